Context: an optimization exercise on an open-source flow, tuned for small area, a short achievable clock period and few clock cycles per item. The choices shown serve that exercise and are no tape-out recipe. At most, simulation tests tie the RTL to the original design; equivalence was not proved. Order is by start time. A run may have started before the one above it ended, and the first run may already hold edits. Not every run is shown, and edits may drop behaviour that the tests do not exercise. Only the layout flow was run in runs 5 to 7, 10, 12, 13, 15 and 16; the RTL was not checked for function there. Power and IR drop assume default switching activity.

===== flow/run.sh =====
#!/bin/bash
# synth_recipe.tcl (not shown) runs the flow's synth.tcl, then flattens the netlist and writes it again
# the make line also repeats each setting of config.mk as NAME=value (left out here)
make -C /OpenROAD-flow-scripts/flow DESIGN_CONFIG=/design/flow/config.mk WORK_HOME=/design/flow/orfs CLKGATE_MAP_FILE= SYNTH_SCRIPT=/design/flow/synth_recipe.tcl finish

===== flow/config.mk =====
export PLATFORM = sky130hd
export DESIGN_NAME = SET
export DESIGN_NICKNAME = SET
export VERILOG_FILES = /design/flow/design.v
export SDC_FILE = /design/flow/constraint.sdc
export NUM_CORES = 4
export LEC_CHECK = 0
export CAP_MARGIN = 20
export CORE_MARGIN = 2
export CORE_UTILIZATION = 40
export SLEW_MARGIN = 20

===== flow/constraint.sdc =====
create_clock -name core_clock -period 8.0 [get_ports {clk}]
set_input_delay 1.6000 -clock core_clock [delete_from_list [all_inputs] [get_ports {clk}]]
set_output_delay 1.6000 -clock core_clock [all_outputs]
set_load 0.01 [all_outputs]

===== flow/design.v =====
module SET (rst,clk,en,central,radius,mode,busy,valid,candidate);
    input   rst;
    input   clk;
    input   en;
    input   [23:0]central;
    input   [11:0]radius;
    input   [1:0]mode;
    output    busy;
    output    valid;
    output   [7:0]candidate;
    reg valid_d1;
    wire read_done;
    reg en_d1;
    wire cal_done;
    reg [8:0]ANS;
    wire [8:0]site;
    reg [2:0]circle;
    wire[3:0] ax,ay,bx,by,cx,cy,ar,br,cr;
    reg [1:0]counter_pic;
    reg [3:0]counter_x;
    reg [3:0]counter_y;
    reg [2:0]next_state;
    reg [2:0]cur_state;
    parameter IDLE=4'd0,READ=4'd1,CALCULATE=4'd2,ADDPIC=4'd3,CALANS=4'd4,ADDSITE=4'd5,OUTPUT=4'd6;
always @(posedge clk or posedge rst) begin
    if(rst)
        cur_state<=IDLE;
    else
        cur_state<=next_state;
end
always @(posedge clk) begin
    en_d1<=en;
end
assign read_done=((~en)&&(en_d1));
always @(*) begin
    case (cur_state)
        IDLE:begin
                next_state=READ;
        end
        READ:begin
            if(read_done) 
                next_state=CALCULATE;
            else
                next_state=READ;
        end
        CALCULATE:begin
            next_state=ADDPIC;
        end
        ADDPIC:begin
            if(counter_pic==2)
                next_state=CALANS;
            else
                next_state=CALCULATE;
        end
        CALANS:begin
            next_state=ADDSITE;
        end
        ADDSITE:begin
            if(cal_done)
                next_state=OUTPUT;
            else
                next_state=CALCULATE;
        end
        OUTPUT:begin
                next_state=READ;
        end
        default: next_state=IDLE;
    endcase
end
assign ax=central[23:20];
assign ay=central[19:16];
assign bx=central[15:12];
assign by=central[11:8];
assign cx=central[7:4];
assign cy=central[3:0];
assign ar=radius[11:8];
assign br=radius[7:4];
assign cr=radius[3:0];
assign busy=(~((cur_state==IDLE)||(cur_state==READ)));
assign valid=(cur_state==OUTPUT);
assign candidate=(cur_state==OUTPUT)?ANS:8'd0;
assign cal_done=((counter_y==8)&&(counter_x==8));
always @(posedge clk) begin     
    case (cur_state)
        READ:ANS=0;
        CALANS:begin
            case(mode)
                0:begin
                    ANS=ANS+circle[0];
                end
                1:begin
                    ANS=ANS+(circle[0]&circle[1]);
                end
                2:begin
                    ANS=ANS+(circle[0]^circle[1]);
                end
                3:begin
                    ANS=ANS+((circle[0]&circle[1])+(circle[0]&circle[2])+(circle[2]&circle[1])-3*(circle[2]&(circle[0]&circle[1])));
                end
            endcase
        end
    endcase
end
always @(posedge clk or posedge rst) begin
    if(rst)
        counter_pic<=0;
    else if (cur_state==ADDPIC)begin
        if(counter_pic==2)
            counter_pic<=0;
        else    
            counter_pic<=counter_pic+1;
        end
end
assign site=counter_x+counter_y*8;
 always @(posedge clk) begin
     if(cur_state==CALCULATE)begin
         case(counter_pic)
         0:circle[0]=dot_compare(counter_x,counter_y,ar,ax,ay);
		 1:circle[1]=dot_compare(counter_x,counter_y,br,bx,by);
		 2:circle[2]=dot_compare(counter_x,counter_y,cr,cx,cy);
         default:circle=circle;
        endcase
     end
     else begin
         circle=circle;
     end
 end
always @(posedge clk) begin
    if (cur_state==READ) counter_x<=1;
        else if((counter_x==8)&&(cur_state==ADDSITE))
                    counter_x<=1;
                else if(cur_state==ADDSITE)
                    counter_x<=counter_x+1;
end
always @(posedge clk) begin
    if(cur_state==READ)
        counter_y<=1;
    else if((counter_x==8)&&(cur_state==ADDSITE))
        counter_y<=counter_y+1;
end
function dot_compare;
    input [3:0] X,Y,radius ;
    input [3:0] central_x,central_y;
    reg  [4:0] XD,YD;
    reg  [9:0] squ_x,squ_y;
    reg [9:0] squ_r;
    begin
        XD=(central_x>X)?(central_x-X):(X-central_x);
        YD=(central_y>Y)?(central_y-Y):(Y-central_y);
        squ_x=XD*XD;
        squ_y=YD*YD;
        squ_r=radius*radius;
        dot_compare=(squ_r>=(squ_x+squ_y));
    end
endfunction
endmodule

==> load_flow_metrics.sql, run 1 <==
INSERT INTO impl_metrics (metric_group, metric, value, unit) VALUES
('layout', 'drive_above_1_share', '16.4', '%'),
('die', 'design.portCount', '51', ''),
('sta', 'finalCriticalPeriod', '7.72', 'ns'),
('die', 'start_util', '40.6', '%'),
('synth', 'yosys_warnings', '1', ''),
('clock_network', 'cts.clk_slew.worst_paths', '0.07', 'ns'),
('sta', 'setup_tns_final', '0', 'ns'),
('clock_network', 'clock_latency', '0.26', 'ns'),
('critical_path', 'crit_slowest_cell', 'sky130_fd_sc_hd__clkdlybuf4s50_1', ''),
('die', 'placeableCoreArea', '20100', 'um2'),
('synth', 'ys_dominant_reg_cell', 'sky130_fd_sc_hd__edfxtp_1', ''),
('place', 'final_weighted_congestion_of_routability_driven_global_placement', '0.838', ''),
('die', 'die_h', '147', 'um'),
('min_path', 'type_of_the_tightest_min_delay_check', 'flop to flop', ''),
('clock_network', 'ctsLongestPathBuffers', '2', ''),
('layout', 'layout.cells.most_common', 'sky130_fd_sc_hd__inv_1', ''),
('clock_network', 'cts_tree', 'yes', ''),
('power_and_ir_drop', 'power.leakage', '5.29', 'nW'),
('routing', 'drt-vias-per-instance', '4.83', ''),
('critical_path', 'cp_max_fo', '3', ''),
('synth', 'syn_area', '8170', 'um2'),
('sta', 'report.final.slew_viol_count', '0', ''),
('layout', 'final_instance_count_without_filler_cells', '1387', ''),
('layout', 'design.final.nets', '1413', ''),
('clock_network', 'root_buffer', 'sky130_fd_sc_hd__clkbuf_16', ''),
('critical_path', 'setup.worst_path.start_class', 'input port', ''),
('global_route', 'grt_start_max_net_pins', '17', ''),
('routing', 'post_drt_wl_per_cell', '12.7', 'um'),
('critical_path', 'path_class', 'input port to flop', ''),
('critical_path', 'critPathTopFamily', 'adder cells', ''),
('status', 'status', 'no timing/DRC/antenna violations', ''),
('layout', 'diodes', '0', ''),
('global_route', 'antenna_violations_before_repair', '0', ''),
('synth', 'ys_seq_elements', '25', ''),
('power_and_ir_drop', 'power.density', '225', 'nW/um2'),
('synth', 'async_flop_share', '20.0', '%'),
('power_and_ir_drop', 'power.ir.vdd_worst', '0.000162', 'V'),
('place', 'estimated_wirelength_of_the_detail_placed_design', '15.2', 'mm'),
('die', 'dieWidth', '147', 'um'),
('routing', 'dr_total_vias', '6695', ''),
('critical_path', 'cpMostUsedCell', 'sky130_fd_sc_hd__inv_1', ''),
('critical_path', 'crit_buf_inv', '7', ''),
('synth', 'syn-num-nets', '1258', ''),
('synth', 'yosysSeqAreaShare', '7.78', '%'),
('synth', 'postSynthAreaPerCell', '8.48', 'um2'),
('critical_path', 'critPathArrivalTime', '7.73', 'ns'),
('sta', 'layout_setup_ws', '0.281', 'ns'),
('die', 'fp.dieArea', '21600', 'um2'),
('routing', 'drc', '0', ''),
('die', 'rows', '52', ''),
('clock_network', 'htree_levels', '1', ''),
('power_and_ir_drop', 'total_power', '2.29', 'mW'),
('sta', 'worst_slew_margin_rel', '45.1', '%'),
('sta', 'skew', '0.00428', 'ns'),
('sta', 'max_freq', '130', 'MHz'),
('critical_path', 'crit_path_end_kind', 'flop', ''),
('routing', 'postRouteWirelength', '17.7', 'mm'),
('sta', 'worst_pin_slew', '0.822', 'ns'),
('layout', 'syn2layout_area_growth', '24.8', '%'),
('clock_network', 'cts_inserted_buffers', '3', ''),
('place', 'dp_slack', '-0.720', 'ns'),
('global_route', 'grt_overflow_total', '0', ''),
('synth', 'synth-edff-count', '11', ''),
('layout', 'final_cell_mix', 'sky130_fd_sc_hd__inv_1, sky130_fd_sc_hd__ha_1, sky130_fd_sc_hd__buf_4, sky130_fd_sc_hd__nor2_1, sky130_fd_sc_hd__fa_1', ''),
('global_route', 'number_of_global_route_vias_before_repair', '6628', ''),
('routing', 'ant_nets', '0', ''),
('synth', 'syn_inst', '963', ''),
('place', 'portBuffers', '50', ''),
('sta', 'final.period_utilization', '96.5', '%'),
('global_route', 'globalRouteTotalUtil', '16.5', '%'),
('routing', 'drtIter0Drc', '215', ''),
('critical_path', 'crit_required', '8.01', 'ns'),
('flow_run', 'max_cap_violations', '0', ''),
('synth', 'netlist-cell-type-count', '61', ''),
('clock_network', 'cts_num_sinks', '25', ''),
('critical_path', 'cpPeakStageDelay', '0.53', 'ns'),
('global_route', 'grt_first_pass_wirelength', '30.0', 'mm'),
('clock_network', 'cts_hold_buffers', '0', ''),
('sta', 'number_of_hold_slack_violations_in_the_final_timing_report', '0', ''),
('place', 'dpl.cell_count', '1375', ''),
('routing', 'drt_first_pass_iters', '5', ''),
('sta', 'setup_viol_count_final', '0', '');
tightest hold or removal path, cell delays in order, from the launching register on:
cell,delay [ns]
sky130_fd_sc_hd__dfrtp_1,0.40
sky130_fd_sc_hd__nand2_1,0.06
sky130_fd_sc_hd__o21ai_0,0.07
final timing paths:
| check | start | to | slack [ns] | cells past startpoint |
|---|---|---|---|---|
| max | central[7] | circle[2] | 0.28 | 28 |
| min | counter_pic[1] | counter_pic[1] | 0.57 | 2 |
| max reg2reg | counter_y[1] | circle[2] | 0.74 | 26 |
| min reg2reg | counter_pic[1] | counter_pic[1] | 0.57 | 2 |
| max in group asynchronous | rst | cur_state[2] | 6.20 | 2 |
| min in group asynchronous | rst | counter_pic[0] | 1.59 | 2 |
power by group:
group / switching (mW) / internal, mW
logic: 1.00 / 1.03
clock network: 0.0479 / 0.0680
registers: 0.0000345 / 0.141
final cells by class:
| cell class | count | area [um2] |
|---|---|---|
| fillers | 1905 | 9910 |
| well taps | 270 | 338 |
| flip-flops and latches | 25 | 636 |
| clock buffers | 3 | 75.1 |
| inverters | 188 | 706 |
| clock inverters | 1 | 7.51 |
| multi-input cells | 743 | 7100 |
| repair buffers | 157 | 1330 |
timing repair:
| action | in CTS | in global routing |
|---|---|---|
| gates resized for setup | 7 | 72 |
| setup buffers | 0 | 8 |
| setup endpoints to repair | 2 | 3 |
| pin swaps | 1 | 36 |
layer usage:
layer / part of all wire (%) / routed length (um) / track usage [%] / vias to the layer above
li1: - / - / - / 3472
met1: 50 / 8820 / 23.8 / 3133
met2: 46 / 8140 / 27.9 / 76
met3: 2.6 / 467 / 1.40 / 14
met4: 1.3 / 227 / 1.97 / 0
met5: 0 / 0 / 0 / -
Yosys cell counts, drive strengths merged, types with 12 or more instances:
cell	instances	area, um2
and2	23	144
nor2b	27	169
a21oi	46	234
xor2	18	158
nor2	97	364
nor3	20	105
nand2b	13	88.8
mux2i	21	210
a21o	14	105
nand2	33	124
xnor2	37	324
o21ai	40	200
ha	175	2190
a211oi	12	90.1
inv	188	706
fa	79	1580
cells by family (layout without fill, tap and decap cells):
group | after synthesis | count (layout) | synth area share, %
adder cells (fa/ha/maj) | 254 | 254 | 46.2
AND/OR/NAND/NOR | 254 | 254 | 15.4
buffers and inverters | 195 | 349 | 9.08
AO/OA/AOI/OAI | 152 | 152 | 11.7
XOR/XNOR | 58 | 58 | 6.72
multiplexers | 25 | 25 | 3.12
flip-flops | 25 | 25 | 7.78
flip-flops by register name (all words and copies together) (netlist names):
name         count
counter_x        4
en_d1            1
counter_y        4
ANS              8
counter_pic      2
cur_state        3
circle           3
metrics by stage:
step / hold WS, ns / cell area [um2] / util (%)
after detailed placement: 0.546 / 9710 / 48.3
after floorplan: 0.506 / 8170 / -
after global placement: 0.537 / 9710 / 48.3
final: 0.566 / 10200 / 50.7
after CTS: 0.563 / 9820 / 48.9
after global routing: 0.605 / 10200 / 50.7
Testbench counts, summed over its fixed seeds: cycles 131,840, items 256.
==> run 2: changes to the inputs <==
==> flow/design.v (replaced) <==
module SET (rst,clk,en,central,radius,mode,busy,valid,candidate);
    input   rst;
    input   clk;
    input   en;
    input   [23:0]central;
    input   [11:0]radius;
    input   [1:0]mode;
    output    busy;
    output    valid;
    output   [7:0]candidate;
    reg  [2:0] ph;
    reg        first;      
    reg        valid_r;
    reg [15:0] hit;        
    reg  [5:0] acc;        
    always @(posedge clk or posedge rst) begin
        if (rst) begin
            ph      <= 3'd0;
            valid_r <= 1'b0;
        end else begin
            if (en)
                ph <= 3'd1;
            else if (ph == 3'd4)
                ph <= 3'd0;
            else if (ph != 3'd0)
                ph <= ph + 3'd1;
            valid_r <= (ph == 3'd3);
        end
    end
    assign busy  = (ph != 3'd0);
    assign valid = valid_r;
    wire [11:0] pa = {central[23:16], radius[11:8]};
    wire [11:0] pb = (mode == 2'd0) ? pa : {central[15:8], radius[7:4]};
    wire [11:0] pc = (mode == 2'd3) ? {central[7:0], radius[3:0]} :
                     (mode == 2'd2) ? {4'd4, 4'd4, 4'd15} : {4'd15, 4'd15, 4'd0};
    function [79:0] prof;
        input [3:0] r;
        begin
            case (r)
                4'd0: prof = 80'h84210842108421084200;
                4'd1: prof = 80'h84210842108421084001;
                4'd2: prof = 80'h84210842108421080022;
                4'd3: prof = 80'h84210842108421000843;
                4'd4: prof = 80'h84210842108420010c64;
                4'd5: prof = 80'h84210842108400321085;
                4'd6: prof = 80'h842108421080064294a6;
                4'd7: prof = 80'h842108421000c85318c7;
                4'd8: prof = 80'h8421084200194c639ce8;
                4'd9: prof = 80'h8421084004298e842109;
                4'd10: prof = 80'h84210800863a1094a52a;
                4'd11: prof = 80'h84210010c74252a5294b;
                4'd12: prof = 80'h84200218e84a94b5ad6c;
                4'd13: prof = 80'h840053212a52d8c6318d;
                4'd14: prof = 80'h800a74254b631ad6b5ae;
                4'd15: prof = 80'h014e952d8c6b5ce739cf;
            endcase
        end
    endfunction
    function [3:0] absdiff;
        input [3:0] p, q;
        begin
            absdiff = (p > q) ? (p - q) : (q - p);
        end
    endfunction
    function [7:0] rowmask;
        input [11:0] p;
        input [79:0] pr;
        input [3:0] y;
        reg [4:0] w;
        reg [5:0] lo, hi;
        integer x;
        begin
            w  = pr[5 * absdiff(p[7:4], y) +: 5];
            lo = {2'b00, p[11:8]} - {2'b00, w[3:0]};    
            hi = {2'b00, p[11:8]} + {2'b00, w[3:0]};
            for (x = 1; x <= 8; x = x + 1)
                rowmask[x-1] = ~w[4] & (lo[5] | (lo[4:0] <= x)) & (hi >= x);
        end
    endfunction
    wire [79:0] pra = prof(pa[3:0]);
    wire [79:0] prb = prof(pb[3:0]);
    wire [79:0] prc = prof(pc[3:0]);
    wire [3:0]  y1  = {ph[1:0], 1'b1};
    wire [3:0]  y2  = {ph[1:0], 1'b0} + 4'd2;
    wire [7:0]  a1 = rowmask(pa, pra, y1), b1 = rowmask(pb, prb, y1), c1 = rowmask(pc, prc, y1);
    wire [7:0]  a2 = rowmask(pa, pra, y2), b2 = rowmask(pb, prb, y2), c2 = rowmask(pc, prc, y2);
    wire [15:0] two = {(a2 & b2 & ~c2) | (a2 & ~b2 & c2) | (~a2 & b2 & c2),
                       (a1 & b1 & ~c1) | (a1 & ~b1 & c1) | (~a1 & b1 & c1)};
    always @(posedge clk) begin
        hit   <= two;
        first <= (ph == 3'd0);
    end
    reg [4:0] n;
    integer i;
    always @(*) begin
        n = 5'd0;
        for (i = 0; i < 16; i = i + 1)
            n = n + hit[i];
    end
    wire [6:0] sum = {1'b0, n} + {1'b0, (first ? 6'd0 : acc)};
    always @(posedge clk)
        acc <= sum[5:0];
    assign candidate = {1'b0, sum};
endmodule
==> run 2 against run 1 <==
  * Register-to-register slack better by 0.27 ns
  * Clock skew is 0.0068 ns higher
  * Critical path depth is 3 lower
  * Non-clock buffer count is 66 lower
  * Cell count is 40% higher
  * Critical endpoint is now hit[7]
  * Setup slack better by 0.27 ns
  * Flip-flop and latch count is 2 higher
  * Still clean
  * Core utilization is 6.6 points lower
  * Clock-buffer cell count stayed put
  * Sequential share of layout area is 1.5 points lower
  * Global-route usage is 8.2 points higher
  * Fmax is 3.6% higher
==> load_flow_metrics.sql, run 2 <==
INSERT INTO impl_metrics (metric_group, metric, value, unit) VALUES
('global_route', 'global_route.usage.met1', '36.0', '%'),
('routing', 'drtIter0Drc', '1312', ''),
('sta', 'final.period_utilization', '93.1', '%'),
('clock_network', 'cts_hold_buffers', '0', ''),
('synth', 'top_cell_type_by_total_area_after_synthesis', 'sky130_fd_sc_hd__ha_1', ''),
('status', 'status', 'no timing/DRC/antenna violations', ''),
('sta', 'finalCriticalPeriod', '7.45', 'ns'),
('critical_path', 'crit_slowest_cell', 'sky130_fd_sc_hd__clkdlybuf4s50_1', ''),
('critical_path', 'crit_required', '8.16', 'ns'),
('critical_path', 'cpPeakStageDelay', '0.64', 'ns'),
('critical_path', 'critPathTopFamily', 'compound AO/OA/AOI/OAI gates', ''),
('synth', 'netlist-cell-type-count', '99', ''),
('synth', 'ys_seq_elements', '27', ''),
('die', 'fp.dieArea', '28800', 'um2'),
('global_route', 'grt_overflow_total', '0', ''),
('synth', 'synthDominantCellAreaShare', '13.8', '%'),
('layout', 'final_instance_count_without_filler_cells', '1945', ''),
('sta', 'number_of_hold_slack_violations_in_the_final_timing_report', '0', ''),
('min_path', 'type_of_the_tightest_min_delay_check', 'flop to flop', ''),
('clock_network', 'root_buffer', 'sky130_fd_sc_hd__clkbuf_16', ''),
('synth', 'syn_inst', '1612', ''),
('global_route', 'grt_start_max_net_pins', '47', ''),
('layout', 'design.final.nets', '1804', ''),
('critical_path', 'crit_buf_inv', '1', ''),
('global_route', 'number_of_global_route_vias_before_repair', '10900', ''),
('critical_path', 'cp_max_fo', '20', ''),
('layout', 'layout.cells.most_common', 'sky130_fd_sc_hd__nand2_1', ''),
('sta', 'setup_viol_count_final', '0', ''),
('sta', 'grt_setup_unrepaired', 'false', ''),
('global_route', 'globalRouteTotalUtil', '24.7', '%'),
('flow_run', 'max_cap_violations', '0', ''),
('critical_path', 'cp.depth', '25', ''),
('synth', 'synth-edff-count', '0', ''),
('synth', 'synthMostInstantiatedCell', 'sky130_fd_sc_hd__nand2_1', ''),
('die', 'rows', '60', ''),
('sta', 'report.final.slew_viol_count', '0', ''),
('routing', 'drt_first_pass_iters', '7', ''),
('sta', 'worst_pin_slew', '1.11', 'ns'),
('synth', 'yosysSeqAreaShare', '5.10', '%'),
('layout', 'drive_above_1_share', '6.73', '%'),
('routing', 'drc', '0', ''),
('clock_network', 'cts.repair_timing.setup_buffer_count', '0', ''),
('critical_path', 'worst-r2r-cell-count', '22', ''),
('synth', 'syn-num-nets', '1811', ''),
('routing', 'dr_total_vias', '11900', ''),
('global_route', 'grt_use_met3', '2.01', '%'),
('synth', 'async_flop_share', '14.8', '%'),
('clock_network', 'htree_levels', '1', ''),
('synth', 'yosys_warnings', '1', ''),
('routing', 'postRouteWirelength', '36.1', 'mm'),
('clock_network', 'cts_num_sinks', '27', ''),
('layout', 'diodes', '0', ''),
('critical_path', 'path_class', 'input port to flop', ''),
('layout', 'syn2layout_area_growth', '8.18', '%'),
('critical_path', 'cpMostUsedCell', 'sky130_fd_sc_hd__nor2_1', ''),
('critical_path', 'setup.worst_path.start_class', 'input port', ''),
('critical_path', 'critPathArrivalTime', '7.61', 'ns'),
('routing', 'post_drt_wl_per_cell', '18.6', 'um'),
('sta', 'max_freq', '134', 'MHz'),
('layout', 'final_cell_mix', 'sky130_fd_sc_hd__nand2_1, sky130_fd_sc_hd__nor2_1, sky130_fd_sc_hd__o21ai_0, sky130_fd_sc_hd__a21oi_1, sky130_fd_sc_hd__ha_1', ''),
('min_path', 'hold_depth', '3', ''),
('synth', 'postSynthAreaPerCell', '6.81', 'um2'),
('die', 'dieWidth', '170', 'um'),
('clock_network', 'post_cts_resized', '0', ''),
('clock_network', 'cts.clk_slew.worst_paths', '0.07', 'ns'),
('routing', 'drt-vias-per-instance', '6.14', ''),
('place', 'estimated_wirelength_of_the_detail_placed_design', '28.0', 'mm'),
('synth', 'syn_area', '11000', 'um2'),
('sta', 'worst_slew_margin_rel', '25.5', '%'),
('die', 'start_util', '40.8', '%'),
('layout', 'layout.filler_cells', '2782', ''),
('synth', 'yosys-top-cells-count', 'sky130_fd_sc_hd__nand2_1, sky130_fd_sc_hd__nor2_1, sky130_fd_sc_hd__o21ai_0', ''),
('synth', 'ys_dominant_reg_cell', 'sky130_fd_sc_hd__dfxtp_1', ''),
('clock_network', 'cts_tree', 'yes', ''),
('global_route', 'groute.layer.met2.usage', '40.2', '%'),
('sta', 'skew', '0.0111', 'ns'),
('place', 'dpl.cell_count', '1941', ''),
('routing', 'ant_nets', '0', ''),
('global_route', 'antenna_violations_before_repair', '0', ''),
('layout', 'largest_reg_flops', '16', ''),
('die', 'design.portCount', '51', ''),
('critical_path', 'crit_path_end_kind', 'flop', ''),
('die', 'placeableCoreArea', '27000', 'um2'),
('global_route', 'top_usage_layer', 'met2', ''),
('place', 'portBuffers', '49', ''),
('global_route', 'grt_first_pass_wirelength', '58.6', 'mm'),
('clock_network', 'clock_latency', '0.27', 'ns'),
('sta', 'setup_tns_final', '0', 'ns'),
('die', 'die_h', '170', 'um'),
('synth', 'synth_top_cells_by_area', 'sky130_fd_sc_hd__ha_1, sky130_fd_sc_hd__fa_1, sky130_fd_sc_hd__nand2_1', ''),
('clock_network', 'cts_inserted_buffers', '3', ''),
('place', 'final_weighted_congestion_of_routability_driven_global_placement', '0.965', ''),
('clock_network', 'ctsLongestPathBuffers', '2', '');
run 2: changes by cell type after synthesis, moves of 42 or more:
cell	change
sky130_fd_sc_hd__ha_1	-54
sky130_fd_sc_hd__a21oi_1	+80
sky130_fd_sc_hd__inv_1	-103
sky130_fd_sc_hd__fa_1	-42
sky130_fd_sc_hd__nor2_1	+59
sky130_fd_sc_hd__nand2_1	+164
sky130_fd_sc_hd__clkbuf_1	+75
sky130_fd_sc_hd__o21ai_0	+102
run 2: cells by family after synthesis:
family | synth area share (%)
compound gates | 32.2
buf+inv | 6.78
flops | 5.10
fa+ha+maj | 21.0
xor+xnor | 4.15
mux | 6.36
simple gates | 24.4
other cells | 0.0341
run 2: path summary, 6_finish.rpt:
kind | from | to | slack (ns)
min in group asynchronous | rst | ph[1] | 1.55
worst max-delay path | mode[1] | hit[7] | 0.55
worst max register to register | ph[0] | hit[14] | 1.01
worst min register to register | ph[2] | ph[1] | 0.57
worst min-delay path | ph[2] | ph[1] | 0.57
max in group asynchronous | rst | ph[0] | 6.30
run 2: through the flow:
| step | util (%) | worst slack, ns | hold slack [ns] | area (um2) |
|---|---|---|---|---|
| after global routing | 44.1 | 0.0913 | 0.605 | 11900 |
| final | 44.1 | 0.549 | 0.575 | 11900 |
| after floorplan | - | 0.911 | 0.517 | 11000 |
| after CTS | 44.1 | 0.566 | 0.577 | 11900 |
| after detailed placement | 43.8 | 0.299 | 0.576 | 11800 |
| after global placement | 43.8 | 0.429 | 0.554 | 11800 |
run 2: layout make-up:
class / instances / area, um2 / area share [%]
sequential: 27 / 561 / 4.72
inverter: 85 / 319 / 2.69
multi-input combinational: 1397 / 9690 / 81.5
clock inverter: 1 / 6.26 / 0.0527
timing repair buffer: 91 / 806 / 6.78
tap: 341 / 427 / 3.59
clock buffer: 3 / 75.1 / 0.632
run 2: routing by layer:
metal	share of wire, %	wire [um]	vias to the layer above
met4	1.9	671	0
met1	46	16800	5547
met2	45	16200	513
li1	-	-	5814
met5	0	0	-
met3	6.7	2420	64
run 2: worst min-delay path, stage by stage (launching register included):
cell and delay [ns]:
sky130_fd_sc_hd__dfrtp_1 0.33, sky130_fd_sc_hd__inv_1 0.06, sky130_fd_sc_hd__nand3_1 0.08, sky130_fd_sc_hd__a21oi_1 0.06
Testbench counts for the RTL of run 2, summed over its fixed seeds: cycles 1,280, items 256.
Power of run 2 is not shown: default switching activity piles up to over one toggle a cycle in this logic, so the estimate is an artifact.
==> run 3: changes to the inputs <==
--- a/flow/config.mk
+++ b/flow/config.mk
@@ -7,2 +7,3 @@
 export LEC_CHECK = 0
+export ABC_CLOCK_PERIOD_IN_PS = 4000
 export CAP_MARGIN = 20
@@ -10,2 +11,3 @@
 export CORE_UTILIZATION = 40
+export SETUP_SLACK_MARGIN = 4
 export SLEW_MARGIN = 20
==> run 3 against run 2 <==
  * Still clean
  * Synthesized cell count did not move
  * Critical path depth grew 2
  * Synthesized area unchanged
  * Flip-flop and latch count unchanged
  * Non-clock buffer count rose by 221
  * Setup slack improved by 1.5 ns
  * Hold slack worse by 0.0016 ns
  * Sequential share of layout area down 1.2 points
  * Largest cell class unchanged
  * Highest routed layer unchanged
==> load_flow_metrics.sql, run 3 <==
INSERT INTO impl_metrics (metric_group, metric, value, unit) VALUES
('sta', 'worst_slew_margin_rel', '46.1', '%'),
('synth', 'async_flop_share', '14.8', '%'),
('place', 'portBuffers', '49', ''),
('synth', 'yosysSeqAreaShare', '5.10', '%'),
('clock_network', 'cts_num_sinks', '27', ''),
('critical_path', 'crit_required', '8.19', 'ns'),
('die', 'start_util', '40.8', '%'),
('die', 'die_h', '170', 'um'),
('critical_path', 'cp_max_fo', '6', ''),
('synth', 'ys_dominant_reg_cell', 'sky130_fd_sc_hd__dfxtp_1', ''),
('layout', 'layout.filler_cells', '2382', ''),
('layout', 'syn2layout_area_growth', '45.8', '%'),
('global_route', 'antenna_violations_before_repair', '1', ''),
('global_route', 'globalRouteTotalUtil', '27.8', '%'),
('critical_path', 'reg2reg_to', 'hit[10]', ''),
('clock_network', 'clock_latency', '0.28', 'ns'),
('layout', 'final_cell_mix', 'sky130_fd_sc_hd__buf_4, sky130_fd_sc_hd__nand2_1, sky130_fd_sc_hd__nor2_1, sky130_fd_sc_hd__a21oi_1, sky130_fd_sc_hd__o21ai_0', ''),
('min_path', 'holdCritStartpoint', 'ph[2]', ''),
('routing', 'drt-vias-per-instance', '6.28', ''),
('layout', 'design.final.nets', '2030', ''),
('routing', 'drtIter0Drc', '1756', ''),
('die', 'design.portCount', '51', ''),
('clock_network', 'cts_hold_buffers', '0', ''),
('critical_path', 'worst-r2r-cell-count', '24', ''),
('die', 'fp.dieArea', '28800', 'um2'),
('global_route', 'grt_start_max_net_pins', '47', ''),
('place', 'final_weighted_congestion_of_routability_driven_global_placement', '0.946', ''),
('layout', 'multi_input_area', '11700', 'um2'),
('min_path', 'min_to', 'ph[1]', ''),
('layout', 'largest_reg_flops', '16', ''),
('place', 'estimated_wirelength_of_the_detail_placed_design', '28.3', 'mm'),
('routing', 'drt_first_pass_iters', '6', ''),
('sta', 'layout_setup_ws', '2.02', 'ns'),
('routing', 'ant_nets', '0', ''),
('synth', 'postSynthAreaPerCell', '6.81', 'um2'),
('critical_path', 'reg2reg_from', 'ph[1]', ''),
('critical_path', 'crit_path_end_kind', 'flop', ''),
('sta', 'final.period_utilization', '74.8', '%'),
('clock_network', 'cts.clk_slew.worst_paths', '0.09', 'ns'),
('sta', 'report.final.slew_viol_count', '0', ''),
('routing', 'postRouteWirelength', '43.9', 'mm'),
('critical_path', 'rrSetupSlack', '2.18', 'ns'),
('synth', 'synth_compound_area_share', '32.2', '%'),
('routing', 'dr_total_vias', '13600', ''),
('clock_network', 'htree_levels', '1', ''),
('sta', 'grt_setup_unrepaired', 'true', ''),
('die', 'dieWidth', '170', 'um'),
('synth', 'synth-edff-count', '0', ''),
('routing', 'drc', '0', ''),
('layout', 'layout.cells.most_common', 'sky130_fd_sc_hd__buf_4', ''),
('routing', 'post_drt_wl_per_cell', '20.2', 'um'),
('synth', 'top_cell_type_by_total_area_after_synthesis', 'sky130_fd_sc_hd__ha_1', ''),
('synth', 'syn-num-nets', '1811', ''),
('global_route', 'grt_overflow_total', '0', ''),
('synth', 'netlist-cell-type-count', '99', ''),
('synth', 'synth_top_cells_by_area', 'sky130_fd_sc_hd__ha_1, sky130_fd_sc_hd__fa_1, sky130_fd_sc_hd__nand2_1', ''),
('synth', 'syn_area', '11000', 'um2'),
('clock_network', 'cts_inserted_buffers', '3', ''),
('flow_run', 'max_cap_violations', '0', ''),
('clock_network', 'root_buffer', 'sky130_fd_sc_hd__clkbuf_16', ''),
('clock_network', 'ctsLongestPathBuffers', '2', ''),
('sta', 'skew', '0.0119', 'ns'),
('status', 'status', 'no timing/DRC/antenna violations', ''),
('synth', 'synthSimpleGateAreaFrac', '24.4', '%'),
('synth', 'synth_xor_area_share', '4.15', '%'),
('synth', 'synthMostInstantiatedCell', 'sky130_fd_sc_hd__nand2_1', ''),
('sta', 'number_of_hold_slack_violations_in_the_final_timing_report', '0', ''),
('die', 'placeableCoreArea', '27000', 'um2'),
('clock_network', 'cts_tree', 'yes', ''),
('synth', 'yosys-top-cells-count', 'sky130_fd_sc_hd__nand2_1, sky130_fd_sc_hd__nor2_1, sky130_fd_sc_hd__o21ai_0', ''),
('sta', 'setup_tns_final', '0', 'ns'),
('sta', 'finalCriticalPeriod', '5.98', 'ns'),
('critical_path', 'path_class', 'input port to flop', ''),
('min_path', 'type_of_the_tightest_min_delay_check', 'flop to flop', ''),
('synth', 'synth.mux.area_fraction', '6.36', '%'),
('synth', 'combinational_family_with_the_most_area_after_synthesis', 'compound AO/OA/AOI/OAI gates', ''),
('layout', 'final_util', '59.4', '%'),
('layout', 'final_instance_count_without_filler_cells', '2171', ''),
('place', 'dpl.cell_count', '1937', ''),
('layout', 'diodes', '0', ''),
('synth', 'synthDominantCellAreaShare', '13.8', '%'),
('sta', 'max_freq', '167', 'MHz'),
('synth', 'ys_seq_elements', '27', ''),
('synth', 'syn_inst', '1612', ''),
('die', 'rows', '60', ''),
('min_path', 'hold_depth', '3', ''),
('synth', 'synth-adder-area-share', '21.0', '%'),
('global_route', 'number_of_global_route_vias_before_repair', '12400', ''),
('sta', 'setup_viol_count_final', '0', ''),
('place', 'dp_slack', '0.416', 'ns'),
('layout', 'ff_latch_area', '562', 'um2'),
('sta', 'worst_pin_slew', '0.793', 'ns'),
('critical_path', 'setup.worst_path.start_class', 'input port', ''),
('global_route', 'grt_first_pass_wirelength', '65.6', 'mm'),
('synth', 'yosys_warnings', '1', ''),
('layout', 'drive_above_1_share', '36.8', '%'),
('critical_path', 'critPathArrivalTime', '6.17', 'ns');
[run 3: cell count changes in the layout (fill, tap and decap cells not counted), sizes merged, moves of 2 or more]
cell and change:
buf +230, clkinvlp +10, inv -10, clkdlybuf4s15 +3, dlygate4sd2 +6, mux2 +2, clkdlybuf4s50 -25, clkbuf +6
[run 3: critical path: stages]
cell and delay (ns):
sky130_fd_sc_hd__buf_16 0.12, sky130_fd_sc_hd__buf_12 0.11, sky130_fd_sc_hd__nand2_8 0.04, sky130_fd_sc_hd__or2_4 0.26
sky130_fd_sc_hd__inv_4 0.06, sky130_fd_sc_hd__ha_4 0.20, sky130_fd_sc_hd__and2b_1 0.19, sky130_fd_sc_hd__o21ai_2 0.19
sky130_fd_sc_hd__a22o_4 0.19, sky130_fd_sc_hd__mux2i_4 0.31, sky130_fd_sc_hd__buf_12 0.15, sky130_fd_sc_hd__buf_16 0.11
sky130_fd_sc_hd__o211ai_1 0.11, sky130_fd_sc_hd__a31oi_2 0.20, sky130_fd_sc_hd__nor2_1 0.07, sky130_fd_sc_hd__a21oi_2 0.19
sky130_fd_sc_hd__ha_2 0.24, sky130_fd_sc_hd__inv_2 0.04, sky130_fd_sc_hd__fa_2 0.36, sky130_fd_sc_hd__nor3_2 0.20
sky130_fd_sc_hd__a21oi_2 0.07, sky130_fd_sc_hd__nor4_4 0.39, sky130_fd_sc_hd__buf_4 0.19, sky130_fd_sc_hd__or2_4 0.13
sky130_fd_sc_hd__nor3_2 0.05, sky130_fd_sc_hd__xor2_1 0.20, sky130_fd_sc_hd__mux2i_1 0.20
[run 3: cell families after synthesis]
| kind of cell | after synthesis |
|---|---|
| simple gates | 579 |
| compound gates | 540 |
| buf+inv | 188 |
| fa+ha+maj | 163 |
| mux | 62 |
| xor+xnor | 52 |
| flops | 27 |
| other cells | 1 |
[run 3: layer usage]
metal	up-vias	track usage (%)	wire length, um
met5	-	0	0
met4	0	6.91	1410
met1	6453	38.1	18600
li1	6289	-	-
met3	139	2.92	3590
met2	752	46.7	20300
[run 3: worst max path at each step]
stage / start / to / depth (start not counted)
after global placement: central[18] / hit[10] / 23
final: mode[0] / hit[14] / 27
after CTS: mode[1] / hit[5] / 24
after floorplan: mode[0] / hit[7] / 28
after global routing: mode[0] / hit[12] / 27
after detailed placement: central[18] / hit[10] / 23
[run 3: through the flow]
stage	instance area (um2)	hold slack [ns]
floorplan	11700	0.517
global placement	12200	0.541
detailed placement	12200	0.556
CTS	14500	0.568
global route	16000	0.589
finish	16000	0.573
[run 3: layout make-up]
| cell class | instances | area share [%] |
|---|---|---|
| clock buffers | 3 | 0.469 |
| clock inverters | 1 | 0.0391 |
| inverters | 85 | 2.38 |
| multi-input cells | 1402 | 73.4 |
| flip-flops and latches | 27 | 3.51 |
| well taps | 341 | 2.66 |
| repair buffers | 312 | 17.6 |
[run 3: repair_timing]
item / 4_1_cts / 5_1_grt
endpoints found under the setup margin: 23 / 23
pin swaps: 142 / 137
gates resized for setup: 339 / 177
cloned: 6 / 5
setup buffers: 127 / 92
hold endpoints to repair: 0 / 0
Power of run 3 is left out for the same reason.
==> run 4: changes to the inputs <==
--- a/flow/config.mk
+++ b/flow/config.mk
@@ -7,3 +7,3 @@
 export LEC_CHECK = 0
-export ABC_CLOCK_PERIOD_IN_PS = 4000
+export ABC_CLOCK_PERIOD_IN_PS = 6000
 export CAP_MARGIN = 20
@@ -11,3 +11,3 @@
 export CORE_UTILIZATION = 40
-export SETUP_SLACK_MARGIN = 4
+export SETUP_SLACK_MARGIN = 2
 export SLEW_MARGIN = 20
==> run 4 against run 3 <==
  * First-iteration DRC count down 6.6%
  * Clock-buffer cell count unchanged
  * Die area unchanged
  * Routed wire length down 7.1%
  * Synthesized cell count unchanged
  * Sequential share of layout area up 0.34 points
  * Non-clock buffer count down 81
  * Register-to-register slack better by 0.31 ns
  * Cell area down 8.5%
  * Largest cell class unchanged
  * Synthesized area unchanged
  * Flip-flop and latch count unchanged
  * Highest routed layer unchanged
  * Critical path type unchanged
  * Cell count down 3.8%
==> load_flow_metrics.sql, run 4 <==
INSERT INTO impl_metrics (metric_group, metric, value, unit) VALUES
('critical_path', 'path_class', 'input port to flop', ''),
('synth', 'synth_top_cells_by_area', 'sky130_fd_sc_hd__ha_1, sky130_fd_sc_hd__fa_1, sky130_fd_sc_hd__nand2_1', ''),
('synth', 'synthDominantCellAreaShare', '13.8', '%'),
('layout', 'diodes', '0', ''),
('synth', 'yosys-top-cells-count', 'sky130_fd_sc_hd__nand2_1, sky130_fd_sc_hd__nor2_1, sky130_fd_sc_hd__o21ai_0', ''),
('clock_network', 'cts_num_sinks', '27', ''),
('place', 'estimated_wirelength_of_the_detail_placed_design', '28.4', 'mm'),
('min_path', 'holdCritStartpoint', 'ph[2]', ''),
('routing', 'drtIter0Drc', '1640', ''),
('global_route', 'globalRouteTotalUtil', '26.5', '%'),
('layout', 'drive_above_1_share', '28.1', '%'),
('routing', 'drc', '0', ''),
('routing', 'postRouteWirelength', '40.8', 'mm'),
('die', 'dieWidth', '170', 'um'),
('sta', 'final.period_utilization', '74.4', '%'),
('sta', 'number_of_hold_slack_violations_in_the_final_timing_report', '0', ''),
('critical_path', 'cp_max_fo', '10', ''),
('synth', 'synth-edff-count', '0', ''),
('global_route', 'grt_start_max_net_pins', '44', ''),
('sta', 'setup_tns_final', '0', 'ns'),
('die', 'start_util', '40.8', '%'),
('sta', 'worst_pin_slew', '0.863', 'ns'),
('critical_path', 'critPathArrivalTime', '6.12', 'ns'),
('synth', 'synthSimpleGateAreaFrac', '24.4', '%'),
('die', 'fp.dieArea', '28800', 'um2'),
('layout', 'largest_reg_flops', '16', ''),
('flow_run', 'max_cap_violations', '0', ''),
('synth', 'syn_inst', '1612', ''),
('sta', 'skew', '0.00803', 'ns'),
('routing', 'drt_first_pass_iters', '6', ''),
('sta', 'setup_viol_count_final', '0', ''),
('global_route', 'antenna_violations_before_repair', '0', ''),
('place', 'final_weighted_congestion_of_routability_driven_global_placement', '0.959', ''),
('critical_path', 'crit_path_end_kind', 'flop', ''),
('critical_path', 'reg2reg_from', 'ph[0]', ''),
('routing', 'dr_total_vias', '13000', ''),
('synth', 'async_flop_share', '14.8', '%'),
('sta', 'hold_slack', '0.563', 'ns'),
('synth', 'yosysSeqAreaShare', '5.10', '%'),
('min_path', 'hold_depth', '3', ''),
('synth', 'synthMostInstantiatedCell', 'sky130_fd_sc_hd__nand2_1', ''),
('sta', 'grt_setup_unrepaired', 'true', ''),
('global_route', 'groute.layer.met2.usage', '42.2', '%'),
('sta', 'max_freq', '168', 'MHz'),
('global_route', 'grt_use_met3', '4.06', '%'),
('critical_path', 'setup.worst_path.start_class', 'input port', ''),
('global_route', 'global_route.usage.met1', '37.6', '%'),
('global_route', 'grt_first_pass_wirelength', '62.1', 'mm'),
('synth', 'synth.mux.area_fraction', '6.36', '%'),
('sta', 'report.final.slew_viol_count', '0', ''),
('die', 'design.portCount', '51', ''),
('die', 'placeableCoreArea', '27000', 'um2'),
('synth', 'synth_xor_area_share', '4.15', '%'),
('synth', 'combinational_family_with_the_most_area_after_synthesis', 'compound AO/OA/AOI/OAI gates', ''),
('synth', 'yosys_warnings', '1', ''),
('min_path', 'type_of_the_tightest_min_delay_check', 'flop to flop', ''),
('place', 'portBuffers', '49', ''),
('die', 'rows', '60', ''),
('clock_network', 'root_buffer', 'sky130_fd_sc_hd__clkbuf_16', ''),
('routing', 'drt-vias-per-instance', '6.20', ''),
('routing', 'ant_nets', '0', ''),
('critical_path', 'rrSetupSlack', '2.49', 'ns'),
('place', 'placement_stage_cell_area', '12200', 'um2'),
('critical_path', 'reg2reg_to', 'hit[14]', ''),
('synth', 'syn_area', '11000', 'um2'),
('synth', 'syn-num-nets', '1811', ''),
('clock_network', 'cts.clk_slew.worst_paths', '0.08', 'ns'),
('routing', 'post_drt_wl_per_cell', '19.6', 'um'),
('die', 'die_h', '170', 'um'),
('clock_network', 'cts_inserted_buffers', '3', ''),
('synth', 'ys_dominant_reg_cell', 'sky130_fd_sc_hd__dfxtp_1', ''),
('synth', 'synth-adder-area-share', '21.0', '%'),
('clock_network', 'clock_latency', '0.28', 'ns'),
('global_route', 'top_usage_layer', 'met2', ''),
('layout', 'stdcell_area', '14600', 'um2'),
('layout', 'layout.cells.most_common', 'sky130_fd_sc_hd__nand2_1', ''),
('synth', 'netlist-cell-type-count', '99', ''),
('clock_network', 'cts_tree', 'yes', ''),
('status', 'status', 'no timing/DRC/antenna violations', ''),
('min_path', 'min_to', 'ph[1]', ''),
('layout', 'final_cell_mix', 'sky130_fd_sc_hd__nand2_1, sky130_fd_sc_hd__buf_4, sky130_fd_sc_hd__nor2_1, sky130_fd_sc_hd__a21oi_1, sky130_fd_sc_hd__o21ai_0', ''),
('global_route', 'grt_overflow_total', '0', ''),
('sta', 'worst_slew_margin_rel', '42.1', '%'),
('critical_path', 'worst-r2r-cell-count', '21', ''),
('clock_network', 'cts_hold_buffers', '0', ''),
('critical_path', 'worstSetupStartpoint', 'mode[1]', ''),
('synth', 'top_cell_type_by_total_area_after_synthesis', 'sky130_fd_sc_hd__ha_1', ''),
('layout', 'syn2layout_area_growth', '33.4', '%'),
('synth', 'synth_compound_area_share', '32.2', '%'),
('clock_network', 'htree_levels', '1', ''),
('clock_network', 'ctsLongestPathBuffers', '2', ''),
('global_route', 'number_of_global_route_vias_before_repair', '11500', ''),
('synth', 'postSynthAreaPerCell', '6.81', 'um2'),
('sta', 'finalCriticalPeriod', '5.95', 'ns'),
('critical_path', 'crit_required', '8.17', 'ns'),
('layout', 'design.final.nets', '1947', ''),
('synth', 'ys_seq_elements', '27', '');
-- run 4: final cells by class --
| class | instances | area, um2 |
|---|---|---|
| flip-flops and latches | 27 | 563 |
| multi-input cells | 1400 | 11100 |
| inverters | 85 | 367 |
| fillers | 2508 | 12300 |
| repair buffers | 231 | 2160 |
| clock inverters | 1 | 6.26 |
| clock buffers | 3 | 75.1 |
| well taps | 341 | 427 |
-- run 4: cells by family after synthesis --
| family | after synthesis |
|---|---|
| AOI/OAI and AO/OA | 540 |
| xor gates and xnor gates | 52 |
| adders and majority gates | 163 |
| buffers and inverters | 188 |
| DFF | 27 |
| muxes | 62 |
| other | 1 |
| and+or+nand+nor | 579 |
-- run 4: per-stage QoR --
step | util, % | worst slack (ns) | std cells
final | 54.3 | 2.05 | 2088
after detailed placement | 45.2 | 0.475 | 1939
after floorplan | - | 1.80 | 1612
after global routing | 54.3 | 1.89 | 2088
after CTS | 49.4 | 1.91 | 2008
after global placement | 45.2 | 0.496 | 1939
-- run 4: worst max-delay path by stage --
stage / end / slack, ns / cells past startpoint
6_report: hit[13] / 2.05 / 23
5_1_grt: hit[8] / 1.89 / 26
4_1_cts: hit[14] / 1.91 / 21
3_5_place_dp: hit[12] / 0.47 / 23
3_3_place_gp: hit[8] / 0.50 / 25
2_1_floorplan: hit[7] / 1.80 / 28
-- run 4: timing repair --
| item | 4_1_cts | 5_1_grt |
|---|---|---|
| endpoints found under the hold margin | 0 | 0 |
| pin swaps | 28 | 103 |
| gates resized for setup | 141 | 184 |
| setup endpoints to repair | 19 | 21 |
| setup buffers | 59 | 74 |
| cloned | 6 | 6 |
-- run 4: per-layer routing --
layer,part of all wire (%),wire [um]
met1,44,17900
met2,44,18000
met3,9.2,3750
met4,2.8,1130
met5,0,0
-- run 4: worst max-delay path, cell delays in order --
cell	delay (ns)
sky130_fd_sc_hd__buf_12	0.11
sky130_fd_sc_hd__buf_12	0.14
sky130_fd_sc_hd__or3b_4	0.43
sky130_fd_sc_hd__nand2_8	0.11
sky130_fd_sc_hd__clkinv_8	0.06
sky130_fd_sc_hd__buf_12	0.14
sky130_fd_sc_hd__ha_2	0.18
sky130_fd_sc_hd__a32o_2	0.31
sky130_fd_sc_hd__mux2_4	0.35
sky130_fd_sc_hd__buf_4	0.16
sky130_fd_sc_hd__buf_4	0.16
sky130_fd_sc_hd__a211oi_2	0.23
sky130_fd_sc_hd__a21oi_1	0.10
sky130_fd_sc_hd__a21oi_1	0.20
sky130_fd_sc_hd__o21ai_2	0.13
sky130_fd_sc_hd__ha_4	0.20
sky130_fd_sc_hd__fa_2	0.48
sky130_fd_sc_hd__or2_2	0.32
sky130_fd_sc_hd__o21a_1	0.17
sky130_fd_sc_hd__o22ai_1	0.17
sky130_fd_sc_hd__nor2b_1	0.10
sky130_fd_sc_hd__xnor2_1	0.16
sky130_fd_sc_hd__o21ai_1	0.09
Power of run 4 is left out for the same reason.
==> run 5: changes to the inputs <==
==> flow/design.v (replaced) <==
module SET (rst,clk,en,central,radius,mode,busy,valid,candidate);
    input   rst;
    input   clk;
    input   en;
    input   [23:0]central;
    input   [11:0]radius;
    input   [1:0]mode;
    output    busy;
    output    valid;
    output   [7:0]candidate;
    reg  [3:0] ph;
    reg        valid_r;
    always @(posedge clk or posedge rst) begin
        if (rst) begin
            ph      <= 4'd0;
            valid_r <= 1'b0;
        end else begin
            if (en)
                ph <= 4'd1;
            else if (ph == 4'd9)
                ph <= 4'd0;
            else if (ph != 4'd0)
                ph <= ph + 4'd1;
            valid_r <= (ph == 4'd8);
        end
    end
    assign busy  = (ph != 4'd0);
    assign valid = valid_r;
    wire [3:0] ax = central[23:20], ay = central[19:16], ar = radius[11:8];
    wire [3:0] bx = central[15:12], by = central[11:8],  br = radius[7:4];
    wire [3:0] cx = central[7:4],   cy = central[3:0],   cr = radius[3:0];
    function [79:0] prof;
        input [3:0] r;
        begin
            case (r)
                4'd0: prof = 80'h84210842108421084200;
                4'd1: prof = 80'h84210842108421084001;
                4'd2: prof = 80'h84210842108421080022;
                4'd3: prof = 80'h84210842108421000843;
                4'd4: prof = 80'h84210842108420010c64;
                4'd5: prof = 80'h84210842108400321085;
                4'd6: prof = 80'h842108421080064294a6;
                4'd7: prof = 80'h842108421000c85318c7;
                4'd8: prof = 80'h8421084200194c639ce8;
                4'd9: prof = 80'h8421084004298e842109;
                4'd10: prof = 80'h84210800863a1094a52a;
                4'd11: prof = 80'h84210010c74252a5294b;
                4'd12: prof = 80'h84200218e84a94b5ad6c;
                4'd13: prof = 80'h840053212a52d8c6318d;
                4'd14: prof = 80'h800a74254b631ad6b5ae;
                4'd15: prof = 80'h014e952d8c6b5ce739cf;
            endcase
        end
    endfunction
    function [3:0] absdiff;
        input [3:0] p, q;
        begin
            absdiff = (p > q) ? (p - q) : (q - p);
        end
    endfunction
    function [7:0] rowmask;
        input [3:0] x0;
        input [4:0] w;
        reg [5:0] lo, hi;
        integer x;
        begin
            lo = {2'b00, x0} - {2'b00, w[3:0]};    
            hi = {2'b00, x0} + {2'b00, w[3:0]};
            for (x = 1; x <= 8; x = x + 1)
                rowmask[x-1] = ~w[4] & (lo[5] | (lo[4:0] <= x)) & (hi >= x);
        end
    endfunction
    function [7:0] pick;
        input [1:0] m;
        input [7:0] a, b, c;
        begin
            case (m)
                2'd0: pick = a;
                2'd1: pick = a & b;
                2'd2: pick = a ^ b;
                default: pick = (a & b & ~c) | (a & ~b & c) | (~a & b & c);
            endcase
        end
    endfunction
    function [3:0] ones;
        input [7:0] v;
        integer i;
        begin
            ones = 0;
            for (i = 0; i < 8; i = i + 1)
                ones = ones + v[i];
        end
    endfunction
    wire [79:0] pra = prof(ar);
    wire [79:0] prb = prof(br);
    wire [79:0] prc = prof(cr);
    wire [3:0] y0 = ph * 1 + 1;
    reg  [4:0] wa0, wb0, wc0;
    always @(posedge clk) begin
        wa0 <= pra[5 * absdiff(ay, y0) +: 5];
        wb0 <= prb[5 * absdiff(by, y0) +: 5];
        wc0 <= prc[5 * absdiff(cy, y0) +: 5];
    end
    wire [7:0] sel = {pick(mode, rowmask(ax, wa0), rowmask(bx, wb0), rowmask(cx, wc0))};
    reg  [3:0] n;
    reg        first1, first2;
    always @(posedge clk) begin
        n      <= ones(sel);
        first1 <= (ph == 4'd0);
        first2 <= first1;
    end
    reg  [5:0] acc;
    wire [6:0] sum = n + (first2 ? 6'd0 : acc);
    always @(posedge clk)
        acc <= sum[5:0];
    assign candidate = {1'b0, sum};
endmodule
--- a/flow/config.mk
+++ b/flow/config.mk
@@ -7,3 +7,2 @@
 export LEC_CHECK = 0
-export ABC_CLOCK_PERIOD_IN_PS = 6000
 export CAP_MARGIN = 20
@@ -11,3 +10,2 @@
 export CORE_UTILIZATION = 40
-export SETUP_SLACK_MARGIN = 2
 export SLEW_MARGIN = 20
==> run 5 against run 4 <==
  * Still clean on timing, DRC and antenna
  * Critical path depth down 2
  * Sequential share of layout area up 4.8 points
  * Die area down 36%
  * Cell count down 44%
  * Core utilization down 9.3 points
  * Via count down 48%
  * Non-clock buffer count down 173
==> load_flow_metrics.sql, run 5 <==
INSERT INTO impl_metrics (metric_group, metric, value, unit) VALUES
('global_route', 'globalRouteTotalUtil', '18.6', '%'),
('sta', 'finalCriticalPeriod', '6.87', 'ns'),
('routing', 'drc', '0', ''),
('synth', 'synthMostInstantiatedCell', 'sky130_fd_sc_hd__ha_1', ''),
('flow_run', 'max_cap_violations', '0', ''),
('sta', 'worst_slew_margin_rel', '37.6', '%'),
('place', 'portBuffers', '49', ''),
('layout', 'largest_reg_flops', '6', ''),
('global_route', 'grt_first_pass_wirelength', '28.9', 'mm'),
('critical_path', 'critPathArrivalTime', '7.04', 'ns'),
('critical_path', 'setup.worst_path.start_class', 'input port', ''),
('layout', 'stdcell_area', '7730', 'um2'),
('global_route', 'number_of_global_route_vias_before_repair', '6100', ''),
('sta', 'skew', '0.00471', 'ns'),
('synth', 'top_cell_type_by_total_area_after_synthesis', 'sky130_fd_sc_hd__ha_1', ''),
('global_route', 'grt_start_max_net_pins', '53', ''),
('layout', 'design.final.nets', '1110', ''),
('clock_network', 'clock_latency', '0.27', 'ns'),
('sta', 'number_of_hold_slack_violations_in_the_final_timing_report', '0', ''),
('layout', 'final_cell_mix', 'sky130_fd_sc_hd__ha_1, sky130_fd_sc_hd__inv_1, sky130_fd_sc_hd__nand2_1, sky130_fd_sc_hd__nor2_1, sky130_fd_sc_hd__a21oi_1', ''),
('sta', 'setup_tns_final', '0', 'ns'),
('layout', 'diodes', '0', ''),
('critical_path', 'crit_slowest_cell', 'sky130_fd_sc_hd__fa_1', ''),
('place', 'final_weighted_congestion_of_routability_driven_global_placement', '0.818', ''),
('status', 'status', 'no timing/DRC/antenna violations', ''),
('layout', 'final_util', '45.0', '%'),
('clock_network', 'cts_num_sinks', '32', ''),
('global_route', 'antenna_violations_before_repair', '0', ''),
('global_route', 'grt_overflow_total', '0', ''),
('die', 'die_h', '136', 'um'),
('clock_network', 'post_cts_resized', '0', ''),
('routing', 'ant_nets', '0', ''),
('critical_path', 'setup.worst_path.end', 'n[2]', ''),
('critical_path', 'reg2reg_to', 'n[2]', ''),
('routing', 'dr_total_vias', '6689', ''),
('synth', 'syn_inst', '931', ''),
('clock_network', 'ctsLongestPathBuffers', '2', ''),
('sta', 'worst_pin_slew', '0.933', 'ns'),
('critical_path', 'worst-r2r-cell-count', '19', ''),
('min_path', 'type_of_the_tightest_min_delay_check', 'flop to flop', ''),
('critical_path', 'worstPathCellList', 'clkdlybuf4s50_1 > inv_1 > ha_1 > inv_1 > fa_1 > xnor2_1 > nand2b_1 > a21oi_1 > o221a_2 > ha_1 > nor2_1 > mux2_2 > mux4_2 > fa_1 > fa_1 > fa_1 > inv_1 > ha_1 > inv_1 > fa_1 > xnor2_1', ''),
('critical_path', 'cpPeakStageDelay', '0.52', 'ns'),
('die', 'dieWidth', '136', 'um'),
('clock_network', 'htree_levels', '2', ''),
('place', 'placement_stage_cell_area', '7580', 'um2'),
('critical_path', 'cp_max_fo', '6', ''),
('synth', 'syn-num-nets', '1098', ''),
('synth', 'ys_seq_elements', '32', ''),
('layout', 'drive_above_1_share', '4.66', '%'),
('synth', 'syn_area', '6970', 'um2'),
('layout', 'layout.filler_cells', '1757', ''),
('routing', 'drt-vias-per-instance', '5.72', ''),
('place', 'estimated_wirelength_of_the_detail_placed_design', '13.1', 'mm'),
('clock_network', 'cts_inserted_buffers', '5', ''),
('place', 'dp_slack', '0.855', 'ns'),
('clock_network', 'cts_tree', 'yes', ''),
('sta', 'layout_setup_ws', '1.13', 'ns'),
('critical_path', 'cpMostUsedCell', 'sky130_fd_sc_hd__fa_1', ''),
('clock_network', 'cts.repair_timing.setup_buffer_count', '0', ''),
('synth', 'postSynthAreaPerCell', '7.49', 'um2'),
('die', 'fp.dieArea', '18500', 'um2'),
('sta', 'max_freq', '146', 'MHz'),
('layout', 'syn2layout_area_growth', '10.9', '%'),
('sta', 'final.period_utilization', '85.9', '%'),
('critical_path', 'crit_path_end_kind', 'flop', ''),
('critical_path', 'crit_required', '8.16', 'ns'),
('synth', 'synth-edff-count', '0', ''),
('layout', 'layout.cells.most_common', 'sky130_fd_sc_hd__ha_1', ''),
('die', 'start_util', '40.6', '%'),
('synth', 'synth_top_cells_by_area', 'sky130_fd_sc_hd__ha_1, sky130_fd_sc_hd__dfxtp_1, sky130_fd_sc_hd__fa_1', ''),
('routing', 'drtIter0Drc', '506', ''),
('clock_network', 'root_buffer', 'sky130_fd_sc_hd__clkbuf_16', ''),
('synth', 'ys_dominant_reg_cell', 'sky130_fd_sc_hd__dfxtp_1', ''),
('sta', 'setup_viol_count_final', '0', ''),
('critical_path', 'worstSetupStartpoint', 'central[12]', ''),
('synth', 'yosys_warnings', '1', ''),
('die', 'rows', '48', ''),
('synth', 'netlist-cell-type-count', '80', ''),
('die', 'design.portCount', '51', ''),
('critical_path', 'rrSetupSlack', '2.59', 'ns'),
('sta', 'report.final.slew_viol_count', '0', ''),
('routing', 'drt_first_pass_iters', '5', ''),
('synth', 'yosys-top-cells-count', 'sky130_fd_sc_hd__ha_1, sky130_fd_sc_hd__inv_1, sky130_fd_sc_hd__nand2_1', ''),
('clock_network', 'cts_hold_buffers', '0', ''),
('sta', 'grt_setup_unrepaired', 'false', ''),
('synth', 'yosysSeqAreaShare', '9.54', '%'),
('critical_path', 'path_class', 'input port to flop', ''),
('synth', 'synthDominantCellAreaShare', '19.6', '%'),
('clock_network', 'cts.clk_slew.worst_paths', '0.05', 'ns'),
('routing', 'post_drt_wl_per_cell', '14.8', 'um'),
('die', 'placeableCoreArea', '17200', 'um2'),
('critical_path', 'reg2reg_from', 'wb0[0]', ''),
('routing', 'postRouteWirelength', '17.3', 'mm'),
('synth', 'async_flop_share', '15.6', '%');
==> run 5: critical path: cells and delay by family <==
family | cells | cell delay (ns)
AOI/OAI and AO/OA | 2 | 0.66
xor gates and xnor gates | 2 | 0.53
adders and majority gates | 8 | 2.71
buffers and inverters | 5 | 0.66
muxes | 2 | 0.74
and+or+nand+nor | 2 | 0.14
==> run 5: worst min-delay path by stage <==
stage,from,to,depth (start not counted)
floorplan,first1,first2,0
global placement,first1,first2,0
detailed placement,first1,first2,0
CTS,first1,first2,0
global route,first1,first2,0
finish,first1,first2,0
==> run 5: logic make-up after synthesis <==
group / count (synthesis) / synth area share, %
buf+inv: 136 / 8.02
mux: 40 / 6.69
simple gates: 289 / 20.3
compound gates: 283 / 27.9
other cells: 1 / 0.0538
xor+xnor: 21 / 2.64
fa+ha+maj: 129 / 24.9
flops: 32 / 9.54
==> run 5: layout make-up <==
type / instances / area, um2 / area share (%)
clock inverters: 1 / 7.51 / 0.0971
multi-input cells: 763 / 5760 / 74.6
well taps: 225 / 282 / 3.64
inverters: 83 / 312 / 4.03
clock buffers: 7 / 143 / 1.84
repair buffers: 58 / 558 / 7.22
flip-flops and latches: 32 / 666 / 8.61
==> run 5: stage by stage <==
step	hold WS [ns]	instances
after detailed placement	0.322	1161
after floorplan	0.310	931
after global routing	0.340	1169
after global placement	0.313	1161
after CTS	0.334	1169
final	0.331	1169
==> run 5: layer usage <==
metal	vias up	GRT usage [%]	wire length, um
li1	3406	-	-
met1	3115	26.2	8380
met3	17	1.53	563
met2	151	31.3	8140
met5	-	0	0
met4	0	3.47	215
Power of run 5 is not shown: the default activity estimate is doubtful for this run.
==> run 6: changes to the inputs <==
--- a/flow/design.v
+++ b/flow/design.v
@@ -10,3 +10,3 @@
     output   [7:0]candidate;
-    reg  [3:0] ph;
+    reg  [2:0] ph;
     reg        valid_r;
@@ -14,3 +14,3 @@
         if (rst) begin
-            ph      <= 4'd0;
+            ph      <= 3'd0;
             valid_r <= 1'b0;
@@ -18,11 +18,11 @@
             if (en)
-                ph <= 4'd1;
-            else if (ph == 4'd9)
-                ph <= 4'd0;
-            else if (ph != 4'd0)
-                ph <= ph + 4'd1;
-            valid_r <= (ph == 4'd8);
+                ph <= 3'd1;
+            else if (ph == 3'd4)
+                ph <= 3'd0;
+            else if (ph != 3'd0)
+                ph <= ph + 3'd1;
+            valid_r <= (ph == 3'd3);
         end
     end
-    assign busy  = (ph != 4'd0);
+    assign busy  = (ph != 3'd0);
     assign valid = valid_r;
@@ -84,11 +84,2 @@
     endfunction
-    function [3:0] ones;
-        input [7:0] v;
-        integer i;
-        begin
-            ones = 0;
-            for (i = 0; i < 8; i = i + 1)
-                ones = ones + v[i];
-        end
-    endfunction
     wire [79:0] pra = prof(ar);
@@ -96,19 +87,52 @@
     wire [79:0] prc = prof(cr);
-    wire [3:0] y0 = ph * 1 + 1;
-    reg  [4:0] wa0, wb0, wc0;
+    wire [3:0] y0 = ph * 2 + 1;
+    wire [4:0] wa0 = pra[5 * absdiff(ay, y0) +: 5];
+    wire [4:0] wb0 = prb[5 * absdiff(by, y0) +: 5];
+    wire [4:0] wc0 = prc[5 * absdiff(cy, y0) +: 5];
+    wire [3:0] y1 = ph * 2 + 2;
+    wire [4:0] wa1 = pra[5 * absdiff(ay, y1) +: 5];
+    wire [4:0] wb1 = prb[5 * absdiff(by, y1) +: 5];
+    wire [4:0] wc1 = prc[5 * absdiff(cy, y1) +: 5];
+    reg  [15:0] hit;
+    reg        first;
     always @(posedge clk) begin
-        wa0 <= pra[5 * absdiff(ay, y0) +: 5];
-        wb0 <= prb[5 * absdiff(by, y0) +: 5];
-        wc0 <= prc[5 * absdiff(cy, y0) +: 5];
-    end
-    wire [7:0] sel = {pick(mode, rowmask(ax, wa0), rowmask(bx, wb0), rowmask(cx, wc0))};
-    reg  [3:0] n;
-    reg        first1, first2;
-    always @(posedge clk) begin
-        n      <= ones(sel);
-        first1 <= (ph == 4'd0);
-        first2 <= first1;
+        hit   <= {pick(mode, rowmask(ax, wa1), rowmask(bx, wb1), rowmask(cx, wc1)),
+                  pick(mode, rowmask(ax, wa0), rowmask(bx, wb0), rowmask(cx, wc0))};
+        first <= (ph == 3'd0);
     end
     reg  [5:0] acc;
-    wire [6:0] sum = n + (first2 ? 6'd0 : acc);
+    wire [5:0] accg = first ? 6'd0 : acc;
+    wire s1 = hit[0] ^ hit[1] ^ hit[2];
+    wire k1 = (hit[0] & hit[1]) | (hit[0] & hit[2]) | (hit[1] & hit[2]);
+    wire s2 = hit[3] ^ hit[4] ^ hit[5];
+    wire k2 = (hit[3] & hit[4]) | (hit[3] & hit[5]) | (hit[4] & hit[5]);
+    wire s3 = hit[6] ^ hit[7] ^ hit[8];
+    wire k3 = (hit[6] & hit[7]) | (hit[6] & hit[8]) | (hit[7] & hit[8]);
+    wire s4 = hit[9] ^ hit[10] ^ hit[11];
+    wire k4 = (hit[9] & hit[10]) | (hit[9] & hit[11]) | (hit[10] & hit[11]);
+    wire s5 = hit[12] ^ hit[13] ^ hit[14];
+    wire k5 = (hit[12] & hit[13]) | (hit[12] & hit[14]) | (hit[13] & hit[14]);
+    wire s6 = hit[15] ^ accg[0];
+    wire k6 = hit[15] & accg[0];
+    wire s7 = s1 ^ s2 ^ s3;
+    wire k7 = (s1 & s2) | (s1 & s3) | (s2 & s3);
+    wire s8 = s4 ^ s5 ^ s6;
+    wire k8 = (s4 & s5) | (s4 & s6) | (s5 & s6);
+    wire s9 = k1 ^ k2 ^ k3;
+    wire k9 = (k1 & k2) | (k1 & k3) | (k2 & k3);
+    wire s10 = k4 ^ k5 ^ k6;
+    wire k10 = (k4 & k5) | (k4 & k6) | (k5 & k6);
+    wire s11 = k7 ^ k8 ^ s9;
+    wire k11 = (k7 & k8) | (k7 & s9) | (k8 & s9);
+    wire s12 = s10 ^ accg[1];
+    wire k12 = s10 & accg[1];
+    wire s13 = k9 ^ k10 ^ accg[2];
+    wire k13 = (k9 & k10) | (k9 & accg[2]) | (k10 & accg[2]);
+    wire s14 = k11 ^ k12 ^ s13;
+    wire k14 = (k11 & k12) | (k11 & s13) | (k12 & s13);
+    wire s15 = k14 ^ k13 ^ accg[3];
+    wire k15 = (k14 & k13) | (k14 & accg[3]) | (k13 & accg[3]);
+    wire [6:0] ta = {1'b0, accg[5], k15, s15, s14, s11, s7};
+    wire [6:0] tb = {1'b0, 1'b0, accg[4], 1'b0, 1'b0, s12, s8};
+    wire [6:0] sum = ta + tb;
     always @(posedge clk)
--- a/flow/config.mk
+++ b/flow/config.mk
@@ -10,2 +10,3 @@
 export CORE_UTILIZATION = 40
+export SETUP_SLACK_MARGIN = 2
 export SLEW_MARGIN = 20
==> run 6 against run 5 <==
  * Setup slack better by 0.66 ns
  * Cell count is 89% higher
  * Flip-flop and latch count is 5 lower
  * Fmax is 11% higher
  * Non-clock buffer count is 166 higher
  * Via count is 99% higher
  * Largest cell class unchanged
  * Cell area is 100% higher
  * Critical path type unchanged
  * Clock skew is 0.0043 ns higher
  * Clock-buffer cell count is 4 lower
  * Die area is 66% higher
  * Still clean on timing, DRC and antenna
  * Sequential share of layout area is 5.0 points lower
  * Global-route usage is 5.3 points higher
==> load_flow_metrics.sql, run 6 <==
INSERT INTO impl_metrics (metric_group, metric, value, unit) VALUES
('global_route', 'grt_first_pass_wirelength', '62.1', 'mm'),
('routing', 'dr_total_vias', '13300', ''),
('critical_path', 'setup.worst_path.start_class', 'input port', ''),
('routing', 'drt-vias-per-instance', '6.03', ''),
('sta', 'worst_slew_margin_rel', '24.6', '%'),
('global_route', 'number_of_global_route_vias_before_repair', '12300', ''),
('clock_network', 'cts.clk_slew.worst_paths', '0.07', 'ns'),
('sta', 'report.final.slew_viol_count', '0', ''),
('global_route', 'grt_overflow_total', '0', ''),
('synth', 'syn_inst', '1691', ''),
('synth', 'synth-edff-count', '0', ''),
('place', 'final_weighted_congestion_of_routability_driven_global_placement', '0.929', ''),
('sta', 'layout_setup_ws', '1.79', 'ns'),
('synth', 'synth_top_cells_by_area', 'sky130_fd_sc_hd__ha_1, sky130_fd_sc_hd__fa_1, sky130_fd_sc_hd__a21oi_1', ''),
('clock_network', 'cts_num_sinks', '27', ''),
('routing', 'post_drt_wl_per_cell', '18.1', 'um'),
('sta', 'grt_setup_unrepaired', 'true', ''),
('routing', 'ant_nets', '0', ''),
('synth', 'ys_dominant_reg_cell', 'sky130_fd_sc_hd__dfxtp_1', ''),
('synth', 'synthDominantCellAreaShare', '16.4', '%'),
('status', 'status', 'no timing/DRC/antenna violations', ''),
('sta', 'setup_tns_final', '0', 'ns'),
('sta', 'max_freq', '161', 'MHz'),
('critical_path', 'cp_max_fo', '4', ''),
('layout', 'largest_reg_flops', '16', ''),
('critical_path', 'crit_path_end_kind', 'flop', ''),
('layout', 'design.final.nets', '2062', ''),
('critical_path', 'crit_required', '8.15', 'ns'),
('synth', 'top_cell_type_by_total_area_after_synthesis', 'sky130_fd_sc_hd__ha_1', ''),
('routing', 'drtIter0Drc', '1433', ''),
('clock_network', 'cts_tree', 'yes', ''),
('layout', 'final_cell_mix', 'sky130_fd_sc_hd__nor2_1, sky130_fd_sc_hd__buf_4, sky130_fd_sc_hd__nand2_1, sky130_fd_sc_hd__a21oi_1, sky130_fd_sc_hd__inv_1', ''),
('die', 'design.portCount', '51', ''),
('layout', 'drive_above_1_share', '28.5', '%'),
('critical_path', 'path_class', 'input port to flop', ''),
('routing', 'drt_first_pass_iters', '6', ''),
('die', 'rows', '62', ''),
('sta', 'finalCriticalPeriod', '6.21', 'ns'),
('synth', 'yosys_warnings', '1', ''),
('die', 'start_util', '40.8', '%'),
('global_route', 'antenna_violations_before_repair', '0', ''),
('layout', 'diodes', '0', ''),
('die', 'die_h', '176', 'um'),
('synth', 'syn_area', '11800', 'um2'),
('clock_network', 'htree_levels', '1', ''),
('sta', 'hold_slack', '0.530', 'ns'),
('clock_network', 'clock_latency', '0.28', 'ns'),
('layout', 'layout.cells.most_common', 'sky130_fd_sc_hd__nor2_1', ''),
('sta', 'number_of_hold_slack_violations_in_the_final_timing_report', '0', ''),
('die', 'placeableCoreArea', '28900', 'um2'),
('synth', 'ys_seq_elements', '27', ''),
('critical_path', 'critPathArrivalTime', '6.36', 'ns'),
('sta', 'skew', '0.00897', 'ns'),
('routing', 'postRouteWirelength', '40.1', 'mm'),
('place', 'portBuffers', '49', ''),
('place', 'placement_stage_cell_area', '12800', 'um2'),
('synth', 'synthMostInstantiatedCell', 'sky130_fd_sc_hd__nor2_1', ''),
('clock_network', 'cts_inserted_buffers', '3', ''),
('synth', 'yosys-top-cells-count', 'sky130_fd_sc_hd__nor2_1, sky130_fd_sc_hd__nand2_1, sky130_fd_sc_hd__ha_1', ''),
('place', 'dp_slack', '0.419', 'ns'),
('synth', 'syn-num-nets', '1927', ''),
('global_route', 'grt_start_max_net_pins', '53', ''),
('clock_network', 'root_buffer', 'sky130_fd_sc_hd__clkbuf_16', ''),
('sta', 'worst_pin_slew', '1.10', 'ns'),
('synth', 'yosysSeqAreaShare', '4.76', '%'),
('place', 'estimated_wirelength_of_the_detail_placed_design', '27.9', 'mm'),
('min_path', 'type_of_the_tightest_min_delay_check', 'flop to flop', ''),
('synth', 'postSynthAreaPerCell', '6.96', 'um2'),
('synth', 'async_flop_share', '14.8', '%'),
('synth', 'netlist-cell-type-count', '93', ''),
('clock_network', 'ctsLongestPathBuffers', '2', ''),
('flow_run', 'max_cap_violations', '0', ''),
('layout', 'syn2layout_area_growth', '32.2', '%'),
('sta', 'setup_viol_count_final', '0', ''),
('global_route', 'globalRouteTotalUtil', '23.9', '%'),
('die', 'fp.dieArea', '30800', 'um2'),
('routing', 'drc', '0', ''),
('layout', 'stdcell_area', '15500', 'um2'),
('die', 'dieWidth', '176', 'um'),
('sta', 'final.period_utilization', '77.6', '%');
[run 6: cell count changes in the layout (fill, tap and decap cells not counted), moves of 19 or more]
cell	delta
sky130_fd_sc_hd__a21oi_1	+67
sky130_fd_sc_hd__a31oi_1	+19
sky130_fd_sc_hd__buf_4	+140
sky130_fd_sc_hd__buf_6	+19
sky130_fd_sc_hd__ha_2	+25
sky130_fd_sc_hd__ha_4	+29
sky130_fd_sc_hd__inv_1	+31
sky130_fd_sc_hd__nand2_1	+71
sky130_fd_sc_hd__nor2_1	+84
sky130_fd_sc_hd__nor2_2	+19
sky130_fd_sc_hd__o21ai_0	+34
sky130_fd_sc_hd__o21ai_1	+36
[run 6: final cells by class]
class / count / area, um2
multi-input combinational: 1431 / 11900
sequential: 27 / 562
clock inverter: 1 / 6.26
tap: 384 / 480
clock buffer: 3 / 75.1
timing repair buffer: 224 / 1980
inverter: 139 / 572
fill: 2722 / 13300
[run 6: worst max-delay path, cell delays in order]
cell and delay, ns:
sky130_fd_sc_hd__buf_12 0.09, sky130_fd_sc_hd__inv_6 0.03, sky130_fd_sc_hd__buf_6 0.11, sky130_fd_sc_hd__fa_2 0.49
sky130_fd_sc_hd__nand3b_1 0.15, sky130_fd_sc_hd__o311ai_4 0.13, sky130_fd_sc_hd__buf_4 0.16, sky130_fd_sc_hd__a211o_4 0.35
sky130_fd_sc_hd__buf_4 0.15, sky130_fd_sc_hd__nand2_2 0.09, sky130_fd_sc_hd__o22ai_2 0.08, sky130_fd_sc_hd__o211ai_1 0.22
sky130_fd_sc_hd__o31a_1 0.24, sky130_fd_sc_hd__buf_6 0.13, sky130_fd_sc_hd__inv_1 0.06, sky130_fd_sc_hd__fa_2 0.38
sky130_fd_sc_hd__buf_4 0.14, sky130_fd_sc_hd__a21oi_1 0.25, sky130_fd_sc_hd__nor4_4 0.11, sky130_fd_sc_hd__buf_4 0.16
sky130_fd_sc_hd__nor3_4 0.28, sky130_fd_sc_hd__inv_1 0.08, sky130_fd_sc_hd__ha_2 0.18, sky130_fd_sc_hd__or4_1 0.52
sky130_fd_sc_hd__o21ai_1 0.10, sky130_fd_sc_hd__o21ai_1 0.07
[run 6: kinds of logic (layout without fill, tap and decap cells)]
family / count (synthesis) / count (layout) / share of synthesized area (%)
adders and majority gates: 203 / 203 / 24.1
and+or+nand+nor: 557 / 557 / 22.1
muxes: 73 / 73 / 7.85
other: 1 / 1 / 0.0319
buffers and inverters: 235 / 367 / 7.78
AOI/OAI and AO/OA: 554 / 556 / 30.3
DFF: 27 / 27 / 4.76
xor gates and xnor gates: 41 / 41 / 3.12
[run 6: timing repair]
| item | CTS | global route |
|---|---|---|
| cloned | 1 | 4 |
| setup buffers | 69 | 70 |
| resized for setup | 229 | 219 |
| pin swaps | 66 | 108 |
| endpoints found under the setup margin | 16 | 16 |
| hold buffers | 0 | 0 |
[run 6: worst paths after layout]
kind	startpoint	end	slack [ns]	cells after the start
max	central[17]	hit[5]	1.79	26
min	acc[5]	acc[5]	0.53	2
max reg2reg	ph[0]	hit[14]	1.96	24
min reg2reg	acc[5]	acc[5]	0.53	2
max in group asynchronous	rst	ph[0]	6.34	2
min in group asynchronous	rst	valid_r	1.49	2
[run 6: layer usage]
metal | global-route usage [%] | wire length [um]
met2 | 39.7 | 18800
met1 | 32.2 | 17300
met3 | 2.92 | 2540
met5 | 0 | 0
met4 | 8.06 | 1420
[run 6: per-stage QoR]
step	util [%]	instances
floorplan	-	1691
global placement	44.3	2061
detailed placement	44.3	2061
CTS	49.0	2135
global route	53.9	2209
finish	53.9	2209
Power of run 6 is not shown: default switching activity piles up to over one toggle a cycle in this logic, so the estimate is an artifact.
==> run 7: changes to the inputs <==
--- a/flow/design.v
+++ b/flow/design.v
@@ -10,3 +10,3 @@
     output   [7:0]candidate;
-    reg  [2:0] ph;
+    reg  [1:0] ph;
     reg        valid_r;
@@ -14,3 +14,3 @@
         if (rst) begin
-            ph      <= 3'd0;
+            ph      <= 2'd0;
             valid_r <= 1'b0;
@@ -18,11 +18,11 @@
             if (en)
-                ph <= 3'd1;
-            else if (ph == 3'd4)
-                ph <= 3'd0;
-            else if (ph != 3'd0)
-                ph <= ph + 3'd1;
-            valid_r <= (ph == 3'd3);
+                ph <= 2'd1;
+            else if (ph == 2'd2)
+                ph <= 2'd0;
+            else if (ph != 2'd0)
+                ph <= ph + 2'd1;
+            valid_r <= (ph == 2'd1);
         end
     end
-    assign busy  = (ph != 3'd0);
+    assign busy  = (ph != 2'd0);
     assign valid = valid_r;
@@ -87,3 +87,3 @@
     wire [79:0] prc = prof(cr);
-    wire [3:0] y0 = ph * 2 + 1;
+    wire [3:0] y0 = ph * 4 + 1;
     wire [4:0] wa0 = pra[5 * absdiff(ay, y0) +: 5];
@@ -91,3 +91,3 @@
     wire [4:0] wc0 = prc[5 * absdiff(cy, y0) +: 5];
-    wire [3:0] y1 = ph * 2 + 2;
+    wire [3:0] y1 = ph * 4 + 2;
     wire [4:0] wa1 = pra[5 * absdiff(ay, y1) +: 5];
@@ -95,8 +95,18 @@
     wire [4:0] wc1 = prc[5 * absdiff(cy, y1) +: 5];
-    reg  [15:0] hit;
+    wire [3:0] y2 = ph * 4 + 3;
+    wire [4:0] wa2 = pra[5 * absdiff(ay, y2) +: 5];
+    wire [4:0] wb2 = prb[5 * absdiff(by, y2) +: 5];
+    wire [4:0] wc2 = prc[5 * absdiff(cy, y2) +: 5];
+    wire [3:0] y3 = ph * 4 + 4;
+    wire [4:0] wa3 = pra[5 * absdiff(ay, y3) +: 5];
+    wire [4:0] wb3 = prb[5 * absdiff(by, y3) +: 5];
+    wire [4:0] wc3 = prc[5 * absdiff(cy, y3) +: 5];
+    reg  [31:0] hit;
     reg        first;
     always @(posedge clk) begin
-        hit   <= {pick(mode, rowmask(ax, wa1), rowmask(bx, wb1), rowmask(cx, wc1)),
+        hit   <= {pick(mode, rowmask(ax, wa3), rowmask(bx, wb3), rowmask(cx, wc3)),
+                  pick(mode, rowmask(ax, wa2), rowmask(bx, wb2), rowmask(cx, wc2)),
+                  pick(mode, rowmask(ax, wa1), rowmask(bx, wb1), rowmask(cx, wc1)),
                   pick(mode, rowmask(ax, wa0), rowmask(bx, wb0), rowmask(cx, wc0))};
-        first <= (ph == 3'd0);
+        first <= (ph == 2'd0);
     end
@@ -114,24 +124,58 @@
     wire k5 = (hit[12] & hit[13]) | (hit[12] & hit[14]) | (hit[13] & hit[14]);
-    wire s6 = hit[15] ^ accg[0];
-    wire k6 = hit[15] & accg[0];
-    wire s7 = s1 ^ s2 ^ s3;
-    wire k7 = (s1 & s2) | (s1 & s3) | (s2 & s3);
-    wire s8 = s4 ^ s5 ^ s6;
-    wire k8 = (s4 & s5) | (s4 & s6) | (s5 & s6);
-    wire s9 = k1 ^ k2 ^ k3;
-    wire k9 = (k1 & k2) | (k1 & k3) | (k2 & k3);
-    wire s10 = k4 ^ k5 ^ k6;
-    wire k10 = (k4 & k5) | (k4 & k6) | (k5 & k6);
-    wire s11 = k7 ^ k8 ^ s9;
-    wire k11 = (k7 & k8) | (k7 & s9) | (k8 & s9);
-    wire s12 = s10 ^ accg[1];
-    wire k12 = s10 & accg[1];
-    wire s13 = k9 ^ k10 ^ accg[2];
-    wire k13 = (k9 & k10) | (k9 & accg[2]) | (k10 & accg[2]);
-    wire s14 = k11 ^ k12 ^ s13;
-    wire k14 = (k11 & k12) | (k11 & s13) | (k12 & s13);
-    wire s15 = k14 ^ k13 ^ accg[3];
-    wire k15 = (k14 & k13) | (k14 & accg[3]) | (k13 & accg[3]);
-    wire [6:0] ta = {1'b0, accg[5], k15, s15, s14, s11, s7};
-    wire [6:0] tb = {1'b0, 1'b0, accg[4], 1'b0, 1'b0, s12, s8};
+    wire s6 = hit[15] ^ hit[16] ^ hit[17];
+    wire k6 = (hit[15] & hit[16]) | (hit[15] & hit[17]) | (hit[16] & hit[17]);
+    wire s7 = hit[18] ^ hit[19] ^ hit[20];
+    wire k7 = (hit[18] & hit[19]) | (hit[18] & hit[20]) | (hit[19] & hit[20]);
+    wire s8 = hit[21] ^ hit[22] ^ hit[23];
+    wire k8 = (hit[21] & hit[22]) | (hit[21] & hit[23]) | (hit[22] & hit[23]);
+    wire s9 = hit[24] ^ hit[25] ^ hit[26];
+    wire k9 = (hit[24] & hit[25]) | (hit[24] & hit[26]) | (hit[25] & hit[26]);
+    wire s10 = hit[27] ^ hit[28] ^ hit[29];
+    wire k10 = (hit[27] & hit[28]) | (hit[27] & hit[29]) | (hit[28] & hit[29]);
+    wire s11 = hit[30] ^ hit[31] ^ accg[0];
+    wire k11 = (hit[30] & hit[31]) | (hit[30] & accg[0]) | (hit[31] & accg[0]);
+    wire s12 = s1 ^ s2 ^ s3;
+    wire k12 = (s1 & s2) | (s1 & s3) | (s2 & s3);
+    wire s13 = s4 ^ s5 ^ s6;
+    wire k13 = (s4 & s5) | (s4 & s6) | (s5 & s6);
+    wire s14 = s7 ^ s8 ^ s9;
+    wire k14 = (s7 & s8) | (s7 & s9) | (s8 & s9);
+    wire s15 = s10 ^ s11;
+    wire k15 = s10 & s11;
+    wire s16 = k1 ^ k2 ^ k3;
+    wire k16 = (k1 & k2) | (k1 & k3) | (k2 & k3);
+    wire s17 = k4 ^ k5 ^ k6;
+    wire k17 = (k4 & k5) | (k4 & k6) | (k5 & k6);
+    wire s18 = k7 ^ k8 ^ k9;
+    wire k18 = (k7 & k8) | (k7 & k9) | (k8 & k9);
+    wire s19 = k10 ^ k11 ^ accg[1];
+    wire k19 = (k10 & k11) | (k10 & accg[1]) | (k11 & accg[1]);
+    wire s20 = s12 ^ s13 ^ s14;
+    wire k20 = (s12 & s13) | (s12 & s14) | (s13 & s14);
+    wire s21 = k12 ^ k13 ^ k14;
+    wire k21 = (k12 & k13) | (k12 & k14) | (k13 & k14);
+    wire s22 = k15 ^ s16 ^ s17;
+    wire k22 = (k15 & s16) | (k15 & s17) | (s16 & s17);
+    wire s23 = s18 ^ s19;
+    wire k23 = s18 & s19;
+    wire s24 = k16 ^ k17 ^ k18;
+    wire k24 = (k16 & k17) | (k16 & k18) | (k17 & k18);
+    wire s25 = k19 ^ accg[2];
+    wire k25 = k19 & accg[2];
+    wire s26 = k20 ^ s21 ^ s22;
+    wire k26 = (k20 & s21) | (k20 & s22) | (s21 & s22);
+    wire s27 = k21 ^ k22 ^ k23;
+    wire k27 = (k21 & k22) | (k21 & k23) | (k22 & k23);
+    wire s28 = s24 ^ s25;
+    wire k28 = s24 & s25;
+    wire s29 = k24 ^ k25 ^ accg[3];
+    wire k29 = (k24 & k25) | (k24 & accg[3]) | (k25 & accg[3]);
+    wire s30 = k26 ^ s27 ^ s28;
+    wire k30 = (k26 & s27) | (k26 & s28) | (s27 & s28);
+    wire s31 = k27 ^ k28 ^ s29;
+    wire k31 = (k27 & k28) | (k27 & s29) | (k28 & s29);
+    wire s32 = k31 ^ k29 ^ accg[4];
+    wire k32 = (k31 & k29) | (k31 & accg[4]) | (k29 & accg[4]);
+    wire [6:0] ta = {1'b0, k32, s32, k30, s30, s26, s20};
+    wire [6:0] tb = {1'b0, accg[5], 1'b0, s31, 1'b0, s23, s15};
     wire [6:0] sum = ta + tb;
==> run 7 against run 6 <==
  * Core utilization about the same
  * Synthesized cell count is 59% higher
  * Critical endpoint is now hit[0]
  * Flip-flop and latch count increased by 15
  * Global-route usage is 2.5 points higher
  * Synthesized area rose by 60%
  * Clock-buffer cell count grew 2
  * Register-to-register slack better by 0.43 ns
==> load_flow_metrics.sql, run 7 <==
INSERT INTO impl_metrics (metric_group, metric, value, unit) VALUES
('status', 'status', 'no timing/DRC/antenna violations', ''),
('synth', 'netlist-cell-type-count', '110', ''),
('die', 'start_util', '40.4', '%'),
('synth', 'async_flop_share', '7.14', '%'),
('clock_network', 'cts_num_sinks', '42', ''),
('sta', 'finalCriticalPeriod', '6.13', 'ns'),
('clock_network', 'cts_tree', 'yes', ''),
('synth', 'yosysSeqAreaShare', '4.54', '%'),
('routing', 'post_drt_wl_per_cell', '20.3', 'um'),
('synth', 'syn-num-nets', '3051', ''),
('critical_path', 'cp_max_fo', '7', ''),
('synth', 'synth_top_cells_by_area', 'sky130_fd_sc_hd__ha_1, sky130_fd_sc_hd__fa_1, sky130_fd_sc_hd__a21oi_1', ''),
('clock_network', 'cts.clk_slew.worst_paths', '0.08', 'ns'),
('critical_path', 'crit_slowest_cell', 'sky130_fd_sc_hd__or4_4', ''),
('sta', 'final.period_utilization', '76.7', '%'),
('synth', 'ys_seq_elements', '42', ''),
('critical_path', 'cpPeakStageDelay', '0.50', 'ns'),
('sta', 'worst_slew_margin_rel', '32.5', '%'),
('critical_path', 'crit_path_end_kind', 'flop', ''),
('clock_network', 'htree_levels', '2', ''),
('global_route', 'grt_start_max_net_pins', '68', ''),
('layout', 'syn2layout_area_growth', '33.3', '%'),
('sta', 'skew', '0.00864', 'ns'),
('sta', 'setup_viol_count_final', '0', ''),
('sta', 'report.final.slew_viol_count', '0', ''),
('sta', 'worst_pin_slew', '1.01', 'ns'),
('die', 'dieWidth', '221', 'um'),
('die', 'rows', '79', ''),
('clock_network', 'root_buffer', 'sky130_fd_sc_hd__clkbuf_16', ''),
('critical_path', 'setup.worst_path.start_class', 'input port', ''),
('min_path', 'holdCritStartpoint', 'ph[1]', ''),
('routing', 'ant_nets', '0', ''),
('layout', 'layout.filler_cells', '4270', ''),
('routing', 'drt-vias-per-instance', '6.14', ''),
('die', 'design.portCount', '51', ''),
('layout', 'drive_above_1_share', '31.3', '%'),
('synth', 'yosys_warnings', '1', ''),
('layout', 'ff_latch_area', '856', 'um2'),
('layout', 'largest_reg_flops', '32', ''),
('routing', 'postRouteWirelength', '71.2', 'mm'),
('die', 'placeableCoreArea', '46600', 'um2'),
('die', 'fp.dieArea', '48800', 'um2'),
('min_path', 'type_of_the_tightest_min_delay_check', 'flop to flop', ''),
('sta', 'layout_setup_ws', '1.87', 'ns'),
('clock_network', 'cts_inserted_buffers', '5', ''),
('place', 'final_weighted_congestion_of_routability_driven_global_placement', '0.948', ''),
('routing', 'drtIter0Drc', '2453', ''),
('layout', 'design.final.nets', '3256', ''),
('routing', 'dr_total_vias', '21500', ''),
('global_route', 'globalRouteTotalUtil', '26.4', '%'),
('synth', 'synth-edff-count', '0', ''),
('critical_path', 'crit_required', '8.15', 'ns'),
('critical_path', 'critPathArrivalTime', '6.29', 'ns'),
('synth', 'synthDominantCellAreaShare', '16.7', '%'),
('synth', 'syn_area', '18800', 'um2'),
('layout', 'layout.cells.most_common', 'sky130_fd_sc_hd__buf_4', ''),
('flow_run', 'max_cap_violations', '0', ''),
('global_route', 'number_of_global_route_vias_before_repair', '19600', ''),
('layout', 'final_cell_mix', 'sky130_fd_sc_hd__buf_4, sky130_fd_sc_hd__nand2_1, sky130_fd_sc_hd__nor2_1, sky130_fd_sc_hd__inv_1, sky130_fd_sc_hd__a21oi_1', ''),
('place', 'portBuffers', '49', ''),
('synth', 'yosys-top-cells-count', 'sky130_fd_sc_hd__nor2_1, sky130_fd_sc_hd__nand2_1, sky130_fd_sc_hd__ha_1', ''),
('synth', 'top_cell_type_by_total_area_after_synthesis', 'sky130_fd_sc_hd__ha_1', ''),
('place', 'dp_slack', '0.242', 'ns'),
('layout', 'diodes', '0', ''),
('critical_path', 'reg2reg_from', 'ph[0]', ''),
('global_route', 'grt_first_pass_wirelength', '107', 'mm'),
('die', 'die_h', '221', 'um'),
('critical_path', 'worstSetupStartpoint', 'central[10]', ''),
('synth', 'postSynthAreaPerCell', '6.99', 'um2'),
('synth', 'synthMostInstantiatedCell', 'sky130_fd_sc_hd__nor2_1', ''),
('clock_network', 'ctsLongestPathBuffers', '2', ''),
('sta', 'max_freq', '163', 'MHz'),
('layout', 'multi_input_area', '19200', 'um2'),
('clock_network', 'clock_latency', '0.32', 'ns'),
('sta', 'grt_setup_unrepaired', 'true', ''),
('routing', 'drc', '0', ''),
('global_route', 'grt_overflow_total', '0', ''),
('synth', 'ys_dominant_reg_cell', 'sky130_fd_sc_hd__dfxtp_1', ''),
('critical_path', 'path_class', 'input port to flop', ''),
('routing', 'drt_first_pass_iters', '6', ''),
('sta', 'setup_tns_final', '0', 'ns'),
('global_route', 'antenna_violations_before_repair', '0', ''),
('synth', 'syn_inst', '2695', ''),
('sta', 'number_of_hold_slack_violations_in_the_final_timing_report', '0', ''),
('place', 'estimated_wirelength_of_the_detail_placed_design', '51.0', 'mm');
==> run 7: changes by cell type after synthesis, sizes merged, moves of 23 or more <==
cell	change
inv	+106
fa	+23
o211ai	+31
ha	+97
a21oi	+85
mux2i	+59
o21ai	+78
a211oi	+28
nand2	+95
xnor2	+28
buf	+26
nor2	+101
clkbuf	+30
o22ai	+23
==> run 7: worst paths after layout <==
path / slack (ns) / depth (start not counted) / end
worst max register to register: 2.39 / 26 / hit[0]
max in group asynchronous: 6.41 / 2 / ph[1]
min in group asynchronous: 1.46 / 2 / ph[0]
worst min register to register: 0.72 / 3 / ph[1]
worst min-delay path: 0.72 / 3 / ph[1]
worst max-delay path: 1.87 / 25 / hit[0]
==> run 7: final cells by class <==
cell class                 count  area share (%)
sequential                    42            3.41
timing repair buffer         348            12.3
tap                          607            3.03
multi-input combinational   2259            76.5
clock inverter                 3           0.194
clock buffer                   5           0.498
inverter                     244            4.02
==> run 7: cell families (layout without fill, tap and decap cells) <==
logic type	count (synthesis)	in the layout	share of synthesized area (%)
fa+ha+maj	341	341	24.9
simple gates	820	820	20.1
mux	141	142	8.52
compound gates	887	888	30.4
other cells	1	1	0.0199
xor+xnor	67	67	3.16
flops	42	42	4.54
buf+inv	396	600	8.32
==> run 7: per-stage QoR <==
| step | hold WS (ns) | cell area [um2] | instances | utilization, % |
|---|---|---|---|---|
| finish | 0.720 | 25100 | 3508 | 53.9 |
| global placement | 0.733 | 20200 | 3270 | 43.5 |
| global route | 0.767 | 25100 | 3508 | 53.9 |
| CTS | 0.770 | 22400 | 3377 | 48.2 |
| floorplan | 0.695 | 19200 | 2695 | - |
| detailed placement | 0.739 | 20200 | 3270 | 43.5 |
==> run 7: critical path: cells and delay by family <==
kind | cells | cell delay, ns
simple gates | 6 | 1.26
fa+ha+maj | 5 | 1.34
compound gates | 7 | 1.07
mux | 2 | 0.46
buf+inv | 5 | 0.56
==> run 7: what timing repair did <==
| item | CTS | global route |
|---|---|---|
| hold buffers | 0 | 0 |
| cloned | 3 | 5 |
| endpoints found under the hold margin | 0 | 0 |
| buffers inserted | 96 | 126 |
| resized for setup | 321 | 430 |
| setup endpoints to repair | 36 | 36 |
| pin swaps | 79 | 191 |
==> run 7: layer usage <==
metal	up-vias	global-route usage [%]	share of wire (%)
met1	10300	34.8	42
li1	10000	-	-
met2	1019	45.2	48
met3	165	1.85	6.4
met4	0	9.48	3.6
met5	-	0	0
Power of run 7 is not shown: the default activity estimate is doubtful for this run.
==> run 8: changes to the inputs <==
==> flow/design.v: back to that of run 2 <==
--- a/flow/config.mk
+++ b/flow/config.mk
@@ -10,3 +10,3 @@
 export CORE_UTILIZATION = 40
-export SETUP_SLACK_MARGIN = 2
+export SETUP_SLACK_MARGIN = 1
 export SLEW_MARGIN = 20
==> run 8 against run 7 <==
  * Die area is 41% lower
  * Global-route usage is 2.0 points lower
  * Cell area is 52% lower
  * Fmax is 11% lower
  * Core utilization is 8.9 points lower
  * Flip-flop and latch count is 15 lower
  * Routed wire length is 49% lower
  * Cell count is 44% lower
  * Register-to-register slack worse by 0.44 ns
  * Critical path type unchanged
==> load_flow_metrics.sql, run 8 <==
INSERT INTO impl_metrics (metric_group, metric, value, unit) VALUES
('status', 'status', 'no timing/DRC/antenna violations', ''),
('synth', 'ys_dominant_reg_cell', 'sky130_fd_sc_hd__dfxtp_1', ''),
('critical_path', 'setup.worst_path.start_class', 'input port', ''),
('layout', 'syn2layout_area_growth', '10.4', '%'),
('global_route', 'number_of_global_route_vias_before_repair', '10900', ''),
('global_route', 'grt_overflow_total', '0', ''),
('synth', 'syn_inst', '1612', ''),
('layout', 'multi_input_area', '9840', 'um2'),
('synth', 'syn_area', '11000', 'um2'),
('routing', 'drt-vias-per-instance', '6.14', ''),
('clock_network', 'cts_tree', 'yes', ''),
('layout', 'design.final.nets', '1814', ''),
('place', 'portBuffers', '49', ''),
('sta', 'finalCriticalPeriod', '6.85', 'ns'),
('clock_network', 'clock_latency', '0.27', 'ns'),
('clock_network', 'cts.clk_slew.worst_paths', '0.08', 'ns'),
('critical_path', 'cpMostUsedCell', 'sky130_fd_sc_hd__o21ai_0', ''),
('layout', 'diodes', '0', ''),
('synth', 'synth-edff-count', '0', ''),
('sta', 'number_of_hold_slack_violations_in_the_final_timing_report', '0', ''),
('routing', 'drtIter0Drc', '1255', ''),
('sta', 'max_freq', '146', 'MHz'),
('clock_network', 'htree_levels', '1', ''),
('layout', 'largest_reg_flops', '16', ''),
('die', 'placeableCoreArea', '27000', 'um2'),
('global_route', 'grt_start_max_net_pins', '47', ''),
('synth', 'synthMostInstantiatedCell', 'sky130_fd_sc_hd__nand2_1', ''),
('layout', 'ff_latch_area', '561', 'um2'),
('sta', 'worst_slew_margin_rel', '31.4', '%'),
('die', 'dieWidth', '170', 'um'),
('critical_path', 'path_class', 'input port to flop', ''),
('flow_run', 'max_cap_violations', '0', ''),
('critical_path', 'critPathArrivalTime', '7.03', 'ns'),
('sta', 'setup_tns_final', '0', 'ns'),
('synth', 'synthDominantCellAreaShare', '13.8', '%'),
('routing', 'postRouteWirelength', '36.1', 'mm'),
('synth', 'syn-num-nets', '1811', ''),
('clock_network', 'root_buffer', 'sky130_fd_sc_hd__clkbuf_16', ''),
('synth', 'ys_seq_elements', '27', ''),
('layout', 'drive_above_1_share', '8.86', '%'),
('critical_path', 'crit_slowest_cell', 'sky130_fd_sc_hd__clkdlybuf4s50_1', ''),
('critical_path', 'cp_max_fo', '10', ''),
('clock_network', 'cts_inserted_buffers', '3', ''),
('routing', 'dr_total_vias', '12000', ''),
('layout', 'layout.filler_cells', '2755', ''),
('global_route', 'globalRouteTotalUtil', '24.4', '%'),
('synth', 'netlist-cell-type-count', '99', ''),
('synth', 'top_cell_type_by_total_area_after_synthesis', 'sky130_fd_sc_hd__ha_1', ''),
('routing', 'drc', '0', ''),
('die', 'rows', '60', ''),
('routing', 'ant_nets', '0', ''),
('global_route', 'antenna_violations_before_repair', '0', ''),
('synth', 'yosys-top-cells-count', 'sky130_fd_sc_hd__nand2_1, sky130_fd_sc_hd__nor2_1, sky130_fd_sc_hd__o21ai_0', ''),
('place', 'final_weighted_congestion_of_routability_driven_global_placement', '1.01', ''),
('synth', 'yosysSeqAreaShare', '5.10', '%'),
('critical_path', 'crit_path_end_kind', 'flop', ''),
('sta', 'setup_viol_count_final', '0', ''),
('sta', 'final.period_utilization', '85.7', '%'),
('sta', 'report.final.slew_viol_count', '0', ''),
('die', 'die_h', '170', 'um'),
('min_path', 'type_of_the_tightest_min_delay_check', 'flop to flop', ''),
('sta', 'worst_pin_slew', '1.02', 'ns'),
('synth', 'synth_top_cells_by_area', 'sky130_fd_sc_hd__ha_1, sky130_fd_sc_hd__fa_1, sky130_fd_sc_hd__nand2_1', ''),
('routing', 'post_drt_wl_per_cell', '18.5', 'um'),
('die', 'start_util', '40.8', '%'),
('layout', 'layout.cells.most_common', 'sky130_fd_sc_hd__nand2_1', ''),
('clock_network', 'cts_num_sinks', '27', ''),
('die', 'design.portCount', '51', ''),
('sta', 'skew', '0.00946', 'ns'),
('routing', 'drt_first_pass_iters', '5', ''),
('die', 'fp.dieArea', '28800', 'um2'),
('critical_path', 'cpPeakStageDelay', '0.56', 'ns'),
('place', 'estimated_wirelength_of_the_detail_placed_design', '27.6', 'mm'),
('sta', 'grt_setup_unrepaired', 'true', ''),
('layout', 'final_cell_mix', 'sky130_fd_sc_hd__nand2_1, sky130_fd_sc_hd__nor2_1, sky130_fd_sc_hd__o21ai_0, sky130_fd_sc_hd__a21oi_1, sky130_fd_sc_hd__ha_1', ''),
('global_route', 'grt_first_pass_wirelength', '57.9', 'mm'),
('synth', 'async_flop_share', '14.8', '%'),
('synth', 'yosys_warnings', '1', ''),
('critical_path', 'worstPathCellList', 'clkdlybuf4s50_1 > or3b_1 > nand2_2 > inv_1 > fa_1 > nor2b_1 > o21ai_0 > nand2_2 > buf_4 > mux2_2 > or3_1 > a21oi_1 > o21ai_0 > o211ai_1 > o21ai_0 > a21o_1 > ha_1 > nor2_1 > or2_2 > o21ai_0 > o22ai_1 > nor2_1 > xnor2_1 > o31ai_1', ''),
('synth', 'postSynthAreaPerCell', '6.81', 'um2'),
('clock_network', 'ctsLongestPathBuffers', '2', ''),
('critical_path', 'crit_required', '8.18', 'ns');
run 8: logic make-up (layout without fill, tap and decap cells):
logic type                 Yosys count  after routing  share of synthesized area [%]
and+or+nand+nor                    579            579                           24.4
AOI/OAI and AO/OA                  540            540                           32.2
buffers and inverters              188            189                           6.78
adders and majority gates          163            163                           21.0
muxes                               62             63                           6.36
xor gates and xnor gates            52             52                           4.15
DFF                                 27             27                           5.10
other                                1              1                         0.0341
run 8: through the flow:
stage	setup slack (ns)	cells	hold slack, ns	cell area (um2)	util [%]
after detailed placement	0.313	1938	0.580	11800	43.7
final	1.15	1955	0.583	12100	45.0
after global routing	0.962	1955	0.609	12100	45.0
after floorplan	1.06	1612	0.517	11000	-
after CTS	1.02	1945	0.585	11900	44.3
after global placement	0.383	1938	0.555	11800	43.7
run 8: routing by layer:
| metal | global-route usage (%) | up-vias | part of all wire [%] | routed length [um] |
|---|---|---|---|---|
| li1 | - | 5839 | - | - |
| met1 | 34.4 | 5539 | 46 | 16500 |
| met2 | 40.2 | 548 | 45 | 16200 |
| met3 | 1.80 | 80 | 6.9 | 2490 |
| met4 | 6.32 | 0 | 2.6 | 952 |
| met5 | 0 | - | 0 | 0 |
run 8: final cells by class:
type | instances | share of cell area (%)
sequential | 27 | 4.62
tap | 341 | 3.52
multi-input combinational | 1398 | 81.2
timing repair buffer | 100 | 7.38
clock inverter | 1 | 0.0516
inverter | 85 | 2.63
clock buffer | 3 | 0.619
run 8: repair_timing:
item,4_1_cts,5_1_grt
hold buffers,0,0
buffers inserted,3,7
pin swaps,1,3
endpoints found under the setup margin,16,16
resized for setup,18,34
gates cloned,0,2
run 8: critical path, delay by kind of cell:
kind                     cells  cell delay, ns
AND/OR/NAND/NOR              8            1.72
AO/OA/AOI/OAI                9            1.52
adder cells (fa/ha/maj)      2            0.82
buffers and inverters        3            0.81
multiplexers                 1            0.44
XOR/XNOR                     1            0.10
run 8: worst paths after layout:
kind                             start      end  slack [ns]  cells past startpoint
min in group asynchronous          rst  valid_r        1.56                      2
hold / removal                   ph[2]    ph[1]        0.58                      3
max in group asynchronous          rst    ph[1]        6.30                      2
setup / recovery           central[16]   hit[5]        1.15                     24
hold reg to reg                  ph[2]    ph[1]        0.58                      3
setup reg to reg                 ph[0]  hit[14]        1.95                     24
Testbench counts for the RTL of run 8, summed over its fixed seeds: cycles 1,280, items 256.
Power of run 8 is left out: the tool's default activity adds up to more than one toggle a clock period on the data nets, which glitch-free logic cannot reach.
==> run 9: changes to the inputs <==
--- a/flow/config.mk
+++ b/flow/config.mk
@@ -9,4 +9,5 @@
 export CORE_MARGIN = 2
-export CORE_UTILIZATION = 40
-export SETUP_SLACK_MARGIN = 1
+export CORE_UTILIZATION = 65
+export PLACE_DENSITY = 0.75
+export SETUP_SLACK_MARGIN = 2
 export SLEW_MARGIN = 20
==> run 9 against run 8 <==
  * Fmax is 3.6% higher
  * Flip-flop and latch count stayed put
  * Register-to-register slack worse by 0.14 ns
==> load_flow_metrics.sql, run 9 <==
INSERT INTO impl_metrics (metric_group, metric, value, unit) VALUES
('status', 'status', 'no timing/DRC/antenna violations', ''),
('die', 'design.portCount', '51', ''),
('routing', 'drtIter0Drc', '2748', ''),
('layout', 'drive_above_1_share', '29.3', '%'),
('layout', 'final_util', '87.8', '%'),
('synth', 'yosys_warnings', '1', ''),
('synth', 'synth-adder-area-share', '21.0', '%'),
('synth', 'synthMostInstantiatedCell', 'sky130_fd_sc_hd__nand2_1', ''),
('layout', 'design.final.nets', '1953', ''),
('synth', 'ys_seq_elements', '27', ''),
('die', 'placeableCoreArea', '16500', 'um2'),
('layout', 'syn2layout_area_growth', '32.1', '%'),
('sta', 'worst_pin_slew', '1.12', 'ns'),
('sta', 'setup_viol_count_final', '0', ''),
('routing', 'post_drt_wl_per_cell', '22.8', 'um'),
('synth', 'syn_inst', '1612', ''),
('flow_run', 'max_cap_violations', '0', ''),
('min_path', 'type_of_the_tightest_min_delay_check', 'flop to flop', ''),
('synth', 'top_cell_type_by_total_area_after_synthesis', 'sky130_fd_sc_hd__ha_1', ''),
('synth', 'synth_xor_area_share', '4.15', '%'),
('critical_path', 'crit_required', '8.18', 'ns'),
('global_route', 'globalRouteTotalUtil', '41.7', '%'),
('critical_path', 'crit_path_end_kind', 'flop', ''),
('routing', 'drt-vias-per-instance', '7.29', ''),
('clock_network', 'cts.clk_slew.worst_paths', '0.08', 'ns'),
('sta', 'max_freq', '151', 'MHz'),
('synth', 'yosysSeqAreaShare', '5.10', '%'),
('critical_path', 'critPathArrivalTime', '6.79', 'ns'),
('clock_network', 'htree_levels', '1', ''),
('sta', 'finalCriticalPeriod', '6.61', 'ns'),
('routing', 'ant_nets', '0', ''),
('clock_network', 'cts_inserted_buffers', '3', ''),
('place', 'portBuffers', '49', ''),
('synth', 'synthDominantCellAreaShare', '13.8', '%'),
('sta', 'grt_setup_unrepaired', 'true', ''),
('sta', 'setup_tns_final', '0', 'ns'),
('place', 'final_weighted_congestion_of_routability_driven_global_placement', '1.04', ''),
('synth', 'postSynthAreaPerCell', '6.81', 'um2'),
('sta', 'final.period_utilization', '82.7', '%'),
('layout', 'layout.cells.most_common', 'sky130_fd_sc_hd__nand2_1', ''),
('clock_network', 'cts_tree', 'yes', ''),
('routing', 'postRouteWirelength', '45.0', 'mm'),
('sta', 'report.final.slew_viol_count', '0', ''),
('synth', 'netlist-cell-type-count', '99', ''),
('routing', 'drt_first_pass_iters', '14', ''),
('clock_network', 'clock_latency', '0.28', 'ns'),
('sta', 'number_of_hold_slack_violations_in_the_final_timing_report', '0', ''),
('synth', 'synth_compound_area_share', '32.2', '%'),
('critical_path', 'cp_max_fo', '7', ''),
('synth', 'async_flop_share', '14.8', '%'),
('synth', 'synth-edff-count', '0', ''),
('clock_network', 'cts_num_sinks', '27', ''),
('synth', 'ys_dominant_reg_cell', 'sky130_fd_sc_hd__dfxtp_1', ''),
('die', 'die_h', '134', 'um'),
('synth', 'syn-num-nets', '1811', ''),
('clock_network', 'ctsLongestPathBuffers', '2', ''),
('global_route', 'grt_start_max_net_pins', '42', ''),
('global_route', 'number_of_global_route_vias_before_repair', '12100', ''),
('place', 'estimated_wirelength_of_the_detail_placed_design', '26.9', 'mm'),
('routing', 'dr_total_vias', '14400', ''),
('die', 'rows', '47', ''),
('global_route', 'grt_overflow_total', '0', ''),
('die', 'fp.dieArea', '18000', 'um2'),
('sta', 'skew', '0.00950', 'ns'),
('synth', 'synth_top_cells_by_area', 'sky130_fd_sc_hd__ha_1, sky130_fd_sc_hd__fa_1, sky130_fd_sc_hd__nand2_1', ''),
('global_route', 'antenna_violations_before_repair', '3', ''),
('synth', 'yosys-top-cells-count', 'sky130_fd_sc_hd__nand2_1, sky130_fd_sc_hd__nor2_1, sky130_fd_sc_hd__o21ai_0', ''),
('layout', 'largest_reg_flops', '16', ''),
('critical_path', 'setup.worst_path.start_class', 'input port', ''),
('layout', 'final_cell_mix', 'sky130_fd_sc_hd__nand2_1, sky130_fd_sc_hd__buf_4, sky130_fd_sc_hd__nor2_1, sky130_fd_sc_hd__a21oi_1, sky130_fd_sc_hd__o21ai_0', ''),
('synth', 'synthSimpleGateAreaFrac', '24.4', '%'),
('synth', 'synth.mux.area_fraction', '6.36', '%'),
('synth', 'combinational_family_with_the_most_area_after_synthesis', 'compound AO/OA/AOI/OAI gates', ''),
('clock_network', 'root_buffer', 'sky130_fd_sc_hd__clkbuf_16', ''),
('sta', 'worst_slew_margin_rel', '25.2', '%'),
('global_route', 'grt_first_pass_wirelength', '61.6', 'mm'),
('synth', 'syn_area', '11000', 'um2'),
('die', 'dieWidth', '134', 'um'),
('routing', 'drc', '0', ''),
('critical_path', 'path_class', 'input port to flop', ''),
('die', 'start_util', '66.5', '%');
run 9: changes by cell type in the layout (fill, tap and decap cells not counted), moves of 22 or more:
cell | before | now
sky130_fd_sc_hd__inv_1 | 83 | 61
sky130_fd_sc_hd__buf_4 | 43 | 159
sky130_fd_sc_hd__o21ai_0 | 129 | 96
sky130_fd_sc_hd__ha_1 | 119 | 81
sky130_fd_sc_hd__ha_4 | 0 | 23
run 9: cell type report:
| class | count | area [um2] |
|---|---|---|
| inverters | 85 | 379 |
| clock inverters | 1 | 6.26 |
| flip-flops and latches | 27 | 562 |
| clock buffers | 3 | 75.1 |
| repair buffers | 236 | 2100 |
| diodes | 1 | 2.50 |
| repair inverters | 1 | 7.51 |
| multi-input cells | 1400 | 11100 |
| well taps | 220 | 275 |
| fillers | 846 | 2020 |
run 9: final timing paths:
path / from / slack (ns) / cells after the start / endpoint
min reg2reg: hit[4] / 0.60 / 1 / acc[0]
min in group asynchronous: rst / 1.51 / 2 / valid_r
max reg2reg: ph[0] / 1.81 / 22 / hit[11]
max in group asynchronous: rst / 6.33 / 2 / ph[0]
min: hit[4] / 0.60 / 1 / acc[0]
max: mode[1] / 1.39 / 24 / hit[11]
run 9: per-stage QoR:
step / instances / instance area (um2) / setup slack (ns) / hold WS [ns]
3_3_place_gp: 1813 / 12000 / 0.580 / 0.536
5_1_grt: 1973 / 14500 / 1.28 / 0.630
4_1_cts: 1867 / 12900 / 1.96 / 0.557
2_1_floorplan: 1612 / 11600 / 1.80 / 0.517
3_5_place_dp: 1813 / 12000 / 0.461 / 0.546
6_report: 1974 / 14500 / 1.39 / 0.603
run 9: routing by layer:
| layer | part of all wire (%) | vias to the layer above | track usage [%] | routed length [um] |
|---|---|---|---|---|
| li1 | - | 6128 | - | - |
| met2 | 43 | 1356 | 68.4 | 19500 |
| met4 | 7.1 | 2 | 11.2 | 3220 |
| met5 | 0.080 | - | 0 | 36 |
| met3 | 14 | 448 | 7.94 | 6090 |
| met1 | 36 | 6453 | 56.1 | 16200 |
run 9: logic make-up after synthesis:
| kind of cell | after synthesis |
|---|---|
| fa+ha+maj | 163 |
| simple gates | 579 |
| mux | 62 |
| buf+inv | 188 |
| flops | 27 |
| compound gates | 540 |
| other cells | 1 |
| xor+xnor | 52 |
run 9: critical path: stages:
cell	delay, ns
sky130_fd_sc_hd__buf_12	0.12
sky130_fd_sc_hd__or2_4	0.27
sky130_fd_sc_hd__buf_8	0.13
sky130_fd_sc_hd__o21ai_4	0.20
sky130_fd_sc_hd__ha_4	0.27
sky130_fd_sc_hd__inv_8	0.08
sky130_fd_sc_hd__ha_4	0.12
sky130_fd_sc_hd__a32o_2	0.27
sky130_fd_sc_hd__mux2i_4	0.42
sky130_fd_sc_hd__buf_4	0.23
sky130_fd_sc_hd__nor2_1	0.06
sky130_fd_sc_hd__a211oi_1	0.82
sky130_fd_sc_hd__o31ai_1	0.25
sky130_fd_sc_hd__a21o_1	0.24
sky130_fd_sc_hd__ha_4	0.28
sky130_fd_sc_hd__inv_6	0.10
sky130_fd_sc_hd__a21oi_2	0.08
sky130_fd_sc_hd__mux2_4	0.28
sky130_fd_sc_hd__a22oi_2	0.24
sky130_fd_sc_hd__nand2_1	0.08
sky130_fd_sc_hd__o21ai_1	0.19
sky130_fd_sc_hd__nand3_4	0.13
sky130_fd_sc_hd__xor2_1	0.16
sky130_fd_sc_hd__a21o_1	0.17
run 9: what timing repair did:
action | 4_1_cts | 5_1_grt
setup endpoints to repair | 19 | 19
pin swaps | 21 | 119
hold buffers | 0 | 0
buffers inserted | 46 | 104
cloned | 4 | 2
gates resized for setup | 133 | 210
Power of run 9 is left out for the same reason.
==> run 10: changes to the inputs <==
--- a/flow/design.v
+++ b/flow/design.v
@@ -61,3 +61,260 @@
         begin
-            absdiff = (p > q) ? (p - q) : (q - p);
+            case ({p, q})
+                8'd0: absdiff = 4'd0;
+                8'd1: absdiff = 4'd1;
+                8'd2: absdiff = 4'd2;
+                8'd3: absdiff = 4'd3;
+                8'd4: absdiff = 4'd4;
+                8'd5: absdiff = 4'd5;
+                8'd6: absdiff = 4'd6;
+                8'd7: absdiff = 4'd7;
+                8'd8: absdiff = 4'd8;
+                8'd9: absdiff = 4'd9;
+                8'd10: absdiff = 4'd10;
+                8'd11: absdiff = 4'd11;
+                8'd12: absdiff = 4'd12;
+                8'd13: absdiff = 4'd13;
+                8'd14: absdiff = 4'd14;
+                8'd15: absdiff = 4'd15;
+                8'd16: absdiff = 4'd1;
+                8'd17: absdiff = 4'd0;
+                8'd18: absdiff = 4'd1;
+                8'd19: absdiff = 4'd2;
+                8'd20: absdiff = 4'd3;
+                8'd21: absdiff = 4'd4;
+                8'd22: absdiff = 4'd5;
+                8'd23: absdiff = 4'd6;
+                8'd24: absdiff = 4'd7;
+                8'd25: absdiff = 4'd8;
+                8'd26: absdiff = 4'd9;
+                8'd27: absdiff = 4'd10;
+                8'd28: absdiff = 4'd11;
+                8'd29: absdiff = 4'd12;
+                8'd30: absdiff = 4'd13;
+                8'd31: absdiff = 4'd14;
+                8'd32: absdiff = 4'd2;
+                8'd33: absdiff = 4'd1;
+                8'd34: absdiff = 4'd0;
+                8'd35: absdiff = 4'd1;
+                8'd36: absdiff = 4'd2;
+                8'd37: absdiff = 4'd3;
+                8'd38: absdiff = 4'd4;
+                8'd39: absdiff = 4'd5;
+                8'd40: absdiff = 4'd6;
+                8'd41: absdiff = 4'd7;
+                8'd42: absdiff = 4'd8;
+                8'd43: absdiff = 4'd9;
+                8'd44: absdiff = 4'd10;
+                8'd45: absdiff = 4'd11;
+                8'd46: absdiff = 4'd12;
+                8'd47: absdiff = 4'd13;
+                8'd48: absdiff = 4'd3;
+                8'd49: absdiff = 4'd2;
+                8'd50: absdiff = 4'd1;
+                8'd51: absdiff = 4'd0;
+                8'd52: absdiff = 4'd1;
+                8'd53: absdiff = 4'd2;
+                8'd54: absdiff = 4'd3;
+                8'd55: absdiff = 4'd4;
+                8'd56: absdiff = 4'd5;
+                8'd57: absdiff = 4'd6;
+                8'd58: absdiff = 4'd7;
+                8'd59: absdiff = 4'd8;
+                8'd60: absdiff = 4'd9;
+                8'd61: absdiff = 4'd10;
+                8'd62: absdiff = 4'd11;
+                8'd63: absdiff = 4'd12;
+                8'd64: absdiff = 4'd4;
+                8'd65: absdiff = 4'd3;
+                8'd66: absdiff = 4'd2;
+                8'd67: absdiff = 4'd1;
+                8'd68: absdiff = 4'd0;
+                8'd69: absdiff = 4'd1;
+                8'd70: absdiff = 4'd2;
+                8'd71: absdiff = 4'd3;
+                8'd72: absdiff = 4'd4;
+                8'd73: absdiff = 4'd5;
+                8'd74: absdiff = 4'd6;
+                8'd75: absdiff = 4'd7;
+                8'd76: absdiff = 4'd8;
+                8'd77: absdiff = 4'd9;
+                8'd78: absdiff = 4'd10;
+                8'd79: absdiff = 4'd11;
+                8'd80: absdiff = 4'd5;
+                8'd81: absdiff = 4'd4;
+                8'd82: absdiff = 4'd3;
+                8'd83: absdiff = 4'd2;
+                8'd84: absdiff = 4'd1;
+                8'd85: absdiff = 4'd0;
+                8'd86: absdiff = 4'd1;
+                8'd87: absdiff = 4'd2;
+                8'd88: absdiff = 4'd3;
+                8'd89: absdiff = 4'd4;
+                8'd90: absdiff = 4'd5;
+                8'd91: absdiff = 4'd6;
+                8'd92: absdiff = 4'd7;
+                8'd93: absdiff = 4'd8;
+                8'd94: absdiff = 4'd9;
+                8'd95: absdiff = 4'd10;
+                8'd96: absdiff = 4'd6;
+                8'd97: absdiff = 4'd5;
+                8'd98: absdiff = 4'd4;
+                8'd99: absdiff = 4'd3;
+                8'd100: absdiff = 4'd2;
+                8'd101: absdiff = 4'd1;
+                8'd102: absdiff = 4'd0;
+                8'd103: absdiff = 4'd1;
+                8'd104: absdiff = 4'd2;
+                8'd105: absdiff = 4'd3;
+                8'd106: absdiff = 4'd4;
+                8'd107: absdiff = 4'd5;
+                8'd108: absdiff = 4'd6;
+                8'd109: absdiff = 4'd7;
+                8'd110: absdiff = 4'd8;
+                8'd111: absdiff = 4'd9;
+                8'd112: absdiff = 4'd7;
+                8'd113: absdiff = 4'd6;
+                8'd114: absdiff = 4'd5;
+                8'd115: absdiff = 4'd4;
+                8'd116: absdiff = 4'd3;
+                8'd117: absdiff = 4'd2;
+                8'd118: absdiff = 4'd1;
+                8'd119: absdiff = 4'd0;
+                8'd120: absdiff = 4'd1;
+                8'd121: absdiff = 4'd2;
+                8'd122: absdiff = 4'd3;
+                8'd123: absdiff = 4'd4;
+                8'd124: absdiff = 4'd5;
+                8'd125: absdiff = 4'd6;
+                8'd126: absdiff = 4'd7;
+                8'd127: absdiff = 4'd8;
+                8'd128: absdiff = 4'd8;
+                8'd129: absdiff = 4'd7;
+                8'd130: absdiff = 4'd6;
+                8'd131: absdiff = 4'd5;
+                8'd132: absdiff = 4'd4;
+                8'd133: absdiff = 4'd3;
+                8'd134: absdiff = 4'd2;
+                8'd135: absdiff = 4'd1;
+                8'd136: absdiff = 4'd0;
+                8'd137: absdiff = 4'd1;
+                8'd138: absdiff = 4'd2;
+                8'd139: absdiff = 4'd3;
+                8'd140: absdiff = 4'd4;
+                8'd141: absdiff = 4'd5;
+                8'd142: absdiff = 4'd6;
+                8'd143: absdiff = 4'd7;
+                8'd144: absdiff = 4'd9;
+                8'd145: absdiff = 4'd8;
+                8'd146: absdiff = 4'd7;
+                8'd147: absdiff = 4'd6;
+                8'd148: absdiff = 4'd5;
+                8'd149: absdiff = 4'd4;
+                8'd150: absdiff = 4'd3;
+                8'd151: absdiff = 4'd2;
+                8'd152: absdiff = 4'd1;
+                8'd153: absdiff = 4'd0;
+                8'd154: absdiff = 4'd1;
+                8'd155: absdiff = 4'd2;
+                8'd156: absdiff = 4'd3;
+                8'd157: absdiff = 4'd4;
+                8'd158: absdiff = 4'd5;
+                8'd159: absdiff = 4'd6;
+                8'd160: absdiff = 4'd10;
+                8'd161: absdiff = 4'd9;
+                8'd162: absdiff = 4'd8;
+                8'd163: absdiff = 4'd7;
+                8'd164: absdiff = 4'd6;
+                8'd165: absdiff = 4'd5;
+                8'd166: absdiff = 4'd4;
+                8'd167: absdiff = 4'd3;
+                8'd168: absdiff = 4'd2;
+                8'd169: absdiff = 4'd1;
+                8'd170: absdiff = 4'd0;
+                8'd171: absdiff = 4'd1;
+                8'd172: absdiff = 4'd2;
+                8'd173: absdiff = 4'd3;
+                8'd174: absdiff = 4'd4;
+                8'd175: absdiff = 4'd5;
+                8'd176: absdiff = 4'd11;
+                8'd177: absdiff = 4'd10;
+                8'd178: absdiff = 4'd9;
+                8'd179: absdiff = 4'd8;
+                8'd180: absdiff = 4'd7;
+                8'd181: absdiff = 4'd6;
+                8'd182: absdiff = 4'd5;
+                8'd183: absdiff = 4'd4;
+                8'd184: absdiff = 4'd3;
+                8'd185: absdiff = 4'd2;
+                8'd186: absdiff = 4'd1;
+                8'd187: absdiff = 4'd0;
+                8'd188: absdiff = 4'd1;
+                8'd189: absdiff = 4'd2;
+                8'd190: absdiff = 4'd3;
+                8'd191: absdiff = 4'd4;
+                8'd192: absdiff = 4'd12;
+                8'd193: absdiff = 4'd11;
+                8'd194: absdiff = 4'd10;
+                8'd195: absdiff = 4'd9;
+                8'd196: absdiff = 4'd8;
+                8'd197: absdiff = 4'd7;
+                8'd198: absdiff = 4'd6;
+                8'd199: absdiff = 4'd5;
+                8'd200: absdiff = 4'd4;
+                8'd201: absdiff = 4'd3;
+                8'd202: absdiff = 4'd2;
+                8'd203: absdiff = 4'd1;
+                8'd204: absdiff = 4'd0;
+                8'd205: absdiff = 4'd1;
+                8'd206: absdiff = 4'd2;
+                8'd207: absdiff = 4'd3;
+                8'd208: absdiff = 4'd13;
+                8'd209: absdiff = 4'd12;
+                8'd210: absdiff = 4'd11;
+                8'd211: absdiff = 4'd10;
+                8'd212: absdiff = 4'd9;
+                8'd213: absdiff = 4'd8;
+                8'd214: absdiff = 4'd7;
+                8'd215: absdiff = 4'd6;
+                8'd216: absdiff = 4'd5;
+                8'd217: absdiff = 4'd4;
+                8'd218: absdiff = 4'd3;
+                8'd219: absdiff = 4'd2;
+                8'd220: absdiff = 4'd1;
+                8'd221: absdiff = 4'd0;
+                8'd222: absdiff = 4'd1;
+                8'd223: absdiff = 4'd2;
+                8'd224: absdiff = 4'd14;
+                8'd225: absdiff = 4'd13;
+                8'd226: absdiff = 4'd12;
+                8'd227: absdiff = 4'd11;
+                8'd228: absdiff = 4'd10;
+                8'd229: absdiff = 4'd9;
+                8'd230: absdiff = 4'd8;
+                8'd231: absdiff = 4'd7;
+                8'd232: absdiff = 4'd6;
+                8'd233: absdiff = 4'd5;
+                8'd234: absdiff = 4'd4;
+                8'd235: absdiff = 4'd3;
+                8'd236: absdiff = 4'd2;
+                8'd237: absdiff = 4'd1;
+                8'd238: absdiff = 4'd0;
+                8'd239: absdiff = 4'd1;
+                8'd240: absdiff = 4'd15;
+                8'd241: absdiff = 4'd14;
+                8'd242: absdiff = 4'd13;
+                8'd243: absdiff = 4'd12;
+                8'd244: absdiff = 4'd11;
+                8'd245: absdiff = 4'd10;
+                8'd246: absdiff = 4'd9;
+                8'd247: absdiff = 4'd8;
+                8'd248: absdiff = 4'd7;
+                8'd249: absdiff = 4'd6;
+                8'd250: absdiff = 4'd5;
+                8'd251: absdiff = 4'd4;
+                8'd252: absdiff = 4'd3;
+                8'd253: absdiff = 4'd2;
+                8'd254: absdiff = 4'd1;
+                8'd255: absdiff = 4'd0;
+            endcase
         end
--- a/flow/config.mk
+++ b/flow/config.mk
@@ -9,5 +9,4 @@
 export CORE_MARGIN = 2
-export CORE_UTILIZATION = 65
-export PLACE_DENSITY = 0.75
-export SETUP_SLACK_MARGIN = 2
+export CORE_UTILIZATION = 40
+export SETUP_SLACK_MARGIN = 1
 export SLEW_MARGIN = 20
==> run 10 against run 9 <==
  * Still clean
  * Sequential share of layout area rose by 0.75 points
  * Cell count rose by 1.7%
  * Setup slack got worse by 0.058 ns
  * Synthesized area rose by 2.2%
  * Critical path type unchanged
==> load_flow_metrics.sql, run 10 <==
INSERT INTO impl_metrics (metric_group, metric, value, unit) VALUES
('layout', 'largest_reg_flops', '16', ''),
('layout', 'diodes', '0', ''),
('power_and_ir_drop', 'power.density', '366', 'nW/um2'),
('status', 'status', 'no timing/DRC/antenna violations', ''),
('layout', 'layout.cells.most_common', 'sky130_fd_sc_hd__nand2_1', ''),
('die', 'placeableCoreArea', '27700', 'um2'),
('power_and_ir_drop', 'total_power', '4.43', 'mW'),
('critical_path', 'cp_max_fo', '31', ''),
('synth', 'synth-edff-count', '0', ''),
('critical_path', 'setup.worst_path.start_class', 'input port', ''),
('critical_path', 'reg2reg_to', 'hit[4]', ''),
('sta', 'final.period_utilization', '83.4', '%'),
('routing', 'drtIter0Drc', '1484', ''),
('synth', 'ys_dominant_reg_cell', 'sky130_fd_sc_hd__dfxtp_1', ''),
('synth', 'syn-num-nets', '1817', ''),
('die', 'dieWidth', '172', 'um'),
('clock_network', 'root_buffer', 'sky130_fd_sc_hd__clkbuf_16', ''),
('synth', 'synth-adder-area-share', '16.0', '%'),
('layout', 'design.final.nets', '1795', ''),
('critical_path', 'crit_required', '8.17', 'ns'),
('critical_path', 'rrSetupSlack', '1.90', 'ns'),
('die', 'design.portCount', '51', ''),
('clock_network', 'clock_latency', '0.28', 'ns'),
('synth', 'yosys_warnings', '1', ''),
('critical_path', 'critPathTopFamily', 'simple AND/OR/NAND/NOR gates', ''),
('synth', 'yosysSeqAreaShare', '4.99', '%'),
('flow_run', 'max_cap_violations', '0', ''),
('layout', 'final_cell_mix', 'sky130_fd_sc_hd__nand2_1, sky130_fd_sc_hd__nor2_1, sky130_fd_sc_hd__a21oi_1, sky130_fd_sc_hd__o21ai_0, sky130_fd_sc_hd__ha_1', ''),
('critical_path', 'cpPeakStageDelay', '0.47', 'ns'),
('synth', 'synth_xor_area_share', '4.29', '%'),
('place', 'final_weighted_congestion_of_routability_driven_global_placement', '0.943', ''),
('synth', 'async_flop_share', '14.8', '%'),
('clock_network', 'cts.clk_slew.worst_paths', '0.08', 'ns'),
('sta', 'worst_slew_margin_rel', '38.3', '%'),
('sta', 'layout_setup_ws', '1.33', 'ns'),
('die', 'start_util', '40.5', '%'),
('clock_network', 'ctsLongestPathBuffers', '2', ''),
('critical_path', 'worstSetupStartpoint', 'central[17]', ''),
('synth', 'top_cell_type_by_total_area_after_synthesis', 'sky130_fd_sc_hd__ha_1', ''),
('global_route', 'number_of_global_route_vias_before_repair', '11300', ''),
('clock_network', 'cts_tree', 'yes', ''),
('routing', 'post_drt_wl_per_cell', '18.8', 'um'),
('sta', 'setup_viol_count_final', '0', ''),
('sta', 'hold_slack', '0.508', 'ns'),
('critical_path', 'crit_slowest_cell', 'sky130_fd_sc_hd__clkdlybuf4s50_1', ''),
('die', 'die_h', '172', 'um'),
('synth', 'synthMostInstantiatedCell', 'sky130_fd_sc_hd__nand2_1', ''),
('sta', 'skew', '0.00831', 'ns'),
('clock_network', 'htree_levels', '1', ''),
('synth', 'syn_inst', '1652', ''),
('place', 'portBuffers', '49', ''),
('place', 'estimated_wirelength_of_the_detail_placed_design', '28.4', 'mm'),
('synth', 'netlist-cell-type-count', '99', ''),
('place', 'dp_slack', '0.751', 'ns'),
('routing', 'drt-vias-per-instance', '6.21', ''),
('power_and_ir_drop', 'power.ir.vdd_worst', '0.000198', 'V'),
('critical_path', 'reg2reg_from', 'ph[1]', ''),
('synth', 'synth_top_cells_by_area', 'sky130_fd_sc_hd__ha_1, sky130_fd_sc_hd__nand2_1, sky130_fd_sc_hd__a21oi_1', ''),
('layout', 'final_util', '43.7', '%'),
('sta', 'number_of_hold_slack_violations_in_the_final_timing_report', '0', ''),
('critical_path', 'setup.worst_path.end', 'hit[9]', ''),
('critical_path', 'worst-r2r-cell-count', '22', ''),
('power_and_ir_drop', 'power.leakage', '4.93', 'nW'),
('sta', 'grt_setup_unrepaired', 'true', ''),
('global_route', 'grt_first_pass_wirelength', '60.6', 'mm'),
('global_route', 'grt_overflow_total', '0', ''),
('critical_path', 'worstPathCellList', 'clkdlybuf4s50_1 > buf_4 > or3b_1 > nand3_1 > and3_1 > o31a_1 > nor2_4 > buf_4 > o21ai_0 > mux2i_1 > nand2_1 > o2111ai_1 > a31oi_1 > ha_1 > inv_1 > fa_1 > nand2_1 > mux2_2 > or3_1 > nor2_1 > a22oi_1 > o21ai_1 > xor2_1 > mux2_2', ''),
('sta', 'setup_tns_final', '0', 'ns'),
('sta', 'finalCriticalPeriod', '6.67', 'ns'),
('synth', 'synth.mux.area_fraction', '10.3', '%'),
('die', 'fp.dieArea', '29400', 'um2'),
('die', 'rows', '61', ''),
('layout', 'syn2layout_area_growth', '7.96', '%'),
('critical_path', 'crit_buf_inv', '4', ''),
('layout', 'drive_above_1_share', '8.53', '%'),
('synth', 'synthSimpleGateAreaFrac', '23.1', '%'),
('routing', 'postRouteWirelength', '37.6', 'mm'),
('critical_path', 'crit_path_end_kind', 'flop', ''),
('clock_network', 'cts_inserted_buffers', '3', ''),
('global_route', 'antenna_violations_before_repair', '0', ''),
('synth', 'synthDominantCellAreaShare', '11.1', '%'),
('routing', 'ant_nets', '0', ''),
('sta', 'report.final.slew_viol_count', '0', ''),
('critical_path', 'cp.depth', '24', ''),
('synth', 'synth_compound_area_share', '33.7', '%'),
('critical_path', 'critPathArrivalTime', '6.84', 'ns'),
('synth', 'syn_area', '11200', 'um2'),
('synth', 'postSynthAreaPerCell', '6.80', 'um2'),
('critical_path', 'path_class', 'input port to flop', ''),
('global_route', 'grt_start_max_net_pins', '58', ''),
('clock_network', 'cts_hold_buffers', '0', ''),
('clock_network', 'cts_num_sinks', '27', ''),
('routing', 'drt_first_pass_iters', '7', ''),
('sta', 'worst_pin_slew', '0.925', 'ns'),
('min_path', 'type_of_the_tightest_min_delay_check', 'flop to flop', ''),
('sta', 'max_freq', '150', 'MHz'),
('routing', 'dr_total_vias', '12500', ''),
('synth', 'yosys-top-cells-count', 'sky130_fd_sc_hd__nand2_1, sky130_fd_sc_hd__nor2_1, sky130_fd_sc_hd__a21oi_1', ''),
('synth', 'ys_seq_elements', '27', ''),
('global_route', 'globalRouteTotalUtil', '25.3', '%'),
('synth', 'combinational_family_with_the_most_area_after_synthesis', 'compound AO/OA/AOI/OAI gates', ''),
('routing', 'drc', '0', '');
-- run 10: cell count changes after synthesis, moves of 8 or more --
| cell | previous run | this run |
|---|---|---|
| sky130_fd_sc_hd__o21ai_0 | 138 | 121 |
| sky130_fd_sc_hd__a31oi_1 | 27 | 39 |
| sky130_fd_sc_hd__a21o_1 | 27 | 13 |
| sky130_fd_sc_hd__ha_1 | 121 | 100 |
| sky130_fd_sc_hd__mux2i_1 | 38 | 56 |
| sky130_fd_sc_hd__fa_1 | 37 | 24 |
| sky130_fd_sc_hd__o21ai_1 | 5 | 15 |
| sky130_fd_sc_hd__nand2_1 | 197 | 187 |
| sky130_fd_sc_hd__buf_2 | 8 | 17 |
| sky130_fd_sc_hd__mux2_2 | 18 | 28 |
| sky130_fd_sc_hd__a21oi_1 | 125 | 140 |
| sky130_fd_sc_hd__clkbuf_1 | 79 | 87 |
| sky130_fd_sc_hd__o31ai_1 | 8 | 19 |
-- run 10: repair_timing --
item | in CTS | in global routing
setup buffers | 0 | 7
endpoints found under the setup margin | 0 | 16
gates resized for setup | 0 | 12
-- run 10: layer usage --
layer | vias up | routed length, um | global-route usage (%)
met1 | 5869 | 17400 | 36.7
met3 | 50 | 2810 | 2.62
met4 | 0 | 574 | 4.57
met2 | 538 | 16900 | 40.6
met5 | - | 0 | 0
li1 | 6009 | - | -
-- run 10: cell families after synthesis --
| family | Yosys count |
|---|---|
| AOI/OAI and AO/OA | 575 |
| and+or+nand+nor | 561 |
| buffers and inverters | 205 |
| adders and majority gates | 130 |
| muxes | 98 |
| xor gates and xnor gates | 55 |
| DFF | 27 |
| other | 1 |
-- run 10: area by class of cell --
| cell class | count | area, um2 |
|---|---|---|
| inverters | 80 | 304 |
| clock inverters | 1 | 6.26 |
| fillers | 2860 | 15600 |
| flip-flops and latches | 27 | 561 |
| repair buffers | 98 | 850 |
| clock buffers | 3 | 75.1 |
| multi-input cells | 1420 | 9850 |
| well taps | 378 | 473 |
-- run 10: through the flow --
step	std cells	instance area [um2]
after floorplan	1652	11200
after global placement	1996	12000
after detailed placement	1996	12000
after CTS	2000	12000
after global routing	2007	12100
final	2007	12100
-- run 10: worst min-delay path by stage --
stage | startpoint | end | slack, ns | depth (start not counted)
2_1_floorplan | ph[2] | valid_r | 0.45 | 1
3_3_place_gp | ph[2] | valid_r | 0.48 | 1
3_5_place_dp | ph[2] | valid_r | 0.49 | 1
4_1_cts | ph[2] | valid_r | 0.50 | 1
5_1_grt | ph[2] | valid_r | 0.54 | 1
6_report | ph[2] | valid_r | 0.51 | 1
-- run 10: power by group --
part	internal, mW	switching (mW)	leakage, nW
Sequential	0.212	0.0445	0.242
Combinational	1.71	2.35	4.64
Clock	0.0686	0.0569	0.0414
Total	1.99	2.45	4.93
-- run 10: worst reg2reg max path, delay by kind of cell (launching register included) --
| family | cells | cell delay, ns |
|---|---|---|
| flip-flops | 1 | 0.79 |
| AND/OR/NAND/NOR | 4 | 0.56 |
| buffers and inverters | 5 | 1.12 |
| XOR/XNOR | 1 | 0.12 |
| adder cells (fa/ha/maj) | 3 | 1.05 |
| AO/OA/AOI/OAI | 9 | 2.36 |
==> run 11: changes to the inputs <==
==> flow/design.v: back to that of run 2 <==
==> flow/flow/run.sh (new file) <==
#!/bin/bash
# The standard layout, with the port buffers made of plain buffers
# (sky130_fd_sc_hd__buf_4) instead of the default cell.
set -euo pipefail
export BUFFER_PORTS_ARGS="-buffer_cell sky130_fd_sc_hd__buf_4"
bash standard.sh > standard.log 2>&1
==> flow/standard.sh (new file) <==
#!/bin/bash
# synth_recipe.tcl (not shown) runs the flow's synth.tcl, then flattens the netlist and writes it again
# the make line also repeats each setting of config.mk as NAME=value (left out here)
make -C /OpenROAD-flow-scripts/flow DESIGN_CONFIG=/design/flow/config.mk WORK_HOME=/design/flow/orfs CLKGATE_MAP_FILE= SYNTH_SCRIPT=/design/flow/synth_recipe.tcl "${@:-finish}"
removed: flow/run.sh
==> run 11 against run 10 <==
  * Cell count down 3.8%
  * Global-route usage fell by 0.95 points
  * Register-to-register slack worse by 0.19 ns
  * Cell area shrank 2.5%
  * Clock-buffer cell count did not move
  * Setup slack improved by 0.014 ns
  * Non-clock buffer count decreased by 22
  * Sequential share of layout area rose by 0.12 points
  * Flip-flop and latch count unchanged
  * Synthesized cell count is 2.4% lower
  * Largest cell class unchanged
==> load_flow_metrics.sql, run 11 <==
INSERT INTO impl_metrics (metric_group, metric, value, unit) VALUES
('status', 'status', 'no timing/DRC/antenna violations', ''),
('die', 'start_util', '40.8', '%'),
('synth', 'ys_seq_elements', '27', ''),
('critical_path', 'reg2reg_to', 'hit[14]', ''),
('critical_path', 'crit_slowest_cell', 'sky130_fd_sc_hd__or2_2', ''),
('global_route', 'grt_first_pass_wirelength', '58.1', 'mm'),
('place', 'dp_slack', '0.538', 'ns'),
('sta', 'report.final.slew_viol_count', '0', ''),
('critical_path', 'crit_required', '8.16', 'ns'),
('die', 'dieWidth', '170', 'um'),
('global_route', 'antenna_violations_before_repair', '0', ''),
('synth', 'syn_inst', '1612', ''),
('clock_network', 'cts_num_sinks', '27', ''),
('synth', 'postSynthAreaPerCell', '6.81', 'um2'),
('place', 'placement_stage_cell_area', '11500', 'um2'),
('layout', 'diodes', '0', ''),
('sta', 'layout_setup_ws', '1.34', 'ns'),
('layout', 'largest_reg_flops', '16', ''),
('clock_network', 'htree_levels', '1', ''),
('global_route', 'number_of_global_route_vias_before_repair', '11000', ''),
('critical_path', 'cpPeakStageDelay', '0.42', 'ns'),
('clock_network', 'cts_inserted_buffers', '3', ''),
('routing', 'drtIter0Drc', '1251', ''),
('sta', 'setup_viol_count_final', '0', ''),
('global_route', 'globalRouteTotalUtil', '24.3', '%'),
('critical_path', 'cp_max_fo', '38', ''),
('synth', 'synth-edff-count', '0', ''),
('clock_network', 'ctsLongestPathBuffers', '2', ''),
('synth', 'synthDominantCellAreaShare', '13.8', '%'),
('synth', 'yosys_warnings', '1', ''),
('synth', 'synthMostInstantiatedCell', 'sky130_fd_sc_hd__nand2_1', ''),
('die', 'fp.dieArea', '28800', 'um2'),
('synth', 'netlist-cell-type-count', '99', ''),
('layout', 'layout.cells.most_common', 'sky130_fd_sc_hd__nand2_1', ''),
('clock_network', 'clock_latency', '0.27', 'ns'),
('routing', 'drc', '0', ''),
('sta', 'setup_tns_final', '0', 'ns'),
('clock_network', 'cts_tree', 'yes', ''),
('routing', 'ant_nets', '0', ''),
('routing', 'drt-vias-per-instance', '6.15', ''),
('synth', 'yosysSeqAreaShare', '5.10', '%'),
('critical_path', 'critPathArrivalTime', '6.81', 'ns'),
('clock_network', 'cts.clk_slew.worst_paths', '0.07', 'ns'),
('layout', 'final_cell_mix', 'sky130_fd_sc_hd__nand2_1, sky130_fd_sc_hd__nor2_1, sky130_fd_sc_hd__o21ai_0, sky130_fd_sc_hd__a21oi_1, sky130_fd_sc_hd__ha_1', ''),
('routing', 'postRouteWirelength', '35.7', 'mm'),
('critical_path', 'setup.worst_path.start_class', 'input port', ''),
('synth', 'async_flop_share', '14.8', '%'),
('synth', 'syn_area', '11000', 'um2'),
('routing', 'post_drt_wl_per_cell', '18.5', 'um'),
('sta', 'worst_pin_slew', '1.05', 'ns'),
('synth', 'synth_top_cells_by_area', 'sky130_fd_sc_hd__ha_1, sky130_fd_sc_hd__fa_1, sky130_fd_sc_hd__nand2_1', ''),
('flow_run', 'max_cap_violations', '0', ''),
('layout', 'syn2layout_area_growth', '7.55', '%'),
('routing', 'drt_first_pass_iters', '5', ''),
('layout', 'stdcell_area', '11800', 'um2'),
('sta', 'final.period_utilization', '83.2', '%'),
('global_route', 'grt_overflow_total', '0', ''),
('critical_path', 'worst-r2r-cell-count', '23', ''),
('synth', 'syn-num-nets', '1811', ''),
('critical_path', 'cpMostUsedCell', 'sky130_fd_sc_hd__o21ai_0', ''),
('synth', 'yosys-top-cells-count', 'sky130_fd_sc_hd__nand2_1, sky130_fd_sc_hd__nor2_1, sky130_fd_sc_hd__o21ai_0', ''),
('min_path', 'hold_depth', '3', ''),
('layout', 'design.final.nets', '1790', ''),
('min_path', 'type_of_the_tightest_min_delay_check', 'flop to flop', ''),
('synth', 'top_cell_type_by_total_area_after_synthesis', 'sky130_fd_sc_hd__ha_1', ''),
('place', 'final_weighted_congestion_of_routability_driven_global_placement', '0.955', ''),
('clock_network', 'root_buffer', 'sky130_fd_sc_hd__clkbuf_16', ''),
('synth', 'ys_dominant_reg_cell', 'sky130_fd_sc_hd__dfxtp_1', ''),
('routing', 'dr_total_vias', '11900', ''),
('layout', 'drive_above_1_share', '9.94', '%'),
('critical_path', 'rrSetupSlack', '1.71', 'ns'),
('min_path', 'holdCritStartpoint', 'ph[2]', ''),
('die', 'rows', '60', ''),
('global_route', 'grt_start_max_net_pins', '49', ''),
('layout', 'final_util', '43.8', '%'),
('critical_path', 'crit_path_end_kind', 'flop', ''),
('die', 'design.portCount', '51', ''),
('sta', 'number_of_hold_slack_violations_in_the_final_timing_report', '0', ''),
('sta', 'max_freq', '150', 'MHz'),
('critical_path', 'path_class', 'input port to flop', ''),
('sta', 'worst_slew_margin_rel', '30.2', '%'),
('place', 'portBuffers', '49', ''),
('sta', 'finalCriticalPeriod', '6.66', 'ns'),
('place', 'estimated_wirelength_of_the_detail_placed_design', '26.7', 'mm'),
('sta', 'skew', '0.00130', 'ns'),
('die', 'placeableCoreArea', '27000', 'um2'),
('clock_network', 'cts_hold_buffers', '0', ''),
('sta', 'grt_setup_unrepaired', 'false', ''),
('min_path', 'min_to', 'ph[1]', ''),
('die', 'die_h', '170', 'um'),
('critical_path', 'reg2reg_from', 'ph[1]', '');
-- run 11: metrics by stage --
stage	hold slack [ns]	instances
floorplan	0.517	1612
global placement	0.540	1924
detailed placement	0.546	1924
CTS	0.555	1929
global route	0.585	1931
finish	0.552	1931
-- run 11: worst max-delay path: cells and delay by family --
kind,cells,cell delay [ns]
xor+xnor,1,0.14
compound gates,9,1.51
simple gates,8,1.68
mux,2,0.27
buf+inv,3,0.61
fa+ha+maj,3,1.00
-- run 11: cells by family (layout without fill, tap and decap cells) --
logic type / after synthesis / after routing / synth area share (%)
other cells: 1 / 1 / 0.0341
buf+inv: 188 / 165 / 6.78
mux: 62 / 63 / 6.36
xor+xnor: 52 / 52 / 4.15
simple gates: 579 / 579 / 24.4
compound gates: 540 / 540 / 32.2
fa+ha+maj: 163 / 163 / 21.0
flops: 27 / 27 / 5.10
-- run 11: layout make-up --
class                      instances  area (um2)
clock inverter                     1        6.26
clock buffer                       3        75.1
tap                              341         427
sequential                        27         561
fill                            2783       15100
timing repair buffer              76         606
inverter                          85         319
multi-input combinational       1398        9820
-- run 11: routing by layer --
metal  global-route usage (%)  routed length [um]
met2                     39.1               16000
met3                     1.91                2380
met1                     35.6               16600
met4                     4.98                 729
met5                        0                   0
-- run 11: repair_timing --
action                                  4_1_cts  5_1_grt
resized for setup                             9       26
cloned                                        1        0
buffers inserted                              0        2
endpoints found under the setup margin       15       16
-- run 11: worst max path at each step --
stage	startpoint	to	cells past startpoint
final	mode[1]	hit[2]	26
after detailed placement	mode[1]	hit[4]	23
after global placement	mode[0]	hit[10]	22
after global routing	mode[1]	hit[2]	26
after CTS	mode[1]	hit[8]	24
after floorplan	mode[1]	hit[8]	26
Testbench counts for the RTL of run 11, summed over its fixed seeds: cycles 1,280, items 256.
Power of run 11 is left out: the tool's default activity adds up to more than one toggle a clock period on the data nets, which glitch-free logic cannot reach.
==> run 12: changes to the inputs <==
==> flow/design.v: back to that of run 10 <==
==> run 12 against run 11 <==
  * Still clean
  * Flip-flop and latch count stayed put
  * Sequential share of layout area down 0.074 points
  * Clock skew increased by 0.0030 ns
  * Core utilization decreased by 0.52 points
  * Synthesized area increased by 2.2%
  * Clock-buffer cell count unchanged
  * Critical path depth down 3
  * First-iteration DRC count rose by 21%
  * Hold slack got worse by 0.030 ns
  * Routed wire length rose by 6.6%
  * Synthesized cell count increased by 2.5%
  * Setup slack worse by 0.013 ns
  * Critical endpoint is now hit[9]
  * Largest cell class unchanged
==> load_flow_metrics.sql, run 12 <==
INSERT INTO impl_metrics (metric_group, metric, value, unit) VALUES
('layout', 'largest_reg_flops', '16', ''),
('clock_network', 'cts_num_sinks', '27', ''),
('synth', 'synth_compound_area_share', '33.7', '%'),
('sta', 'report.final.slew_viol_count', '0', ''),
('clock_network', 'ctsLongestPathBuffers', '2', ''),
('synth', 'synthMostInstantiatedCell', 'sky130_fd_sc_hd__nand2_1', ''),
('synth', 'combinational_family_with_the_most_area_after_synthesis', 'compound AO/OA/AOI/OAI gates', ''),
('layout', 'design.final.nets', '1790', ''),
('clock_network', 'cts_inserted_buffers', '3', ''),
('routing', 'drc', '0', ''),
('synth', 'yosysSeqAreaShare', '4.99', '%'),
('critical_path', 'crit_required', '8.16', 'ns'),
('routing', 'ant_nets', '0', ''),
('synth', 'synth_top_cells_by_area', 'sky130_fd_sc_hd__ha_1, sky130_fd_sc_hd__nand2_1, sky130_fd_sc_hd__a21oi_1', ''),
('synth', 'synth-adder-area-share', '16.0', '%'),
('global_route', 'number_of_global_route_vias_before_repair', '11300', ''),
('die', 'dieWidth', '172', 'um'),
('synth', 'ys_seq_elements', '27', ''),
('power_and_ir_drop', 'power_frac_clock', '2.8', '%'),
('sta', 'number_of_hold_slack_violations_in_the_final_timing_report', '0', ''),
('clock_network', 'root_buffer', 'sky130_fd_sc_hd__clkbuf_16', ''),
('sta', 'final.period_utilization', '83.4', '%'),
('place', 'dp_slack', '0.937', 'ns'),
('power_and_ir_drop', 'power.switching', '2.47', 'mW'),
('global_route', 'globalRouteTotalUtil', '25.5', '%'),
('layout', 'layout.cells.most_common', 'sky130_fd_sc_hd__nand2_1', ''),
('routing', 'post_drt_wl_per_cell', '19.0', 'um'),
('sta', 'setup_tns_final', '0', 'ns'),
('critical_path', 'path_class', 'input port to flop', ''),
('clock_network', 'cts.clk_slew.worst_paths', '0.08', 'ns'),
('sta', 'setup_viol_count_final', '0', ''),
('critical_path', 'cp_max_fo', '28', ''),
('sta', 'worst_pin_slew', '0.860', 'ns'),
('layout', 'diodes', '0', ''),
('routing', 'postRouteWirelength', '38.1', 'mm'),
('sta', 'worst_slew_margin_rel', '41.5', '%'),
('global_route', 'antenna_violations_before_repair', '0', ''),
('synth', 'yosys_warnings', '1', ''),
('place', 'portBuffers', '49', ''),
('layout', 'multi_input_area', '9880', 'um2'),
('synth', 'postSynthAreaPerCell', '6.80', 'um2'),
('synth', 'syn-num-nets', '1817', ''),
('place', 'dpl.cell_count', '1995', ''),
('routing', 'dr_total_vias', '12500', ''),
('synth', 'syn_inst', '1652', ''),
('global_route', 'grt_overflow_total', '0', ''),
('routing', 'drt-vias-per-instance', '6.23', ''),
('power_and_ir_drop', 'pwr-share-comb', '91.6', '%'),
('place', 'estimated_wirelength_of_the_detail_placed_design', '29.0', 'mm'),
('layout', 'layout.filler_cells', '2904', ''),
('die', 'rows', '61', ''),
('place', 'final_weighted_congestion_of_routability_driven_global_placement', '0.995', ''),
('die', 'start_util', '40.5', '%'),
('layout', 'drive_above_1_share', '11.1', '%'),
('min_path', 'type_of_the_tightest_min_delay_check', 'flop to flop', ''),
('layout', 'final_instance_count_without_filler_cells', '2002', ''),
('synth', 'synthDominantCellAreaShare', '11.1', '%'),
('power_and_ir_drop', 'swShare', '56.3', '%'),
('global_route', 'grt_first_pass_wirelength', '61.2', 'mm'),
('routing', 'wl_met2', '17.0', 'mm'),
('layout', 'final_cell_mix', 'sky130_fd_sc_hd__nand2_1, sky130_fd_sc_hd__nor2_1, sky130_fd_sc_hd__a21oi_1, sky130_fd_sc_hd__o21ai_0, sky130_fd_sc_hd__ha_1', ''),
('synth', 'yosys-top-cells-count', 'sky130_fd_sc_hd__nand2_1, sky130_fd_sc_hd__nor2_1, sky130_fd_sc_hd__a21oi_1', ''),
('die', 'design.portCount', '51', ''),
('synth', 'netlist-cell-type-count', '99', ''),
('clock_network', 'cts_hold_buffers', '0', ''),
('sta', 'max_freq', '150', 'MHz'),
('sta', 'skew', '0.00427', 'ns'),
('power_and_ir_drop', 'power.leakage', '4.94', 'nW'),
('clock_network', 'clock_latency', '0.27', 'ns'),
('clock_network', 'cts_tree', 'yes', ''),
('routing', 'wl_met3', '3.24', 'mm'),
('synth', 'ys_dominant_reg_cell', 'sky130_fd_sc_hd__dfxtp_1', ''),
('synth', 'synth.mux.area_fraction', '10.3', '%'),
('sta', 'layout_setup_ws', '1.33', 'ns'),
('sta', 'grt_setup_unrepaired', 'true', ''),
('synth', 'async_flop_share', '14.8', '%'),
('global_route', 'grt_start_max_net_pins', '59', ''),
('die', 'die_h', '172', 'um'),
('power_and_ir_drop', 'pwr-share-seq', '5.6', '%'),
('power_and_ir_drop', 'power.ir.vdd_worst', '0.000198', 'V'),
('flow_run', 'max_cap_violations', '0', ''),
('synth', 'synthSimpleGateAreaFrac', '23.1', '%'),
('synth', 'synth-edff-count', '0', ''),
('clock_network', 'htree_levels', '1', ''),
('power_and_ir_drop', 'power.density', '366', 'nW/um2'),
('critical_path', 'critPathArrivalTime', '6.84', 'ns'),
('die', 'placeableCoreArea', '27700', 'um2'),
('routing', 'drt_first_pass_iters', '6', ''),
('synth', 'top_cell_type_by_total_area_after_synthesis', 'sky130_fd_sc_hd__ha_1', ''),
('routing', 'top_layer_used', 'met4', ''),
('critical_path', 'crit_path_end_kind', 'flop', ''),
('status', 'status', 'no timing/DRC/antenna violations', ''),
('sta', 'finalCriticalPeriod', '6.67', 'ns'),
('synth', 'syn_area', '11200', 'um2'),
('layout', 'ff_latch_area', '561', 'um2'),
('sta', 'hold_slack', '0.522', 'ns'),
('synth', 'synth_xor_area_share', '4.29', '%'),
('die', 'fp.dieArea', '29400', 'um2'),
('routing', 'wire_length_the_detailed_router_placed_on_met1', '17.2', 'mm'),
('layout', 'syn2layout_area_growth', '6.88', '%'),
('power_and_ir_drop', 'power_report.internal_total', '1.92', 'mW'),
('critical_path', 'setup.worst_path.start_class', 'input port', ''),
('routing', 'drtIter0Drc', '1511', '');
==> run 12: cell count changes in the layout (fill, tap and decap cells not counted), sizes merged, moves of 7 or more <==
cell / before / now
fa: 37 / 24
o31ai: 9 / 19
mux4: 3 / 10
a31oi: 27 / 39
buf: 76 / 93
nand2: 198 / 188
a21o: 27 / 13
mux2i: 41 / 58
ha: 121 / 100
a21oi: 126 / 141
mux2: 19 / 30
o21ai: 143 / 136
inv: 86 / 79
nor3b: 1 / 8
==> run 12: area by class of cell <==
cell class | count | share of cell area [%]
Tap cell | 378 | 3.94
Inverter | 80 | 2.50
Timing Repair Buffer | 93 | 5.85
Clock buffer | 3 | 0.626
Multi-Input combinational cell | 1420 | 82.4
Sequential cell | 27 | 4.67
Clock inverter | 1 | 0.0521
==> run 12: power by group through the flow <==
stage / registers [mW] / clock network (mW) / logic, mW
floorplan: 0.239 / 0 / 2.92
global placement: 0.251 / 0 / 3.91
detailed placement: 0.252 / 0 / 3.96
CTS: 0.248 / 0.127 / 3.97
global route: 0.255 / 0.133 / 4.49
finish: 0.247 / 0.123 / 4.02
==> run 12: path summary, 6_finish.rpt <==
path,slack [ns],end,startpoint,cells past startpoint
worst max-delay path,1.33,hit[9],mode[0],23
worst min-delay path,0.52,valid_r,ph[2],1
worst max register to register,1.86,hit[15],ph[0],23
worst min register to register,0.52,valid_r,ph[2],1
max in group asynchronous,6.60,ph[1],rst,2
min in group asynchronous,1.23,ph[0],rst,2
==> run 12: critical path, stage by stage <==
cell	delay, ns
sky130_fd_sc_hd__buf_4	0.21
sky130_fd_sc_hd__buf_4	0.25
sky130_fd_sc_hd__nor3b_1	0.37
sky130_fd_sc_hd__o21ai_1	0.27
sky130_fd_sc_hd__and3_1	0.30
sky130_fd_sc_hd__o31a_1	0.41
sky130_fd_sc_hd__nor2_4	0.38
sky130_fd_sc_hd__mux2i_1	0.24
sky130_fd_sc_hd__mux2i_1	0.09
sky130_fd_sc_hd__mux2_2	0.28
sky130_fd_sc_hd__o22ai_1	0.12
sky130_fd_sc_hd__a31oi_1	0.11
sky130_fd_sc_hd__ha_1	0.25
sky130_fd_sc_hd__inv_1	0.07
sky130_fd_sc_hd__fa_1	0.24
sky130_fd_sc_hd__nand2_1	0.06
sky130_fd_sc_hd__mux2_2	0.25
sky130_fd_sc_hd__or3_1	0.41
sky130_fd_sc_hd__nor2_1	0.26
sky130_fd_sc_hd__a22oi_1	0.14
sky130_fd_sc_hd__o21ai_1	0.14
sky130_fd_sc_hd__xor2_1	0.09
sky130_fd_sc_hd__mux2_2	0.26
==> run 12: per-layer routing <==
layer,vias up,track usage (%)
li1,5996,-
met3,62,4.16
met4,0,4.83
met5,-,0
met2,603,40.2
met1,5811,36.6
==> run 12: stage by stage <==
stage	cell area [um2]	power [mW]	utilization, %
final	12000	4.39	43.3
after global routing	12000	4.88	43.3
after global placement	11800	4.16	42.7
after floorplan	11200	3.16	-
after CTS	11900	4.35	43.0
after detailed placement	11800	4.21	42.7
==> run 12: cells by family (layout without fill, tap and decap cells) <==
logic type | Yosys count | in the layout
xor+xnor | 55 | 55
simple gates | 561 | 561
flops | 27 | 27
mux | 98 | 98
compound gates | 575 | 575
fa+ha+maj | 130 | 130
buf+inv | 205 | 177
other cells | 1 | 1
==> run 12: what timing repair did <==
action | CTS | global route
resized for setup | 0 | 14
buffers inserted | 0 | 3
endpoints found under the setup margin | 0 | 14
==> run 13: changes to the inputs <==
==> flow/design.v (replaced) <==
module SET (rst,clk,en,central,radius,mode,busy,valid,candidate);
    input   rst;
    input   clk;
    input   en;
    input   [23:0]central;
    input   [11:0]radius;
    input   [1:0]mode;
    output    busy;
    output    valid;
    output   [7:0]candidate;
    reg  [2:0] ph;
    reg        valid_r;
    always @(posedge clk or posedge rst) begin
        if (rst) begin
            ph      <= 3'd0;
            valid_r <= 1'b0;
        end else begin
            if (en)
                ph <= 3'd1;
            else if (ph == 3'd5)
                ph <= 3'd0;
            else if (ph != 3'd0)
                ph <= ph + 3'd1;
            valid_r <= (ph == 3'd4);
        end
    end
    assign busy  = (ph != 3'd0);
    assign valid = valid_r;
    wire [3:0] ax = central[23:20], ay = central[19:16], ar = radius[11:8];
    wire [3:0] bx = central[15:12], by = central[11:8],  br = radius[7:4];
    wire [3:0] cx = central[7:4],   cy = central[3:0],   cr = radius[3:0];
    function [79:0] prof;
        input [3:0] r;
        begin
            case (r)
                4'd0: prof = 80'h84210842108421084200;
                4'd1: prof = 80'h84210842108421084001;
                4'd2: prof = 80'h84210842108421080022;
                4'd3: prof = 80'h84210842108421000843;
                4'd4: prof = 80'h84210842108420010c64;
                4'd5: prof = 80'h84210842108400321085;
                4'd6: prof = 80'h842108421080064294a6;
                4'd7: prof = 80'h842108421000c85318c7;
                4'd8: prof = 80'h8421084200194c639ce8;
                4'd9: prof = 80'h8421084004298e842109;
                4'd10: prof = 80'h84210800863a1094a52a;
                4'd11: prof = 80'h84210010c74252a5294b;
                4'd12: prof = 80'h84200218e84a94b5ad6c;
                4'd13: prof = 80'h840053212a52d8c6318d;
                4'd14: prof = 80'h800a74254b631ad6b5ae;
                4'd15: prof = 80'h014e952d8c6b5ce739cf;
            endcase
        end
    endfunction
    function [3:0] absdiff;
        input [3:0] p, q;
        begin
            absdiff = (p > q) ? (p - q) : (q - p);
        end
    endfunction
    function [7:0] rowmask;
        input [3:0] x0;
        input [4:0] w;
        reg [5:0] lo, hi;
        integer x;
        begin
            lo = {2'b00, x0} - {2'b00, w[3:0]};    
            hi = {2'b00, x0} + {2'b00, w[3:0]};
            for (x = 1; x <= 8; x = x + 1)
                rowmask[x-1] = ~w[4] & (lo[5] | (lo[4:0] <= x)) & (hi >= x);
        end
    endfunction
    function [7:0] pick;
        input [1:0] m;
        input [7:0] a, b, c;
        begin
            case (m)
                2'd0: pick = a;
                2'd1: pick = a & b;
                2'd2: pick = a ^ b;
                default: pick = (a & b & ~c) | (a & ~b & c) | (~a & b & c);
            endcase
        end
    endfunction
    function [4:0] ones;
        input [15:0] v;
        integer i;
        begin
            ones = 0;
            for (i = 0; i < 16; i = i + 1)
                ones = ones + v[i];
        end
    endfunction
    wire [79:0] pra = prof(ar);
    wire [79:0] prb = prof(br);
    wire [79:0] prc = prof(cr);
    wire [3:0] y0 = ph * 2 + 1;
    reg  [4:0] wa0, wb0, wc0;
    wire [3:0] y1 = ph * 2 + 2;
    reg  [4:0] wa1, wb1, wc1;
    always @(posedge clk) begin
        wa0 <= pra[5 * absdiff(ay, y0) +: 5];
        wb0 <= prb[5 * absdiff(by, y0) +: 5];
        wc0 <= prc[5 * absdiff(cy, y0) +: 5];
        wa1 <= pra[5 * absdiff(ay, y1) +: 5];
        wb1 <= prb[5 * absdiff(by, y1) +: 5];
        wc1 <= prc[5 * absdiff(cy, y1) +: 5];
    end
    wire [15:0] sel = {pick(mode, rowmask(ax, wa1), rowmask(bx, wb1), rowmask(cx, wc1)), pick(mode, rowmask(ax, wa0), rowmask(bx, wb0), rowmask(cx, wc0))};
    reg  [4:0] n;
    reg        first1, first2;
    always @(posedge clk) begin
        n      <= ones(sel);
        first1 <= (ph == 3'd0);
        first2 <= first1;
    end
    reg  [5:0] acc;
    wire [6:0] sum = n + (first2 ? 6'd0 : acc);
    always @(posedge clk)
        acc <= sum[5:0];
    assign candidate = {1'b0, sum};
endmodule
--- a/flow/config.mk
+++ b/flow/config.mk
@@ -10,3 +10,3 @@
 export CORE_UTILIZATION = 40
-export SETUP_SLACK_MARGIN = 1
+export SETUP_SLACK_MARGIN = 3
 export SLEW_MARGIN = 20
==> run 13 against run 12 <==
  * Critical endpoint is now n[3]
  * Flip-flop and latch count is 20 higher
  * Highest routed layer unchanged
  * Sequential share of layout area is 2.2 points higher
  * Non-clock buffer count is 1 lower
  * Clock-buffer cell count is 4 higher
  * Clock skew is 0.0011 ns higher
  * Die area is 11% higher
  * Via count is 1.5% higher
  * First-iteration DRC count is 15% lower
  * Global-route usage is 4.1 points lower
==> load_flow_metrics.sql, run 13 <==
INSERT INTO impl_metrics (metric_group, metric, value, unit) VALUES
('layout', 'drive_above_1_share', '13.8', '%'),
('synth', 'postSynthAreaPerCell', '7.27', 'um2'),
('die', 'fp.dieArea', '32800', 'um2'),
('flow_run', 'max_cap_violations', '0', ''),
('global_route', 'grt_first_pass_wirelength', '59.5', 'mm'),
('sta', 'final.period_utilization', '82.9', '%'),
('synth', 'synthDominantCellAreaShare', '17.1', '%'),
('global_route', 'globalRouteTotalUtil', '21.4', '%'),
('critical_path', 'path_class', 'input port to flop', ''),
('synth', 'synth-edff-count', '0', ''),
('routing', 'drtIter0Drc', '1290', ''),
('sta', 'number_of_hold_slack_violations_in_the_final_timing_report', '0', ''),
('layout', 'diodes', '0', ''),
('layout', 'largest_reg_flops', '6', ''),
('die', 'die_h', '181', 'um'),
('critical_path', 'crit_path_end_kind', 'flop', ''),
('sta', 'setup_tns_final', '0', 'ns'),
('synth', 'synth_top_cells_by_area', 'sky130_fd_sc_hd__ha_1, sky130_fd_sc_hd__dfxtp_1, sky130_fd_sc_hd__o21ai_0', ''),
('place', 'portBuffers', '49', ''),
('clock_network', 'cts_tree', 'yes', ''),
('clock_network', 'cts.clk_slew.worst_paths', '0.06', 'ns'),
('sta', 'grt_setup_unrepaired', 'true', ''),
('routing', 'drt-vias-per-instance', '5.97', ''),
('layout', 'multi_input_area', '11000', 'um2'),
('critical_path', 'cpMostUsedCell', 'sky130_fd_sc_hd__fa_1', ''),
('sta', 'worst_slew_margin_rel', '44.5', '%'),
('die', 'rows', '64', ''),
('die', 'dieWidth', '181', 'um'),
('synth', 'yosys-top-cells-count', 'sky130_fd_sc_hd__ha_1, sky130_fd_sc_hd__nand2_1, sky130_fd_sc_hd__o21ai_0', ''),
('clock_network', 'clock_latency', '0.29', 'ns'),
('routing', 'ant_nets', '0', ''),
('min_path', 'type_of_the_tightest_min_delay_check', 'flop to flop', ''),
('place', 'final_weighted_congestion_of_routability_driven_global_placement', '0.874', ''),
('routing', 'dr_total_vias', '12700', ''),
('sta', 'skew', '0.00538', 'ns'),
('critical_path', 'setup.worst_path.start_class', 'input port', ''),
('layout', 'final_cell_mix', 'sky130_fd_sc_hd__nand2_1, sky130_fd_sc_hd__ha_1, sky130_fd_sc_hd__o21ai_0, sky130_fd_sc_hd__inv_1, sky130_fd_sc_hd__nor2_1', ''),
('die', 'placeableCoreArea', '30700', 'um2'),
('critical_path', 'worstPathCellList', 'buf_4 > ha_2 > or4b_4 > a21oi_4 > a311o_1 > a21oi_2 > o31ai_4 > inv_1 > ha_1 > o21ai_1 > o22ai_2 > fa_1 > fa_1 > inv_1 > fa_1 > inv_2 > fa_1 > inv_2 > ha_4 > buf_4 > a21o_1 > a21oi_2 > xnor2_1', ''),
('global_route', 'grt_overflow_total', '0', ''),
('clock_network', 'root_buffer', 'sky130_fd_sc_hd__clkbuf_16', ''),
('layout', 'layout.filler_cells', '3093', ''),
('synth', 'synthMostInstantiatedCell', 'sky130_fd_sc_hd__ha_1', ''),
('synth', 'yosysSeqAreaShare', '7.66', '%'),
('clock_network', 'cts_num_sinks', '47', ''),
('global_route', 'grt_start_max_net_pins', '58', ''),
('sta', 'finalCriticalPeriod', '6.63', 'ns'),
('critical_path', 'rrSetupSlack', '2.42', 'ns'),
('synth', 'syn_inst', '1727', ''),
('clock_network', 'cts_hold_buffers', '0', ''),
('clock_network', 'htree_levels', '2', ''),
('synth', 'syn-num-nets', '1976', ''),
('layout', 'design.final.nets', '1970', ''),
('synth', 'yosys_warnings', '1', ''),
('critical_path', 'cp_max_fo', '10', ''),
('layout', 'layout.cells.most_common', 'sky130_fd_sc_hd__nand2_1', ''),
('routing', 'postRouteWirelength', '36.1', 'mm'),
('die', 'start_util', '40.8', '%'),
('critical_path', 'critPathArrivalTime', '6.85', 'ns'),
('synth', 'ys_seq_elements', '47', ''),
('routing', 'drt_first_pass_iters', '6', ''),
('sta', 'report.final.slew_viol_count', '0', ''),
('sta', 'setup_viol_count_final', '0', ''),
('status', 'status', 'no timing/DRC/antenna violations', ''),
('die', 'design.portCount', '51', ''),
('clock_network', 'cts_inserted_buffers', '5', ''),
('routing', 'post_drt_wl_per_cell', '17.0', 'um'),
('place', 'estimated_wirelength_of_the_detail_placed_design', '26.7', 'mm'),
('global_route', 'number_of_global_route_vias_before_repair', '11800', ''),
('critical_path', 'crit_slowest_cell', 'sky130_fd_sc_hd__or4b_4', ''),
('critical_path', 'crit_required', '8.22', 'ns'),
('sta', 'max_freq', '151', 'MHz'),
('layout', 'ff_latch_area', '961', 'um2'),
('layout', 'syn2layout_area_growth', '11.1', '%'),
('global_route', 'antenna_violations_before_repair', '0', ''),
('synth', 'netlist-cell-type-count', '91', ''),
('clock_network', 'ctsLongestPathBuffers', '2', ''),
('synth', 'ys_dominant_reg_cell', 'sky130_fd_sc_hd__dfxtp_1', ''),
('synth', 'syn_area', '12500', 'um2'),
('synth', 'async_flop_share', '8.51', '%'),
('sta', 'worst_pin_slew', '0.829', 'ns'),
('routing', 'drc', '0', ''),
('synth', 'top_cell_type_by_total_area_after_synthesis', 'sky130_fd_sc_hd__ha_1', ''),
('critical_path', 'cpPeakStageDelay', '0.57', 'ns');
run 13: final cells by class:
type	count	share of cell area, %
Sequential cell	47	6.89
Clock buffer	7	0.951
Timing Repair Buffer	92	5.25
Clock inverter	1	0.0359
Tap cell	396	3.55
Inverter	150	4.20
Timing Repair inverter	1	0.0359
Multi-Input combinational cell	1424	79.1
run 13: what timing repair did:
action                     CTS  global route
gates resized for setup     38            31
pin swaps                   29            16
setup endpoints to repair   15            24
buffers inserted            21            13
gates cloned                 1             0
run 13: per-layer routing:
layer,routed length [um],track usage (%),part of all wire (%)
met5,0,0,0
met1,17000,30.1,47
met4,721,6.11,2.0
met3,1670,1.71,4.6
met2,16700,34.9,46
run 13: worst paths after layout:
path	from	endpoint	cells past startpoint
min reg2reg	first1	first2	0
min in group asynchronous	rst	ph[0]	2
max in group asynchronous	rst	valid_r	2
max	central[22]	n[3]	23
max reg2reg	wa1[1]	n[3]	24
min	first1	first2	0
run 13: kinds of logic after synthesis:
family | synth area share, %
AO/OA/AOI/OAI | 29.1
XOR/XNOR | 3.14
adder cells (fa/ha/maj) | 23.0
buffers and inverters | 8.01
flip-flops | 7.66
multiplexers | 9.32
other | 0.0299
AND/OR/NAND/NOR | 19.7
run 13: metrics by stage:
stage / hold WS (ns) / utilization (%) / instances / worst slack [ns] / cell area, um2
global placement: 0.358 / 42.9 / 2075 / 0.922 / 13200
finish: 0.349 / 45.3 / 2118 / 1.37 / 13900
global route: 0.353 / 45.3 / 2118 / 1.17 / 13900
CTS: 0.347 / 44.6 / 2105 / 1.39 / 13700
detailed placement: 0.335 / 42.9 / 2075 / 0.813 / 13200
floorplan: 0.310 / - / 1727 / 1.37 / 12700
run 13: critical path, delay by kind of cell:
family | cells | cell delay [ns]
fa+ha+maj | 7 | 2.90
compound gates | 8 | 1.16
simple gates | 1 | 0.57
buf+inv | 6 | 0.50
xor+xnor | 1 | 0.12
Power of run 13 is not shown: the default activity estimate is doubtful for this run.
==> run 14: changes to the inputs <==
==> flow/design.v: back to that of run 2 <==
--- a/flow/config.mk
+++ b/flow/config.mk
@@ -10,3 +10,3 @@
 export CORE_UTILIZATION = 40
-export SETUP_SLACK_MARGIN = 3
+export SETUP_SLACK_MARGIN = 1.5
 export SLEW_MARGIN = 20
==> run 14 against run 13 <==
  * Via count decreased by 3.3%
  * Clock-buffer cell count down 4
  * Fmax increased by 4.2%
  * Synthesized cell count decreased by 6.7%
  * Routed wire length up 1.7%
  * First-iteration DRC count grew 15%
  * Flip-flop and latch count decreased by 20
  * Die area is 12% lower
  * Critical path type unchanged
  * Critical endpoint is now hit[1]
  * Highest routed layer unchanged
==> load_flow_metrics.sql, run 14 <==
INSERT INTO impl_metrics (metric_group, metric, value, unit) VALUES
('synth', 'synth_top_cells_by_area', 'sky130_fd_sc_hd__ha_1, sky130_fd_sc_hd__fa_1, sky130_fd_sc_hd__nand2_1', ''),
('layout', 'layout.cells.most_common', 'sky130_fd_sc_hd__nand2_1', ''),
('min_path', 'hold_depth', '1', ''),
('min_path', 'holdCritStartpoint', 'hit[4]', ''),
('global_route', 'top_usage_layer', 'met2', ''),
('synth', 'ys_seq_elements', '27', ''),
('synth', 'async_flop_share', '14.8', '%'),
('layout', 'final_cell_mix', 'sky130_fd_sc_hd__nand2_1, sky130_fd_sc_hd__nor2_1, sky130_fd_sc_hd__a21oi_1, sky130_fd_sc_hd__o21ai_0, sky130_fd_sc_hd__ha_1', ''),
('critical_path', 'cpMostUsedCell', 'sky130_fd_sc_hd__nor2_1', ''),
('routing', 'drt_first_pass_iters', '8', ''),
('synth', 'ys_dominant_reg_cell', 'sky130_fd_sc_hd__dfxtp_1', ''),
('clock_network', 'cts_inserted_buffers', '3', ''),
('min_path', 'min_to', 'acc[0]', ''),
('global_route', 'number_of_global_route_vias_before_repair', '10900', ''),
('routing', 'drc', '0', ''),
('clock_network', 'htree_levels', '1', ''),
('critical_path', 'cpPeakStageDelay', '0.45', 'ns'),
('sta', 'final.period_utilization', '79.6', '%'),
('sta', 'skew', '0.00763', 'ns'),
('die', 'dieWidth', '170', 'um'),
('critical_path', 'reg2reg_to', 'hit[14]', ''),
('die', 'die_h', '170', 'um'),
('global_route', 'global_route.usage.met1', '34.5', '%'),
('critical_path', 'crit_path_end_kind', 'flop', ''),
('global_route', 'grt_use_met3', '1.77', '%'),
('layout', 'drive_above_1_share', '14.6', '%'),
('flow_run', 'max_cap_violations', '0', ''),
('die', 'fp.dieArea', '28800', 'um2'),
('global_route', 'grt_first_pass_wirelength', '57.9', 'mm'),
('sta', 'setup_viol_count_final', '0', ''),
('die', 'start_util', '40.8', '%'),
('global_route', 'grt_overflow_total', '0', ''),
('routing', 'drtIter0Drc', '1489', ''),
('layout', 'layout.filler_cells', '2775', ''),
('clock_network', 'cts.clk_slew.worst_paths', '0.06', 'ns'),
('sta', 'setup_tns_final', '0', 'ns'),
('status', 'status', 'no timing/DRC/antenna violations', ''),
('routing', 'post_drt_wl_per_cell', '18.7', 'um'),
('synth', 'syn_area', '11000', 'um2'),
('sta', 'number_of_hold_slack_violations_in_the_final_timing_report', '0', ''),
('sta', 'worst_slew_margin_rel', '44.8', '%'),
('layout', 'design.final.nets', '1821', ''),
('place', 'portBuffers', '49', ''),
('clock_network', 'cts_tree', 'yes', ''),
('synth', 'top_cell_type_by_total_area_after_synthesis', 'sky130_fd_sc_hd__ha_1', ''),
('routing', 'dr_total_vias', '12200', ''),
('synth', 'syn_inst', '1612', ''),
('synth', 'synth-edff-count', '0', ''),
('die', 'placeableCoreArea', '27000', 'um2'),
('die', 'rows', '60', ''),
('synth', 'yosys-top-cells-count', 'sky130_fd_sc_hd__nand2_1, sky130_fd_sc_hd__nor2_1, sky130_fd_sc_hd__o21ai_0', ''),
('place', 'final_weighted_congestion_of_routability_driven_global_placement', '0.905', ''),
('layout', 'syn2layout_area_growth', '12.4', '%'),
('place', 'estimated_wirelength_of_the_detail_placed_design', '26.8', 'mm'),
('synth', 'netlist-cell-type-count', '99', ''),
('critical_path', 'critPathArrivalTime', '6.52', 'ns'),
('layout', 'final_instance_count_without_filler_cells', '1962', ''),
('clock_network', 'ctsLongestPathBuffers', '2', ''),
('layout', 'diodes', '0', ''),
('critical_path', 'critPathTopFamily', 'simple AND/OR/NAND/NOR gates', ''),
('critical_path', 'crit_buf_inv', '4', ''),
('clock_network', 'cts_hold_buffers', '0', ''),
('critical_path', 'worst-r2r-cell-count', '23', ''),
('global_route', 'groute.layer.met2.usage', '40.3', '%'),
('synth', 'yosysSeqAreaShare', '5.10', '%'),
('sta', 'grt_setup_unrepaired', 'true', ''),
('routing', 'ant_nets', '0', ''),
('synth', 'postSynthAreaPerCell', '6.81', 'um2'),
('synth', 'synthMostInstantiatedCell', 'sky130_fd_sc_hd__nand2_1', ''),
('critical_path', 'reg2reg_from', 'ph[0]', ''),
('layout', 'largest_reg_flops', '16', ''),
('synth', 'yosys_warnings', '1', ''),
('critical_path', 'rrSetupSlack', '1.99', 'ns'),
('sta', 'max_freq', '157', 'MHz'),
('clock_network', 'root_buffer', 'sky130_fd_sc_hd__clkbuf_16', ''),
('global_route', 'antenna_violations_before_repair', '0', ''),
('global_route', 'globalRouteTotalUtil', '24.3', '%'),
('critical_path', 'setup.worst_path.start_class', 'input port', ''),
('routing', 'drt-vias-per-instance', '6.24', ''),
('synth', 'syn-num-nets', '1811', ''),
('critical_path', 'cp_max_fo', '29', ''),
('place', 'dpl.cell_count', '1920', ''),
('critical_path', 'crit_required', '8.15', 'ns'),
('sta', 'worst_pin_slew', '0.823', 'ns'),
('routing', 'postRouteWirelength', '36.7', 'mm'),
('clock_network', 'clock_latency', '0.26', 'ns'),
('synth', 'synthDominantCellAreaShare', '13.8', '%'),
('sta', 'report.final.slew_viol_count', '0', ''),
('sta', 'finalCriticalPeriod', '6.37', 'ns'),
('clock_network', 'cts_num_sinks', '27', ''),
('critical_path', 'path_class', 'input port to flop', ''),
('die', 'design.portCount', '51', ''),
('critical_path', 'crit_slowest_cell', 'sky130_fd_sc_hd__fa_1', ''),
('global_route', 'grt_start_max_net_pins', '49', ''),
('min_path', 'type_of_the_tightest_min_delay_check', 'flop to flop', '');
[run 14: cell count changes after synthesis, moves of 10 or more]
cell	previous run	this run
sky130_fd_sc_hd__o22ai_1	9	23
sky130_fd_sc_hd__nand2_1	162	197
sky130_fd_sc_hd__ha_1	171	121
sky130_fd_sc_hd__nand3_1	35	52
sky130_fd_sc_hd__clkbuf_1	69	79
sky130_fd_sc_hd__mux2_2	6	18
sky130_fd_sc_hd__mux4_2	17	3
sky130_fd_sc_hd__inv_1	147	84
sky130_fd_sc_hd__dfxtp_1	43	23
sky130_fd_sc_hd__mux2i_1	66	38
sky130_fd_sc_hd__nor2b_1	32	20
sky130_fd_sc_hd__o21ai_0	149	138
sky130_fd_sc_hd__nor2_1	138	156
[run 14: stage by stage]
stage / util (%) / worst slack (ns) / hold slack (ns) / cell area, um2
3_5_place_dp: 42.9 / 0.622 / 0.548 / 11600
3_3_place_gp: 42.9 / 0.624 / 0.549 / 11600
5_1_grt: 45.8 / 1.43 / 0.577 / 12300
2_1_floorplan: - / 1.50 / 0.517 / 11100
4_1_cts: 44.2 / 1.51 / 0.560 / 11900
6_report: 45.8 / 1.63 / 0.557 / 12300
[run 14: worst max-delay path by stage]
stage	cells past startpoint	start	to	slack [ns]
CTS	23	central[18]	hit[14]	1.51
global placement	23	mode[0]	hit[2]	0.62
detailed placement	20	mode[0]	hit[2]	0.62
global route	24	mode[0]	hit[11]	1.43
floorplan	27	central[16]	hit[3]	1.50
finish	25	mode[1]	hit[1]	1.63
[run 14: cells by family after synthesis]
kind of cell | count (synthesis) | share of synthesized area (%)
DFF | 27 | 5.10
and+or+nand+nor | 579 | 24.4
other | 1 | 0.0341
adders and majority gates | 163 | 21.0
xor gates and xnor gates | 52 | 4.15
buffers and inverters | 188 | 6.78
muxes | 62 | 6.36
AOI/OAI and AO/OA | 540 | 32.2
[run 14: per-layer routing]
layer  vias to the layer above  share of wire [%]
met5                         -                  0
met4                         0                2.3
met3                        69                6.9
met2                       560                 46
met1                      5748                 45
li1                       5863                  -
[run 14: area by class of cell]
cell class	count	area [um2]	share of cell area, %
multi-input cells	1401	10100	81.9
repair buffers	104	848	6.87
flip-flops and latches	27	561	4.54
well taps	341	427	3.46
inverters	85	319	2.58
clock buffers	3	75.1	0.608
clock inverters	1	5.00	0.0405
[run 14: timing repair]
item                       4_1_cts  5_1_grt
setup endpoints to repair       16       16
pin swaps                        2       15
buffers inserted                11       23
gates cloned                     1        3
gates resized for setup         36       57
Testbench counts for the RTL of run 14, summed over its fixed seeds: cycles 1,280, items 256.
Power of run 14 is not shown: default switching activity piles up to over one toggle a cycle in this logic, so the estimate is an artifact.
==> run 15: changes to the inputs <==
--- a/flow/design.v
+++ b/flow/design.v
@@ -10,6 +10,6 @@
     output   [7:0]candidate;
-    reg  [2:0] ph;
+    reg  [3:0] ph;
     reg        first;      
     reg        valid_r;
-    reg [15:0] hit;        
+    reg [7:0] hit;        
     reg  [5:0] acc;        
@@ -21,11 +21,11 @@
             if (en)
-                ph <= 3'd1;
-            else if (ph == 3'd4)
-                ph <= 3'd0;
-            else if (ph != 3'd0)
-                ph <= ph + 3'd1;
-            valid_r <= (ph == 3'd3);
+                ph <= 4'd1;
+            else if (ph == 4'd8)
+                ph <= 4'd0;
+            else if (ph != 4'd0)
+                ph <= ph + 4'd1;
+            valid_r <= (ph == 4'd7);
         end
     end
-    assign busy  = (ph != 3'd0);
+    assign busy  = (ph != 4'd0);
     assign valid = valid_r;
@@ -82,20 +82,17 @@
     wire [79:0] prc = prof(pc[3:0]);
-    wire [3:0]  y1  = {ph[1:0], 1'b1};
-    wire [3:0]  y2  = {ph[1:0], 1'b0} + 4'd2;
-    wire [7:0]  a1 = rowmask(pa, pra, y1), b1 = rowmask(pb, prb, y1), c1 = rowmask(pc, prc, y1);
-    wire [7:0]  a2 = rowmask(pa, pra, y2), b2 = rowmask(pb, prb, y2), c2 = rowmask(pc, prc, y2);
-    wire [15:0] two = {(a2 & b2 & ~c2) | (a2 & ~b2 & c2) | (~a2 & b2 & c2),
-                       (a1 & b1 & ~c1) | (a1 & ~b1 & c1) | (~a1 & b1 & c1)};
+    wire [3:0] y0 = ph * 1 + 1;
+    wire [7:0] a0 = rowmask(pa, pra, y0), b0 = rowmask(pb, prb, y0), c0 = rowmask(pc, prc, y0);
+    wire [7:0] two = {(a0 & b0 & ~c0) | (a0 & ~b0 & c0) | (~a0 & b0 & c0)};
     always @(posedge clk) begin
         hit   <= two;
-        first <= (ph == 3'd0);
+        first <= (ph == 4'd0);
     end
-    reg [4:0] n;
+    reg [3:0] n;
     integer i;
     always @(*) begin
-        n = 5'd0;
-        for (i = 0; i < 16; i = i + 1)
+        n = 0;
+        for (i = 0; i < 8; i = i + 1)
             n = n + hit[i];
     end
-    wire [6:0] sum = {1'b0, n} + {1'b0, (first ? 6'd0 : acc)};
+    wire [6:0] sum = n + (first ? 6'd0 : acc);
     always @(posedge clk)
--- a/flow/config.mk
+++ b/flow/config.mk
@@ -10,3 +10,3 @@
 export CORE_UTILIZATION = 40
-export SETUP_SLACK_MARGIN = 1.5
+export SETUP_SLACK_MARGIN = 1
 export SLEW_MARGIN = 20
==> run 15 against run 14 <==
  * Still clean
  * Clock-buffer cell count increased by 1
  * Core utilization increased by 0.48 points
  * Clock skew fell by 0.0045 ns
  * Routed wire length shrank 49%
  * Flip-flop and latch count down 7
  * Synthesized area down 42%
  * Non-clock buffer count down 24
  * Critical path type unchanged
  * Critical endpoint is now hit[5]
==> load_flow_metrics.sql, run 15 <==
INSERT INTO impl_metrics (metric_group, metric, value, unit) VALUES
('routing', 'drt_first_pass_iters', '6', ''),
('routing', 'drtIter0Drc', '498', ''),
('layout', 'layout.cells.most_common', 'sky130_fd_sc_hd__nor2_1', ''),
('layout', 'drive_above_1_share', '14.9', '%'),
('critical_path', 'worstSetupStartpoint', 'mode[0]', ''),
('die', 'die_h', '130', 'um'),
('global_route', 'globalRouteTotalUtil', '21.4', '%'),
('synth', 'syn-num-nets', '1053', ''),
('routing', 'post_drt_wl_per_cell', '16.0', 'um'),
('critical_path', 'setup.worst_path.start_class', 'input port', ''),
('critical_path', 'rrSetupSlack', '1.53', 'ns'),
('place', 'portBuffers', '49', ''),
('synth', 'synth_compound_area_share', '28.9', '%'),
('sta', 'skew', '0.00309', 'ns'),
('critical_path', 'reg2reg_to', 'hit[5]', ''),
('sta', 'grt_setup_unrepaired', 'false', ''),
('flow_run', 'max_cap_violations', '0', ''),
('clock_network', 'ctsLongestPathBuffers', '2', ''),
('sta', 'setup_tns_final', '0', 'ns'),
('critical_path', 'cp_max_fo', '16', ''),
('min_path', 'min_to', 'acc[0]', ''),
('die', 'placeableCoreArea', '15700', 'um2'),
('global_route', 'grt_overflow_total', '0', ''),
('global_route', 'grt_first_pass_wirelength', '29.9', 'mm'),
('critical_path', 'critPathArrivalTime', '6.88', 'ns'),
('layout', 'multi_input_area', '5610', 'um2'),
('sta', 'worst_pin_slew', '0.696', 'ns'),
('synth', 'synth-edff-count', '0', ''),
('die', 'rows', '46', ''),
('sta', 'finalCriticalPeriod', '6.70', 'ns'),
('synth', 'async_flop_share', '25.0', '%'),
('global_route', 'antenna_violations_before_repair', '0', ''),
('routing', 'ant_nets', '0', ''),
('critical_path', 'worst-r2r-cell-count', '22', ''),
('sta', 'max_freq', '149', 'MHz'),
('min_path', 'type_of_the_tightest_min_delay_check', 'flop to flop', ''),
('place', 'estimated_wirelength_of_the_detail_placed_design', '14.2', 'mm'),
('synth', 'synth.mux.area_fraction', '8.80', '%'),
('critical_path', 'crit_path_end_kind', 'flop', ''),
('synth', 'top_cell_type_by_total_area_after_synthesis', 'sky130_fd_sc_hd__ha_1', ''),
('critical_path', 'path_class', 'input port to flop', ''),
('critical_path', 'crit_required', '8.18', 'ns'),
('clock_network', 'cts_inserted_buffers', '3', ''),
('layout', 'diodes', '0', ''),
('layout', 'ff_latch_area', '425', 'um2'),
('synth', 'combinational_family_with_the_most_area_after_synthesis', 'compound AO/OA/AOI/OAI gates', ''),
('sta', 'report.final.slew_viol_count', '0', ''),
('min_path', 'holdCritStartpoint', 'hit[2]', ''),
('die', 'design.portCount', '51', ''),
('synth', 'ys_seq_elements', '20', ''),
('layout', 'final_cell_mix', 'sky130_fd_sc_hd__nor2_1, sky130_fd_sc_hd__nand2_1, sky130_fd_sc_hd__a21oi_1, sky130_fd_sc_hd__ha_1, sky130_fd_sc_hd__buf_4', ''),
('sta', 'final.period_utilization', '83.8', '%'),
('place', 'final_weighted_congestion_of_routability_driven_global_placement', '0.860', ''),
('synth', 'synth_top_cells_by_area', 'sky130_fd_sc_hd__ha_1, sky130_fd_sc_hd__a21oi_1, sky130_fd_sc_hd__nor2_1', ''),
('sta', 'setup_viol_count_final', '0', ''),
('synth', 'postSynthAreaPerCell', '6.94', 'um2'),
('synth', 'synthMostInstantiatedCell', 'sky130_fd_sc_hd__nor2_1', ''),
('synth', 'yosys_warnings', '1', ''),
('die', 'start_util', '40.5', '%'),
('routing', 'drc', '0', ''),
('clock_network', 'cts_tree', 'yes', ''),
('status', 'status', 'no timing/DRC/antenna violations', ''),
('min_path', 'hold_depth', '1', ''),
('die', 'fp.dieArea', '16900', 'um2'),
('die', 'dieWidth', '130', 'um'),
('layout', 'largest_reg_flops', '8', ''),
('clock_network', 'htree_levels', '1', ''),
('synth', 'synth_xor_area_share', '4.78', '%'),
('clock_network', 'root_buffer', 'sky130_fd_sc_hd__clkbuf_16', ''),
('sta', 'worst_slew_margin_rel', '52.3', '%'),
('synth', 'synthDominantCellAreaShare', '15.7', '%'),
('global_route', 'number_of_global_route_vias_before_repair', '5996', ''),
('routing', 'dr_total_vias', '6720', ''),
('critical_path', 'reg2reg_from', 'ph[0]', ''),
('synth', 'synthSimpleGateAreaFrac', '22.1', '%'),
('routing', 'postRouteWirelength', '18.7', 'mm'),
('layout', 'layout.filler_cells', '1636', ''),
('layout', 'syn2layout_area_growth', '14.4', '%'),
('clock_network', 'clock_latency', '0.26', 'ns'),
('synth', 'yosysSeqAreaShare', '6.69', '%'),
('clock_network', 'cts_num_sinks', '20', ''),
('routing', 'drt-vias-per-instance', '5.76', ''),
('synth', 'synth-adder-area-share', '21.9', '%'),
('clock_network', 'cts.clk_slew.worst_paths', '0.06', 'ns'),
('synth', 'yosys-top-cells-count', 'sky130_fd_sc_hd__nor2_1, sky130_fd_sc_hd__nand2_1, sky130_fd_sc_hd__a21oi_1', ''),
('synth', 'syn_area', '6360', 'um2'),
('synth', 'syn_inst', '916', ''),
('global_route', 'grt_start_max_net_pins', '37', ''),
('synth', 'netlist-cell-type-count', '76', ''),
('layout', 'design.final.nets', '1088', ''),
('synth', 'ys_dominant_reg_cell', 'sky130_fd_sc_hd__dfxtp_1', ''),
('sta', 'number_of_hold_slack_violations_in_the_final_timing_report', '0', '');
[run 15: worst max path at each step]
stage | to | slack, ns | depth (start not counted)
2_1_floorplan | hit[1] | 1.02 | 25
3_3_place_gp | hit[0] | 0.88 | 27
3_5_place_dp | hit[0] | 0.87 | 27
4_1_cts | hit[0] | 1.12 | 27
5_1_grt | hit[0] | 0.97 | 27
6_report | hit[5] | 1.30 | 25
[run 15: cell type report]
class	instances	share of cell area (%)
tap	216	3.72
timing repair buffer	80	8.72
clock buffer	4	1.38
multi-input combinational	784	77.1
inverter	62	3.20
sequential	20	5.85
[run 15: repair_timing]
action                                  in CTS  in global routing
endpoints found under the setup margin       0                  7
buffers inserted                             0                 12
resized for setup                            0                 19
hold buffers                                 0                  0
[run 15: stage by stage]
step                std cells  setup WS (ns)  utilization, %  hold slack (ns)  area [um2]
detailed placement       1149          0.869            44.3            0.549        6970
finish                   1166           1.30            46.3            0.561        7270
global placement         1149          0.883            44.3            0.546        6970
floorplan                 916           1.02               -            0.473        6400
global route             1166          0.969            46.3            0.576        7270
CTS                      1153           1.12            45.0            0.563        7070
[run 15: kinds of logic after synthesis]
| kind of cell | after synthesis |
|---|---|
| simple gates | 309 |
| xor+xnor | 33 |
| other cells | 1 |
| flops | 20 |
| mux | 52 |
| fa+ha+maj | 103 |
| compound gates | 286 |
| buf+inv | 112 |
[run 15: per-layer routing]
metal / GRT usage [%] / wire (um) / vias to the layer above
met5: 0 / 0 / -
met4: 4.93 / 382 / 0
met3: 1.23 / 885 / 36
met2: 36.6 / 8720 / 242
met1: 29.5 / 8670 / 3075
li1: - / - / 3367
[run 15: worst max-delay path, cell delays in order]
cell                       delay, ns
sky130_fd_sc_hd__buf_4          0.17
sky130_fd_sc_hd__nand2_1        0.07
sky130_fd_sc_hd__nand2_1        0.06
sky130_fd_sc_hd__inv_1          0.06
sky130_fd_sc_hd__ha_1           0.12
sky130_fd_sc_hd__inv_1          0.05
sky130_fd_sc_hd__fa_1           0.39
sky130_fd_sc_hd__a21boi_0       0.15
sky130_fd_sc_hd__maj3_1         0.37
sky130_fd_sc_hd__a22oi_2        0.37
sky130_fd_sc_hd__mux2i_4        0.33
sky130_fd_sc_hd__buf_12         0.16
sky130_fd_sc_hd__nor3_1         0.05
sky130_fd_sc_hd__or3_1          0.36
sky130_fd_sc_hd__o31ai_1        0.08
sky130_fd_sc_hd__mux2i_1        0.13
sky130_fd_sc_hd__mux2_4         0.32
sky130_fd_sc_hd__fa_2           0.38
sky130_fd_sc_hd__or4b_4         0.54
sky130_fd_sc_hd__a211oi_4       0.32
sky130_fd_sc_hd__nand2_2        0.13
sky130_fd_sc_hd__nand2_1        0.11
sky130_fd_sc_hd__and4b_1        0.22
sky130_fd_sc_hd__xnor2_1        0.13
sky130_fd_sc_hd__o31ai_1        0.20
Power of run 15 is left out for the same reason.
==> run 16: changes to the inputs <==
--- a/flow/design.v
+++ b/flow/design.v
@@ -10,6 +10,6 @@
     output   [7:0]candidate;
-    reg  [3:0] ph;
+    reg  [1:0] ph;
     reg        first;      
     reg        valid_r;
-    reg [7:0] hit;        
+    reg [31:0] hit;        
     reg  [5:0] acc;        
@@ -21,11 +21,11 @@
             if (en)
-                ph <= 4'd1;
-            else if (ph == 4'd8)
-                ph <= 4'd0;
-            else if (ph != 4'd0)
-                ph <= ph + 4'd1;
-            valid_r <= (ph == 4'd7);
+                ph <= 2'd1;
+            else if (ph == 2'd2)
+                ph <= 2'd0;
+            else if (ph != 2'd0)
+                ph <= ph + 2'd1;
+            valid_r <= (ph == 2'd1);
         end
     end
-    assign busy  = (ph != 4'd0);
+    assign busy  = (ph != 2'd0);
     assign valid = valid_r;
@@ -82,10 +82,19 @@
     wire [79:0] prc = prof(pc[3:0]);
-    wire [3:0] y0 = ph * 1 + 1;
+    wire [3:0] y0 = ph * 4 + 1;
     wire [7:0] a0 = rowmask(pa, pra, y0), b0 = rowmask(pb, prb, y0), c0 = rowmask(pc, prc, y0);
-    wire [7:0] two = {(a0 & b0 & ~c0) | (a0 & ~b0 & c0) | (~a0 & b0 & c0)};
+    wire [3:0] y1 = ph * 4 + 2;
+    wire [7:0] a1 = rowmask(pa, pra, y1), b1 = rowmask(pb, prb, y1), c1 = rowmask(pc, prc, y1);
+    wire [3:0] y2 = ph * 4 + 3;
+    wire [7:0] a2 = rowmask(pa, pra, y2), b2 = rowmask(pb, prb, y2), c2 = rowmask(pc, prc, y2);
+    wire [3:0] y3 = ph * 4 + 4;
+    wire [7:0] a3 = rowmask(pa, pra, y3), b3 = rowmask(pb, prb, y3), c3 = rowmask(pc, prc, y3);
+    wire [31:0] two = {(a3 & b3 & ~c3) | (a3 & ~b3 & c3) | (~a3 & b3 & c3),
+        (a2 & b2 & ~c2) | (a2 & ~b2 & c2) | (~a2 & b2 & c2),
+        (a1 & b1 & ~c1) | (a1 & ~b1 & c1) | (~a1 & b1 & c1),
+        (a0 & b0 & ~c0) | (a0 & ~b0 & c0) | (~a0 & b0 & c0)};
     always @(posedge clk) begin
         hit   <= two;
-        first <= (ph == 4'd0);
+        first <= (ph == 2'd0);
     end
-    reg [3:0] n;
+    reg [5:0] n;
     integer i;
@@ -93,3 +102,3 @@
         n = 0;
-        for (i = 0; i < 8; i = i + 1)
+        for (i = 0; i < 32; i = i + 1)
             n = n + hit[i];
==> run 16 against run 15 <==
  * Synthesized area rose to 2.8 times the previous value
  * Fmax down 3.7%
  * Die area rose to 2.7 times the previous value
  * Flip-flop and latch count up 22
  * Critical path depth down 7
  * Global-route usage up 4.9 points
  * Clock-buffer cell count up 2
  * Sequential share of layout area down 1.4 points
  * Non-clock buffer count up 47
==> load_flow_metrics.sql, run 16 <==
INSERT INTO impl_metrics (metric_group, metric, value, unit) VALUES
('routing', 'drc', '0', ''),
('synth', 'synthMostInstantiatedCell', 'sky130_fd_sc_hd__nand2_1', ''),
('routing', 'ant_nets', '0', ''),
('global_route', 'grt_start_max_net_pins', '65', ''),
('power_and_ir_drop', 'power.leakage', '8.14', 'nW'),
('clock_network', 'clock_latency', '0.29', 'ns'),
('synth', 'syn-num-nets', '2866', ''),
('critical_path', 'rrSetupSlack', '1.78', 'ns'),
('synth', 'postSynthAreaPerCell', '6.90', 'um2'),
('die', 'design.portCount', '51', ''),
('power_and_ir_drop', 'power.ir.vdd_worst', '0.000911', 'V'),
('sta', 'worst_slew_margin_rel', '25.2', '%'),
('synth', 'syn_inst', '2585', ''),
('routing', 'wl_met3', '4.32', 'mm'),
('global_route', 'grt_first_pass_wirelength', '100', 'mm'),
('min_path', 'type_of_the_tightest_min_delay_check', 'flop to flop', ''),
('clock_network', 'cts.clk_slew.worst_paths', '0.07', 'ns'),
('layout', 'final_cell_mix', 'sky130_fd_sc_hd__nand2_1, sky130_fd_sc_hd__nor2_1, sky130_fd_sc_hd__a21oi_1, sky130_fd_sc_hd__o21ai_0, sky130_fd_sc_hd__ha_1', ''),
('status', 'status', 'no timing/DRC/antenna violations', ''),
('routing', 'wire_length_the_detailed_router_placed_on_met1', '29.0', 'mm'),
('synth', 'top_cell_type_by_total_area_after_synthesis', 'sky130_fd_sc_hd__ha_1', ''),
('layout', 'largest_reg_flops', '32', ''),
('routing', 'post_drt_wl_per_cell', '20.1', 'um'),
('critical_path', 'worst-r2r-cell-count', '25', ''),
('synth', 'yosys_warnings', '1', ''),
('die', 'fp.dieArea', '46300', 'um2'),
('min_path', 'hold_depth', '1', ''),
('flow_run', 'max_cap_violations', '0', ''),
('clock_network', 'cts_inserted_buffers', '5', ''),
('synth', 'yosys-top-cells-count', 'sky130_fd_sc_hd__nand2_1, sky130_fd_sc_hd__nor2_1, sky130_fd_sc_hd__a21oi_1', ''),
('critical_path', 'setup.worst_path.start_class', 'flop', ''),
('global_route', 'grt_overflow_total', '0', ''),
('routing', 'drtIter0Drc', '2134', ''),
('routing', 'wl_met2', '28.8', 'mm'),
('sta', 'setup_viol_count_final', '0', ''),
('synth', 'synth_top_cells_by_area', 'sky130_fd_sc_hd__ha_1, sky130_fd_sc_hd__mux2i_1, sky130_fd_sc_hd__nand2_1', ''),
('critical_path', 'crit_path_end_kind', 'output pin', ''),
('sta', 'report.final.slew_viol_count', '0', ''),
('layout', 'syn2layout_area_growth', '8.23', '%'),
('synth', 'syn_area', '17800', 'um2'),
('die', 'die_h', '215', 'um'),
('critical_path', 'reg2reg_from', 'ph[1]', ''),
('sta', 'finalCriticalPeriod', '6.96', 'ns'),
('sta', 'worst_pin_slew', '1.09', 'ns'),
('critical_path', 'crit_required', '6.40', 'ns'),
('synth', 'netlist-cell-type-count', '101', ''),
('place', 'dpl.cell_count', '3143', ''),
('critical_path', 'path_class', 'flop to output pin', ''),
('place', 'portBuffers', '49', ''),
('critical_path', 'critPathArrivalTime', '5.36', 'ns'),
('global_route', 'antenna_violations_before_repair', '2', ''),
('min_path', 'holdCritStartpoint', 'hit[2]', ''),
('place', 'final_weighted_congestion_of_routability_driven_global_placement', '0.961', ''),
('synth', 'ys_dominant_reg_cell', 'sky130_fd_sc_hd__dfxtp_1', ''),
('synth', 'async_flop_share', '7.14', '%'),
('layout', 'final_instance_count_without_filler_cells', '3158', ''),
('routing', 'drt_first_pass_iters', '6', ''),
('power_and_ir_drop', 'power.density', '395', 'nW/um2'),
('global_route', 'number_of_global_route_vias_before_repair', '18100', ''),
('clock_network', 'root_buffer', 'sky130_fd_sc_hd__clkbuf_16', ''),
('layout', 'design.final.nets', '2845', ''),
('layout', 'drive_above_1_share', '10.1', '%'),
('clock_network', 'cts_tree', 'yes', ''),
('synth', 'synth-edff-count', '0', ''),
('min_path', 'min_to', 'acc[0]', ''),
('sta', 'max_freq', '144', 'MHz'),
('routing', 'top_layer_used', 'met5', ''),
('routing', 'dr_total_vias', '19700', ''),
('die', 'dieWidth', '215', 'um'),
('die', 'start_util', '40.4', '%'),
('clock_network', 'htree_levels', '2', ''),
('clock_network', 'ctsLongestPathBuffers', '2', ''),
('synth', 'ys_seq_elements', '42', ''),
('routing', 'drt-vias-per-instance', '6.23', ''),
('place', 'estimated_wirelength_of_the_detail_placed_design', '50.0', 'mm'),
('critical_path', 'reg2reg_to', 'hit[26]', ''),
('synth', 'yosysSeqAreaShare', '4.80', '%'),
('die', 'rows', '77', ''),
('critical_path', 'cp_max_fo', '2', ''),
('routing', 'postRouteWirelength', '63.5', 'mm'),
('sta', 'setup_tns_final', '0', 'ns'),
('die', 'placeableCoreArea', '44100', 'um2'),
('sta', 'skew', '0.00722', 'ns'),
('sta', 'grt_setup_unrepaired', 'true', ''),
('global_route', 'globalRouteTotalUtil', '26.3', '%'),
('sta', 'number_of_hold_slack_violations_in_the_final_timing_report', '0', ''),
('sta', 'final.period_utilization', '87.0', '%'),
('clock_network', 'cts_num_sinks', '42', ''),
('synth', 'synthDominantCellAreaShare', '13.0', '%'),
('layout', 'layout.cells.most_common', 'sky130_fd_sc_hd__nand2_1', '');
## run 16: changes by cell type after synthesis, sizes merged, moves of 95 or more
cell | previous run | this run
a21oi | 92 | 220
clkbuf | 37 | 132
ha | 80 | 185
nand2 | 96 | 303
nor2 | 109 | 227
o21ai | 62 | 212
## run 16: timing repair
item	4_1_cts	5_1_grt
pin swaps	3	6
endpoints found under the setup margin	16	33
endpoints found under the hold margin	0	0
gates resized for setup	5	36
setup buffers	0	6
hold buffers	0	0
## run 16: power breakdown
part | internal [mW] | switching [mW]
registers | 0.318 | 0.0310
clock network | 0.124 | 0.0909
logic | 2.91 | 4.15
## run 16: kinds of logic after synthesis
group | after synthesis | share of synthesized area (%)
AOI/OAI and AO/OA | 871 | 32.1
xor gates and xnor gates | 93 | 4.57
adders and majority gates | 246 | 19.5
buffers and inverters | 305 | 6.51
DFF | 42 | 4.80
muxes | 160 | 10.2
other | 1 | 0.0210
and+or+nand+nor | 867 | 22.4
## run 16: worst max-delay path, cell delays in order, from the launching register on
cell and delay [ns]:
sky130_fd_sc_hd__dfxtp_2 0.32, sky130_fd_sc_hd__fa_1 0.53, sky130_fd_sc_hd__inv_1 0.05, sky130_fd_sc_hd__fa_1 0.49
sky130_fd_sc_hd__inv_1 0.05, sky130_fd_sc_hd__fa_1 0.50, sky130_fd_sc_hd__inv_2 0.04, sky130_fd_sc_hd__fa_1 0.49
sky130_fd_sc_hd__fa_1 0.44, sky130_fd_sc_hd__fa_1 0.49, sky130_fd_sc_hd__inv_1 0.05, sky130_fd_sc_hd__fa_2 0.35
sky130_fd_sc_hd__fa_2 0.36, sky130_fd_sc_hd__a21o_1 0.20, sky130_fd_sc_hd__a21oi_2 0.16, sky130_fd_sc_hd__o21bai_1 0.09
sky130_fd_sc_hd__a21oi_1 0.16, sky130_fd_sc_hd__xnor2_1 0.14, sky130_fd_sc_hd__buf_4 0.14
## run 16: per-layer routing
metal,up-vias,track usage (%)
li1,9413,-
met1,9368,37.4
met2,804,42.8
met3,89,2.48
met4,2,5.70
met5,-,0
## run 16: cell type report
cell class	count	area (um2)
Antenna cell	1	2.50
Clock buffer	6	139
Clock inverter	2	12.5
Fill cell	4666	24800
Inverter	150	563
Multi-Input combinational cell	2238	16000
Sequential cell	42	858
Tap cell	592	741
Timing Repair Buffer	127	970
## run 16: through the flow
step | total power, mW | setup slack, ns | instance area (um2) | hold slack (ns) | util [%]
finish | 7.62 | 1.04 | 19300 | 0.598 | 43.7
floorplan | 5.31 | 0.986 | 17900 | 0.572 | -
CTS | 7.53 | 0.931 | 19100 | 0.606 | 43.3
detailed placement | 7.24 | 0.433 | 18900 | 0.558 | 42.9
global placement | 7.08 | 0.645 | 18900 | 0.549 | 42.9
global route | 8.40 | 0.861 | 19300 | 0.631 | 43.7
## run 16: worst max-delay path by stage
stage            start           end  slack (ns)  cells past startpoint
2_1_floorplan  mode[1]        hit[3]        0.99                     26
4_1_cts        mode[1]        hit[9]        0.93                     24
6_report       hit[17]  candidate[6]        1.04                     18
3_5_place_dp   mode[1]        hit[9]        0.43                     23
5_1_grt        hit[17]  candidate[6]        0.86                     18
3_3_place_gp   mode[1]       hit[20]        0.65                     23
==> run 17: changes to the inputs <==
==> flow/design.v: back to that of run 2 <==
--- a/flow/config.mk
+++ b/flow/config.mk
@@ -9,4 +9,5 @@
 export CORE_MARGIN = 2
-export CORE_UTILIZATION = 40
-export SETUP_SLACK_MARGIN = 1
+export CORE_UTILIZATION = 50
+export SETUP_SLACK_MARGIN = 1.5
 export SLEW_MARGIN = 20
+export TNS_END_PERCENT = 100
==> run 17 against run 16 <==
  * Synthesized area down 38%
  * Highest routed layer is now met4
  * Synthesized cell count is 38% lower
  * Fmax grew 11%
  * Global-route usage is 3.4 points higher
==> load_flow_metrics.sql, run 17 <==
INSERT INTO impl_metrics (metric_group, metric, value, unit) VALUES
('status', 'status', 'no timing/DRC/antenna violations', ''),
('global_route', 'grt_overflow_total', '0', ''),
('critical_path', 'cp_max_fo', '27', ''),
('die', 'fp.dieArea', '23200', 'um2'),
('synth', 'syn-num-nets', '1811', ''),
('sta', 'setup_tns_final', '0', 'ns'),
('sta', 'worst_pin_slew', '0.949', 'ns'),
('die', 'rows', '54', ''),
('synth', 'yosysSeqAreaShare', '5.10', '%'),
('layout', 'diodes', '0', ''),
('layout', 'drive_above_1_share', '14.9', '%'),
('min_path', 'holdCritStartpoint', 'hit[2]', ''),
('layout', 'largest_reg_flops', '16', ''),
('clock_network', 'ctsLongestPathBuffers', '2', ''),
('critical_path', 'cpPeakStageDelay', '0.46', 'ns'),
('global_route', 'number_of_global_route_vias_before_repair', '11000', ''),
('min_path', 'min_to', 'acc[0]', ''),
('critical_path', 'reg2reg_to', 'hit[10]', ''),
('global_route', 'antenna_violations_before_repair', '0', ''),
('synth', 'syn_area', '11000', 'um2'),
('routing', 'drc', '0', ''),
('clock_network', 'cts_num_sinks', '27', ''),
('synth', 'async_flop_share', '14.8', '%'),
('global_route', 'grt_start_max_net_pins', '49', ''),
('critical_path', 'critPathArrivalTime', '6.46', 'ns'),
('sta', 'max_freq', '159', 'MHz'),
('critical_path', 'worst-r2r-cell-count', '24', ''),
('sta', 'final.period_utilization', '78.6', '%'),
('routing', 'drt_first_pass_iters', '5', ''),
('routing', 'ant_nets', '0', ''),
('synth', 'netlist-cell-type-count', '99', ''),
('synth', 'synthMostInstantiatedCell', 'sky130_fd_sc_hd__nand2_1', ''),
('global_route', 'grt_first_pass_wirelength', '57.7', 'mm'),
('global_route', 'globalRouteTotalUtil', '29.7', '%'),
('synth', 'postSynthAreaPerCell', '6.81', 'um2'),
('sta', 'skew', '0.00440', 'ns'),
('critical_path', 'crit_path_end_kind', 'flop', ''),
('synth', 'yosys-top-cells-count', 'sky130_fd_sc_hd__nand2_1, sky130_fd_sc_hd__nor2_1, sky130_fd_sc_hd__o21ai_0', ''),
('routing', 'post_drt_wl_per_cell', '19.1', 'um'),
('sta', 'number_of_hold_slack_violations_in_the_final_timing_report', '0', ''),
('die', 'start_util', '50.6', '%'),
('synth', 'ys_seq_elements', '27', ''),
('sta', 'finalCriticalPeriod', '6.29', 'ns'),
('synth', 'synth_top_cells_by_area', 'sky130_fd_sc_hd__ha_1, sky130_fd_sc_hd__fa_1, sky130_fd_sc_hd__nand2_1', ''),
('clock_network', 'cts.clk_slew.worst_paths', '0.07', 'ns'),
('clock_network', 'root_buffer', 'sky130_fd_sc_hd__clkbuf_16', ''),
('sta', 'worst_slew_margin_rel', '34.9', '%'),
('synth', 'ys_dominant_reg_cell', 'sky130_fd_sc_hd__dfxtp_1', ''),
('min_path', 'type_of_the_tightest_min_delay_check', 'flop to flop', ''),
('routing', 'dr_total_vias', '12000', ''),
('layout', 'syn2layout_area_growth', '11.9', '%'),
('critical_path', 'path_class', 'input port to flop', ''),
('die', 'placeableCoreArea', '21700', 'um2'),
('synth', 'top_cell_type_by_total_area_after_synthesis', 'sky130_fd_sc_hd__ha_1', ''),
('clock_network', 'cts_tree', 'yes', ''),
('critical_path', 'crit_required', '8.17', 'ns'),
('critical_path', 'reg2reg_from', 'ph[0]', ''),
('place', 'portBuffers', '49', ''),
('die', 'dieWidth', '152', 'um'),
('sta', 'setup_viol_count_final', '0', ''),
('flow_run', 'max_cap_violations', '0', ''),
('place', 'final_weighted_congestion_of_routability_driven_global_placement', '0.929', ''),
('critical_path', 'worstPathCellList', 'buf_8 > or2_4 > nand2_1 > o21ai_4 > ha_2 > inv_2 > ha_1 > a32o_2 > mux2_4 > mux4_2 > and2_1 > o21ai_0 > o21ai_2 > ha_1 > o21bai_2 > a21oi_2 > mux2_2 > a22oi_2 > nand2_1 > o21ai_0 > nand3_1 > xor2_1 > a21o_1', ''),
('clock_network', 'clock_latency', '0.27', 'ns'),
('sta', 'report.final.slew_viol_count', '0', ''),
('place', 'estimated_wirelength_of_the_detail_placed_design', '27.0', 'mm'),
('clock_network', 'cts_inserted_buffers', '3', ''),
('critical_path', 'rrSetupSlack', '2.00', 'ns'),
('layout', 'layout.cells.most_common', 'sky130_fd_sc_hd__nand2_1', ''),
('die', 'design.portCount', '51', ''),
('routing', 'drtIter0Drc', '1023', ''),
('clock_network', 'htree_levels', '1', ''),
('synth', 'syn_inst', '1612', ''),
('synth', 'synthDominantCellAreaShare', '13.8', '%'),
('layout', 'design.final.nets', '1822', ''),
('routing', 'postRouteWirelength', '36.4', 'mm'),
('die', 'die_h', '152', 'um'),
('critical_path', 'setup.worst_path.start_class', 'input port', ''),
('min_path', 'hold_depth', '1', ''),
('sta', 'grt_setup_unrepaired', 'true', ''),
('layout', 'final_cell_mix', 'sky130_fd_sc_hd__nand2_1, sky130_fd_sc_hd__nor2_1, sky130_fd_sc_hd__a21oi_1, sky130_fd_sc_hd__o21ai_0, sky130_fd_sc_hd__ha_1', ''),
('critical_path', 'crit_slowest_cell', 'sky130_fd_sc_hd__mux4_2', ''),
('synth', 'yosys_warnings', '1', ''),
('synth', 'synth-edff-count', '0', ''),
('routing', 'drt-vias-per-instance', '6.33', '');
==> run 17: cell types whose count changed after synthesis, moves of 60 or more <==
cell / delta
sky130_fd_sc_hd__a21oi_1: -95
sky130_fd_sc_hd__nand2_1: -105
sky130_fd_sc_hd__mux2i_1: -77
sky130_fd_sc_hd__nor2_1: -70
sky130_fd_sc_hd__ha_1: -64
sky130_fd_sc_hd__o21ai_0: -60
==> run 17: what timing repair did <==
item / in CTS / in global routing
pin swaps: 1 / 13
endpoints found under the setup margin: 16 / 16
hold buffers: 0 / 0
setup buffers: 9 / 22
cloned: 1 / 2
resized for setup: 20 / 79
==> run 17: how the worst max path moves through the flow <==
stage	to	from	cells past startpoint	slack, ns
final	hit[11]	mode[0]	23	1.71
after global routing	hit[11]	mode[0]	23	1.46
after detailed placement	hit[12]	mode[0]	21	0.69
after floorplan	hit[3]	central[16]	27	1.50
after global placement	hit[12]	mode[0]	21	0.87
after CTS	hit[2]	mode[0]	22	1.51
==> run 17: area by class of cell <==
type	instances	area [um2]
multi-input cells	1400	10100
fillers	2156	9400
repair buffers	106	863
flip-flops and latches	27	562
well taps	280	350
inverters	85	334
clock buffers	3	75.1
clock inverters	1	6.26
==> run 17: logic make-up (layout without fill, tap and decap cells) <==
logic type                 count (synthesis)  after routing  share of synthesized area [%]
and+or+nand+nor                          579            579                           24.4
AOI/OAI and AO/OA                        540            540                           32.2
buffers and inverters                    188            195                           6.78
adders and majority gates                163            163                           21.0
muxes                                     62             65                           6.36
xor gates and xnor gates                  52             52                           4.15
DFF                                       27             27                           5.10
other                                      1              1                         0.0341
==> run 17: critical path, delay by kind of cell <==
kind            cells  cell delay, ns
buf+inv             2            0.27
fa+ha+maj           3            0.94
xor+xnor            1            0.19
mux                 3            1.12
compound gates      9            1.50
simple gates        5            0.84
==> run 17: routing by layer <==
layer | global-route usage [%] | vias up | wire (um)
met4 | 10.1 | 0 | 1250
li1 | - | 5847 | -
met1 | 40.9 | 5565 | 16000
met5 | 0 | - | 0
met2 | 48.1 | 521 | 16400
met3 | 3.70 | 100 | 2780
==> run 17: through the flow <==
step | cell area, um2 | hold WS, ns | utilization, % | setup slack, ns | cells
4_1_cts | 11800 | 0.561 | 54.3 | 1.51 | 1878
5_1_grt | 12300 | 0.583 | 56.7 | 1.46 | 1902
3_5_place_dp | 11500 | 0.550 | 53.2 | 0.690 | 1864
2_1_floorplan | 11100 | 0.517 | - | 1.50 | 1612
6_report | 12300 | 0.559 | 56.7 | 1.71 | 1902
3_3_place_gp | 11500 | 0.541 | 53.2 | 0.869 | 1864
Testbench counts for the RTL of run 17, summed over its fixed seeds: cycles 1,280, items 256.
Power of run 17 is not shown: default switching activity piles up to over one toggle a cycle in this logic, so the estimate is an artifact.
==> run 18: changes to the inputs <==
==> flow/flow/run.sh (replaced) <==
#!/bin/bash
# The standard layout, with the port buffers made of plain buffers
# (sky130_fd_sc_hd__buf_2) instead of the default cell.
set -euo pipefail
export BUFFER_PORTS_ARGS="-buffer_cell sky130_fd_sc_hd__buf_2"
bash standard.sh > standard.log 2>&1
--- a/flow/config.mk
+++ b/flow/config.mk
@@ -9,5 +9,4 @@
 export CORE_MARGIN = 2
-export CORE_UTILIZATION = 50
+export CORE_UTILIZATION = 40
 export SETUP_SLACK_MARGIN = 1.5
 export SLEW_MARGIN = 20
-export TNS_END_PERCENT = 100
==> run 18 against run 17 <==
  * Fmax decreased by 0.67%
  * First-iteration DRC count increased by 11%
  * Highest routed layer unchanged
  * Core utilization down 11 points
  * Global-route usage is 5.2 points lower
  * Synthesized area did not move
  * Cell area down 0.47%
  * Via count up 0.23%
  * Hold slack worse by 0.0080 ns
  * Flip-flop and latch count did not move
  * Largest cell class unchanged
  * Sequential share of layout area hardly changed
  * Still clean on timing, DRC and antenna
  * Synthesized cell count is the same
  * Critical path depth unchanged
==> load_flow_metrics.sql, run 18 <==
INSERT INTO impl_metrics (metric_group, metric, value, unit) VALUES
('synth', 'syn_inst', '1612', ''),
('synth', 'yosysSeqAreaShare', '5.10', '%'),
('synth', 'synthMostInstantiatedCell', 'sky130_fd_sc_hd__nand2_1', ''),
('routing', 'dr_total_vias', '12100', ''),
('routing', 'drtIter0Drc', '1134', ''),
('global_route', 'antenna_violations_before_repair', '0', ''),
('sta', 'worst_pin_slew', '1.01', 'ns'),
('critical_path', 'cpMostUsedCell', 'sky130_fd_sc_hd__nand2_1', ''),
('status', 'status', 'no timing/DRC/antenna violations', ''),
('synth', 'ys_dominant_reg_cell', 'sky130_fd_sc_hd__dfxtp_1', ''),
('layout', 'drive_above_1_share', '14.7', '%'),
('sta', 'finalCriticalPeriod', '6.33', 'ns'),
('critical_path', 'crit_slowest_cell', 'sky130_fd_sc_hd__a2111oi_0', ''),
('sta', 'setup_viol_count_final', '0', ''),
('flow_run', 'max_cap_violations', '0', ''),
('critical_path', 'critPathTopFamily', 'simple AND/OR/NAND/NOR gates', ''),
('clock_network', 'clock_latency', '0.26', 'ns'),
('clock_network', 'root_buffer', 'sky130_fd_sc_hd__clkbuf_16', ''),
('synth', 'top_cell_type_by_total_area_after_synthesis', 'sky130_fd_sc_hd__ha_1', ''),
('clock_network', 'cts_num_sinks', '27', ''),
('critical_path', 'setup.worst_path.start_class', 'input port', ''),
('clock_network', 'htree_levels', '1', ''),
('synth', 'ys_seq_elements', '27', ''),
('synth', 'synthDominantCellAreaShare', '13.8', '%'),
('global_route', 'grt_overflow_total', '0', ''),
('sta', 'grt_setup_unrepaired', 'false', ''),
('layout', 'design.final.nets', '1816', ''),
('synth', 'yosys-top-cells-count', 'sky130_fd_sc_hd__nand2_1, sky130_fd_sc_hd__nor2_1, sky130_fd_sc_hd__o21ai_0', ''),
('die', 'die_h', '170', 'um'),
('global_route', 'grt_first_pass_wirelength', '58.1', 'mm'),
('critical_path', 'path_class', 'input port to flop', ''),
('layout', 'largest_reg_flops', '16', ''),
('place', 'final_weighted_congestion_of_routability_driven_global_placement', '0.929', ''),
('sta', 'skew', '0.00844', 'ns'),
('clock_network', 'cts.clk_slew.worst_paths', '0.07', 'ns'),
('clock_network', 'cts_inserted_buffers', '3', ''),
('synth', 'yosys_warnings', '1', ''),
('global_route', 'globalRouteTotalUtil', '24.5', '%'),
('synth', 'syn_area', '11000', 'um2'),
('critical_path', 'crit_buf_inv', '3', ''),
('place', 'portBuffers', '49', ''),
('die', 'dieWidth', '170', 'um'),
('clock_network', 'cts_tree', 'yes', ''),
('routing', 'ant_nets', '0', ''),
('sta', 'final.period_utilization', '79.2', '%'),
('sta', 'worst_slew_margin_rel', '31.0', '%'),
('synth', 'netlist-cell-type-count', '99', ''),
('die', 'design.portCount', '51', ''),
('routing', 'drc', '0', ''),
('sta', 'max_freq', '158', 'MHz'),
('layout', 'diodes', '0', ''),
('synth', 'postSynthAreaPerCell', '6.81', 'um2'),
('routing', 'post_drt_wl_per_cell', '18.7', 'um'),
('clock_network', 'ctsLongestPathBuffers', '2', ''),
('min_path', 'type_of_the_tightest_min_delay_check', 'flop to flop', ''),
('die', 'rows', '60', ''),
('die', 'fp.dieArea', '28800', 'um2'),
('layout', 'final_cell_mix', 'sky130_fd_sc_hd__nand2_1, sky130_fd_sc_hd__nor2_1, sky130_fd_sc_hd__a21oi_1, sky130_fd_sc_hd__o21ai_0, sky130_fd_sc_hd__ha_1', ''),
('global_route', 'number_of_global_route_vias_before_repair', '11000', ''),
('clock_network', 'cts_hold_buffers', '0', ''),
('synth', 'synth_top_cells_by_area', 'sky130_fd_sc_hd__ha_1, sky130_fd_sc_hd__fa_1, sky130_fd_sc_hd__nand2_1', ''),
('global_route', 'grt_start_max_net_pins', '49', ''),
('routing', 'postRouteWirelength', '36.6', 'mm'),
('synth', 'syn-num-nets', '1811', ''),
('routing', 'drt-vias-per-instance', '6.16', ''),
('critical_path', 'crit_required', '8.16', 'ns'),
('sta', 'number_of_hold_slack_violations_in_the_final_timing_report', '0', ''),
('sta', 'report.final.slew_viol_count', '0', ''),
('critical_path', 'cpPeakStageDelay', '0.47', 'ns'),
('critical_path', 'critPathArrivalTime', '6.50', 'ns'),
('layout', 'layout.cells.most_common', 'sky130_fd_sc_hd__nand2_1', ''),
('critical_path', 'cp_max_fo', '13', ''),
('layout', 'syn2layout_area_growth', '11.4', '%'),
('critical_path', 'worstPathCellList', 'clkbuf_4 > or2_4 > buf_4 > nand2_1 > o21ai_2 > ha_1 > nor2b_1 > o21ai_2 > nor2_1 > nand2_1 > o221ai_4 > nand2_1 > a2111oi_0 > or3_1 > ha_1 > inv_1 > fa_1 > xor2_1 > and3_1 > o21bai_1 > nor2_1 > xnor2_1 > a21o_1', ''),
('die', 'placeableCoreArea', '27000', 'um2'),
('synth', 'synth-edff-count', '0', ''),
('die', 'start_util', '40.8', '%'),
('sta', 'setup_tns_final', '0', 'ns'),
('critical_path', 'crit_path_end_kind', 'flop', ''),
('synth', 'async_flop_share', '14.8', '%'),
('place', 'estimated_wirelength_of_the_detail_placed_design', '27.3', 'mm'),
('routing', 'drt_first_pass_iters', '5', '');
==> run 18: worst register-to-register path: stages, from the launching register on <==
cell	delay, ns
sky130_fd_sc_hd__dfrtp_1	0.33
sky130_fd_sc_hd__buf_4	0.24
sky130_fd_sc_hd__clkinvlp_4	0.39
sky130_fd_sc_hd__ha_2	0.51
sky130_fd_sc_hd__inv_1	0.28
sky130_fd_sc_hd__ha_1	0.25
sky130_fd_sc_hd__nor2_1	0.07
sky130_fd_sc_hd__or3b_1	0.36
sky130_fd_sc_hd__a32oi_2	0.27
sky130_fd_sc_hd__buf_6	0.22
sky130_fd_sc_hd__inv_1	0.17
sky130_fd_sc_hd__maj3_1	0.36
sky130_fd_sc_hd__nor2_1	0.09
sky130_fd_sc_hd__o21ai_0	0.08
sky130_fd_sc_hd__o21ai_0	0.14
sky130_fd_sc_hd__o21ai_1	0.13
sky130_fd_sc_hd__ha_1	0.23
sky130_fd_sc_hd__fa_1	0.41
sky130_fd_sc_hd__xor2_1	0.31
sky130_fd_sc_hd__o21ai_0	0.28
sky130_fd_sc_hd__o31ai_1	0.36
sky130_fd_sc_hd__nand3b_1	0.20
sky130_fd_sc_hd__xor2_1	0.18
sky130_fd_sc_hd__a21o_1	0.17
==> run 18: worst paths after layout <==
kind | start | end | slack [ns] | cells past startpoint
worst min register to register | hit[2] | acc[0] | 0.55 | 1
worst min-delay path | hit[2] | acc[0] | 0.55 | 1
max in group asynchronous | rst | valid_r | 6.56 | 2
min in group asynchronous | rst | ph[1] | 1.24 | 2
worst max-delay path | mode[0] | hit[3] | 1.67 | 23
worst max register to register | ph[0] | hit[11] | 1.89 | 23
==> run 18: what timing repair did <==
item                       in CTS  in global routing
resized for setup              26                 77
setup buffers                  11                 11
pin swaps                       1                  6
setup endpoints to repair      16                 16
gates cloned                    2                  3
==> run 18: through the flow <==
| step | hold slack [ns] | cell area (um2) | util (%) | setup slack, ns | std cells |
|---|---|---|---|---|---|
| 2_1_floorplan | 0.517 | 11100 | - | 1.50 | 1612 |
| 3_3_place_gp | 0.550 | 11500 | 42.6 | 0.714 | 1926 |
| 3_5_place_dp | 0.547 | 11500 | 42.6 | 0.706 | 1926 |
| 4_1_cts | 0.558 | 11800 | 43.8 | 1.51 | 1943 |
| 5_1_grt | 0.586 | 12200 | 45.4 | 1.47 | 1957 |
| 6_report | 0.551 | 12200 | 45.4 | 1.67 | 1957 |
==> run 18: metal layers <==
metal	share of wire, %	track usage [%]	vias to the layer above
met5	0	0	-
met4	2.9	6.47	0
met3	6.4	2.71	75
met2	45	39.2	487
met1	46	34.8	5648
li1	-	-	5851
==> run 18: layout make-up <==
class / instances / area [um2]
clock inverter: 1 / 5.00
multi-input combinational: 1401 / 10100
fill: 2761 / 14700
clock buffer: 3 / 75.1
sequential: 27 / 561
timing repair buffer: 99 / 703
inverter: 85 / 327
tap: 341 / 427
==> run 18: kinds of logic after synthesis <==
kind of cell,share of synthesized area (%)
AO/OA/AOI/OAI,32.2
AND/OR/NAND/NOR,24.4
buffers and inverters,6.78
flip-flops,5.10
adder cells (fa/ha/maj),21.0
other,0.0341
XOR/XNOR,4.15
multiplexers,6.36
Power of run 18 is left out for the same reason.
==> run 19: changes to the inputs <==
--- a/flow/design.v
+++ b/flow/design.v
@@ -32,5 +32,7 @@
     wire [11:0] pa = {central[23:16], radius[11:8]};
-    wire [11:0] pb = (mode == 2'd0) ? pa : {central[15:8], radius[7:4]};
-    wire [11:0] pc = (mode == 2'd3) ? {central[7:0], radius[3:0]} :
-                     (mode == 2'd2) ? {4'd4, 4'd4, 4'd15} : {4'd15, 4'd15, 4'd0};
+    wire [11:0] pb = {central[15:8], radius[7:4]};
+    wire [11:0] pc = {central[7:0], radius[3:0]};
+    wire        m0 = (mode == 2'd0);
+    wire        m2 = (mode == 2'd2);
+    wire        m3 = (mode == 2'd3);
     function [79:0] prof;
@@ -61,3 +63,260 @@
         begin
-            absdiff = (p > q) ? (p - q) : (q - p);
+            case ({p, q})
+                8'd0: absdiff = 4'd0;
+                8'd1: absdiff = 4'd1;
+                8'd2: absdiff = 4'd2;
+                8'd3: absdiff = 4'd3;
+                8'd4: absdiff = 4'd4;
+                8'd5: absdiff = 4'd5;
+                8'd6: absdiff = 4'd6;
+                8'd7: absdiff = 4'd7;
+                8'd8: absdiff = 4'd8;
+                8'd9: absdiff = 4'd9;
+                8'd10: absdiff = 4'd10;
+                8'd11: absdiff = 4'd11;
+                8'd12: absdiff = 4'd12;
+                8'd13: absdiff = 4'd13;
+                8'd14: absdiff = 4'd14;
+                8'd15: absdiff = 4'd15;
+                8'd16: absdiff = 4'd1;
+                8'd17: absdiff = 4'd0;
+                8'd18: absdiff = 4'd1;
+                8'd19: absdiff = 4'd2;
+                8'd20: absdiff = 4'd3;
+                8'd21: absdiff = 4'd4;
+                8'd22: absdiff = 4'd5;
+                8'd23: absdiff = 4'd6;
+                8'd24: absdiff = 4'd7;
+                8'd25: absdiff = 4'd8;
+                8'd26: absdiff = 4'd9;
+                8'd27: absdiff = 4'd10;
+                8'd28: absdiff = 4'd11;
+                8'd29: absdiff = 4'd12;
+                8'd30: absdiff = 4'd13;
+                8'd31: absdiff = 4'd14;
+                8'd32: absdiff = 4'd2;
+                8'd33: absdiff = 4'd1;
+                8'd34: absdiff = 4'd0;
+                8'd35: absdiff = 4'd1;
+                8'd36: absdiff = 4'd2;
+                8'd37: absdiff = 4'd3;
+                8'd38: absdiff = 4'd4;
+                8'd39: absdiff = 4'd5;
+                8'd40: absdiff = 4'd6;
+                8'd41: absdiff = 4'd7;
+                8'd42: absdiff = 4'd8;
+                8'd43: absdiff = 4'd9;
+                8'd44: absdiff = 4'd10;
+                8'd45: absdiff = 4'd11;
+                8'd46: absdiff = 4'd12;
+                8'd47: absdiff = 4'd13;
+                8'd48: absdiff = 4'd3;
+                8'd49: absdiff = 4'd2;
+                8'd50: absdiff = 4'd1;
+                8'd51: absdiff = 4'd0;
+                8'd52: absdiff = 4'd1;
+                8'd53: absdiff = 4'd2;
+                8'd54: absdiff = 4'd3;
+                8'd55: absdiff = 4'd4;
+                8'd56: absdiff = 4'd5;
+                8'd57: absdiff = 4'd6;
+                8'd58: absdiff = 4'd7;
+                8'd59: absdiff = 4'd8;
+                8'd60: absdiff = 4'd9;
+                8'd61: absdiff = 4'd10;
+                8'd62: absdiff = 4'd11;
+                8'd63: absdiff = 4'd12;
+                8'd64: absdiff = 4'd4;
+                8'd65: absdiff = 4'd3;
+                8'd66: absdiff = 4'd2;
+                8'd67: absdiff = 4'd1;
+                8'd68: absdiff = 4'd0;
+                8'd69: absdiff = 4'd1;
+                8'd70: absdiff = 4'd2;
+                8'd71: absdiff = 4'd3;
+                8'd72: absdiff = 4'd4;
+                8'd73: absdiff = 4'd5;
+                8'd74: absdiff = 4'd6;
+                8'd75: absdiff = 4'd7;
+                8'd76: absdiff = 4'd8;
+                8'd77: absdiff = 4'd9;
+                8'd78: absdiff = 4'd10;
+                8'd79: absdiff = 4'd11;
+                8'd80: absdiff = 4'd5;
+                8'd81: absdiff = 4'd4;
+                8'd82: absdiff = 4'd3;
+                8'd83: absdiff = 4'd2;
+                8'd84: absdiff = 4'd1;
+                8'd85: absdiff = 4'd0;
+                8'd86: absdiff = 4'd1;
+                8'd87: absdiff = 4'd2;
+                8'd88: absdiff = 4'd3;
+                8'd89: absdiff = 4'd4;
+                8'd90: absdiff = 4'd5;
+                8'd91: absdiff = 4'd6;
+                8'd92: absdiff = 4'd7;
+                8'd93: absdiff = 4'd8;
+                8'd94: absdiff = 4'd9;
+                8'd95: absdiff = 4'd10;
+                8'd96: absdiff = 4'd6;
+                8'd97: absdiff = 4'd5;
+                8'd98: absdiff = 4'd4;
+                8'd99: absdiff = 4'd3;
+                8'd100: absdiff = 4'd2;
+                8'd101: absdiff = 4'd1;
+                8'd102: absdiff = 4'd0;
+                8'd103: absdiff = 4'd1;
+                8'd104: absdiff = 4'd2;
+                8'd105: absdiff = 4'd3;
+                8'd106: absdiff = 4'd4;
+                8'd107: absdiff = 4'd5;
+                8'd108: absdiff = 4'd6;
+                8'd109: absdiff = 4'd7;
+                8'd110: absdiff = 4'd8;
+                8'd111: absdiff = 4'd9;
+                8'd112: absdiff = 4'd7;
+                8'd113: absdiff = 4'd6;
+                8'd114: absdiff = 4'd5;
+                8'd115: absdiff = 4'd4;
+                8'd116: absdiff = 4'd3;
+                8'd117: absdiff = 4'd2;
+                8'd118: absdiff = 4'd1;
+                8'd119: absdiff = 4'd0;
+                8'd120: absdiff = 4'd1;
+                8'd121: absdiff = 4'd2;
+                8'd122: absdiff = 4'd3;
+                8'd123: absdiff = 4'd4;
+                8'd124: absdiff = 4'd5;
+                8'd125: absdiff = 4'd6;
+                8'd126: absdiff = 4'd7;
+                8'd127: absdiff = 4'd8;
+                8'd128: absdiff = 4'd8;
+                8'd129: absdiff = 4'd7;
+                8'd130: absdiff = 4'd6;
+                8'd131: absdiff = 4'd5;
+                8'd132: absdiff = 4'd4;
+                8'd133: absdiff = 4'd3;
+                8'd134: absdiff = 4'd2;
+                8'd135: absdiff = 4'd1;
+                8'd136: absdiff = 4'd0;
+                8'd137: absdiff = 4'd1;
+                8'd138: absdiff = 4'd2;
+                8'd139: absdiff = 4'd3;
+                8'd140: absdiff = 4'd4;
+                8'd141: absdiff = 4'd5;
+                8'd142: absdiff = 4'd6;
+                8'd143: absdiff = 4'd7;
+                8'd144: absdiff = 4'd9;
+                8'd145: absdiff = 4'd8;
+                8'd146: absdiff = 4'd7;
+                8'd147: absdiff = 4'd6;
+                8'd148: absdiff = 4'd5;
+                8'd149: absdiff = 4'd4;
+                8'd150: absdiff = 4'd3;
+                8'd151: absdiff = 4'd2;
+                8'd152: absdiff = 4'd1;
+                8'd153: absdiff = 4'd0;
+                8'd154: absdiff = 4'd1;
+                8'd155: absdiff = 4'd2;
+                8'd156: absdiff = 4'd3;
+                8'd157: absdiff = 4'd4;
+                8'd158: absdiff = 4'd5;
+                8'd159: absdiff = 4'd6;
+                8'd160: absdiff = 4'd10;
+                8'd161: absdiff = 4'd9;
+                8'd162: absdiff = 4'd8;
+                8'd163: absdiff = 4'd7;
+                8'd164: absdiff = 4'd6;
+                8'd165: absdiff = 4'd5;
+                8'd166: absdiff = 4'd4;
+                8'd167: absdiff = 4'd3;
+                8'd168: absdiff = 4'd2;
+                8'd169: absdiff = 4'd1;
+                8'd170: absdiff = 4'd0;
+                8'd171: absdiff = 4'd1;
+                8'd172: absdiff = 4'd2;
+                8'd173: absdiff = 4'd3;
+                8'd174: absdiff = 4'd4;
+                8'd175: absdiff = 4'd5;
+                8'd176: absdiff = 4'd11;
+                8'd177: absdiff = 4'd10;
+                8'd178: absdiff = 4'd9;
+                8'd179: absdiff = 4'd8;
+                8'd180: absdiff = 4'd7;
+                8'd181: absdiff = 4'd6;
+                8'd182: absdiff = 4'd5;
+                8'd183: absdiff = 4'd4;
+                8'd184: absdiff = 4'd3;
+                8'd185: absdiff = 4'd2;
+                8'd186: absdiff = 4'd1;
+                8'd187: absdiff = 4'd0;
+                8'd188: absdiff = 4'd1;
+                8'd189: absdiff = 4'd2;
+                8'd190: absdiff = 4'd3;
+                8'd191: absdiff = 4'd4;
+                8'd192: absdiff = 4'd12;
+                8'd193: absdiff = 4'd11;
+                8'd194: absdiff = 4'd10;
+                8'd195: absdiff = 4'd9;
+                8'd196: absdiff = 4'd8;
+                8'd197: absdiff = 4'd7;
+                8'd198: absdiff = 4'd6;
+                8'd199: absdiff = 4'd5;
+                8'd200: absdiff = 4'd4;
+                8'd201: absdiff = 4'd3;
+                8'd202: absdiff = 4'd2;
+                8'd203: absdiff = 4'd1;
+                8'd204: absdiff = 4'd0;
+                8'd205: absdiff = 4'd1;
+                8'd206: absdiff = 4'd2;
+                8'd207: absdiff = 4'd3;
+                8'd208: absdiff = 4'd13;
+                8'd209: absdiff = 4'd12;
+                8'd210: absdiff = 4'd11;
+                8'd211: absdiff = 4'd10;
+                8'd212: absdiff = 4'd9;
+                8'd213: absdiff = 4'd8;
+                8'd214: absdiff = 4'd7;
+                8'd215: absdiff = 4'd6;
+                8'd216: absdiff = 4'd5;
+                8'd217: absdiff = 4'd4;
+                8'd218: absdiff = 4'd3;
+                8'd219: absdiff = 4'd2;
+                8'd220: absdiff = 4'd1;
+                8'd221: absdiff = 4'd0;
+                8'd222: absdiff = 4'd1;
+                8'd223: absdiff = 4'd2;
+                8'd224: absdiff = 4'd14;
+                8'd225: absdiff = 4'd13;
+                8'd226: absdiff = 4'd12;
+                8'd227: absdiff = 4'd11;
+                8'd228: absdiff = 4'd10;
+                8'd229: absdiff = 4'd9;
+                8'd230: absdiff = 4'd8;
+                8'd231: absdiff = 4'd7;
+                8'd232: absdiff = 4'd6;
+                8'd233: absdiff = 4'd5;
+                8'd234: absdiff = 4'd4;
+                8'd235: absdiff = 4'd3;
+                8'd236: absdiff = 4'd2;
+                8'd237: absdiff = 4'd1;
+                8'd238: absdiff = 4'd0;
+                8'd239: absdiff = 4'd1;
+                8'd240: absdiff = 4'd15;
+                8'd241: absdiff = 4'd14;
+                8'd242: absdiff = 4'd13;
+                8'd243: absdiff = 4'd12;
+                8'd244: absdiff = 4'd11;
+                8'd245: absdiff = 4'd10;
+                8'd246: absdiff = 4'd9;
+                8'd247: absdiff = 4'd8;
+                8'd248: absdiff = 4'd7;
+                8'd249: absdiff = 4'd6;
+                8'd250: absdiff = 4'd5;
+                8'd251: absdiff = 4'd4;
+                8'd252: absdiff = 4'd3;
+                8'd253: absdiff = 4'd2;
+                8'd254: absdiff = 4'd1;
+                8'd255: absdiff = 4'd0;
+            endcase
         end
@@ -84,4 +343,6 @@
     wire [3:0]  y2  = {ph[1:0], 1'b0} + 4'd2;
-    wire [7:0]  a1 = rowmask(pa, pra, y1), b1 = rowmask(pb, prb, y1), c1 = rowmask(pc, prc, y1);
-    wire [7:0]  a2 = rowmask(pa, pra, y2), b2 = rowmask(pb, prb, y2), c2 = rowmask(pc, prc, y2);
+    wire [7:0]  a1 = rowmask(pa, pra, y1), bb1 = rowmask(pb, prb, y1), cc1 = rowmask(pc, prc, y1);
+    wire [7:0]  a2 = rowmask(pa, pra, y2), bb2 = rowmask(pb, prb, y2), cc2 = rowmask(pc, prc, y2);
+    wire [7:0]  b1 = m0 ? a1 : bb1, b2 = m0 ? a2 : bb2;
+    wire [7:0]  c1 = m3 ? cc1 : {8{m2}}, c2 = m3 ? cc2 : {8{m2}};
     wire [15:0] two = {(a2 & b2 & ~c2) | (a2 & ~b2 & c2) | (~a2 & b2 & c2),
--- a/flow/config.mk
+++ b/flow/config.mk
@@ -10,3 +10,3 @@
 export CORE_UTILIZATION = 40
-export SETUP_SLACK_MARGIN = 1.5
+export SETUP_SLACK_MARGIN = 1
 export SLEW_MARGIN = 20
==> run 19 against run 18 <==
  * Still clean
  * Hold slack got worse by 0.057 ns
  * Critical path depth fell by 2
  * Setup slack worse by 0.26 ns
  * Die area rose by 7.4%
  * Via count grew 6.5%
  * Sequential share of layout area barely moved
  * Cell count rose by 3.3%
  * Core utilization down 3.3 points
  * Critical endpoint is now hit[8]
==> load_flow_metrics.sql, run 19 <==
INSERT INTO impl_metrics (metric_group, metric, value, unit) VALUES
('status', 'status', 'no timing/DRC/antenna violations', ''),
('critical_path', 'crit_slowest_cell', 'sky130_fd_sc_hd__ha_1', ''),
('clock_network', 'cts_inserted_buffers', '3', ''),
('sta', 'setup_viol_count_final', '0', ''),
('clock_network', 'root_buffer', 'sky130_fd_sc_hd__clkbuf_16', ''),
('sta', 'number_of_hold_slack_violations_in_the_final_timing_report', '0', ''),
('synth', 'top_cell_type_by_total_area_after_synthesis', 'sky130_fd_sc_hd__ha_1', ''),
('synth', 'synthMostInstantiatedCell', 'sky130_fd_sc_hd__nand2_1', ''),
('critical_path', 'path_class', 'flop to flop', ''),
('critical_path', 'cpPeakStageDelay', '0.93', 'ns'),
('die', 'dieWidth', '176', 'um'),
('synth', 'async_flop_share', '14.8', '%'),
('critical_path', 'critPathTopFamily', 'compound AO/OA/AOI/OAI gates', ''),
('sta', 'final.period_utilization', '82.4', '%'),
('die', 'fp.dieArea', '30900', 'um2'),
('clock_network', 'clock_latency', '0.29', 'ns'),
('global_route', 'antenna_violations_before_repair', '4', ''),
('die', 'start_util', '40.9', '%'),
('global_route', 'grt_start_max_net_pins', '51', ''),
('synth', 'ys_dominant_reg_cell', 'sky130_fd_sc_hd__dfxtp_1', ''),
('routing', 'drc', '0', ''),
('critical_path', 'setup.worst_path.start_class', 'flop', ''),
('layout', 'drive_above_1_share', '10.8', '%'),
('clock_network', 'ctsLongestPathBuffers', '2', ''),
('flow_run', 'max_cap_violations', '0', ''),
('synth', 'yosys_warnings', '1', ''),
('die', 'placeableCoreArea', '28900', 'um2'),
('sta', 'grt_setup_unrepaired', 'false', ''),
('clock_network', 'htree_levels', '1', ''),
('synth', 'netlist-cell-type-count', '108', ''),
('global_route', 'globalRouteTotalUtil', '23.5', '%'),
('synth', 'syn-num-nets', '1860', ''),
('synth', 'synth_top_cells_by_area', 'sky130_fd_sc_hd__ha_1, sky130_fd_sc_hd__a21oi_1, sky130_fd_sc_hd__nand2_1', ''),
('layout', 'design.final.nets', '1802', ''),
('die', 'die_h', '176', 'um'),
('place', 'estimated_wirelength_of_the_detail_placed_design', '28.2', 'mm'),
('layout', 'layout.filler_cells', '3042', ''),
('layout', 'syn2layout_area_growth', '2.78', '%'),
('routing', 'dr_total_vias', '12800', ''),
('synth', 'syn_area', '11800', 'um2'),
('routing', 'drtIter0Drc', '1222', ''),
('die', 'design.portCount', '51', ''),
('global_route', 'grt_first_pass_wirelength', '60.7', 'mm'),
('critical_path', 'cpMostUsedCell', 'sky130_fd_sc_hd__o21ai_0', ''),
('sta', 'setup_tns_final', '0', 'ns'),
('routing', 'post_drt_wl_per_cell', '18.8', 'um'),
('clock_network', 'cts_num_sinks', '27', ''),
('critical_path', 'crit_buf_inv', '3', ''),
('critical_path', 'cp_max_fo', '26', ''),
('power_and_ir_drop', 'power.density', '373', 'nW/um2'),
('sta', 'finalCriticalPeriod', '6.59', 'ns'),
('global_route', 'grt_overflow_total', '0', ''),
('sta', 'max_freq', '152', 'MHz'),
('synth', 'yosys-top-cells-count', 'sky130_fd_sc_hd__nand2_1, sky130_fd_sc_hd__nor2_1, sky130_fd_sc_hd__a21oi_1', ''),
('die', 'rows', '62', ''),
('critical_path', 'critPathArrivalTime', '6.77', 'ns'),
('synth', 'ys_seq_elements', '27', ''),
('layout', 'largest_reg_flops', '16', ''),
('routing', 'postRouteWirelength', '37.9', 'mm'),
('critical_path', 'worstPathCellList', 'buf_4 > inv_1 > ha_1 > and3_1 > o21ai_0 > a311o_1 > o21ai_0 > buf_4 > mux4_2 > a221o_1 > o211a_1 > ha_1 > a21o_1 > a21o_1 > a211oi_1 > nand3_1 > o21ai_0 > a211oi_1 > or3_1 > a21oi_1 > nor3_1', ''),
('routing', 'drt-vias-per-instance', '6.36', ''),
('routing', 'ant_nets', '0', ''),
('synth', 'synth-edff-count', '0', ''),
('clock_network', 'cts_tree', 'yes', ''),
('routing', 'drt_first_pass_iters', '6', ''),
('synth', 'yosysSeqAreaShare', '4.75', '%'),
('sta', 'worst_pin_slew', '1.05', 'ns'),
('layout', 'layout.cells.most_common', 'sky130_fd_sc_hd__nand2_1', ''),
('power_and_ir_drop', 'power.ir.vdd_worst', '0.000337', 'V'),
('sta', 'skew', '0.0115', 'ns'),
('power_and_ir_drop', 'power.leakage', '4.84', 'nW'),
('global_route', 'number_of_global_route_vias_before_repair', '11500', ''),
('sta', 'report.final.slew_viol_count', '0', ''),
('layout', 'final_cell_mix', 'sky130_fd_sc_hd__nand2_1, sky130_fd_sc_hd__nor2_1, sky130_fd_sc_hd__a21oi_1, sky130_fd_sc_hd__o21ai_0, sky130_fd_sc_hd__ha_1', ''),
('clock_network', 'cts.clk_slew.worst_paths', '0.09', 'ns'),
('sta', 'hold_slack', '0.494', 'ns'),
('synth', 'syn_inst', '1693', ''),
('place', 'final_weighted_congestion_of_routability_driven_global_placement', '0.967', ''),
('clock_network', 'cts.repair_timing.setup_buffer_count', '0', ''),
('critical_path', 'crit_path_end_kind', 'flop', ''),
('synth', 'postSynthAreaPerCell', '6.98', 'um2'),
('place', 'portBuffers', '49', ''),
('synth', 'synthDominantCellAreaShare', '10.8', '%'),
('min_path', 'type_of_the_tightest_min_delay_check', 'flop to flop', ''),
('critical_path', 'crit_required', '8.18', 'ns'),
('sta', 'worst_slew_margin_rel', '30.3', '%');
## run 19: changes by cell type after synthesis, sizes merged, moves of 10 or more
cell   previous run  this run
a21o             27        16
a21oi           126       152
buf              22        60
fa               37        24
ha              121       102
mux4              3        17
nand2           198       176
nor2            157       170
nor2b            20        30
o21ai           143       121
## run 19: final cells by class
type	count	area, um2	area share (%)
Multi-Input combinational cell	1449	10300	84.8
Sequential cell	27	561	4.62
Tap cell	384	480	3.96
Timing Repair Buffer	69	399	3.29
Inverter	85	319	2.63
Clock buffer	3	75.1	0.618
Antenna cell	3	7.51	0.0618
Clock inverter	1	6.26	0.0515
## run 19: worst paths after layout
path	endpoint	slack, ns	from	cells after the start
max	hit[8]	1.41	ph[1]	21
min	valid_r	0.49	ph[2]	1
max reg2reg	hit[8]	1.41	ph[1]	21
min reg2reg	valid_r	0.49	ph[2]	1
max in group asynchronous	ph[0]	6.69	rst	2
min in group asynchronous	valid_r	1.17	rst	2
## run 19: routing by layer
metal  GRT usage, %  vias up  share of wire (%)
li1               -     6174                  -
met1           33.2     6043                 44
met2           37.3      553                 45
met3           3.10       75                8.1
met4           6.89        2                2.5
met5              0        -              0.034
## run 19: timing repair
| action | in CTS | in global routing |
|---|---|---|
| gates resized for setup | 0 | 1 |
| hold buffers | 0 | 0 |
| setup endpoints to repair | 0 | 1 |
## run 19: metrics by stage
step                      setup slack, ns  total power, mW  util (%)  cells  area [um2]
final                                1.41             4.53      42.1   2021       12100
after global routing                 1.02             5.01      42.1   2019       12100
after CTS                            1.46             4.51      42.0   2018       12100
after detailed placement             1.20             4.35      41.7   2014       12000
after global placement               1.28             4.28      41.7   2014       12000
after floorplan                      1.92             3.39         -   1693       11800
## run 19: cell families (layout without fill, tap and decap cells)
logic type               Yosys count  in the layout  share of synthesized area (%)
AO/OA/AOI/OAI                    614            614                           36.3
AND/OR/NAND/NOR                  584            584                           23.6
buffers and inverters            217            158                           8.18
adder cells (fa/ha/maj)          137            137                           15.8
multiplexers                      73             73                           8.31
XOR/XNOR                          40             40                           3.03
flip-flops                        27             27                           4.75
other                              1              4                         0.0317
## run 19: power by group
part           switching [mW]  leakage, nW  internal (mW)
Sequential             0.0288        0.243          0.218
Combinational            2.51         4.56           1.64
Clock                  0.0669       0.0415         0.0691
Testbench counts for the RTL of run 19, summed over its fixed seeds: cycles 1,280, items 256.
==> run 20: changes to the inputs <==
--- a/flow/config.mk
+++ b/flow/config.mk
@@ -10,3 +10,3 @@
 export CORE_UTILIZATION = 40
-export SETUP_SLACK_MARGIN = 1
+export SETUP_SLACK_MARGIN = 2.5
 export SLEW_MARGIN = 20
==> run 20 against run 19 <==
  * Clock power barely moved
  * Global-route usage rose by 1.8 points
  * Fmax rose by 15%
  * Clock skew rose by 0.0029 ns
  * Synthesized cell count did not move
  * Sequential share of layout area fell by 1.0 points
  * Setup slack improved by 0.85 ns
  * Sequential power barely moved
  * Critical endpoint is now candidate[6]
  * Die area did not move
  * Core utilization rose by 12 points
  * Clock-buffer cell count did not move
  * Routed wire length rose by 15%
==> load_flow_metrics.sql, run 20 <==
INSERT INTO impl_metrics (metric_group, metric, value, unit) VALUES
('place', 'placement_stage_cell_area', '12100', 'um2'),
('clock_network', 'cts_num_sinks', '27', ''),
('status', 'status', 'no timing/DRC/antenna violations', ''),
('clock_network', 'cts_tree', 'yes', ''),
('routing', 'drt-vias-per-instance', '6.45', ''),
('synth', 'async_flop_share', '14.8', '%'),
('synth', 'ys_dominant_reg_cell', 'sky130_fd_sc_hd__dfxtp_1', ''),
('routing', 'post_drt_wl_per_cell', '19.9', 'um'),
('clock_network', 'ctsLongestPathBuffers', '2', ''),
('global_route', 'top_usage_layer', 'met2', ''),
('global_route', 'grt_start_max_net_pins', '54', ''),
('synth', 'synthMostInstantiatedCell', 'sky130_fd_sc_hd__nand2_1', ''),
('critical_path', 'crit_required', '6.40', 'ns'),
('routing', 'dr_total_vias', '14100', ''),
('global_route', 'grt_first_pass_wirelength', '65.4', 'mm'),
('die', 'placeableCoreArea', '28900', 'um2'),
('critical_path', 'cpPeakStageDelay', '0.54', 'ns'),
('global_route', 'antenna_violations_before_repair', '1', ''),
('synth', 'netlist-cell-type-count', '108', ''),
('min_path', 'type_of_the_tightest_min_delay_check', 'flop to flop', ''),
('die', 'start_util', '40.9', '%'),
('layout', 'layout.cells.most_common', 'sky130_fd_sc_hd__nand2_1', ''),
('critical_path', 'crit_slowest_cell', 'sky130_fd_sc_hd__fa_1', ''),
('critical_path', 'path_class', 'flop to output pin', ''),
('die', 'dieWidth', '176', 'um'),
('layout', 'drive_above_1_share', '31.6', '%'),
('clock_network', 'cts_hold_buffers', '0', ''),
('synth', 'synth_compound_area_share', '36.3', '%'),
('sta', 'final.period_utilization', '71.8', '%'),
('synth', 'synth_xor_area_share', '3.03', '%'),
('clock_network', 'cts.clk_slew.worst_paths', '0.09', 'ns'),
('synth', 'synth_top_cells_by_area', 'sky130_fd_sc_hd__ha_1, sky130_fd_sc_hd__a21oi_1, sky130_fd_sc_hd__nand2_1', ''),
('critical_path', 'crit_path_end_kind', 'output pin', ''),
('synth', 'syn_inst', '1693', ''),
('layout', 'design.final.nets', '1970', ''),
('power_and_ir_drop', 'power.density', '381', 'nW/um2'),
('sta', 'setup_tns_final', '0', 'ns'),
('critical_path', 'cp_max_fo', '2', ''),
('layout', 'largest_reg_flops', '16', ''),
('synth', 'synth.mux.area_fraction', '8.31', '%'),
('sta', 'report.final.slew_viol_count', '0', ''),
('critical_path', 'critPathArrivalTime', '4.14', 'ns'),
('place', 'portBuffers', '49', ''),
('critical_path', 'rrSetupSlack', '2.47', 'ns'),
('place', 'final_weighted_congestion_of_routability_driven_global_placement', '0.949', ''),
('die', 'fp.dieArea', '30900', 'um2'),
('place', 'dp_slack', '1.15', 'ns'),
('synth', 'synth-edff-count', '0', ''),
('die', 'design.portCount', '51', ''),
('synth', 'synth-adder-area-share', '15.8', '%'),
('routing', 'drc', '0', ''),
('sta', 'setup_viol_count_final', '0', ''),
('sta', 'number_of_hold_slack_violations_in_the_final_timing_report', '0', ''),
('synth', 'postSynthAreaPerCell', '6.98', 'um2'),
('global_route', 'global_route.usage.met1', '34.6', '%'),
('die', 'rows', '62', ''),
('synth', 'yosys-top-cells-count', 'sky130_fd_sc_hd__nand2_1, sky130_fd_sc_hd__nor2_1, sky130_fd_sc_hd__a21oi_1', ''),
('sta', 'max_freq', '174', 'MHz'),
('routing', 'ant_nets', '0', ''),
('layout', 'final_cell_mix', 'sky130_fd_sc_hd__nand2_1, sky130_fd_sc_hd__buf_4, sky130_fd_sc_hd__nor2_1, sky130_fd_sc_hd__a21oi_1, sky130_fd_sc_hd__o21ai_0', ''),
('synth', 'syn_area', '11800', 'um2'),
('synth', 'synthSimpleGateAreaFrac', '23.6', '%'),
('global_route', 'globalRouteTotalUtil', '25.3', '%'),
('flow_run', 'max_cap_violations', '0', ''),
('global_route', 'groute.layer.met2.usage', '42.1', '%'),
('layout', 'syn2layout_area_growth', '31.8', '%'),
('synth', 'synthDominantCellAreaShare', '10.8', '%'),
('layout', 'stdcell_area', '15600', 'um2'),
('critical_path', 'critPathTopFamily', 'adder cells', ''),
('power_and_ir_drop', 'power.leakage', '6.07', 'nW'),
('sta', 'layout_setup_ws', '2.26', 'ns'),
('clock_network', 'htree_levels', '1', ''),
('clock_network', 'clock_latency', '0.29', 'ns'),
('critical_path', 'worstPathCellList', 'fa_1 > fa_1 > inv_2 > fa_1 > fa_1 > inv_1 > fa_2 > fa_2 > a21oi_2 > nor2_1 > nor2_1 > nor2b_1 > o21a_1 > buf_2', ''),
('synth', 'ys_seq_elements', '27', ''),
('sta', 'finalCriticalPeriod', '5.74', 'ns'),
('critical_path', 'cpMostUsedCell', 'sky130_fd_sc_hd__fa_1', ''),
('die', 'die_h', '176', 'um'),
('synth', 'top_cell_type_by_total_area_after_synthesis', 'sky130_fd_sc_hd__ha_1', ''),
('sta', 'worst_pin_slew', '1.16', 'ns'),
('synth', 'yosysSeqAreaShare', '4.75', '%'),
('critical_path', 'setup.worst_path.start_class', 'flop', ''),
('global_route', 'grt_overflow_total', '0', ''),
('critical_path', 'crit_buf_inv', '3', ''),
('routing', 'drt_first_pass_iters', '7', ''),
('routing', 'drtIter0Drc', '1333', ''),
('sta', 'skew', '0.0144', 'ns'),
('clock_network', 'root_buffer', 'sky130_fd_sc_hd__clkbuf_16', ''),
('global_route', 'grt_use_met3', '3.01', '%'),
('place', 'estimated_wirelength_of_the_detail_placed_design', '28.2', 'mm'),
('synth', 'syn-num-nets', '1860', ''),
('global_route', 'number_of_global_route_vias_before_repair', '12400', ''),
('synth', 'combinational_family_with_the_most_area_after_synthesis', 'compound AO/OA/AOI/OAI gates', ''),
('clock_network', 'cts_inserted_buffers', '3', ''),
('sta', 'grt_setup_unrepaired', 'true', ''),
('routing', 'postRouteWirelength', '43.5', 'mm'),
('sta', 'worst_slew_margin_rel', '22.4', '%'),
('synth', 'yosys_warnings', '1', ''),
('power_and_ir_drop', 'power.ir.vdd_worst', '0.000302', 'V');
-- run 20: cell types whose count changed in the layout (fill, tap and decap cells not counted), moves of 23 or more --
cell and delta:
sky130_fd_sc_hd__inv_1 -23, sky130_fd_sc_hd__ha_1 -29, sky130_fd_sc_hd__nor2_1 -25, sky130_fd_sc_hd__o21ai_0 -23, sky130_fd_sc_hd__buf_4 +135
-- run 20: path summary, 6_finish.rpt --
path	depth (start not counted)	start	end
max	14	hit[11]	candidate[6]
min	1	ph[2]	valid_r
max reg2reg	22	ph[0]	hit[8]
min reg2reg	1	ph[2]	valid_r
max in group asynchronous	2	rst	ph[2]
min in group asynchronous	2	rst	valid_r
-- run 20: per-layer routing --
layer,share of wire [%],vias to the layer above
li1,-,6524
met1,41,6647
met2,47,804
met3,8.6,128
met4,3.2,0
met5,0,-
-- run 20: cells by family after synthesis --
logic type      after synthesis
simple gates                584
buf+inv                     217
fa+ha+maj                   137
mux                          73
flops                        27
other cells                   1
xor+xnor                     40
compound gates              614
-- run 20: area by class of cell --
class                      instances  area (um2)
timing repair inverter             2        13.8
sequential                        27         562
fill                            2687       13300
timing repair buffer             234        2250
clock inverter                     1        6.26
multi-input combinational       1450       11800
antenna                            1        2.50
inverter                          85         390
tap                              384         480
clock buffer                       3        75.1
-- run 20: per-stage QoR --
| step | hold WS, ns | instances | total power [mW] | utilization [%] |
|---|---|---|---|---|
| finish | 0.486 | 2187 | 5.93 | 54.0 |
| detailed placement | 0.475 | 2009 | 4.41 | 41.9 |
| global placement | 0.475 | 2009 | 4.33 | 41.9 |
| floorplan | 0.444 | 1693 | 3.45 | - |
| CTS | 0.488 | 2086 | 5.08 | 47.3 |
| global route | 0.516 | 2187 | 6.44 | 54.0 |
-- run 20: timing repair --
action / 4_1_cts / 5_1_grt
pin swaps: 55 / 105
setup buffers: 65 / 92
endpoints found under the setup margin: 20 / 21
gates cloned: 8 / 8
resized for setup: 175 / 231
-- run 20: power breakdown --
part           internal, mW  total [mW]  switching (mW)  leakage (nW)
registers             0.218       0.248          0.0295         0.243
clock network        0.0690       0.133          0.0641        0.0414
logic                  2.49        5.55            3.05          5.79
==> run 21: changes to the inputs <==
==> flow/flow/run.sh (replaced) <==
#!/bin/bash
# The standard layout, with the port buffers made of plain buffers
# (sky130_fd_sc_hd__buf_4) instead of the default cell.
set -euo pipefail
export BUFFER_PORTS_ARGS="-buffer_cell sky130_fd_sc_hd__buf_4"
bash standard.sh > standard.log 2>&1
--- a/flow/config.mk
+++ b/flow/config.mk
@@ -10,3 +10,3 @@
 export CORE_UTILIZATION = 40
-export SETUP_SLACK_MARGIN = 2.5
+export SETUP_SLACK_MARGIN = 1.5
 export SLEW_MARGIN = 20
==> run 21 against run 20 <==
  * Flip-flop and latch count is the same
  * Global-route usage shrank 1.6 points
  * Die area is the same
  * Synthesized cell count is the same
==> load_flow_metrics.sql, run 21 <==
INSERT INTO impl_metrics (metric_group, metric, value, unit) VALUES
('critical_path', 'path_class', 'input port to flop', ''),
('sta', 'skew', '0.0111', 'ns'),
('routing', 'drtIter0Drc', '962', ''),
('synth', 'synthDominantCellAreaShare', '10.8', '%'),
('sta', 'report.final.slew_viol_count', '0', ''),
('die', 'placeableCoreArea', '28900', 'um2'),
('synth', 'async_flop_share', '14.8', '%'),
('clock_network', 'cts_inserted_buffers', '3', ''),
('global_route', 'number_of_global_route_vias_before_repair', '11700', ''),
('global_route', 'antenna_violations_before_repair', '1', ''),
('synth', 'yosys-top-cells-count', 'sky130_fd_sc_hd__nand2_1, sky130_fd_sc_hd__nor2_1, sky130_fd_sc_hd__a21oi_1', ''),
('power_and_ir_drop', 'power.leakage', '4.90', 'nW'),
('sta', 'setup_tns_final', '0', 'ns'),
('layout', 'drive_above_1_share', '11.6', '%'),
('power_and_ir_drop', 'total_power', '4.72', 'mW'),
('sta', 'grt_setup_unrepaired', 'false', ''),
('clock_network', 'cts_hold_buffers', '0', ''),
('global_route', 'grt_overflow_total', '0', ''),
('place', 'portBuffers', '49', ''),
('sta', 'number_of_hold_slack_violations_in_the_final_timing_report', '0', ''),
('status', 'status', 'no timing/DRC/antenna violations', ''),
('die', 'design.portCount', '51', ''),
('synth', 'ys_dominant_reg_cell', 'sky130_fd_sc_hd__dfxtp_1', ''),
('power_and_ir_drop', 'power.density', '381', 'nW/um2'),
('synth', 'top_cell_type_by_total_area_after_synthesis', 'sky130_fd_sc_hd__ha_1', ''),
('synth', 'yosys_warnings', '1', ''),
('synth', 'syn_inst', '1693', ''),
('global_route', 'globalRouteTotalUtil', '23.7', '%'),
('synth', 'ys_seq_elements', '27', ''),
('critical_path', 'crit_slowest_cell', 'sky130_fd_sc_hd__mux4_2', ''),
('min_path', 'type_of_the_tightest_min_delay_check', 'flop to flop', ''),
('layout', 'final_cell_mix', 'sky130_fd_sc_hd__nand2_1, sky130_fd_sc_hd__nor2_1, sky130_fd_sc_hd__a21oi_1, sky130_fd_sc_hd__o21ai_0, sky130_fd_sc_hd__ha_1', ''),
('synth', 'postSynthAreaPerCell', '6.98', 'um2'),
('sta', 'setup_viol_count_final', '0', ''),
('layout', 'syn2layout_area_growth', '4.91', '%'),
('layout', 'diodes', '0', ''),
('clock_network', 'ctsLongestPathBuffers', '2', ''),
('layout', 'multi_input_area', '10400', 'um2'),
('synth', 'yosysSeqAreaShare', '4.75', '%'),
('clock_network', 'clock_latency', '0.28', 'ns'),
('synth', 'synthMostInstantiatedCell', 'sky130_fd_sc_hd__nand2_1', ''),
('synth', 'syn_area', '11800', 'um2'),
('routing', 'drt-vias-per-instance', '6.32', ''),
('clock_network', 'root_buffer', 'sky130_fd_sc_hd__clkbuf_16', ''),
('critical_path', 'crit_path_end_kind', 'flop', ''),
('clock_network', 'cts.clk_slew.worst_paths', '0.08', 'ns'),
('routing', 'ant_nets', '0', ''),
('flow_run', 'max_cap_violations', '0', ''),
('place', 'final_weighted_congestion_of_routability_driven_global_placement', '0.902', ''),
('place', 'estimated_wirelength_of_the_detail_placed_design', '28.1', 'mm'),
('clock_network', 'htree_levels', '1', ''),
('critical_path', 'cp_max_fo', '62', ''),
('die', 'start_util', '40.9', '%'),
('layout', 'layout.filler_cells', '3003', ''),
('layout', 'design.final.nets', '1802', ''),
('clock_network', 'cts_tree', 'yes', ''),
('power_and_ir_drop', 'power.ir.vdd_worst', '0.000333', 'V'),
('synth', 'synth_top_cells_by_area', 'sky130_fd_sc_hd__ha_1, sky130_fd_sc_hd__a21oi_1, sky130_fd_sc_hd__nand2_1', ''),
('sta', 'worst_slew_margin_rel', '36.1', '%'),
('routing', 'postRouteWirelength', '37.7', 'mm'),
('routing', 'drt_first_pass_iters', '6', ''),
('global_route', 'grt_start_max_net_pins', '77', ''),
('clock_network', 'cts_num_sinks', '27', ''),
('synth', 'netlist-cell-type-count', '108', ''),
('die', 'die_h', '176', 'um'),
('synth', 'synth-edff-count', '0', ''),
('routing', 'dr_total_vias', '12700', ''),
('critical_path', 'worst-r2r-cell-count', '21', ''),
('layout', 'layout.cells.most_common', 'sky130_fd_sc_hd__nand2_1', ''),
('sta', 'finalCriticalPeriod', '6.23', 'ns'),
('critical_path', 'cpPeakStageDelay', '0.52', 'ns'),
('die', 'dieWidth', '176', 'um'),
('layout', 'largest_reg_flops', '16', ''),
('die', 'fp.dieArea', '30900', 'um2'),
('routing', 'drc', '0', ''),
('synth', 'syn-num-nets', '1860', ''),
('sta', 'max_freq', '161', 'MHz'),
('sta', 'final.period_utilization', '77.8', '%'),
('critical_path', 'critPathArrivalTime', '6.39', 'ns'),
('critical_path', 'worstPathCellList', 'buf_8 > clkinv_1 > o311a_1 > a311o_1 > o21ai_0 > buf_4 > mux4_2 > a221o_1 > o211a_1 > ha_1 > a21o_1 > a21o_1 > a211oi_4 > nand3_1 > o21ai_0 > a211oi_1 > or3_1 > a21oi_1 > nor3_1', ''),
('die', 'rows', '62', ''),
('layout', 'ff_latch_area', '561', 'um2'),
('global_route', 'grt_first_pass_wirelength', '61.2', 'mm'),
('sta', 'worst_pin_slew', '0.956', 'ns'),
('critical_path', 'crit_required', '8.17', 'ns'),
('routing', 'post_drt_wl_per_cell', '18.7', 'um'),
('critical_path', 'setup.worst_path.start_class', 'input port', ''),
('min_path', 'hold_depth', '1', '');
## run 21: final cells by class
class                   instances  area share [%]
multi-input cells            1449            84.0
flip-flops and latches         27            4.52
repair buffers                 69            4.33
well taps                     384            3.88
inverters                      85            2.57
clock buffers                   3           0.606
clock inverters                 1          0.0505
## run 21: worst paths after layout
check	slack, ns	startpoint	end
hold / removal	0.49	ph[2]	valid_r
setup reg to reg	2.06	ph[0]	hit[4]
min in group asynchronous	1.19	rst	ph[2]
setup / recovery	1.77	central[0]	hit[8]
hold reg to reg	0.49	ph[2]	valid_r
max in group asynchronous	6.67	rst	ph[0]
## run 21: logic make-up (layout without fill, tap and decap cells)
logic type | after synthesis | count (layout) | share of synthesized area, %
AOI/OAI and AO/OA | 614 | 614 | 36.3
other | 1 | 1 | 0.0317
xor gates and xnor gates | 40 | 40 | 3.03
and+or+nand+nor | 584 | 584 | 23.6
DFF | 27 | 27 | 4.75
muxes | 73 | 73 | 8.31
buffers and inverters | 217 | 158 | 8.18
adders and majority gates | 137 | 137 | 15.8
## run 21: critical path, delay by kind of cell
| kind | cells | cell delay (ns) |
|---|---|---|
| multiplexers | 1 | 0.52 |
| AO/OA/AOI/OAI | 11 | 2.66 |
| adder cells (fa/ha/maj) | 1 | 0.32 |
| AND/OR/NAND/NOR | 3 | 0.60 |
| buffers and inverters | 3 | 0.65 |
## run 21: what timing repair did
action	in CTS	in global routing
setup endpoints to repair	6	16
gates resized for setup	4	27
cloned	0	0
pin swaps	0	1
buffers inserted	0	6
## run 21: per-layer routing
metal	vias up	routed length, um	track usage, %	part of all wire (%)
met4	0	872	6.20	2.3
met1	6014	16500	31.8	44
met2	494	17200	39.1	46
met3	59	3080	4.33	8.2
met5	-	0	0	0
li1	6178	-	-	-
## run 21: where the power goes
part           total, mW  internal (mW)  switching, mW  leakage [nW]
Clock              0.127         0.0687         0.0582        0.0414
Combinational       4.34           1.80           2.55          4.62
Sequential         0.247          0.218         0.0291         0.243
## run 21: metrics by stage
stage | hold WS [ns] | instances | worst slack (ns) | utilization [%] | area (um2)
final | 0.485 | 2018 | 1.77 | 42.9 | 12400
after floorplan | 0.444 | 1693 | 1.92 | - | 11800
after global routing | 0.526 | 2018 | 1.54 | 42.9 | 12400
after global placement | 0.472 | 2008 | 1.06 | 42.0 | 12100
after CTS | 0.492 | 2012 | 1.52 | 42.3 | 12200
after detailed placement | 0.480 | 2008 | 1.01 | 42.0 | 12100
==> run 22: changes to the inputs <==
==> flow/flow/run.sh (replaced) <==
#!/bin/bash
# The standard layout, with the port buffers made of plain buffers
# (sky130_fd_sc_hd__buf_2) instead of the default cell.
set -euo pipefail
export BUFFER_PORTS_ARGS="-buffer_cell sky130_fd_sc_hd__buf_2"
bash standard.sh > standard.log 2>&1
==> run 22 against run 21 <==
  * Critical endpoint is now hit[11]
  * Flip-flop and latch count did not move
  * Non-clock buffer count grew 8
  * Still clean on timing, DRC and antenna
  * Largest cell class unchanged
  * Fmax shrank 0.28%
  * Critical path type unchanged
==> load_flow_metrics.sql, run 22 <==
INSERT INTO impl_metrics (metric_group, metric, value, unit) VALUES
('sta', 'finalCriticalPeriod', '6.24', 'ns'),
('synth', 'synth-edff-count', '0', ''),
('synth', 'ys_seq_elements', '27', ''),
('critical_path', 'rrSetupSlack', '2.05', 'ns'),
('synth', 'top_cell_type_by_total_area_after_synthesis', 'sky130_fd_sc_hd__ha_1', ''),
('clock_network', 'clock_latency', '0.29', 'ns'),
('layout', 'final_cell_mix', 'sky130_fd_sc_hd__nand2_1, sky130_fd_sc_hd__nor2_1, sky130_fd_sc_hd__a21oi_1, sky130_fd_sc_hd__o21ai_0, sky130_fd_sc_hd__ha_1', ''),
('layout', 'stdcell_area', '12300', 'um2'),
('sta', 'hold_slack', '0.491', 'ns'),
('critical_path', 'worstPathCellList', 'buf_2 > buf_6 > nand2_1 > nor3_1 > o32a_1 > o21a_1 > buf_4 > nor2_1 > o32a_1 > o22ai_1 > nand3_1 > o21ai_0 > ha_1 > inv_1 > fa_1 > xor2_1 > a22oi_2 > nand3_1 > a311oi_1 > nor2_1 > a32o_1 > a211oi_1', ''),
('die', 'rows', '62', ''),
('power_and_ir_drop', 'total_power', '4.59', 'mW'),
('routing', 'wl_met3', '2.73', 'mm'),
('clock_network', 'cts_inserted_buffers', '3', ''),
('global_route', 'grt_overflow_total', '0', ''),
('status', 'status', 'no timing/DRC/antenna violations', ''),
('place', 'dpl.cell_count', '2014', ''),
('place', 'final_weighted_congestion_of_routability_driven_global_placement', '0.967', ''),
('global_route', 'globalRouteTotalUtil', '23.5', '%'),
('synth', 'postSynthAreaPerCell', '6.98', 'um2'),
('critical_path', 'crit_path_end_kind', 'flop', ''),
('critical_path', 'cp.depth', '22', ''),
('global_route', 'antenna_violations_before_repair', '4', ''),
('routing', 'drt_first_pass_iters', '6', ''),
('routing', 'dr_total_vias', '12900', ''),
('clock_network', 'cts.clk_slew.worst_paths', '0.09', 'ns'),
('min_path', 'type_of_the_tightest_min_delay_check', 'flop to flop', ''),
('critical_path', 'cp_max_fo', '43', ''),
('synth', 'syn_inst', '1693', ''),
('die', 'placeableCoreArea', '28900', 'um2'),
('synth', 'async_flop_share', '14.8', '%'),
('power_and_ir_drop', 'power.ir.vdd_worst', '0.000337', 'V'),
('sta', 'setup_tns_final', '0', 'ns'),
('critical_path', 'worst-r2r-cell-count', '21', ''),
('global_route', 'number_of_global_route_vias_before_repair', '11500', ''),
('layout', 'layout.filler_cells', '3021', ''),
('power_and_ir_drop', 'power.leakage', '4.89', 'nW'),
('synth', 'synthDominantCellAreaShare', '10.8', '%'),
('clock_network', 'cts_num_sinks', '27', ''),
('sta', 'number_of_hold_slack_violations_in_the_final_timing_report', '0', ''),
('place', 'placement_stage_cell_area', '12000', 'um2'),
('die', 'dieWidth', '176', 'um'),
('clock_network', 'root_buffer', 'sky130_fd_sc_hd__clkbuf_16', ''),
('die', 'die_h', '176', 'um'),
('die', 'start_util', '40.9', '%'),
('routing', 'drt-vias-per-instance', '6.36', ''),
('critical_path', 'cpPeakStageDelay', '0.40', 'ns'),
('power_and_ir_drop', 'power.density', '373', 'nW/um2'),
('routing', 'wl_met2', '17.1', 'mm'),
('place', 'dp_slack', '1.20', 'ns'),
('layout', 'final_util', '42.6', '%'),
('sta', 'worst_slew_margin_rel', '26.6', '%'),
('critical_path', 'worstSetupStartpoint', 'central[0]', ''),
('die', 'design.portCount', '51', ''),
('routing', 'drtIter0Drc', '1284', ''),
('synth', 'synth_top_cells_by_area', 'sky130_fd_sc_hd__ha_1, sky130_fd_sc_hd__a21oi_1, sky130_fd_sc_hd__nand2_1', ''),
('critical_path', 'reg2reg_to', 'hit[8]', ''),
('sta', 'final.period_utilization', '78.0', '%'),
('routing', 'postRouteWirelength', '38.1', 'mm'),
('synth', 'ys_dominant_reg_cell', 'sky130_fd_sc_hd__dfxtp_1', ''),
('routing', 'drc', '0', ''),
('critical_path', 'setup.worst_path.end', 'hit[11]', ''),
('place', 'portBuffers', '49', ''),
('critical_path', 'crit_slowest_cell', 'sky130_fd_sc_hd__fa_1', ''),
('critical_path', 'critPathArrivalTime', '6.43', 'ns'),
('global_route', 'grt_first_pass_wirelength', '60.7', 'mm'),
('synth', 'synthMostInstantiatedCell', 'sky130_fd_sc_hd__nand2_1', ''),
('sta', 'worst_pin_slew', '1.10', 'ns'),
('critical_path', 'crit_buf_inv', '4', ''),
('layout', 'final_instance_count_without_filler_cells', '2029', ''),
('sta', 'layout_setup_ws', '1.76', 'ns'),
('die', 'fp.dieArea', '30900', 'um2'),
('synth', 'yosys_warnings', '1', ''),
('routing', 'top_layer_used', 'met5', ''),
('layout', 'drive_above_1_share', '12.0', '%'),
('sta', 'skew', '0.0113', 'ns'),
('routing', 'post_drt_wl_per_cell', '18.8', 'um'),
('min_path', 'hold_depth', '1', ''),
('synth', 'yosysSeqAreaShare', '4.75', '%'),
('layout', 'layout.cells.most_common', 'sky130_fd_sc_hd__nand2_1', ''),
('routing', 'wire_length_the_detailed_router_placed_on_met1', '17.3', 'mm'),
('clock_network', 'htree_levels', '1', ''),
('critical_path', 'path_class', 'input port to flop', ''),
('place', 'estimated_wirelength_of_the_detail_placed_design', '28.2', 'mm'),
('synth', 'syn-num-nets', '1860', ''),
('flow_run', 'max_cap_violations', '0', ''),
('routing', 'ant_nets', '0', ''),
('synth', 'yosys-top-cells-count', 'sky130_fd_sc_hd__nand2_1, sky130_fd_sc_hd__nor2_1, sky130_fd_sc_hd__a21oi_1', ''),
('layout', 'largest_reg_flops', '16', ''),
('synth', 'syn_area', '11800', 'um2'),
('synth', 'netlist-cell-type-count', '108', ''),
('sta', 'report.final.slew_viol_count', '0', ''),
('sta', 'max_freq', '160', 'MHz'),
('clock_network', 'cts_tree', 'yes', ''),
('sta', 'setup_viol_count_final', '0', ''),
('global_route', 'grt_start_max_net_pins', '51', ''),
('layout', 'design.final.nets', '1810', ''),
('layout', 'syn2layout_area_growth', '4.13', '%'),
('sta', 'grt_setup_unrepaired', 'true', ''),
('clock_network', 'ctsLongestPathBuffers', '2', ''),
('critical_path', 'crit_required', '8.19', 'ns'),
('critical_path', 'reg2reg_from', 'ph[1]', ''),
('critical_path', 'setup.worst_path.start_class', 'input port', ''),
('critical_path', 'critPathTopFamily', 'compound AO/OA/AOI/OAI gates', '');
run 22: repair_timing:
| item | CTS | global route |
|---|---|---|
| pin swaps | 0 | 2 |
| setup endpoints to repair | 2 | 16 |
| buffers inserted | 0 | 8 |
| resized for setup | 1 | 24 |
| hold buffers | 0 | 0 |
run 22: where the power goes:
part           switching [mW]  internal, mW  total (mW)
logic                    2.53          1.68        4.21
clock network          0.0682        0.0692       0.137
registers              0.0287         0.218       0.247
total                    2.62          1.97        4.59
run 22: worst min path at each step:
stage	from	endpoint
after floorplan	ph[2]	valid_r
after global placement	ph[2]	valid_r
after detailed placement	ph[2]	valid_r
after CTS	ph[2]	valid_r
after global routing	ph[2]	valid_r
final	ph[2]	valid_r
run 22: layer usage:
layer	global-route usage (%)	up-vias
met5	0	-
met1	33.2	6091
met3	3.10	75
li1	-	6193
met2	37.3	550
met4	6.89	2
run 22: cells by family after synthesis:
kind of cell / synth area share (%)
flops: 4.75
fa+ha+maj: 15.8
mux: 8.31
buf+inv: 8.18
xor+xnor: 3.03
simple gates: 23.6
other cells: 0.0317
compound gates: 36.3
run 22: final cells by class:
type / instances / area, um2 / share of cell area [%]
Multi-Input combinational cell: 1449 / 10400 / 84.4
Sequential cell: 27 / 561 / 4.56
Tap cell: 384 / 480 / 3.91
Timing Repair Buffer: 77 / 470 / 3.82
Inverter: 85 / 323 / 2.62
Clock buffer: 3 / 75.1 / 0.610
Antenna cell: 3 / 7.51 / 0.0610
Clock inverter: 1 / 6.26 / 0.0509

## separate check: timing with driven ports
The flow's constraints put no driver on any port. The routed layouts listed below were extracted and timed again, unchanged, in two steps. Step 1, drivers: a clkbuf_16 drives clk and a buf_2 each remaining input, both assumed. Step 2 adds t to the input delays and takes it off the output delays; t is the mean of the earliest and latest rising clock arrival at the registers after step 1. Input paths then give back, and output paths get back, about the clock's delay inside the block. Three values: no drivers, after step 1, after step 2; two values: the first two.
run	shift t [ns]	slack for setup (ns)	worst setup path at the end	worst data-port slew with drivers (ns)	cell pins on the clock port's net
run 1	0.295	0.281 / 0.291 / -0.004	input to register	0.06	1
run 2	0.297	0.549 / 0.553 / 0.255	input to register	0.04	1
run 3	0.320	2.018 / 1.978 / 1.658	input to register	0.08	1
run 4	0.321	2.046 / 2.038 / 1.717	input to register	0.06	1
run 5	0.303	1.129 / 1.139 / 0.836	input to register	0.05	1
run 6	0.304	1.793 / 1.762 / 1.458	input to register	0.06	1
run 7	0.361	1.867 / 1.855 / 1.494	input to register	0.06	1
run 8	0.297	1.145 / 1.147 / 0.849	input to register	0.04	1
run 9	0.316	1.385 / 1.382 / 1.066	input to register	0.06	1
run 10	0.307	1.327 / 1.338 / 1.031	input to register	0.04	1
run 11	0.298	1.341 / 1.336 / 1.038	input to register	0.05	1
run 12	0.308	1.328 / 1.346 / 1.038	input to register	0.04	1
run 13	0.331	1.370 / 1.367 / 1.036	input to register	0.09	1
run 14	0.293	1.635 / 1.630 / 1.337	input to register	0.06	1
run 15	0.290	1.296 / 1.302 / 1.012	input to register	0.07	1
run 16	0.330	1.042 / 1.002 / 0.938	input to register	0.09	1
run 17	0.304	1.708 / 1.706 / 1.401	input to register	0.05	1
run 18	0.293	1.666 / 1.677 / 1.384	input to register	0.03	1
run 19	0.317	1.408 / 1.403 / 1.086	input to register	0.07	1
run 20	0.312	2.258 / 2.172 / 1.860	input to register	0.21	1
run 21	0.308	1.775 / 1.709 / 1.400	input to register	0.09	1
run 22	0.318	1.757 / 1.717 / 1.399	input to register	0.08	1
Met with ideal ports but missed after step 2: setup timing in run 1. For run 20, which loses most, drivers alone change the setup slack by -0.086 ns; drivers and shift together by -0.398 ns.
